What follows belongs to an exercise in optimizing a design on an open flow for small area, a short achievable clock period and few clock cycles; a production flow would make more cautious choices.
At most, simulation tests tie the RTL to the original design; equivalence was not proved.
Runs are listed by start time; runs that overlapped did not see each other's results, and the first one shown may already differ from the original design.
The series may have gaps, and a smaller design here may also do less where the tests do not look.
Function not checked in runs 2 to 10, 13 to 20, 23 and 33: the RTL went through the layout flow alone.
Power figures rest on the tool's default switching activity, not on a simulated workload.

File: config.mk
export PLATFORM = sky130hd
export DESIGN_NAME = rle
export DESIGN_NICKNAME = rle
export VERILOG_FILES = /design/flow/design.v
export SDC_FILE = /design/flow/constraint.sdc
export NUM_CORES = 4
export LEC_CHECK = 0
export CAP_MARGIN = 20
export CORE_MARGIN = 2
export CORE_UTILIZATION = 40
export PLACE_DENSITY = 0.6
export SLEW_MARGIN = 20
File: constraint.sdc
create_clock -name core_clock -period 4.0 [get_ports {clk}]
set_input_delay 0.8000 -clock core_clock [delete_from_list [all_inputs] [get_ports {clk}]]
set_output_delay 0.8000 -clock core_clock [all_outputs]
set_load 0.01 [all_outputs]
File: design.v
module rle (
	clk, 		
	nreset, 	
	start,
	message_addr,	
	message_size, 	
	rle_addr, 	
	rle_size, 	
	done, 		
        port_A_data_in,
        port_A_data_out,
        port_A_addr,
        port_A_we
	);
input	clk;
input	nreset;
input	start;
input 	[31:0] message_addr;
input	[31:0] message_size;
input	[31:0] rle_addr;
input   [31:0] port_A_data_out;
output  [31:0] port_A_data_in;
output  [15:0] port_A_addr;
output  port_A_we;
output	[31:0] rle_size;
output	done;  
parameter IDLE = 2'b00, CALCULATE = 2'b01, PRECALC = 2'b10, FINISH = 2'b11;
reg [7:0] byte_read;		 
reg [7:0] similar_byte_count;  	 
reg [1:0] STATE;		 
reg [31:0] write_address_var;  	 
reg [31:0] read_address_var;	 
reg [31:0] write_buff, newData;  
reg [7:0] rle_counter;
reg [8:0] byte_written;
reg [1:0] byte_tracker;
reg lsb_half;			 
reg write, read;		 
reg doneFlag;
reg [2:0] shift_count;		 
wire [31:0] read_count;		 
wire [31:0] write_count;	 
wire [7:0] update_rle_counter;
wire [2:0] update_shift_count;
wire [7:0] update_similar_byte_count;
wire [8:0] update_byte_written;
wire [1:0] update_byte_tracker;
wire shift_count_compare;
wire similar_byte_compare;
wire byte_tracker_compare;
wire reach_msg_size;
assign read_count = read_address_var + 4;
assign write_count = write_address_var + 4;
assign update_rle_counter = rle_counter + 1;
assign update_shift_count = shift_count + 1;
assign update_similar_byte_count = similar_byte_count + 1;
assign update_byte_written = byte_written + 2;
assign update_byte_tracker = byte_tracker + 1;
assign shift_count_compare = (shift_count == 4);
assign similar_byte_compare = (similar_byte_count == 0);
assign byte_tracker_compare = (byte_tracker == 2);
assign reach_msg_size = (rle_counter == message_size);
assign port_A_addr = (write) ? write_address_var : read_address_var;
assign port_A_we = write;
assign port_A_data_in = write_buff;
assign rle_size = {23'b0, byte_written};
assign done = (doneFlag && STATE == IDLE);
always @ (posedge clk or negedge nreset)
begin
	if(!nreset)
	begin
		STATE <= IDLE;
		byte_read <= 8'b0;
		shift_count <= 3'b0;
		similar_byte_count <= 8'b0;
		write <= 1'b0;
		write_address_var <= 32'b0;
		read_address_var <= 32'b0;
		byte_written <= 9'b0;
		rle_counter <= 8'b0;
		write_buff <= 32'b0;
		lsb_half <= 1'b1;
		read <= 1'b0;
		doneFlag <= 1'b0;
		byte_tracker <= 2'b0;
	end
	else
		case(STATE)
			IDLE:
				if(start)
				begin
					write <= 1'b0;
					read_address_var <= message_addr;
					write_address_var <= rle_addr;
					shift_count <= 3'b0;
					byte_written <= 9'b0;
					rle_counter <= 8'b0;
					byte_read <= 8'b0;
					similar_byte_count <= 8'b0;
					write_buff <= 32'b0;
					lsb_half <= 1'b1;
					read <= 1'b0;
					doneFlag <= 1'b0;
					byte_tracker <= 2'b0;
					STATE <= PRECALC;
				end
			PRECALC: 	begin
				 	read_address_var <= read_count;
					read <= 1'b1;
					STATE <= CALCULATE;
					end
			CALCULATE:	begin
					if(read)
					begin
						read <= 1'b0;
						write <= 1'b0;
						newData <= port_A_data_out;
						STATE <= CALCULATE;
					end
					else 
					begin
						read <= 1'b0;
						STATE <= CALCULATE;
						if(shift_count_compare)
						begin
							shift_count <= 0;
							STATE <= PRECALC;
						end
						if(!write && shift_count != 4)
						begin
							if(!reach_msg_size && (similar_byte_compare || byte_read == newData[7:0]))
							begin
								byte_read <= newData[7:0]; 
								newData <= newData >> 8;
								rle_counter <= update_rle_counter;
								shift_count <= update_shift_count;
								similar_byte_count <= update_similar_byte_count;
							end
							else
							begin
								write <= 1'b1;
								read <= 1'b0;
							end	
						end  
						else if(write)
						begin
							if(byte_tracker_compare)
							begin
								write <= 1'b0;
								byte_tracker <= 0;
								lsb_half <= 1'b1;
								write_address_var <= write_count;
							end
							else
							begin
								byte_written <= update_byte_written;
								byte_tracker <= update_byte_tracker;
								similar_byte_count <= 8'b0;
								write <= 1'b0;
								if(lsb_half || (lsb_half && reach_msg_size))
								begin
									write_buff [31:0] <= {16'b0, byte_read, similar_byte_count};
									lsb_half <= 1'b0;
								end
								else
								begin
									write_buff [31:16] <= {byte_read, similar_byte_count};
									lsb_half <= 1'b1;
								end
								if(reach_msg_size)
								begin
									STATE <= FINISH;
									write <= 1'b1;
								end
							end
						end
					end  
					end
			FINISH: begin			
					write_address_var <= write_count;	
					doneFlag <= 1'b1;
					write <= 1'b0;
					STATE <= IDLE;
				end
		endcase
end
endmodule
File: run.sh
#!/bin/bash
# synth_recipe.tcl (not shown) runs the flow's synth.tcl, then flattens the netlist and writes it again
# the make line also repeats each setting of config.mk as NAME=value (left out here)
make -C /OpenROAD-flow-scripts/flow DESIGN_CONFIG=/design/flow/config.mk WORK_HOME=/design/flow/orfs CLKGATE_MAP_FILE= SYNTH_SCRIPT=/design/flow/synth_recipe.tcl finish
==> results of run 1 <==
-- worst paths after layout --
check,endpoint,slack (ns),cells past startpoint
setup reg to reg,write_address_var[12],1.18,5
min in group core_clock,write_buff[24],0.46,2
hold reg to reg,write_buff[24],0.46,2
max in group asynchronous,write_address_var[6],2.35,2
setup / recovery,port_A_addr[8],0.85,2
hold / removal,byte_read[5],0.36,1
-- Yosys cell counts (all sizes together), types with 2 or more instances --
cell type	count
and4	3
o22ai	13
a31oi	3
o21ai	40
a21oi	26
nor4	7
o31ai	6
ha	8
edfxtp	32
and3	22
xor2	4
nor3	11
a31o	11
xnor2	20
o211ai	2
a221o	5
a211oi	3
nand2b	11
nand4	15
nand2	110
mux2i	9
nor2	43
a22o	6
dfrtp	106
nor4b	2
a21o	3
a32o	2
mux2	43
o21a	2
nand3	36
and2	13
or3	4
inv	13
buf	32
clkbuf	28
-- through the flow --
step           power [uW]  area (sq um)  instances  setup slack [ns]
3_3_place_gp         4800          8840       1063             0.808
5_1_grt              6940          9470       1095             0.725
4_1_cts              6560          9470       1095             0.825
2_1_floorplan        3930          7240        730              1.21
3_5_place_dp         4870          8840       1063             0.780
6_report             6500          9470       1095             0.848
-- sequential cells by signal, indices dropped and copies added (netlist names) --
signal,flops
newData,32
write,1
write_address_var,16
lsb_half,1
byte_tracker,2
byte_written,8
read_address_var,16
rle_counter,8
byte_read,8
doneFlag,1
write_buff,32
STATE,2
shift_count,3
read,1
similar_byte_count,8
-- cell families (layout without fill, tap and decap cells) --
family	count (synthesis)	in the layout
compound gates	128	128
flops	139	139
simple gates	282	282
mux	52	52
fa+ha+maj	8	8
xor+xnor	24	24
other cells	1	24
buf+inv	73	213
-- worst max-delay path, stage by stage (launching register included) --
cell,delay (ns)
dfrtp_1,1.00
mux2_2,0.43
clkdlybuf4s50_1,0.49
-- metal layers --
layer  up-vias  routed length (um)  part of all wire, %
li1       2791                   -                    -
met1      2805                7780                   45
met2       175                8250                   48
met3        17                 959                  5.6
met4         0                 240                  1.4
met5         -                   0                    0
-- area by class of cell --
type / instances / area [sq um] / area share, %
inverter: 13 / 48.8 / 0.515
clock buffer: 21 / 472 / 4.98
multi-input combinational: 518 / 3220 / 34.0
sequential: 139 / 3640 / 38.4
tap: 225 / 282 / 2.97
clock inverter: 11 / 158 / 1.66
timing repair buffer: 168 / 1650 / 17.4
-- power by group --
part	internal, uW	switching, uW	total, uW
sequential	1900	474	2380
combinational	1150	1330	2470
clock	1040	610	1650
==> impl_metrics.toml, run 1 <==
[grt]
gr-total-overflow = 0
grt-busiest-layer = "met2"
antenna_found_initial = 0
met1_usage_pct = 25.4
met3_usage_pct = 4.56
grt_max_degree = 68
use_met2_pct = 30.1
track_usage_pct = 19.0
grt_pass1_vias = 5483
grt_first_pass_wirelength_mm = 27.8

[detailed_routing]
drt_iter0_drc = 254
antenna_left = 0
finalWirelength_mm = 17.2
drt-wirelength-per-cell_um = 15.7
drt_pass1_iterations = 5
drt-vias-per-instance = 5.29
route.detailed.drc = 0
vias = 5788

[die]
die_h_um = 138
rows = 48
die-area_sq_um = 19000
fp.dieW_um = 138
design.core.area_sq_um = 17400
io_pins = 213
start_util_pct = 41.1

[clock_tree]
cts_setup_buffers = 0
cts-root-buf = "clkbuf_16"
cts_hold_buf = 0
clock_path_buffers = 2
cts_buffers = 17
cts_sinks = 139
cts.repair.resized = 0
cts.reportedPaths.clkPinSlew_ns = 0.06
cts_htree_levels = 4
cts_tree = "built"
clock_latency_ns = 0.41

[logic_synthesis]
synth_top_cell_by_area = "dfrtp_1"
synthAdderAreaFrac_pct = 1.40
avgSynthCellArea_sq_um = 10.1
synth_ff_type = "dfrtp_1"
synth.distinct_cells = 60
synth_area_sq_um = 7150
seq_area_frac_synth_pct = 50.9
synthCells = 707
muxShareOfSynthArea_pct = 8.03
synth_edf_count = 32
yosys_warnings = 1
synth_top_area_share_pct = 37.1
synth-simple-area-share_pct = 19.7
synth_async_sr_flop_share_pct = 77.0
synth_top_family_by_area = "simple AND/OR/NAND/NOR gates"
synth_seq_cells = 139
synth_compound_area_share_pct = 11.6
synth_xor_area_share_pct = 2.94
synthTopCellsByArea = "dfrtp_1 (37%), edfxtp_1 (13%), mux2_2 (6.8%), nand2_1 (5.8%), o21ai_0 (2.7%)"

[final_layout]
final_cell_mix = "clkdlybuf4s50_1 (155), nand2_1 (110), dfrtp_1 (106)"
antenna_cells = 0
layout.cells.most_common = "clkdlybuf4s50_1"
fin_util_pct = 54.4
area_growth_pct = 32.4
layout-drive-gt1-share_pct = 12.1
fillerInstances = 1567
fin_nets = 996

[pwr]
power_density_nw_per_um2 = 687
p_leak_uw = 0.00397
peakVddDrop_mv = 0.362

[timing]
timing.setup.tns_ns = 0
fmax_mhz = 317
rsz0062_at_grt = "no"
slew_headroom_pct = 32.7
finalMaxSlewViolations = 0
fin_crit_sh_pct = 78.8
hold_viol_final = 0
min_period_ns = 3.15
whs_ns = 0.362
final-setup-viol-count = 0
finClkSkew_ns = 0.00765
worst_slew_pin_slew_ns = 1.01

[critical_path]
critPathArrivalTime_ns = 2.35
cp_max_fo = 27
crit_start = "write"
cp_data_required_time_ns = 3.20
start_kind = "flip-flop"
reg2reg_from = "write"
path_class = "reg -> out"
critPathCaptureType = "output pin"

[placement]
detailed_place_hpwl_mm = 12.3
place_congestion = 0.807
port_buffers = 156

[min_path]
min_path_type = "in -> async"

[flow_run]
maxCapViolCount = 0

[outcome]
status = "timing/DRC/antenna clean"
Testbench counts, summed over its fixed seeds: cycles 86,662.
==> run 2: changes to the inputs <==
==> design.v (replaced) <==
module rle (
	clk,
	nreset,
	start,
	message_addr,
	message_size,
	rle_addr,
	rle_size,
	done,
	port_A_data_in,
	port_A_data_out,
	port_A_addr,
	port_A_we
	);
input	clk;
input	nreset;
input	start;
input 	[31:0] message_addr;
input	[31:0] message_size;
input	[31:0] rle_addr;
input   [31:0] port_A_data_out;
output  [31:0] port_A_data_in;
output  [15:0] port_A_addr;
output  port_A_we;
output	[31:0] rle_size;
output	done;
localparam RUN = 2'd0, FIN = 2'd1, FIN2 = 2'd2;
reg        busy, done_r, we_r;
reg [1:0]  ph;
reg [13:0] A;             
reg [13:0] O;             
reg        rdv;           
reg        allin;         
reg        rlast;         
reg [5:0]  wleft;         
reg [31:0] W;
reg [3:0]  b;             
reg [3:1]  s;             
reg [3:1]  m;             
reg        Wv, last, first, half;
reg [1:0]  pos;
reg [7:0]  val, cnt, runs;
reg [15:0] lo;
wire [1:0] vb = message_size[1:0];      
wire go_start = start & ~busy;
assign port_A_we      = we_r;
assign port_A_addr    = {A, 2'b00};
assign port_A_data_in = {val, cnt, lo};
assign rle_size       = {23'b0, runs, 1'b0};
assign done           = done_r;
function [2:0] nxt;
	input [1:0] p;
	input [3:1] st;
	begin
		case (p)
			2'd0: nxt = st[1] ? 3'd1 : st[2] ? 3'd2 : st[3] ? 3'd3 : 3'd4;
			2'd1: nxt = st[2] ? 3'd2 : st[3] ? 3'd3 : 3'd4;
			2'd2: nxt = st[3] ? 3'd3 : 3'd4;
			default: nxt = 3'd4;
		endcase
	end
endfunction
wire [3:0] mm   = {m, 1'b0};
wire [2:0] q    = nxt(pos, s);
wire       cons = q[2] | mm[q[1:0]];
wire [2:0] q2   = nxt(q[1:0], s);
wire       cons2 = q2[2] | mm[q2[1:0]];    
wire [2:0] seglen = q - {1'b0, pos};
wire       bp   = b[pos];
wire       nr   = bp | first;
wire       emit = bp & ~first;
wire [7:0] byt  = W[{pos, 3'b000} +: 8];
wire run = busy & (ph == RUN);
wire go  = run & Wv;
wire [31:0] d = port_A_data_out;
wire [3:0] bl;
assign bl[0] = d[7:0]   != W[31:24];
assign bl[1] = d[15:8]  != d[7:0];
assign bl[2] = d[23:16] != d[15:8];
assign bl[3] = d[31:24] != d[23:16];
wire [3:1] ml;
assign ml[1] = rlast & (vb == 2'd1);
assign ml[2] = rlast & (vb == 2'd1 || vb == 2'd2);
assign ml[3] = rlast & (vb != 2'd0);
wire single_l = ~|bl[3:1];
wire land = busy & rdv;
wire free1 = land ? single_l : (go & ~cons) ? cons2 : 1'b1;
wire issue = run & ~we_r & ~allin & free1;
reg        Wv_n, first_n, half_n, busy_n, en_n;
reg [1:0]  ph_n;
always @(*) begin
	Wv_n = Wv; first_n = first; half_n = half;
	ph_n = ph; busy_n = busy; en_n = 1'b0;
	if (busy) begin
		case (ph)
			RUN: begin
				if (go) begin
					first_n = 1'b0;
					if (emit) half_n = ~half;
					if (cons) begin
						Wv_n = 1'b0;
						if (last) ph_n = FIN;
					end else
						en_n = 1'b1;
				end
				if (land) begin
					Wv_n = 1'b1;
					en_n = bl[0] & ~first_n;
				end
			end
			FIN: begin
				if (half) begin
					busy_n = 1'b0;
				end else begin
					half_n = 1'b1;
					ph_n = FIN2;
				end
			end
			default: busy_n = 1'b0;
		endcase
	end
	if (go_start) begin
		busy_n = 1'b1; ph_n = RUN; Wv_n = 1'b0; first_n = 1'b1; half_n = 1'b0;
	end
end
wire we_n = busy_n & ((ph_n == RUN) ? (en_n & half_n) :
                      (ph_n == FIN) ? half_n : 1'b1);
wire [13:0] inc = A + 14'd1;
wire [13:0] pr  = we_r ? O : (issue ? inc : A);
wire [13:0] pw  = we_r ? inc : O;
always @(posedge clk or negedge nreset) begin
	if (!nreset) begin
		busy <= 1'b0;
		done_r <= 1'b0;
		we_r <= 1'b0;
		ph <= RUN;
		rdv <= 1'b0;
		Wv <= 1'b0;
		first <= 1'b1;
		half <= 1'b0;
	end else begin
		busy <= busy_n;
		we_r <= we_n;
		ph <= ph_n;
		Wv <= Wv_n;
		first <= first_n;
		half <= half_n;
		rdv <= issue;
		if (go_start)
			done_r <= 1'b0;
		else if (busy & ~busy_n)
			done_r <= 1'b1;
	end
end
always @(posedge clk) begin
	if (go_start) begin
		A <= message_addr[15:2];
		O <= rle_addr[15:2];
		wleft <= message_size[7:2] - {5'd0, (vb == 2'd0)};
		allin <= 1'b0;
		runs <= 8'd0;
	end else begin
		A <= we_n ? pw : pr;
		O <= we_n ? pr : pw;
		if (issue) begin
			wleft <= wleft - 6'd1;
			rlast <= (wleft == 6'd0);
			if (wleft == 6'd0) allin <= 1'b1;
		end
		if (go) begin
			if (cons) last <= 1'b0;
			else pos <= q[1:0];
			if (nr) begin
				val <= byt;
				cnt <= {5'd0, seglen};
			end else
				cnt <= cnt + {5'd0, seglen};
			if (emit) begin
				runs <= runs + 8'd1;
				if (!half) lo <= {val, cnt};
			end
		end
		if (land) begin
			W <= d;
			b <= bl;
			s <= bl[3:1] | ml;
			m <= ml;
			last <= rlast;
			pos <= 2'd0;
		end
		if (busy && ph == FIN) begin
			runs <= runs + 8'd1;
			if (!half) begin
				lo <= {val, cnt};
				val <= 8'd0;
				cnt <= 8'd0;
			end
		end
	end
end
endmodule
==> impl_metrics.toml, run 2 <==
[placement]
pre_cts_ws_ns = 0.140
placed_cells = 1014
place_congestion = 0.823
detailed_place_hpwl_mm = 12.3
port_buffers = 126
placed_area_sq_um = 8660

[final_layout]
antenna_cells = 0
area_growth_pct = 28.2
layout-drive-gt1-share_pct = 10.6
final_cell_mix = "clkdlybuf4s50_1 (126), edfxtp_1 (84), nor2_1 (73)"
instances_no_fill = 1046
final_area_sq_um = 9310
fin_nets = 949
layout.cells.most_common = "clkdlybuf4s50_1"

[logic_synthesis]
synth.distinct_cells = 71
synth_top_family_by_area = "simple AND/OR/NAND/NOR gates"
synth_top_area_share_pct = 34.8
avgSynthCellArea_sq_um = 10.7
synth_ff_type = "edfxtp_1"
synth_seq_cells = 130
synth_async_sr_flop_share_pct = 6.92
synthTopCellsByArea = "edfxtp_1 (35%), dfxtp_1 (10%), xnor2_1 (4.7%), xor2_1 (4.7%), mux2i_1 (4.0%)"
synth_compound_area_share_pct = 12.2
synthCells = 678
yosys_warnings = 1
seq_area_frac_synth_pct = 48.1
synth_top_cell_by_area = "edfxtp_1"
synth_edf_count = 84
synth_xor_area_share_pct = 9.41
synthAdderAreaFrac_pct = 2.62
ys_top_cells_by_count = "edfxtp_1 (84), nor2_1 (74), nand2_1 (46)"
synth_area_sq_um = 7260
muxShareOfSynthArea_pct = 7.36
synth.most_common_cell = "edfxtp_1"
synth-simple-area-share_pct = 14.2

[clock_tree]
cts_htree_levels = 4
cts_buffers = 17
cts.reportedPaths.clkPinSlew_ns = 0.06
cts_setup_buffers = 0
clock_path_buffers = 2
cts.repair.resized = 0
cts-root-buf = "clkbuf_16"
cts_sinks = 130
cts_tree = "built"
cts_hold_buf = 0
clock_latency_ns = 0.42

[detailed_routing]
drt-met1-wl_mm = 7.86
topRoutingLayerUsed = "met4"
dr_wl_met3_um = 636
drt_iter0_drc = 449
finalWirelength_mm = 17.2
route.detailed.drc = 0
drt_pass1_iterations = 5
drt-wirelength-per-cell_um = 16.5
wl_met2_mm = 8.38
drt-vias-per-instance = 5.28
vias = 5519
antenna_left = 0

[timing]
finalMaxSlewViolations = 0
rsz0062_at_grt = "no"
final-setup-viol-count = 0
worst_slew_pin_slew_ns = 0.722
timing.setup.tns_ns = 0
setup_slack_ns = 0.543
hold_viol_final = 0
min_period_ns = 3.46
fin_crit_sh_pct = 86.4
finClkSkew_ns = 0.0109
fmax_mhz = 289
slew_headroom_pct = 51.6

[critical_path]
max_stage_delay_ns = 0.66
path_delay_family = "compound AO/OA/AOI/OAI gates"
crit_start = "pos[1]"
reg2regPathDepth = 7
cp_cell_sequence = "nand2b_4 > mux2_4 > a211o_1 > a32o_2 > o31ai_4 > nand2_1 > o31ai_1"
cp_data_required_time_ns = 4.31
critPathCaptureType = "flip-flop"
crit_slowest_cell = "o31ai_4"
critPathArrivalTime_ns = 3.76
rrSetupSlack_ns = 0.54
start_kind = "flip-flop"
worstReg2RegEnd = "A[10]"
cp_max_fo = 15
reg2reg_from = "pos[1]"
path_class = "reg -> reg"
critPathBufInv = 0

[grt]
gr-total-overflow = 0
grt_pass1_vias = 5436
grt_first_pass_wirelength_mm = 27.9
antenna_found_initial = 0
grt_max_degree = 47
track_usage_pct = 17.9

[min_path]
min_to = "allin"
holdCritStartpoint = "allin"
whs_path_depth = 1
min_path_type = "reg -> reg"

[die]
die-area_sq_um = 19200
fp.dieW_um = 139
rows = 49
design.core.area_sq_um = 17900
io_pins = 213
die_h_um = 139
start_util_pct = 40.5

[outcome]
status = "timing/DRC/antenna clean"

[pwr]
power_density_nw_per_um2 = 863
peakVddDrop_mv = 0.377
p_leak_uw = 0.00357

[flow_run]
maxCapViolCount = 0
## run 2: stage by stage
stage          util, %  power (uW)  hold WS [ns]
6_report          52.0        8030         0.479
5_1_grt           52.0        8570         0.511
4_1_cts           52.0        8090         0.480
3_5_place_dp      48.4        6340         0.467
3_3_place_gp      48.4        6170         0.459
2_1_floorplan        -        5070         0.443
## run 2: worst register-to-register path, stage by stage (launching register included)
cell,delay [ns]
edfxtp_1,0.57
nand2b_4,0.22
mux2_4,0.31
a211o_1,0.36
a32o_2,0.32
o31ai_4,0.66
nand2_1,0.52
o31ai_1,0.40
## run 2: power breakdown
part | leakage [uW] | switching [uW] | internal, uW
registers | 0.00121 | 454 | 2160
logic | 0.00204 | 2020 | 1690
clock network | 0.000314 | 639 | 1070
total | 0.00357 | 3120 | 4920
## run 2: area by class of cell
type                       instances  area, sq um
inverter                          24         92.6
tap                              229          287
sequential                       130         3490
clock inverter                    15          216
multi-input combinational        491         3430
fill                            1576         8600
clock buffer                      17          425
timing repair buffer             140         1370
## run 2: logic make-up after synthesis
kind of cell,count (synthesis)
buf+inv,82
fa+ha+maj,14
simple gates,206
xor+xnor,78
flops,130
mux,41
compound gates,126
other cells,1
## run 2: how the worst max path moves through the flow
stage / depth (start not counted) / to
floorplan: 15 / cnt[7]
global placement: 8 / A[8]
detailed placement: 8 / A[10]
CTS: 7 / A[10]
global route: 7 / A[10]
finish: 7 / A[10]
## run 2: routing by layer
metal	track usage, %	up-vias
met3	3.11	31
li1	-	2655
met5	0	-
met2	29.1	148
met1	24.0	2685
met4	6.59	0
==> run 3: changes to the inputs <==
--- a/config.mk
+++ b/config.mk
@@ -6,4 +6,5 @@
 export NUM_CORES = 4
 export LEC_CHECK = 0
+export ABC_AREA = 1
 export CAP_MARGIN = 20
 export CORE_MARGIN = 2
==> impl_metrics.toml, run 3 <==
[logic_synthesis]
synthCells = 937
synth_edf_count = 84
synth_top_area_share_pct = 33.0
synth.most_common_cell = "nand2_1"
ys_top_cells_by_count = "nand2_1 (259), inv_1 (107), edfxtp_1 (84)"
synth_ff_type = "edfxtp_1"
yosys_warnings = 1
seq_area_frac_synth_pct = 45.7
synth_seq_cells = 130
synthTopCellsByArea = "edfxtp_1 (33%), nand2_1 (13%), dfxtp_1 (9.7%), inv_1 (5.3%), nand3_1 (4.9%)"
synth_async_sr_flop_share_pct = 6.92
synth_top_cell_by_area = "edfxtp_1"
synth.distinct_cells = 55
avgSynthCellArea_sq_um = 8.16
synth_area_sq_um = 7640

[placement]
port_buffers = 126
place_congestion = 0.852
placed_cells = 1278
detailed_place_hpwl_mm = 13.0

[flow_run]
maxCapViolCount = 0

[grt]
grt_first_pass_wirelength_mm = 29.8
grt_pass1_vias = 6131
track_usage_pct = 18.5
antenna_found_initial = 0
grt_max_degree = 47
gr-total-overflow = 0

[timing]
hold_viol_final = 0
finalMaxSlewViolations = 0
final-setup-viol-count = 0
rsz0062_at_grt = "no"
worst_slew_pin_slew_ns = 0.754
fin_crit_sh_pct = 85.8
timing.setup.tns_ns = 0
min_period_ns = 3.43
slew_headroom_pct = 49.7
fmax_mhz = 291
finClkSkew_ns = 0.0132

[pwr]
p_leak_uw = 0.00411
power_density_nw_per_um2 = 875
peakVddDrop_mv = 0.469
total_power_uw = 8420

[critical_path]
reg2reg_from = "pos[1]"
critPathArrivalTime_ns = 3.60
critPathCaptureType = "flip-flop"
cp_max_fo = 10
worstReg2RegEnd = "cnt[6]"
cp_data_required_time_ns = 4.17
rrSetupSlack_ns = 0.57
reg2regPathDepth = 16
path_class = "reg -> reg"
start_kind = "flip-flop"

[die]
io_pins = 213
die_h_um = 142
die-area_sq_um = 20200
design.core.area_sq_um = 18700
rows = 50
fp.dieW_um = 142
start_util_pct = 40.9

[clock_tree]
cts-root-buf = "clkbuf_16"
cts_hold_buf = 0
cts.repair.resized = 0
cts_sinks = 130
clock_path_buffers = 2
cts_buffers = 17
clock_latency_ns = 0.43
cts_htree_levels = 4
cts.reportedPaths.clkPinSlew_ns = 0.06
cts_setup_buffers = 0
cts_tree = "built"

[final_layout]
antenna_cells = 0
area_growth_pct = 25.9
fin_nets = 1208
final_cell_mix = "nand2_1 (258), clkdlybuf4s50_1 (126), inv_1 (107)"
layout.cells.most_common = "nand2_1"
layout-drive-gt1-share_pct = 8.46
fillerInstances = 1771
instances_no_fill = 1310

[min_path]
whs_path_depth = 2
min_path_type = "reg -> reg"
min_to = "allin"
holdCritStartpoint = "allin"

[detailed_routing]
finalWirelength_mm = 18.0
drt-vias-per-instance = 4.85
vias = 6357
drt_pass1_iterations = 5
drt_iter0_drc = 270
drt-wirelength-per-cell_um = 13.8
antenna_left = 0
route.detailed.drc = 0

[outcome]
status = "timing/DRC/antenna clean"
-- run 3: cell count changes after synthesis, moves of 14 or more --
| cell | before | now |
|---|---|---|
| nor2_1 | 74 | 51 |
| nand4_1 | 8 | 22 |
| o21ai_0 | 24 | 41 |
| nand2_1 | 46 | 259 |
| a211oi_1 | 15 | 1 |
| nand3_1 | 14 | 75 |
| xnor2_1 | 39 | 25 |
| mux2i_1 | 29 | 1 |
| xor2_1 | 39 | 18 |
| inv_1 | 22 | 107 |
| a21oi_1 | 17 | 40 |
-- run 3: metal layers --
metal | vias up | routed length, um | global-route usage, %
li1 | 3309 | - | -
met1 | 2882 | 8540 | 24.4
met2 | 149 | 8550 | 30.3
met3 | 17 | 763 | 3.97
met4 | 0 | 197 | 5.89
met5 | - | 0 | 0
-- run 3: logic make-up (layout without fill, tap and decap cells) --
kind of cell	after synthesis	in the layout	share of synthesized area (%)
compound gates	126	126	9.86
xor+xnor	43	43	4.93
fa+ha+maj	14	14	2.49
buf+inv	171	285	10.4
flops	130	130	45.7
mux	1	1	0.131
other cells	1	26	0.0491
simple gates	451	451	26.5
-- run 3: cell type report --
type	count	area (sq um)	share of cell area (%)
clock buffer	17	425	4.42
timing repair buffer	138	1350	14.0
inverter	115	432	4.48
tap	234	293	3.04
clock inverter	15	183	1.90
sequential	130	3490	36.3
multi-input combinational	661	3450	35.9
-- run 3: worst max-delay path: stages, from the launching register on --
cell	delay, ns
edfxtp_1	0.46
inv_2	0.18
nor2_4	0.10
nand2_2	0.13
nand2_1	0.08
nor2_2	0.17
ha_1	0.16
inv_1	0.05
fa_1	0.51
inv_1	0.07
fa_1	0.42
o21bai_1	0.19
nand2_1	0.07
nor3_1	0.27
nand2_1	0.12
o21ai_0	0.17
a21oi_1	0.05
-- run 3: where the power goes --
part | leakage [uW] | switching (uW) | internal [uW]
logic | 0.00262 | 2570 | 1690
registers | 0.00121 | 411 | 2170
clock network | 0.000286 | 606 | 983
-- run 3: how the worst max path moves through the flow --
| stage | from | endpoint | slack (ns) | depth (start not counted) |
|---|---|---|---|---|
| finish | pos[1] | cnt[6] | 0.57 | 16 |
| global route | pos[1] | cnt[6] | 0.26 | 16 |
| CTS | pos[1] | cnt[6] | 0.57 | 16 |
| detailed placement | pos[1] | cnt[6] | 0.59 | 16 |
| global placement | pos[1] | cnt[6] | 0.64 | 16 |
| floorplan | pos[0] | cnt[6] | 0.85 | 17 |
-- run 3: through the flow --
step                worst slack [ns]  cell area [sq um]  hold WS, ns  util (%)
floorplan                      0.853               7740        0.451         -
global placement               0.636               9020        0.467      48.2
detailed placement             0.590               9020        0.468      48.2
CTS                            0.566               9630        0.480      51.5
global route                   0.264               9630        0.514      51.5
finish                         0.568               9630        0.477      51.5
==> run 4: changes to the inputs <==
--- a/config.mk
+++ b/config.mk
@@ -6,8 +6,8 @@
 export NUM_CORES = 4
 export LEC_CHECK = 0
-export ABC_AREA = 1
 export CAP_MARGIN = 20
 export CORE_MARGIN = 2
 export CORE_UTILIZATION = 40
 export PLACE_DENSITY = 0.6
+export SETUP_SLACK_MARGIN = 1.5
 export SLEW_MARGIN = 20
==> impl_metrics.toml, run 4 <==
[die]
io_pins = 213
rows = 49
die-area_sq_um = 19200
start_util_pct = 40.5
fp.dieW_um = 139
die_h_um = 139
design.core.area_sq_um = 17900

[timing]
finalMaxSlewViolations = 0
final-setup-viol-count = 0
timing.setup.tns_ns = 0
slew_headroom_pct = 49.7
fin_crit_sh_pct = 76.5
hold_viol_final = 0
rsz0062_at_grt = "yes"
worst_slew_pin_slew_ns = 0.750
finClkSkew_ns = 0.0112
min_period_ns = 3.06
fmax_mhz = 327

[logic_synthesis]
synthCells = 678
synth_edf_count = 84
synth_top_area_share_pct = 34.8
synthTopCellsByArea = "edfxtp_1 (35%), dfxtp_1 (10%), xnor2_1 (4.7%), xor2_1 (4.7%), mux2i_1 (4.0%)"
synth_seq_cells = 130
synth_area_sq_um = 7260
avgSynthCellArea_sq_um = 10.7
synth.distinct_cells = 71
synth_async_sr_flop_share_pct = 6.92
synth_top_cell_by_area = "edfxtp_1"
yosys_warnings = 1
seq_area_frac_synth_pct = 48.1
ys_top_cells_by_count = "edfxtp_1 (84), nor2_1 (74), nand2_1 (46)"
synth.most_common_cell = "edfxtp_1"
synth_ff_type = "edfxtp_1"

[critical_path]
crit_slowest_cell = "fa_2"
worstReg2RegEnd = "cnt[7]"
rrSetupSlack_ns = 0.94
reg2reg_from = "pos[1]"
reg2regPathDepth = 12
cp_max_fo = 4
max_stage_delay_ns = 0.52
path_delay_family = "adder cells"
cp_common_cell = "nor2_1"
start_kind = "flip-flop"
critPathCaptureType = "flip-flop"
critPathBufInv = 1
critical_path_cell_count = 12
crit_start = "pos[1]"
path_class = "reg -> reg"
critPathArrivalTime_ns = 3.24
cp_cell_sequence = "nand2b_4 > buf_4 > a211oi_4 > fa_2 > ha_1 > a21o_1 > a21oi_1 > nor2_1 > and3_1 > nand3_1 > xor2_1 > nor2_1"
crit_path_end = "cnt[7]"
cp_data_required_time_ns = 4.17

[final_layout]
multiInputGateArea_sq_um = 3780
seqCellArea_sq_um = 3490
final_cell_mix = "clkdlybuf4s50_1 (104), edfxtp_1 (84), nor2_1 (70)"
antenna_cells = 0
layout.cells.most_common = "clkdlybuf4s50_1"
layout-drive-gt1-share_pct = 21.0
area_growth_pct = 39.1
instances_no_fill = 1094
fin_nets = 997
fillerInstances = 1534

[placement]
placed_cells = 1015
detailed_place_hpwl_mm = 12.5
port_buffers = 126
place_congestion = 0.772

[pwr]
p_leak_uw = 0.00393
power_density_nw_per_um2 = 891
peakVddDrop_mv = 0.439

[detailed_routing]
drt-vias-per-instance = 5.27
route.detailed.drc = 0
antenna_left = 0
finalWirelength_mm = 18.8
drt-wirelength-per-cell_um = 17.2
drt_iter0_drc = 275
drt_pass1_iterations = 5
vias = 5763

[grt]
grt_max_degree = 47
track_usage_pct = 19.1
gr-total-overflow = 0
grt_first_pass_wirelength_mm = 29.6
grt_pass1_vias = 5788
antenna_found_initial = 0

[clock_tree]
cts_tree = "built"
cts_sinks = 130
cts_buffers = 17
clock_latency_ns = 0.42
cts_htree_levels = 4
clock_path_buffers = 2
cts-root-buf = "clkbuf_16"
cts.reportedPaths.clkPinSlew_ns = 0.06

[outcome]
status = "timing/DRC/antenna clean"

[min_path]
min_path_type = "reg -> reg"
whs_path_depth = 1

[flow_run]
maxCapViolCount = 0
[run 4: changes by cell type in the layout (fill, tap and decap cells not counted), sizes merged, moves of 28 or more]
cell   before  now
nand2     271   46
inv       113   26
nand3      86   14
buf        12   59
a21oi      46   18
mux2i       1   29
[run 4: worst reg2reg max path, delay by kind of cell, from the launching register on]
family | cells | cell delay, ns
and+or+nand+nor | 5 | 0.63
AOI/OAI and AO/OA | 3 | 0.55
DFF | 1 | 0.50
xor gates and xnor gates | 1 | 0.14
buffers and inverters | 1 | 0.15
adders and majority gates | 2 | 0.84
[run 4: metal layers]
| layer | track usage, % | share of wire, % |
|---|---|---|
| met5 | 0 | 0 |
| met1 | 25.3 | 45 |
| met2 | 31.7 | 50 |
| met4 | 5.85 | 1.2 |
| met3 | 3.80 | 4.1 |
[run 4: logic make-up (layout without fill, tap and decap cells)]
| group | Yosys count | count (layout) | share of synthesized area, % |
|---|---|---|---|
| adder cells (fa/ha/maj) | 14 | 14 | 2.62 |
| AND/OR/NAND/NOR | 206 | 206 | 14.2 |
| AO/OA/AOI/OAI | 126 | 126 | 12.2 |
| other | 1 | 26 | 0.0517 |
| XOR/XNOR | 78 | 78 | 9.41 |
| buffers and inverters | 82 | 244 | 6.09 |
| multiplexers | 41 | 41 | 7.36 |
| flip-flops | 130 | 130 | 48.1 |
[run 4: how the worst min path moves through the flow]
stage,start,end,slack [ns]
after global placement,allin,allin,0.46
after detailed placement,allin,allin,0.47
final,allin,allin,0.49
after CTS,allin,allin,0.49
after floorplan,allin,allin,0.44
after global routing,allin,allin,0.52
[run 4: metrics by stage]
stage | utilization [%] | instance area [sq um] | setup slack (ns) | total power, uW | hold WS [ns]
after floorplan | - | 7410 | 0.980 | 5130 | 0.443
after global placement | 48.6 | 8700 | 0.177 | 6230 | 0.459
after detailed placement | 48.6 | 8700 | 0.115 | 6420 | 0.471
after CTS | 54.5 | 9750 | 0.997 | 8480 | 0.486
after global routing | 56.4 | 10100 | 0.771 | 9550 | 0.515
final | 56.4 | 10100 | 0.938 | 8990 | 0.494
[run 4: timing repair]
action,4_1_cts,5_1_grt
pin swaps,15,35
gates cloned,1,2
buffers inserted,32,12
hold buffers,0,0
gates resized for setup,73,52
endpoints found under the setup margin,74,74
[run 4: report_power, final]
part | internal (uW) | total [uW] | switching (uW)
registers | 2160 | 2630 | 467
logic | 2400 | 4890 | 2490
clock network | 860 | 1470 | 612
[run 4: layout make-up]
cell class / instances / area share [%]
Multi-Input combinational cell: 491 / 37.5
Clock inverter: 14 / 1.28
Timing Repair inverter: 2 / 0.186
Timing Repair Buffer: 186 / 18.3
Tap cell: 229 / 2.84
Clock buffer: 18 / 4.25
Inverter: 24 / 1.09
Sequential cell: 130 / 34.6
==> run 5: changes to the inputs <==
--- a/config.mk
+++ b/config.mk
@@ -10,4 +10,4 @@
 export CORE_UTILIZATION = 40
 export PLACE_DENSITY = 0.6
-export SETUP_SLACK_MARGIN = 1.5
+export SETUP_SLACK_MARGIN = 2.0
 export SLEW_MARGIN = 20
==> impl_metrics.toml, run 5 <==
[pwr]
seqPwrFrac_pct = 28.6
clkPwrFrac_pct = 19.2
peakVddDrop_mv = 0.493
p_int_uw = 5530
combPwrFrac_pct = 52.2
p_sw_share_pct = 38.9
power_density_nw_per_um2 = 877
p_leak_uw = 0.00429
switchingPower_uw = 3520

[critical_path]
start_kind = "flip-flop"
critPathArrivalTime_ns = 3.29
reg2regPathDepth = 13
path_class = "reg -> reg"
cp_max_fo = 5
cp_data_required_time_ns = 4.17
critPathCaptureType = "flip-flop"

[timing]
slew_headroom_pct = 46.1
whs_ns = 0.481
fmax_mhz = 321
hold_viol_final = 0
timing.setup.tns_ns = 0
finClkSkew_ns = 0.0102
final-setup-viol-count = 0
finalMaxSlewViolations = 0
worst_slew_pin_slew_ns = 0.804
min_period_ns = 3.12
rsz0062_at_grt = "yes"
fin_crit_sh_pct = 78.0

[logic_synthesis]
synth_area_sq_um = 7260
synth_top_area_share_pct = 34.8
synth_seq_cells = 130
seq_area_frac_synth_pct = 48.1
ys_top_cells_by_count = "edfxtp_1 (84), nor2_1 (74), nand2_1 (46)"
avgSynthCellArea_sq_um = 10.7
synth_edf_count = 84
synth_async_sr_flop_share_pct = 6.92
synth_top_cell_by_area = "edfxtp_1"
synth.distinct_cells = 71
synthCells = 678
synth.most_common_cell = "edfxtp_1"
synth_ff_type = "edfxtp_1"
synthTopCellsByArea = "edfxtp_1 (35%), dfxtp_1 (10%), xnor2_1 (4.7%), xor2_1 (4.7%), mux2i_1 (4.0%)"
yosys_warnings = 1

[grt]
grt_pass1_vias = 5825
antenna_found_initial = 0
grt_max_degree = 47
track_usage_pct = 19.2
gr-total-overflow = 0
grt_first_pass_wirelength_mm = 29.8

[clock_tree]
cts-root-buf = "clkbuf_16"
cts_buffers = 17
cts.reportedPaths.clkPinSlew_ns = 0.06
cts_tree = "built"
clock_latency_ns = 0.42
cts_hold_buf = 0
clock_path_buffers = 2
cts_htree_levels = 4
cts_sinks = 130

[final_layout]
final_area_sq_um = 10300
layout-drive-gt1-share_pct = 24.7
layout.cells.most_common = "edfxtp_1"
fillerInstances = 1504
fin_nets = 1007
antenna_cells = 0
final_cell_mix = "edfxtp_1 (84), nor2_1 (67), dlygate4sd2_1 (58)"
area_growth_pct = 42.3

[flow_run]
maxCapViolCount = 0

[detailed_routing]
drt-wirelength-per-cell_um = 17.0
finalWirelength_mm = 18.7
drt_pass1_iterations = 6
vias = 5844
route.detailed.drc = 0
drt-vias-per-instance = 5.29
drt_iter0_drc = 439
antenna_left = 0

[die]
die_h_um = 139
fp.dieW_um = 139
die-area_sq_um = 19200
design.core.area_sq_um = 17900
start_util_pct = 40.5
io_pins = 213
rows = 49

[placement]
port_buffers = 126
detailed_place_hpwl_mm = 12.4
place_congestion = 0.836
placed_area_sq_um = 8740

[min_path]
min_path_type = "reg -> reg"
whs_path_depth = 1

[outcome]
status = "timing/DRC/antenna clean"
## run 5: final timing paths
check                      startpoint      to  slack, ns
max in group asynchronous      nreset    we_r       2.94
min in group asynchronous      nreset    half       0.71
max                            pos[0]  cnt[5]       0.88
min reg2reg                     allin   allin       0.48
max reg2reg                    pos[0]  cnt[5]       0.88
min                             allin   allin       0.48
## run 5: cell type report
cell class	count	area [sq um]	share of cell area [%]
clock buffer	18	429	4.15
clock inverter	14	225	2.18
inverter	24	105	1.02
multi-input combinational	491	3820	37.0
sequential	130	3510	33.9
tap	229	287	2.77
timing repair buffer	196	1940	18.8
timing repair inverter	2	15.0	0.145
## run 5: critical path: stages, from the launching register on
cell	delay, ns
edfxtp_1	0.55
nor3b_4	0.38
a31oi_4	0.08
ha_4	0.20
inv_2	0.05
fa_2	0.49
ha_4	0.26
a21o_1	0.18
a21oi_2	0.14
nor2_2	0.06
and3_4	0.19
buf_6	0.11
xnor2_2	0.11
nor2_1	0.05
## run 5: logic make-up (layout without fill, tap and decap cells)
group	after synthesis	in the layout	synth area share, %
xor+xnor	78	78	9.41
other cells	1	26	0.0517
mux	41	41	7.36
buf+inv	82	254	6.09
compound gates	126	126	12.2
fa+ha+maj	14	14	2.62
simple gates	206	206	14.2
flops	130	130	48.1
## run 5: through the flow
step | cells | utilization (%) | total power (uW) | setup slack (ns)
after detailed placement | 1012 | 48.8 | 6450 | 0.189
after CTS | 1090 | 55.7 | 8700 | 0.993
final | 1104 | 57.7 | 9050 | 0.882
after global routing | 1104 | 57.7 | 9600 | 0.791
after floorplan | 703 | - | 5200 | 0.980
after global placement | 1012 | 48.8 | 6280 | 0.243
## run 5: per-layer routing
metal,track usage (%),part of all wire (%),up-vias
met1,25.1,44,2876
li1,-,-,2769
met5,0,0,-
met2,31.9,50,178
met3,4.25,4.8,21
met4,6.01,1.6,0
## run 5: power groups by stage
stage	registers, uW	logic, uW	clock network (uW)
2_1_floorplan	2620	2580	0
3_3_place_gp	2610	3670	0
3_5_place_dp	2640	3810	0
4_1_cts	2590	4350	1750
5_1_grt	2680	5110	1820
6_report	2590	4730	1740
## run 5: repair_timing
item	4_1_cts	5_1_grt
setup buffers	42	14
cloned	4	0
pin swaps	31	34
endpoints found under the setup margin	160	112
gates resized for setup	140	58
==> run 6: changes to the inputs <==
==> design.v (replaced) <==
module rle (
	clk,
	nreset,
	start,
	message_addr,
	message_size,
	rle_addr,
	rle_size,
	done,
	port_A_data_in,
	port_A_data_out,
	port_A_addr,
	port_A_we
	);
input	clk;
input	nreset;
input	start;
input 	[31:0] message_addr;
input	[31:0] message_size;
input	[31:0] rle_addr;
input   [31:0] port_A_data_out;
output  [31:0] port_A_data_in;
output  [15:0] port_A_addr;
output  port_A_we;
output	[31:0] rle_size;
output	done;
reg        busy, done_r, we_r;
reg        fin, fin2;     
reg [13:0] A;             
reg [13:0] O;             
reg        rdv;           
reg        allin;         
reg        rlast;         
reg [5:0]  wleft;         
reg [31:0] W;
reg [3:1]  rb;            
reg [2:0]  qe;            
reg [1:0]  pos;           
reg [2:0]  sl;            
reg        cons;          
reg        eb;            
reg        Wv, last, first, half;
reg [7:0]  val, cnt, runs;
reg [15:0] lo;
wire [1:0] vb = message_size[1:0];      
wire go_start = start & ~busy;
assign port_A_we      = we_r;
assign port_A_addr    = {A, 2'b00};
assign port_A_data_in = {val, cnt, lo};
assign rle_size       = {23'b0, runs, 1'b0};
assign done           = done_r;
wire       run  = busy & ~fin & ~fin2;
wire       go   = run & Wv;
wire       nr   = eb | first;
wire       emit = eb & ~first;
wire [7:0] byt  = W[{pos, 3'b000} +: 8];
wire [2:0] q    = {1'b0, pos} + sl;                       
wire [2:0] nq   = rb[1] ? 3'd1 : rb[2] ? 3'd2 : rb[3] ? 3'd3 : qe;
wire [3:1] rbn  = rb[1] ? {rb[3:2], 1'b0} : rb[2] ? {rb[3], 2'b00} : 3'b000;
wire       consn = ~|rb;
wire [31:0] d = port_A_data_out;
wire [3:0] bl;
assign bl[0] = d[7:0]   != W[31:24];
assign bl[1] = d[15:8]  != d[7:0];
assign bl[2] = d[23:16] != d[15:8];
assign bl[3] = d[31:24] != d[23:16];
wire [3:1] ml;                                            
assign ml[1] = rlast & (vb == 2'd1);
assign ml[2] = rlast & (vb == 2'd1 || vb == 2'd2);
assign ml[3] = rlast & (vb != 2'd0);
wire [3:1] stl = bl[3:1] & ~ml;
wire [2:0] qel = rlast ? {vb == 2'd0, vb} : 3'd4;
wire [2:0] q0  = stl[1] ? 3'd1 : stl[2] ? 3'd2 : stl[3] ? 3'd3 : qel;
wire [3:1] rb0 = stl[1] ? {stl[3:2], 1'b0} : stl[2] ? {stl[3], 2'b00} : 3'b000;
wire land = busy & rdv;
wire free1 = land ? ~|bl[3:1] : (go & ~cons) ? consn : 1'b1;
wire issue = run & ~we_r & ~allin & free1;
wire first_n = first & ~go;
wire half_n  = half ^ (go & emit);
wire fin_n   = go & cons & last;
wire we_n    = (half_n & ((go & ~cons) | (land & bl[0] & ~first_n) | fin_n)) |
               (fin & ~half);
wire [13:0] inc = A + 14'd1;
wire [13:0] pr  = we_r ? O : (issue ? inc : A);
wire [13:0] pw  = we_r ? inc : O;
always @(posedge clk or negedge nreset) begin
	if (!nreset) begin
		busy <= 1'b0;
		done_r <= 1'b0;
		we_r <= 1'b0;
		fin <= 1'b0;
		fin2 <= 1'b0;
		rdv <= 1'b0;
		Wv <= 1'b0;
		first <= 1'b1;
		half <= 1'b0;
	end else if (go_start) begin
		busy <= 1'b1;
		done_r <= 1'b0;
		we_r <= 1'b0;
		fin <= 1'b0;
		fin2 <= 1'b0;
		rdv <= 1'b0;
		Wv <= 1'b0;
		first <= 1'b1;
		half <= 1'b0;
	end else begin
		we_r <= we_n;
		rdv <= issue;
		first <= first_n;
		half <= half_n | (fin & ~half);
		fin <= fin_n;
		fin2 <= fin & ~half;
		if (land) Wv <= 1'b1;
		else if (go & cons) Wv <= 1'b0;
		if ((fin & half) | fin2) begin
			busy <= 1'b0;
			done_r <= 1'b1;
		end
	end
end
always @(posedge clk) begin
	if (go_start) begin
		A <= message_addr[15:2];
		O <= rle_addr[15:2];
		wleft <= message_size[7:2] - {5'd0, (vb == 2'd0)};
		allin <= 1'b0;
		runs <= 8'd0;
	end else begin
		A <= we_n ? pw : pr;
		O <= we_n ? pr : pw;
		if (issue) begin
			wleft <= wleft - 6'd1;
			rlast <= (wleft == 6'd0);
			if (wleft == 6'd0) allin <= 1'b1;
		end
		if (go) begin
			rb <= rbn;
			pos <= q[1:0];
			sl <= nq - q;
			cons <= consn;
			eb <= 1'b1;
			if (nr) begin
				val <= byt;
				cnt <= {5'd0, sl};
			end else
				cnt <= cnt + {5'd0, sl};
			if (emit) begin
				runs <= runs + 8'd1;
				if (!half) lo <= {val, cnt};
			end
		end
		if (land) begin
			W <= d;
			rb <= rb0;
			qe <= qel;
			sl <= q0;
			cons <= ~|stl;
			eb <= bl[0];
			last <= rlast;
			pos <= 2'd0;
		end
		if (fin) begin
			runs <= runs + 8'd1;
			if (!half) begin
				lo <= {val, cnt};
				val <= 8'd0;
				cnt <= 8'd0;
			end
		end
	end
end
endmodule
--- a/config.mk
+++ b/config.mk
@@ -10,4 +10,4 @@
 export CORE_UTILIZATION = 40
 export PLACE_DENSITY = 0.6
-export SETUP_SLACK_MARGIN = 2.0
+export SETUP_SLACK_MARGIN = 1.5
 export SLEW_MARGIN = 20
==> impl_metrics.toml, run 6 <==
[timing]
final-setup-viol-count = 0
setup_slack_ns = 1.52
hold_viol_final = 0
finClkSkew_ns = 0.00828
slew_headroom_pct = 47.7
min_period_ns = 2.48
rsz0062_at_grt = "yes"
whs_ns = 0.499
fmax_mhz = 403
timing.setup.tns_ns = 0
finalMaxSlewViolations = 0
fin_crit_sh_pct = 62.0
worst_slew_pin_slew_ns = 0.783

[logic_synthesis]
synth_ff_type = "edfxtp_1"
synth_area_sq_um = 7470
seq_area_frac_synth_pct = 46.7
ys_top_cells_by_count = "edfxtp_1 (84), nand2_1 (76), nor2_1 (74)"
synth.distinct_cells = 75
synthTopCellsByArea = "edfxtp_1 (34%), dfxtp_1 (9.9%), xnor2_1 (6.0%), nand2_1 (3.8%), nor2_1 (3.7%)"
avgSynthCellArea_sq_um = 10.3
synth_seq_cells = 130
yosys_warnings = 1
synth_top_cell_by_area = "edfxtp_1"
synth.most_common_cell = "edfxtp_1"
synth_async_sr_flop_share_pct = 6.92
synthCells = 726
synth_edf_count = 84
synth_top_area_share_pct = 33.8

[grt]
track_usage_pct = 19.0
grt_pass1_vias = 5868
grt_max_degree = 49
grt_first_pass_wirelength_mm = 30.2
gr-total-overflow = 0
antenna_found_initial = 0

[detailed_routing]
finalWirelength_mm = 19.0
drt-wirelength-per-cell_um = 17.0
drt_pass1_iterations = 7
drt_iter0_drc = 521
route.detailed.drc = 0
drt-vias-per-instance = 5.38
vias = 6019
antenna_left = 0

[die]
io_pins = 213
design.core.area_sq_um = 18100
die_h_um = 141
start_util_pct = 41.1
fp.dieW_um = 141
die-area_sq_um = 19800
rows = 49

[min_path]
min_to = "runs[1]"
holdCritStartpoint = "runs[1]"
whs_path_depth = 2
min_path_type = "reg -> reg"

[flow_run]
maxCapViolCount = 0

[placement]
detailed_place_hpwl_mm = 13.0
port_buffers = 126
pre_cts_ws_ns = 0.319
place_congestion = 0.798

[critical_path]
critPathArrivalTime_ns = 2.77
reg2regPathDepth = 7
rrSetupSlack_ns = 1.63
critPathCaptureType = "flip-flop"
path_class = "in -> reg"
cp_data_required_time_ns = 4.29
start_kind = "primary input"
reg2reg_from = "fin"
worstReg2RegEnd = "O[9]"
cp_max_fo = 8

[final_layout]
antenna_cells = 0
final_cell_mix = "clkdlybuf4s50_1 (94), edfxtp_1 (84), nand2_1 (72)"
fin_util_pct = 54.2
layout-drive-gt1-share_pct = 18.4
area_growth_pct = 31.6
layout.cells.most_common = "clkdlybuf4s50_1"
fillerInstances = 1585
fin_nets = 1024

[clock_tree]
clock_latency_ns = 0.41
cts_tree = "built"
cts_buffers = 17
cts_sinks = 130
cts.reportedPaths.clkPinSlew_ns = 0.06
clock_path_buffers = 2
cts_htree_levels = 4
cts-root-buf = "clkbuf_16"

[pwr]
p_leak_uw = 0.00376
power_density_nw_per_um2 = 915
total_power_uw = 8990
peakVddDrop_mv = 0.424

[outcome]
status = "timing/DRC/antenna clean"
==> run 6: cell count changes after synthesis, moves of 7 or more <==
| cell | before | now |
|---|---|---|
| a22oi_2 | 7 | 0 |
| a22oi_1 | 20 | 13 |
| inv_1 | 22 | 13 |
| a21oi_1 | 17 | 32 |
| nand2_1 | 46 | 76 |
| o21ai_1 | 13 | 1 |
| xor2_1 | 39 | 16 |
| o21ai_0 | 24 | 34 |
| xnor2_1 | 39 | 51 |
==> run 6: kinds of logic after synthesis <==
kind of cell	share of synthesized area (%)
fa+ha+maj	2.98
other cells	0.0502
xor+xnor	7.86
buf+inv	6.10
flops	46.7
mux	6.33
simple gates	16.2
compound gates	13.8
==> run 6: report_power, final <==
part / total [uW] / internal, uW / switching [uW]
clock: 1490 / 908 / 586
sequential: 2800 / 2250 / 552
combinational: 4690 / 2220 / 2480
total: 8990 / 5380 / 3620
==> run 6: worst max-delay path by stage <==
stage	cells past startpoint	slack, ns	to	from
finish	8	1.52	O[5]	port_A_data_out[7]
detailed placement	9	0.32	A[5]	port_A_data_out[10]
floorplan	5	1.58	flip-flop	start
global placement	9	0.36	A[5]	port_A_data_out[10]
global route	8	1.47	O[5]	port_A_data_out[7]
CTS	9	1.51	A[1]	port_A_data_out[28]
==> run 6: area by class of cell <==
class / count / area, sq um / share of cell area (%)
tap: 229 / 287 / 2.92
sequential: 130 / 3490 / 35.5
clock inverter: 14 / 140 / 1.43
multi-input combinational: 544 / 3900 / 39.7
inverter: 15 / 60.1 / 0.611
clock buffer: 17 / 425 / 4.33
timing repair buffer: 169 / 1520 / 15.5
==> run 6: stage by stage <==
stage	std cells	area, sq um
finish	1118	9830
global route	1118	9830
CTS	1110	9710
detailed placement	1049	8800
global placement	1049	8800
floorplan	751	7570
==> run 6: what timing repair did <==
| action | 4_1_cts | 5_1_grt |
|---|---|---|
| cloned | 4 | 0 |
| hold buffers | 0 | 0 |
| pin swaps | 36 | 27 |
| setup buffers | 26 | 8 |
| gates resized for setup | 85 | 55 |
| setup endpoints to repair | 39 | 32 |
==> run 6: metal layers <==
layer | wire, um | up-vias | global-route usage (%)
li1 | - | 2913 | -
met1 | 8240 | 2866 | 25.3
met2 | 9520 | 216 | 31.8
met3 | 942 | 24 | 3.53
met4 | 270 | 0 | 5.74
met5 | 0 | - | 0
==> run 6: worst max-delay path, cell delays in order <==
cell and delay, ns:
dlygate4sd2_1 0.30, xnor2_2 0.19, nand4_1 0.27, or3_4 0.51, nand2_8 0.14, mux2_2 0.33
a21oi_1 0.15, a211oi_1 0.06
==> run 7: changes to the inputs <==
--- a/config.mk
+++ b/config.mk
@@ -10,4 +10,4 @@
 export CORE_UTILIZATION = 40
 export PLACE_DENSITY = 0.6
-export SETUP_SLACK_MARGIN = 1.5
+export SETUP_SLACK_MARGIN = 2.0
 export SLEW_MARGIN = 20
==> impl_metrics.toml, run 7 <==
[timing]
slew_headroom_pct = 36.4
worst_slew_pin_slew_ns = 0.953
final-setup-viol-count = 0
min_period_ns = 2.40
rsz0062_at_grt = "yes"
whs_ns = 0.489
finClkSkew_ns = 0.00704
finalMaxSlewViolations = 0
timing.setup.tns_ns = 0
fin_crit_sh_pct = 59.9
hold_viol_final = 0
fmax_mhz = 418

[logic_synthesis]
synth_ff_type = "edfxtp_1"
synth_top_area_share_pct = 33.8
synthCells = 726
synth.distinct_cells = 75
synth_area_sq_um = 7470
synth.most_common_cell = "edfxtp_1"
synth_seq_cells = 130
synthTopCellsByArea = "edfxtp_1 (34%), dfxtp_1 (9.9%), xnor2_1 (6.0%), nand2_1 (3.8%), nor2_1 (3.7%)"
synth_async_sr_flop_share_pct = 6.92
avgSynthCellArea_sq_um = 10.3
seq_area_frac_synth_pct = 46.7
synth_edf_count = 84
ys_top_cells_by_count = "edfxtp_1 (84), nand2_1 (76), nor2_1 (74)"
synth_top_cell_by_area = "edfxtp_1"
yosys_warnings = 1

[critical_path]
cp_common_cell = "buf_6"
cp_data_required_time_ns = 4.31
crit_slowest_cell = "nor4_2"
start_kind = "primary input"
max_stage_delay_ns = 0.37
cp_cell_sequence = "buf_12 > xnor2_4 > nand4_1 > nor4_2 > a41o_1 > buf_6 > buf_6 > buf_6 > a41o_1 > nor3_1 > a311oi_1"
path_class = "in -> reg"
critPathArrivalTime_ns = 2.70
critPathCaptureType = "flip-flop"
path_delay_family = "compound AO/OA/AOI/OAI gates"
critPathBufInv = 4
cp_max_fo = 4

[final_layout]
fillerInstances = 1517
fin_nets = 1048
area_growth_pct = 41.3
instances_no_fill = 1143
final_area_sq_um = 10500
fin_util_pct = 58.1
final_cell_mix = "edfxtp_1 (84), nand2_1 (71), nor2_1 (69)"
antenna_cells = 0
layout.cells.most_common = "edfxtp_1"
layout-drive-gt1-share_pct = 29.1

[detailed_routing]
route.detailed.drc = 0
finalWirelength_mm = 20.0
drt-vias-per-instance = 5.42
antenna_left = 0
drt_pass1_iterations = 6
drt-wirelength-per-cell_um = 17.5
drt_iter0_drc = 514
vias = 6199

[grt]
grt_max_degree = 57
gr-total-overflow = 0
grt_first_pass_wirelength_mm = 32.2
track_usage_pct = 20.3
antenna_found_initial = 0
grt_pass1_vias = 6286

[placement]
placed_cells = 1049
detailed_place_hpwl_mm = 13.2
place_congestion = 0.798
port_buffers = 126
placed_area_sq_um = 8900

[clock_tree]
clock_latency_ns = 0.42
cts_sinks = 130
cts.reportedPaths.clkPinSlew_ns = 0.06
cts_htree_levels = 4
cts_buffers = 17
cts_hold_buf = 0
clock_path_buffers = 2
cts-root-buf = "clkbuf_16"
cts_tree = "built"

[pwr]
p_leak_uw = 0.00420
peakVddDrop_mv = 0.448
power_density_nw_per_um2 = 923

[die]
die-area_sq_um = 19800
design.core.area_sq_um = 18100
io_pins = 213
start_util_pct = 41.1
rows = 49
die_h_um = 141
fp.dieW_um = 141

[flow_run]
maxCapViolCount = 0

[outcome]
status = "timing/DRC/antenna clean"

[min_path]
min_path_type = "reg -> reg"
run 7: cell counts after synthesis:
Identical to the previous run, type by type.
run 7: worst register-to-register path, delay by kind of cell, from the launching register on:
kind | cells | cell delay (ns)
adder cells (fa/ha/maj) | 3 | 1.06
AO/OA/AOI/OAI | 1 | 0.10
flip-flops | 1 | 0.41
XOR/XNOR | 3 | 0.49
run 7: kinds of logic after synthesis:
logic type	count (synthesis)	share of synthesized area [%]
compound gates	149	13.8
xor+xnor	67	7.86
mux	37	6.33
simple gates	245	16.2
fa+ha+maj	16	2.98
flops	130	46.7
buf+inv	81	6.10
other cells	1	0.0502
run 7: worst paths after layout:
path | endpoint | cells after the start | start | slack [ns]
worst min register to register | runs[1] | 2 | runs[1] | 0.49
min in group asynchronous | done_r | 1 | nreset | 0.70
worst max register to register | sl[2] | 7 | sl[0] | 1.67
worst max-delay path | A[6] | 11 | port_A_data_out[23] | 1.60
max in group asynchronous | first | 1 | nreset | 2.96
worst min-delay path | runs[1] | 2 | runs[1] | 0.49
run 7: power by group:
| group | internal (uW) | switching (uW) | total, uW |
|---|---|---|---|
| clock network | 987 | 624 | 1610 |
| logic | 2500 | 2810 | 5310 |
| registers | 2280 | 530 | 2810 |
run 7: cell type report:
| class | count | area, sq um | area share [%] |
|---|---|---|---|
| clock inverters | 15 | 180 | 1.71 |
| well taps | 229 | 287 | 2.72 |
| clock buffers | 17 | 425 | 4.03 |
| flip-flops and latches | 130 | 3520 | 33.4 |
| inverters | 15 | 72.6 | 0.688 |
| repair buffers | 192 | 1770 | 16.8 |
| multi-input cells | 545 | 4290 | 40.7 |
run 7: metal layers:
| metal | vias up | part of all wire [%] | track usage (%) |
|---|---|---|---|
| met4 | 0 | 1.8 | 6.53 |
| met5 | - | 0 | 0 |
| met3 | 47 | 5.4 | 4.55 |
| met2 | 212 | 51 | 35.2 |
| li1 | 2970 | - | - |
| met1 | 2970 | 42 | 25.4 |
run 7: what timing repair did:
action,4_1_cts,5_1_grt
resized for setup,297,75
setup buffers,45,12
endpoints found under the setup margin,121,52
cloned,4,1
pin swaps,64,57
run 7: through the flow:
step	setup WS, ns	total power (uW)
finish	1.60	9730
global route	1.55	10400
global placement	0.656	6840
detailed placement	0.553	7010
CTS	1.60	9350
floorplan	1.68	5740
==> run 8: changes to the inputs <==
--- a/design.v
+++ b/design.v
@@ -38,4 +38,5 @@
 reg [1:0]  pos;           
 reg [2:0]  sl;            
+reg [2:0]  q;             
 reg        cons;          
 reg        eb;            
@@ -55,8 +56,10 @@
 wire       emit = eb & ~first;
 wire [7:0] byt  = W[{pos, 3'b000} +: 8];
-wire [2:0] q    = {1'b0, pos} + sl;                       
 wire [2:0] nq   = rb[1] ? 3'd1 : rb[2] ? 3'd2 : rb[3] ? 3'd3 : qe;
 wire [3:1] rbn  = rb[1] ? {rb[3:2], 1'b0} : rb[2] ? {rb[3], 2'b00} : 3'b000;
 wire       consn = ~|rb;
+wire [3:0] clo  = {1'b0, cnt[2:0]} + {1'b0, sl};
+wire [4:0] chi1 = cnt[7:3] + 5'd1;
+wire [7:0] cadd = {clo[3] ? chi1 : cnt[7:3], clo[2:0]};
 wire [31:0] d = port_A_data_out;
 wire [3:0] bl;
@@ -82,6 +85,16 @@
                (fin & ~half);
 wire [13:0] inc = A + 14'd1;
-wire [13:0] pr  = we_r ? O : (issue ? inc : A);
-wire [13:0] pw  = we_r ? inc : O;
+wire [13:0] pr0 = we_r ? O : A;        
+wire [13:0] pr1 = we_r ? O : inc;      
+wire [13:0] pw  = we_r ? inc : O;      
+reg  [13:0] A_n, O_n;
+always @(*) begin
+	case ({we_n, issue})
+		2'b00: begin A_n = pr0; O_n = pw; end
+		2'b01: begin A_n = pr1; O_n = pw; end
+		2'b10: begin A_n = pw;  O_n = pr0; end
+		default: begin A_n = pw; O_n = pr1; end
+	endcase
+end
 always @(posedge clk or negedge nreset) begin
 	if (!nreset) begin
@@ -128,6 +141,6 @@
 		runs <= 8'd0;
 	end else begin
-		A <= we_n ? pw : pr;
-		O <= we_n ? pr : pw;
+		A <= A_n;
+		O <= O_n;
 		if (issue) begin
 			wleft <= wleft - 6'd1;
@@ -138,4 +151,5 @@
 			rb <= rbn;
 			pos <= q[1:0];
+			q <= nq;
 			sl <= nq - q;
 			cons <= consn;
@@ -145,5 +159,5 @@
 				cnt <= {5'd0, sl};
 			end else
-				cnt <= cnt + {5'd0, sl};
+				cnt <= cadd;
 			if (emit) begin
 				runs <= runs + 8'd1;
@@ -156,4 +170,5 @@
 			qe <= qel;
 			sl <= q0;
+			q <= q0;
 			cons <= ~|stl;
 			eb <= bl[0];
--- a/config.mk
+++ b/config.mk
@@ -10,4 +10,4 @@
 export CORE_UTILIZATION = 40
 export PLACE_DENSITY = 0.6
-export SETUP_SLACK_MARGIN = 2.0
+export SETUP_SLACK_MARGIN = 1.5
 export SLEW_MARGIN = 20
==> impl_metrics.toml, run 8 <==
[logic_synthesis]
yosys_warnings = 1
synth_edf_count = 87
synth.most_common_cell = "edfxtp_1"
synth_ff_type = "edfxtp_1"
synthTopCellsByArea = "edfxtp_1 (33%), dfxtp_1 (9.5%), xnor2_1 (5.2%), mux2i_1 (3.7%), nand2_1 (3.7%)"
synthAdderAreaFrac_pct = 2.59
synth.distinct_cells = 83
synth_seq_cells = 133
synthCells = 771
synth_top_area_share_pct = 33.4
synth_async_sr_flop_share_pct = 6.77
synth_top_family_by_area = "simple AND/OR/NAND/NOR gates"
synth-simple-area-share_pct = 15.6
ys_top_cells_by_count = "edfxtp_1 (87), nand2_1 (77), nor2_1 (75)"
avgSynthCellArea_sq_um = 10.1
synth_area_sq_um = 7810
muxShareOfSynthArea_pct = 6.74
synth_xor_area_share_pct = 7.06
synth_compound_area_share_pct = 15.4
seq_area_frac_synth_pct = 45.8
synth_top_cell_by_area = "edfxtp_1"

[min_path]
min_path_type = "reg -> reg"
holdCritStartpoint = "runs[1]"
whs_path_depth = 2
min_to = "runs[1]"

[critical_path]
cp_data_required_time_ns = 4.28
critPathArrivalTime_ns = 2.73
critPathCaptureType = "flip-flop"
cp_max_fo = 5
worstReg2RegEnd = "O[5]"
reg2reg_from = "fin"
start_kind = "primary input"
reg2regPathDepth = 9
path_class = "in -> reg"
rrSetupSlack_ns = 1.59

[detailed_routing]
antenna_left = 0
drt-vias-per-instance = 5.29
vias = 6319
finalWirelength_mm = 19.9
drt_iter0_drc = 416
route.detailed.drc = 0
drt_pass1_iterations = 5
drt-wirelength-per-cell_um = 16.7

[clock_tree]
cts_htree_levels = 4
cts_sinks = 133
cts_tree = "built"
cts-root-buf = "clkbuf_16"
clock_path_buffers = 2
clock_latency_ns = 0.42
cts_hold_buf = 0
cts.reportedPaths.clkPinSlew_ns = 0.06
cts_buffers = 17

[die]
die-area_sq_um = 20700
start_util_pct = 40.4
fp.dieW_um = 144
die_h_um = 144
io_pins = 213
rows = 51
design.core.area_sq_um = 19300

[grt]
grt_pass1_vias = 5887
met1_usage_pct = 26.1
grt_first_pass_wirelength_mm = 31.1
grt_max_degree = 51
gr-total-overflow = 0
track_usage_pct = 19.2
met3_usage_pct = 4.23
grt-busiest-layer = "met2"
use_met2_pct = 30.9
antenna_found_initial = 0

[timing]
slew_headroom_pct = 44.8
setup_slack_ns = 1.55
finClkSkew_ns = 0.00837
fin_crit_sh_pct = 61.2
worst_slew_pin_slew_ns = 0.828
hold_viol_final = 0
rsz0062_at_grt = "yes"
min_period_ns = 2.45
finalMaxSlewViolations = 0
timing.setup.tns_ns = 0
final-setup-viol-count = 0
fmax_mhz = 408

[final_layout]
seqCellArea_sq_um = 3580
final_area_sq_um = 10300
layout.cells.most_common = "clkdlybuf4s50_1"
antenna_cells = 0
layout-drive-gt1-share_pct = 17.7
multiInputGateArea_sq_um = 4040
fin_nets = 1062
fillerInstances = 1752
fin_util_pct = 53.2
final_cell_mix = "clkdlybuf4s50_1 (94), edfxtp_1 (87), nand2_1 (76)"
area_growth_pct = 31.7

[flow_run]
maxCapViolCount = 0

[placement]
port_buffers = 126
place_congestion = 0.840
placed_area_sq_um = 9190
pre_cts_ws_ns = 0.441
detailed_place_hpwl_mm = 13.2

[pwr]
peakVddDrop_mv = 0.413
power_density_nw_per_um2 = 922
p_leak_uw = 0.00396

[outcome]
status = "timing/DRC/antenna clean"
run 8: changes by cell type after synthesis, sizes merged, moves of 4 or more:
cell    change
a211oi     -11
nand3       +5
inv         +7
a21oi       +8
o22ai       +6
a22oi      -12
o31ai       +4
a31oi      +14
o211ai      +5
xnor2       -5
o41ai       +4
run 8: kinds of logic (layout without fill, tap and decap cells):
family                   Yosys count  count (layout)
other                              1              26
flip-flops                       133             133
AO/OA/AOI/OAI                    171             171
adder cells (fa/ha/maj)           15              15
AND/OR/NAND/NOR                  252             254
buffers and inverters             94             225
multiplexers                      42              42
XOR/XNOR                          63              63
run 8: power by group:
group,switching (uW),total (uW),leakage (uW),internal [uW]
clock,600,1640,0.000294,1040
combinational,2620,4970,0.00240,2350
sequential,567,2870,0.00127,2310
total,3790,9490,0.00396,5700
run 8: what timing repair did:
item                                    CTS  global route
setup buffers                            17            10
endpoints found under the setup margin   35            34
pin swaps                                29            29
gates cloned                              3             1
gates resized for setup                  75            94
endpoints found under the hold margin     0             0
run 8: worst max path at each step:
stage	startpoint	endpoint	slack, ns	depth (start not counted)
floorplan	port_A_data_out[11]	O[3]	1.56	8
global placement	port_A_data_out[18]	O[2]	0.47	9
detailed placement	port_A_data_out[1]	O[3]	0.44	8
CTS	port_A_data_out[19]	O[7]	1.50	9
global route	fin	O[3]	1.44	9
finish	port_A_data_out[5]	O[5]	1.55	9
run 8: per-stage QoR:
| stage | hold WS (ns) | power, uW | cells |
|---|---|---|---|
| 2_1_floorplan | 0.452 | 5960 | 796 |
| 3_3_place_gp | 0.484 | 7220 | 1131 |
| 3_5_place_dp | 0.499 | 7290 | 1131 |
| 4_1_cts | 0.508 | 9350 | 1183 |
| 5_1_grt | 0.528 | 10100 | 1194 |
| 6_report | 0.507 | 9490 | 1194 |
run 8: critical path, cell delays in order:
cell	delay, ns
dlygate4sd2_1	0.30
xnor2_1	0.20
nand4_1	0.17
or3_4	0.46
buf_4	0.19
a21o_1	0.17
o211a_1	0.12
a211oi_1	0.22
a211oi_1	0.09
run 8: final cells by class:
class	count	area share (%)
multi-input cells	571	39.2
flip-flops and latches	133	34.8
well taps	265	3.22
repair buffers	171	16.0
clock inverters	13	1.74
clock buffers	19	4.21
inverters	22	0.803
run 8: layer usage:
layer,up-vias,part of all wire [%]
met5,-,0
met4,0,1.3
met3,21,4.6
met2,189,48
met1,3037,46
li1,3072,-
==> run 9: changes to the inputs <==
--- a/config.mk
+++ b/config.mk
@@ -10,4 +10,4 @@
 export CORE_UTILIZATION = 40
 export PLACE_DENSITY = 0.6
-export SETUP_SLACK_MARGIN = 1.5
+export SETUP_SLACK_MARGIN = 2.0
 export SLEW_MARGIN = 20
==> impl_metrics.toml, run 9 <==
[clock_tree]
clock_path_buffers = 2
clock_latency_ns = 0.42
cts_buffers = 17
cts.reportedPaths.clkPinSlew_ns = 0.06
cts-root-buf = "clkbuf_16"
cts_tree = "built"
cts_sinks = 133
cts_htree_levels = 4

[critical_path]
critPathCaptureType = "flip-flop"
cp_max_fo = 6
path_class = "in -> reg"
critPathArrivalTime_ns = 2.74
start_kind = "primary input"
cp_data_required_time_ns = 4.29
rrSetupSlack_ns = 1.60

[logic_synthesis]
synth_ff_type = "edfxtp_1"
synth.most_common_cell = "edfxtp_1"
synth.distinct_cells = 83
avgSynthCellArea_sq_um = 10.1
ys_top_cells_by_count = "edfxtp_1 (87), nand2_1 (77), nor2_1 (75)"
synth_seq_cells = 133
synth_top_area_share_pct = 33.4
seq_area_frac_synth_pct = 45.8
synthTopCellsByArea = "edfxtp_1 (33%), dfxtp_1 (9.5%), xnor2_1 (5.2%), mux2i_1 (3.7%), nand2_1 (3.7%)"
synth_edf_count = 87
yosys_warnings = 1
synth_area_sq_um = 7810
synthCells = 771
synth_top_cell_by_area = "edfxtp_1"
synth_async_sr_flop_share_pct = 6.77

[final_layout]
layout.cells.most_common = "edfxtp_1"
final_cell_mix = "edfxtp_1 (87), nand2_1 (76), buf_4 (72)"
layout-drive-gt1-share_pct = 31.7
area_growth_pct = 46.5
fin_nets = 1132
antenna_cells = 0
instances_no_fill = 1262

[die]
fp.dieW_um = 144
rows = 51
io_pins = 213
die-area_sq_um = 20700
design.core.area_sq_um = 19300
die_h_um = 144
start_util_pct = 40.4

[timing]
slew_headroom_pct = 47.9
fin_crit_sh_pct = 61.1
timing.setup.tns_ns = 0
hold_viol_final = 0
finalMaxSlewViolations = 0
rsz0062_at_grt = "yes"
finClkSkew_ns = 0.00645
final-setup-viol-count = 0
fmax_mhz = 409
worst_slew_pin_slew_ns = 0.780
min_period_ns = 2.44
whs_ns = 0.493

[flow_run]
maxCapViolCount = 0

[detailed_routing]
drt_iter0_drc = 579
route.detailed.drc = 0
drt-vias-per-instance = 5.45
antenna_left = 0
vias = 6883
finalWirelength_mm = 22.8
drt-wirelength-per-cell_um = 18.0
drt_pass1_iterations = 6

[grt]
antenna_found_initial = 0
track_usage_pct = 22.3
grt_max_degree = 51
gr-total-overflow = 0
grt_pass1_vias = 6629
grt_first_pass_wirelength_mm = 35.5

[placement]
place_congestion = 0.834
port_buffers = 126
placed_cells = 1131
detailed_place_hpwl_mm = 13.3

[outcome]
status = "timing/DRC/antenna clean"

[pwr]
p_leak_uw = 0.00469
peakVddDrop_mv = 0.392
power_density_nw_per_um2 = 974

[min_path]
min_path_type = "reg -> reg"
-- run 9: metal layers --
layer	share of wire, %	track usage [%]	up-vias
met5	0	0	-
met4	2.9	9.80	0
met3	6.6	4.20	58
met2	48	35.0	295
met1	43	30.0	3310
li1	-	-	3220
-- run 9: power breakdown --
group	total, uW	internal, uW	switching (uW)	leakage [uW]
Sequential	2880	2330	549	0.00127
Clock	1660	1040	619	0.000287
Combinational	6620	3260	3360	0.00314
-- run 9: critical path: stages --
cell      delay [ns]
buf_4           0.14
xnor2_2         0.14
nand4_1         0.21
nor4_4          0.38
a31oi_4         0.18
buf_6           0.18
or4b_4          0.50
o211ai_1        0.12
o31ai_1         0.09
-- run 9: cell type report --
class / instances / area (sq um)
fill: 1605 / 7890
multi-input combinational: 576 / 4560
sequential: 133 / 3620
timing repair buffer: 236 / 2240
clock buffer: 18 / 429
tap: 265 / 332
clock inverter: 12 / 178
inverter: 22 / 90.1
-- run 9: per-stage QoR --
stage | area, sq um | util, % | power [uW] | setup WS (ns)
2_1_floorplan | 8110 | - | 6130 | 1.62
3_3_place_gp | 9320 | 48.2 | 7310 | 0.505
3_5_place_dp | 9320 | 48.2 | 7380 | 0.470
4_1_cts | 11100 | 57.2 | 10500 | 1.62
5_1_grt | 11400 | 59.2 | 11800 | 1.49
6_report | 11400 | 59.2 | 11200 | 1.56
-- run 9: logic make-up after synthesis --
| kind of cell | share of synthesized area (%) |
|---|---|
| other | 0.0480 |
| XOR/XNOR | 7.06 |
| buffers and inverters | 6.82 |
| AO/OA/AOI/OAI | 15.4 |
| flip-flops | 45.8 |
| multiplexers | 6.74 |
| adder cells (fa/ha/maj) | 2.59 |
| AND/OR/NAND/NOR | 15.6 |
-- run 9: worst paths after layout --
kind                            endpoint                start  depth (start not counted)
min in group asynchronous            fin               nreset                          1
worst min-delay path              done_r               done_r                          1
worst min register to register    done_r               done_r                          1
max in group asynchronous           busy               nreset                          1
worst max-delay path                O[7]  port_A_data_out[22]                          9
worst max register to register      O[7]                 fin2                          8
-- run 9: what timing repair did --
item	4_1_cts	5_1_grt
endpoints found under the setup margin	154	80
pin swaps	68	38
hold buffers	0	0
buffers inserted	64	26
hold endpoints to repair	0	0
cloned	11	0
resized for setup	332	45
==> run 10: changes to the inputs <==
==> flow/run.sh (new file) <==
#!/bin/bash
set -euo pipefail
bash standard.sh "BUFFER_PORTS_ARGS=-buffer_cell sky130_fd_sc_hd__buf_1" finish > standard_flow.log 2>&1
==> standard.sh (new file) <==
#!/bin/bash
# synth_recipe.tcl (not shown) runs the flow's synth.tcl, then flattens the netlist and writes it again
# the make line also repeats each setting of config.mk as NAME=value (left out here)
make -C /OpenROAD-flow-scripts/flow DESIGN_CONFIG=/design/flow/config.mk WORK_HOME=/design/flow/orfs CLKGATE_MAP_FILE= SYNTH_SCRIPT=/design/flow/synth_recipe.tcl "${@:-finish}"
--- a/config.mk
+++ b/config.mk
@@ -10,4 +10,4 @@
 export CORE_UTILIZATION = 40
 export PLACE_DENSITY = 0.6
-export SETUP_SLACK_MARGIN = 2.0
+export SETUP_SLACK_MARGIN = 1.5
 export SLEW_MARGIN = 20
removed: run.sh
==> impl_metrics.toml, run 10 <==
[logic_synthesis]
synth_xor_area_share_pct = 7.06
avgSynthCellArea_sq_um = 10.1
ys_top_cells_by_count = "edfxtp_1 (87), nand2_1 (77), nor2_1 (75)"
synthAdderAreaFrac_pct = 2.59
muxShareOfSynthArea_pct = 6.74
synth_edf_count = 87
synthTopCellsByArea = "edfxtp_1 (33%), dfxtp_1 (9.5%), xnor2_1 (5.2%), mux2i_1 (3.7%), nand2_1 (3.7%)"
synth_area_sq_um = 7810
synth_async_sr_flop_share_pct = 6.77
synth_top_family_by_area = "simple AND/OR/NAND/NOR gates"
synthCells = 771
synth_compound_area_share_pct = 15.4
synth.most_common_cell = "edfxtp_1"
synth_ff_type = "edfxtp_1"
yosys_warnings = 1
synth_top_area_share_pct = 33.4
synth.distinct_cells = 83
synth_seq_cells = 133
seq_area_frac_synth_pct = 45.8
synth_top_cell_by_area = "edfxtp_1"
synth-simple-area-share_pct = 15.6

[clock_tree]
cts_sinks = 133
cts_tree = "built"
cts_buffers = 17
cts_hold_buf = 0
cts_htree_levels = 4
cts-root-buf = "clkbuf_16"
clock_path_buffers = 2
cts.reportedPaths.clkPinSlew_ns = 0.06
clock_latency_ns = 0.42

[timing]
slew_headroom_pct = 44.5
final-setup-viol-count = 0
min_period_ns = 2.57
finClkSkew_ns = 0.00986
finalMaxSlewViolations = 0
whs_ns = 0.323
fin_crit_sh_pct = 64.3
fmax_mhz = 389
rsz0062_at_grt = "yes"
hold_viol_final = 0
worst_slew_pin_slew_ns = 0.831
timing.setup.tns_ns = 0

[die]
rows = 51
die-area_sq_um = 20700
design.core.area_sq_um = 19300
die_h_um = 144
io_pins = 213
start_util_pct = 40.4
fp.dieW_um = 144

[detailed_routing]
vias = 6273
drt_iter0_drc = 444
finalWirelength_mm = 19.5
drt-wirelength-per-cell_um = 16.5
antenna_left = 0
drt_pass1_iterations = 4
drt-vias-per-instance = 5.31
route.detailed.drc = 0

[final_layout]
final_cell_mix = "buf_1 (110), edfxtp_1 (87), nand2_1 (77)"
fin_nets = 1050
area_growth_pct = 21.2
layout-drive-gt1-share_pct = 15.2
fillerInstances = 1844
seqCellArea_sq_um = 3580
antenna_cells = 0
multiInputGateArea_sq_um = 4020
layout.cells.most_common = "buf_1"

[flow_run]
maxCapViolCount = 0

[pwr]
peakVddDrop_mv = 0.336
p_leak_uw = 0.00356
power_density_nw_per_um2 = 954

[placement]
detailed_place_hpwl_mm = 12.7
port_buffers = 126
place_congestion = 0.848

[critical_path]
rrSetupSlack_ns = 1.52
path_delay_family = "simple AND/OR/NAND/NOR gates"
cp_common_cell = "buf_4"
max_stage_delay_ns = 0.46
start_kind = "primary input"
cp_max_fo = 6
critPathArrivalTime_ns = 2.84
cp_cell_sequence = "buf_1 > xnor2_1 > nand4_1 > buf_4 > or3_4 > buf_4 > a21oi_1 > a21oi_4 > nor2_2 > a311oi_1"
reg2reg_from = "W[25]"
path_class = "in -> reg"
reg2regPathDepth = 9
critPathCaptureType = "flip-flop"
cp_data_required_time_ns = 4.27
critPathBufInv = 3
worstReg2RegEnd = "O[8]"
crit_slowest_cell = "or3_4"

[grt]
grt_pass1_vias = 5855
grt_first_pass_wirelength_mm = 30.1
gr-total-overflow = 0
track_usage_pct = 18.6
grt_max_degree = 51
antenna_found_initial = 0

[min_path]
min_path_type = "in -> async"

[outcome]
status = "timing/DRC/antenna clean"
==> run 10: cell counts after synthesis <==
No cell type changed its count.
==> run 10: final cells by class <==
type	count	share of cell area (%)
Multi-Input combinational cell	572	42.4
Sequential cell	133	37.8
Timing Repair Buffer	158	8.87
Clock buffer	19	4.57
Tap cell	265	3.50
Clock inverter	12	1.90
Inverter	22	0.899
==> run 10: worst max path at each step <==
stage                        start   end  slack, ns  cells after the start
6_report        port_A_data_out[1]  O[8]       1.43                     10
5_1_grt        port_A_data_out[11]  O[7]       1.38                      9
4_1_cts        port_A_data_out[22]  O[7]       1.48                      9
3_5_place_dp   port_A_data_out[10]  O[3]       0.73                      9
3_3_place_gp   port_A_data_out[19]  O[8]       0.73                      9
2_1_floorplan  port_A_data_out[11]  O[3]       1.56                      8
==> run 10: metal layers <==
metal  share of wire (%)  up-vias  GRT usage, %
met5                   0        -             0
met4                 1.4        0          5.88
met3                 5.9       20          4.43
met2                  47      191          29.8
met1                  45     3012          24.8
li1                    -     3050             -
==> run 10: timing repair <==
item	CTS	global route
gates resized for setup	12	67
endpoints found under the setup margin	28	27
hold endpoints to repair	0	0
pin swaps	4	19
setup buffers	8	11
gates cloned	2	3
==> run 10: through the flow <==
| stage | power [uW] | setup slack [ns] | cell area (sq um) | std cells | utilization [%] |
|---|---|---|---|---|---|
| after floorplan | 5960 | 1.56 | 7910 | 796 | - |
| after global placement | 6740 | 0.734 | 8360 | 1126 | 43.2 |
| after detailed placement | 6820 | 0.730 | 8360 | 1126 | 43.2 |
| after CTS | 8670 | 1.48 | 9120 | 1167 | 47.2 |
| after global routing | 9680 | 1.38 | 9470 | 1181 | 49.0 |
| final | 9030 | 1.43 | 9470 | 1181 | 49.0 |
==> run 10: report_power, final <==
group | total (uW) | switching [uW] | leakage (uW) | internal [uW]
clock | 1650 | 606 | 0.000295 | 1040
combinational | 4530 | 2620 | 0.00200 | 1900
sequential | 2860 | 553 | 0.00127 | 2300
total | 9030 | 3780 | 0.00356 | 5250
==> run 10: cell families after synthesis <==
family          count (synthesis)
compound gates                171
xor+xnor                       63
fa+ha+maj                      15
buf+inv                        94
flops                         133
mux                            42
other cells                     1
simple gates                  252
==> run 11: changes to the inputs <==
--- a/design.v
+++ b/design.v
@@ -27,6 +27,6 @@
 reg        busy, done_r, we_r;
 reg        fin, fin2;     
-reg [13:0] A;             
-reg [13:0] O;             
+reg [13:0] R;             
+reg [13:0] Wp;            
 reg        rdv;           
 reg        allin;         
@@ -47,5 +47,5 @@
 wire go_start = start & ~busy;
 assign port_A_we      = we_r;
-assign port_A_addr    = {A, 2'b00};
+assign port_A_addr    = {(we_r ? Wp : R), 2'b00};
 assign port_A_data_in = {val, cnt, lo};
 assign rle_size       = {23'b0, runs, 1'b0};
@@ -84,17 +84,4 @@
 wire we_n    = (half_n & ((go & ~cons) | (land & bl[0] & ~first_n) | fin_n)) |
                (fin & ~half);
-wire [13:0] inc = A + 14'd1;
-wire [13:0] pr0 = we_r ? O : A;        
-wire [13:0] pr1 = we_r ? O : inc;      
-wire [13:0] pw  = we_r ? inc : O;      
-reg  [13:0] A_n, O_n;
-always @(*) begin
-	case ({we_n, issue})
-		2'b00: begin A_n = pr0; O_n = pw; end
-		2'b01: begin A_n = pr1; O_n = pw; end
-		2'b10: begin A_n = pw;  O_n = pr0; end
-		default: begin A_n = pw; O_n = pr1; end
-	endcase
-end
 always @(posedge clk or negedge nreset) begin
 	if (!nreset) begin
@@ -135,12 +122,12 @@
 always @(posedge clk) begin
 	if (go_start) begin
-		A <= message_addr[15:2];
-		O <= rle_addr[15:2];
+		R <= message_addr[15:2];
+		Wp <= rle_addr[15:2];
 		wleft <= message_size[7:2] - {5'd0, (vb == 2'd0)};
 		allin <= 1'b0;
 		runs <= 8'd0;
 	end else begin
-		A <= A_n;
-		O <= O_n;
+		if (issue) R <= R + 14'd1;
+		if (we_r) Wp <= Wp + 14'd1;
 		if (issue) begin
 			wleft <= wleft - 6'd1;
--- a/config.mk
+++ b/config.mk
@@ -10,4 +10,4 @@
 export CORE_UTILIZATION = 40
 export PLACE_DENSITY = 0.6
-export SETUP_SLACK_MARGIN = 1.5
+export SETUP_SLACK_MARGIN = 1.8
 export SLEW_MARGIN = 20
==> impl_metrics.toml, run 11 <==
[flow_run]
maxCapViolCount = 0

[timing]
min_period_ns = 2.27
rsz0062_at_grt = "yes"
setup_slack_ns = 1.73
fin_crit_sh_pct = 56.8
worst_slew_pin_slew_ns = 0.997
slew_headroom_pct = 33.6
finalMaxSlewViolations = 0
finClkSkew_ns = 0.00970
fmax_mhz = 440
timing.setup.tns_ns = 0
hold_viol_final = 0
final-setup-viol-count = 0

[final_layout]
area_growth_pct = 19.3
final_area_sq_um = 8470
layout.cells.most_common = "edfxtp_1"
layout-drive-gt1-share_pct = 13.9
multiInputGateArea_sq_um = 3070
final_cell_mix = "edfxtp_1 (115), buf_1 (109), nand2_1 (79)"
fillerInstances = 1606
instances_no_fill = 993
fin_nets = 903
antenna_cells = 0
seqCellArea_sq_um = 3860

[critical_path]
path_class = "reg -> out"
max_stage_delay_ns = 0.49
critical_path_cell_count = 3
critPathBufInv = 2
reg2reg_from = "rb[2]"
start_kind = "flip-flop"
crit_slowest_cell = "dfrtp_4"
reg2regPathDepth = 6
cp_max_fo = 8
critPathCaptureType = "output pin"
critPathArrivalTime_ns = 1.47
cp_cell_sequence = "buf_12 > mux2_2 > clkbuf_2"
crit_start = "we_r"
path_delay_family = "flip-flops"
cp_data_required_time_ns = 3.20

[logic_synthesis]
synthCells = 621
seq_area_frac_synth_pct = 54.4
synthTopCellsByArea = "edfxtp_1 (49%), xnor2_1 (6.0%), nand2_1 (4.3%), xor2_1 (3.5%), dfrtp_1 (2.8%)"
muxShareOfSynthArea_pct = 7.30
synth.distinct_cells = 58
yosys_warnings = 1
synth-simple-area-share_pct = 14.0
synth_area_sq_um = 7100
synth_compound_area_share_pct = 6.45
synth_seq_cells = 133
synth_top_cell_by_area = "edfxtp_1"
synth_async_sr_flop_share_pct = 6.77
synth_xor_area_share_pct = 9.50
synth.most_common_cell = "edfxtp_1"
ys_top_cells_by_count = "edfxtp_1 (115), nand2_1 (81), nor2_1 (52)"
avgSynthCellArea_sq_um = 11.4
synth_ff_type = "edfxtp_1"
synth_top_area_share_pct = 48.6
synth_edf_count = 115
synth_top_family_by_area = "simple AND/OR/NAND/NOR gates"
synthAdderAreaFrac_pct = 3.03

[die]
start_util_pct = 41.1
fp.dieW_um = 137
die-area_sq_um = 18800
die_h_um = 137
rows = 48
io_pins = 213
design.core.area_sq_um = 17300

[placement]
place_congestion = 0.855
placed_cells = 953
port_buffers = 126
placed_area_sq_um = 7680
pre_cts_ws_ns = 1.04
detailed_place_hpwl_mm = 11.4

[clock_tree]
cts_sinks = 133
cts_htree_levels = 4
cts-root-buf = "clkbuf_16"
cts.reportedPaths.clkPinSlew_ns = 0.05
cts_hold_buf = 0
clock_path_buffers = 2
cts_tree = "built"
cts_buffers = 17
clock_latency_ns = 0.42

[detailed_routing]
finalWirelength_mm = 15.7
drt_pass1_iterations = 7
route.detailed.drc = 0
vias = 4959
drt-wirelength-per-cell_um = 15.8
drt_iter0_drc = 265
antenna_left = 0
drt-vias-per-instance = 4.99

[pwr]
p_leak_uw = 0.00305
peakVddDrop_mv = 0.455
power_density_nw_per_um2 = 854

[grt]
grt_pass1_vias = 4780
met1_usage_pct = 22.6
grt-busiest-layer = "met2"
track_usage_pct = 16.8
grt_max_degree = 67
grt_first_pass_wirelength_mm = 24.4
gr-total-overflow = 0
met3_usage_pct = 2.50
antenna_found_initial = 0
use_met2_pct = 27.4

[min_path]
min_path_type = "in -> async"

[outcome]
status = "timing/DRC/antenna clean"
run 11: cell types whose count changed after synthesis, sizes merged, moves of 7 or more:
cell | before | now
mux2i | 29 | 18
edfxtp | 87 | 115
a31oi | 14 | 0
nor3 | 19 | 8
buf | 51 | 36
nand3 | 24 | 17
a21oi | 41 | 19
o22ai | 7 | 0
dfxtp | 37 | 9
mux2 | 5 | 14
nor2 | 76 | 55
o21ai | 33 | 41
clkbuf | 21 | 12
xor2 | 17 | 28
run 11: path summary, 6_finish.rpt:
kind                                  end  slack [ns]
setup / recovery           port_A_addr[2]        1.73
hold / removal                       half        0.32
setup reg to reg                    sl[2]        1.89
hold reg to reg                     allin        0.48
max in group asynchronous            we_r        3.30
min in group core_clock             allin        0.48
run 11: layout make-up:
type,instances,area share (%)
inverters,19,0.886
flip-flops and latches,133,45.6
repair inverters,1,0.0591
repair buffers,135,6.97
clock inverters,13,1.88
clock buffers,18,5.06
well taps,225,3.32
multi-input cells,449,36.2
run 11: layer usage:
layer,vias to the layer above,part of all wire (%)
li1,2425,-
met4,0,1.6
met3,18,4.5
met5,-,0
met1,2370,45
met2,146,49
run 11: power breakdown:
group | total, uW | internal [uW] | switching [uW]
logic | 2690 | 1120 | 1570
registers | 3000 | 2430 | 566
clock network | 1550 | 973 | 576
run 11: kinds of logic after synthesis:
family                     after synthesis
AOI/OAI and AO/OA                       77
xor gates and xnor gates                77
adders and majority gates               16
buffers and inverters                   67
DFF                                    133
muxes                                   40
other                                    1
and+or+nand+nor                        210
run 11: stage by stage:
stage	util, %	hold slack [ns]	power [uW]
finish	49.0	0.321	7240
floorplan	-	0.427	4740
detailed placement	44.4	0.457	5520
CTS	48.4	0.328	7170
global placement	44.4	0.455	5410
global route	49.0	0.347	7740
run 11: what timing repair did:
item / 4_1_cts / 5_1_grt
gates resized for setup: 11 / 28
hold endpoints to repair: 0 / 0
pin swaps: 1 / 9
setup buffers: 3 / 2
cloned: 2 / 2
endpoints found under the setup margin: 39 / 36
Testbench counts for the RTL of run 11, summed over its fixed seeds: cycles 18,174.
==> run 12: changes to the inputs <==
--- a/config.mk
+++ b/config.mk
@@ -10,4 +10,4 @@
 export CORE_UTILIZATION = 40
 export PLACE_DENSITY = 0.6
-export SETUP_SLACK_MARGIN = 1.8
+export SETUP_SLACK_MARGIN = 1.5
 export SLEW_MARGIN = 20
==> impl_metrics.toml, run 12 <==
[final_layout]
final_cell_mix = "buf_1 (126), edfxtp_1 (115), nand2_1 (81)"
layout.cells.most_common = "buf_1"
instances_no_fill = 986
layout-drive-gt1-share_pct = 9.99
multiInputGateArea_sq_um = 2970
fin_nets = 895
fillerInstances = 1650
seqCellArea_sq_um = 3860
antenna_cells = 0
area_growth_pct = 16.3

[critical_path]
crit_slowest_cell = "nor4_1"
path_delay_family = "simple AND/OR/NAND/NOR gates"
cp_cell_sequence = "buf_1 > xnor2_1 > nand4_1 > nor4_1 > a41oi_1 > nand2_1 > buf_4"
crit_start = "port_A_data_out[12]"
critPathCaptureType = "flip-flop"
critPathArrivalTime_ns = 2.44
reg2regPathDepth = 6
worstReg2RegEnd = "R[0]"
max_stage_delay_ns = 0.47
path_class = "in -> reg"
cp_max_fo = 20
start_kind = "primary input"
critPathBufInv = 2
reg2reg_from = "busy"
cp_data_required_time_ns = 4.09
rrSetupSlack_ns = 1.76

[logic_synthesis]
avgSynthCellArea_sq_um = 11.4
synth_top_cell_by_area = "edfxtp_1"
synth_async_sr_flop_share_pct = 6.77
synth_ff_type = "edfxtp_1"
seq_area_frac_synth_pct = 54.4
synth_top_area_share_pct = 48.6
synthTopCellsByArea = "edfxtp_1 (49%), xnor2_1 (6.0%), nand2_1 (4.3%), xor2_1 (3.5%), dfrtp_1 (2.8%)"
ys_top_cells_by_count = "edfxtp_1 (115), nand2_1 (81), nor2_1 (52)"
yosys_warnings = 1
synth_area_sq_um = 7100
synth_edf_count = 115
synth.most_common_cell = "edfxtp_1"
synth_seq_cells = 133
synthCells = 621
synth.distinct_cells = 58

[detailed_routing]
finalWirelength_mm = 15.4
vias = 4891
drt-wirelength-per-cell_um = 15.6
drt_iter0_drc = 233
drt-vias-per-instance = 4.96
route.detailed.drc = 0
drt_pass1_iterations = 4
antenna_left = 0

[timing]
min_period_ns = 2.35
hold_viol_final = 0
finClkSkew_ns = 0.00591
finalMaxSlewViolations = 0
final-setup-viol-count = 0
fin_crit_sh_pct = 58.8
fmax_mhz = 426
worst_slew_pin_slew_ns = 0.999
slew_headroom_pct = 33.4
timing.setup.tns_ns = 0
rsz0062_at_grt = "no"

[die]
die-area_sq_um = 18800
design.core.area_sq_um = 17300
fp.dieW_um = 137
rows = 48
start_util_pct = 41.1
die_h_um = 137
io_pins = 213

[clock_tree]
cts_sinks = 133
cts_htree_levels = 4
cts.reportedPaths.clkPinSlew_ns = 0.06
clock_path_buffers = 2
cts_buffers = 17
cts_hold_buf = 0
cts_tree = "built"
clock_latency_ns = 0.42
cts-root-buf = "clkbuf_16"

[min_path]
min_path_type = "in -> async"

[grt]
track_usage_pct = 17.0
grt_pass1_vias = 4956
grt_max_degree = 67
gr-total-overflow = 0
grt_first_pass_wirelength_mm = 24.8
antenna_found_initial = 0

[placement]
placed_cells = 954
detailed_place_hpwl_mm = 11.4
place_congestion = 0.827
port_buffers = 126

[pwr]
p_leak_uw = 0.00293
power_density_nw_per_um2 = 843
peakVddDrop_mv = 0.385

[flow_run]
maxCapViolCount = 0

[outcome]
status = "timing/DRC/antenna clean"
==> run 12: cell counts after synthesis <==
Identical to the previous run, type by type.
==> run 12: worst max path at each step <==
stage	end	slack (ns)	cells past startpoint
after global placement	wleft[0]	1.20	7
after CTS	R[0]	1.55	6
after detailed placement	R[11]	1.19	7
after floorplan	flip-flop	1.60	4
after global routing	R[0]	1.51	7
final	R[0]	1.65	7
==> run 12: cell families after synthesis <==
| family | count (synthesis) | share of synthesized area (%) |
|---|---|---|
| AND/OR/NAND/NOR | 210 | 14.0 |
| flip-flops | 133 | 54.4 |
| AO/OA/AOI/OAI | 77 | 6.45 |
| XOR/XNOR | 77 | 9.50 |
| buffers and inverters | 67 | 5.34 |
| multiplexers | 40 | 7.30 |
| adder cells (fa/ha/maj) | 16 | 3.03 |
| other | 1 | 0.0528 |
==> run 12: timing repair <==
action / CTS / global route
gates resized for setup: 1 / 2
setup buffers: 0 / 0
setup endpoints to repair: 14 / 20
==> run 12: power breakdown <==
part	switching (uW)	internal, uW	leakage, uW
logic	1460	1020	0.00136
clock network	609	856	0.000264
registers	581	2430	0.00130
==> run 12: cell type report <==
class	count	share of cell area [%]
clock buffer	17	5.15
clock inverter	15	1.59
inverter	19	0.864
multi-input combinational	446	36.0
sequential	133	46.8
tap	225	3.41
timing repair buffer	131	6.26
==> run 12: routing by layer <==
metal	track usage [%]	part of all wire [%]	vias up
li1	-	-	2411
met1	22.4	45	2347
met2	27.4	49	112
met3	4.34	4.3	21
met4	5.78	1.6	0
met5	0	0	-
==> run 12: stage by stage <==
step / hold slack, ns / setup slack (ns) / cell area, sq um / power (uW) / utilization (%)
final: 0.320 / 1.65 / 8260 / 6960 / 47.7
after CTS: 0.333 / 1.55 / 8240 / 7020 / 47.7
after detailed placement: 0.482 / 1.19 / 7690 / 5530 / 44.4
after floorplan: 0.427 / 1.60 / 7200 / 4740 / -
after global placement: 0.457 / 1.20 / 7690 / 5410 / 44.4
after global routing: 0.353 / 1.51 / 8260 / 7460 / 47.7
==> run 13: changes to the inputs <==
--- a/design.v
+++ b/design.v
@@ -41,4 +41,7 @@
 reg        cons;          
 reg        eb;            
+reg        sv;            
+reg [7:0]  sb;            
+reg [2:0]  ssl;           
 reg        Wv, last, first, half;
 reg [7:0]  val, cnt, runs;
@@ -52,11 +55,12 @@
 assign done           = done_r;
 wire       run  = busy & ~fin & ~fin2;
-wire       go   = run & Wv;
+wire       go   = run & Wv & ~sv;
 wire       nr   = eb | first;
-wire       emit = eb & ~first;
+wire       emit = sv | (go & eb & ~first);
 wire [7:0] byt  = W[{pos, 3'b000} +: 8];
 wire [2:0] nq   = rb[1] ? 3'd1 : rb[2] ? 3'd2 : rb[3] ? 3'd3 : qe;
 wire [3:1] rbn  = rb[1] ? {rb[3:2], 1'b0} : rb[2] ? {rb[3], 2'b00} : 3'b000;
-wire       consn = ~|rb;
+wire       consn = ~|rb;                       
+wire       few  = ~((rb[1] & rb[2]) | (rb[1] & rb[3]) | (rb[2] & rb[3]));
 wire [3:0] clo  = {1'b0, cnt[2:0]} + {1'b0, sl};
 wire [4:0] chi1 = cnt[7:3] + 5'd1;
@@ -76,11 +80,18 @@
 wire [2:0] q0  = stl[1] ? 3'd1 : stl[2] ? 3'd2 : stl[3] ? 3'd3 : qel;
 wire [3:1] rb0 = stl[1] ? {stl[3:2], 1'b0} : stl[2] ? {stl[3], 2'b00} : 3'b000;
-wire land = busy & rdv;
-wire free1 = land ? ~|bl[3:1] : (go & ~cons) ? consn : 1'b1;
+wire land  = busy & rdv;
+wire early = land & go & ~cons;       
+wire nland = land & ~early;
+wire two_l = ~((bl[1] & bl[2]) | (bl[1] & bl[3]) | (bl[2] & bl[3]));
+wire free1 = sv    ? (cons | consn) :
+             early ? 1'b0 :
+             nland ? two_l :
+             (go & ~cons) ? few : 1'b1;
 wire issue = run & ~we_r & ~allin & free1;
 wire first_n = first & ~go;
-wire half_n  = half ^ (go & emit);
+wire half_n  = half ^ emit;
 wire fin_n   = go & cons & last;
-wire we_n    = (half_n & ((go & ~cons) | (land & bl[0] & ~first_n) | fin_n)) |
+wire we_n    = (half_n & ((go & ~cons) | (nland & bl[0] & ~first_n) |
+                          (sv & eb) | fin_n)) |
                (fin & ~half);
 always @(posedge clk or negedge nreset) begin
@@ -93,4 +104,5 @@
 		rdv <= 1'b0;
 		Wv <= 1'b0;
+		sv <= 1'b0;
 		first <= 1'b1;
 		half <= 1'b0;
@@ -103,4 +115,5 @@
 		rdv <= 1'b0;
 		Wv <= 1'b0;
+		sv <= 1'b0;
 		first <= 1'b1;
 		half <= 1'b0;
@@ -112,4 +125,5 @@
 		fin <= fin_n;
 		fin2 <= fin & ~half;
+		sv <= early;
 		if (land) Wv <= 1'b1;
 		else if (go & cons) Wv <= 1'b0;
@@ -135,4 +149,12 @@
 			if (wleft == 6'd0) allin <= 1'b1;
 		end
+		if (emit) begin
+			runs <= runs + 8'd1;
+			if (!half) lo <= {val, cnt};
+		end
+		if (sv) begin
+			val <= sb;
+			cnt <= {5'd0, ssl};
+		end
 		if (go) begin
 			rb <= rbn;
@@ -147,8 +169,8 @@
 			end else
 				cnt <= cadd;
-			if (emit) begin
-				runs <= runs + 8'd1;
-				if (!half) lo <= {val, cnt};
-			end
+		end
+		if (early) begin
+			sb <= W[31:24];
+			ssl <= 3'd4 - q;
 		end
 		if (land) begin
--- a/config.mk
+++ b/config.mk
@@ -10,4 +10,4 @@
 export CORE_UTILIZATION = 40
 export PLACE_DENSITY = 0.6
-export SETUP_SLACK_MARGIN = 1.5
+export SETUP_SLACK_MARGIN = 1.8
 export SLEW_MARGIN = 20
==> impl_metrics.toml, run 13 <==
[logic_synthesis]
synth_top_area_share_pct = 49.6
yosys_warnings = 1
seq_area_frac_synth_pct = 55.2
avgSynthCellArea_sq_um = 11.6
synth_area_sq_um = 7630
synth_ff_type = "edfxtp_1"
ys_top_cells_by_count = "edfxtp_1 (126), nand2_1 (70), nor2_1 (58)"
synth_seq_cells = 145
synthCells = 657
synth.distinct_cells = 57
synth_edf_count = 126
synthTopCellsByArea = "edfxtp_1 (50%), xnor2_1 (4.7%), xor2_1 (3.7%), nand2_1 (3.4%), mux2i_1 (3.3%)"
synth.most_common_cell = "edfxtp_1"
synth_top_cell_by_area = "edfxtp_1"
synth_async_sr_flop_share_pct = 6.90

[clock_tree]
cts_hold_buf = 0
cts_htree_levels = 4
cts_buffers = 17
cts.reportedPaths.clkPinSlew_ns = 0.06
clock_latency_ns = 0.42
clock_path_buffers = 2
cts_tree = "built"
cts_sinks = 145
cts-root-buf = "clkbuf_16"

[timing]
final-setup-viol-count = 0
timing.setup.tns_ns = 0
worst_slew_pin_slew_ns = 0.755
min_period_ns = 2.28
rsz0062_at_grt = "yes"
finalMaxSlewViolations = 0
hold_viol_final = 0
finClkSkew_ns = 0.0145
fin_crit_sh_pct = 57.1
slew_headroom_pct = 49.7
fmax_mhz = 438

[detailed_routing]
finalWirelength_mm = 16.5
vias = 5314
drt-vias-per-instance = 5.14
drt-wirelength-per-cell_um = 16.0
drt_iter0_drc = 423
drt_pass1_iterations = 5
route.detailed.drc = 0
antenna_left = 0

[flow_run]
maxCapViolCount = 0

[die]
die_h_um = 142
io_pins = 213
design.core.area_sq_um = 18700
fp.dieW_um = 142
die-area_sq_um = 20200
start_util_pct = 40.8
rows = 50

[critical_path]
critPathArrivalTime_ns = 1.48
max_stage_delay_ns = 0.49
cp_data_required_time_ns = 3.20
cp_cell_sequence = "buf_12 > mux2_2 > buf_6"
reg2reg_from = "rb[2]"
crit_start = "we_r"
critPathCaptureType = "output pin"
path_class = "reg -> out"
start_kind = "flip-flop"
cp_max_fo = 10
crit_slowest_cell = "dfrtp_4"

[pwr]
peakVddDrop_mv = 0.369
power_density_nw_per_um2 = 835
total_power_uw = 7520
p_leak_uw = 0.00320

[grt]
grt_pass1_vias = 5112
gr-total-overflow = 0
track_usage_pct = 16.6
antenna_found_initial = 0
grt_max_degree = 45
grt_first_pass_wirelength_mm = 26.3

[placement]
place_congestion = 0.808
port_buffers = 126
detailed_place_hpwl_mm = 12.1

[final_layout]
antenna_cells = 0
layout-drive-gt1-share_pct = 12.8
fin_nets = 934
final_cell_mix = "edfxtp_1 (126), buf_1 (113), nand2_1 (70)"
fillerInstances = 1685
area_growth_pct = 17.9
layout.cells.most_common = "edfxtp_1"

[outcome]
status = "timing/DRC/antenna clean"

[min_path]
min_path_type = "in -> async"
## run 13: critical path, delay by kind of cell, from the launching register on
| kind | cells | cell delay, ns |
|---|---|---|
| flops | 1 | 0.49 |
| mux | 1 | 0.29 |
| buf+inv | 2 | 0.29 |
## run 13: timing repair
item | CTS | global route
endpoints found under the setup margin | 99 | 42
resized for setup | 9 | 27
gates cloned | 0 | 1
buffers inserted | 3 | 1
pin swaps | 0 | 1
## run 13: worst paths after layout
check / cells past startpoint / to / slack, ns
hold reg to reg: 2 / runs[7] / 0.49
max in group asynchronous: 1 / sv / 3.23
min in group core_clock: 2 / runs[7] / 0.49
setup / recovery: 3 / port_A_addr[2] / 1.72
hold / removal: 1 / done_r / 0.35
setup reg to reg: 5 / sl[2] / 1.92
## run 13: layout make-up
type                            instances  area, sq um  share of cell area (%)
Inverter                               17         65.1                   0.723
Multi-Input combinational cell        470         3250                    36.1
Tap cell                              234          293                    3.25
Clock buffer                           17          425                    4.72
Clock inverter                         15          159                    1.76
Sequential cell                       145         4220                    46.9
Timing Repair Buffer                  135          591                    6.56
## run 13: per-layer routing
layer  vias up  wire (um)  track usage (%)
met5         -          0                0
met4         0        182             5.37
met3        16        857             4.34
met2       143       7930             26.7
met1      2556       7530             22.1
li1       2599          -                -
## run 13: kinds of logic (layout without fill, tap and decap cells)
family,after synthesis,after routing,synth area share (%)
other,1,26,0.0491
adders and majority gates,17,17,2.98
muxes,46,46,7.55
xor gates and xnor gates,73,73,8.37
AOI/OAI and AO/OA,94,94,7.80
and+or+nand+nor,213,214,13.1
DFF,145,145,55.2
buffers and inverters,68,184,4.88
## run 13: per-stage QoR
step	setup WS (ns)	util (%)	cells	area (sq um)	hold slack, ns
after floorplan	1.61	-	682	7800	0.457
after CTS	1.69	47.8	1031	8940	0.338
final	1.72	48.1	1033	9000	0.348
after global routing	1.68	48.1	1033	9000	0.363
after global placement	1.35	44.3	996	8290	0.472
after detailed placement	1.29	44.3	996	8290	0.477
## run 13: where the power goes
part | leakage [uW] | total [uW] | switching [uW] | internal, uW
sequential | 0.00140 | 3200 | 596 | 2610
combinational | 0.00152 | 2740 | 1580 | 1160
clock | 0.000280 | 1580 | 697 | 886
==> run 14: changes to the inputs <==
--- a/design.v
+++ b/design.v
@@ -26,4 +26,5 @@
 output	done;
 reg        busy, done_r, we_r;
+reg        rd_r;          
 reg        fin, fin2;     
 reg [13:0] R;             
@@ -41,7 +42,4 @@
 reg        cons;          
 reg        eb;            
-reg        sv;            
-reg [7:0]  sb;            
-reg [2:0]  ssl;           
 reg        Wv, last, first, half;
 reg [7:0]  val, cnt, runs;
@@ -50,17 +48,18 @@
 wire go_start = start & ~busy;
 assign port_A_we      = we_r;
-assign port_A_addr    = {(we_r ? Wp : R), 2'b00};
+wire [13:0] pa = ({14{we_r}} & Wp) | ({14{rd_r}} & R);
+wire [13:0] pa1 = pa + 14'd1;           
+assign port_A_addr    = {pa, 2'b00};
 assign port_A_data_in = {val, cnt, lo};
 assign rle_size       = {23'b0, runs, 1'b0};
 assign done           = done_r;
 wire       run  = busy & ~fin & ~fin2;
-wire       go   = run & Wv & ~sv;
+wire       go   = run & Wv;
 wire       nr   = eb | first;
-wire       emit = sv | (go & eb & ~first);
+wire       emit = eb & ~first;
 wire [7:0] byt  = W[{pos, 3'b000} +: 8];
 wire [2:0] nq   = rb[1] ? 3'd1 : rb[2] ? 3'd2 : rb[3] ? 3'd3 : qe;
 wire [3:1] rbn  = rb[1] ? {rb[3:2], 1'b0} : rb[2] ? {rb[3], 2'b00} : 3'b000;
-wire       consn = ~|rb;                       
-wire       few  = ~((rb[1] & rb[2]) | (rb[1] & rb[3]) | (rb[2] & rb[3]));
+wire       consn = ~|rb;
 wire [3:0] clo  = {1'b0, cnt[2:0]} + {1'b0, sl};
 wire [4:0] chi1 = cnt[7:3] + 5'd1;
@@ -80,18 +79,11 @@
 wire [2:0] q0  = stl[1] ? 3'd1 : stl[2] ? 3'd2 : stl[3] ? 3'd3 : qel;
 wire [3:1] rb0 = stl[1] ? {stl[3:2], 1'b0} : stl[2] ? {stl[3], 2'b00} : 3'b000;
-wire land  = busy & rdv;
-wire early = land & go & ~cons;       
-wire nland = land & ~early;
-wire two_l = ~((bl[1] & bl[2]) | (bl[1] & bl[3]) | (bl[2] & bl[3]));
-wire free1 = sv    ? (cons | consn) :
-             early ? 1'b0 :
-             nland ? two_l :
-             (go & ~cons) ? few : 1'b1;
+wire land = busy & rdv;
+wire free1 = land ? ~|bl[3:1] : (go & ~cons) ? consn : 1'b1;
 wire issue = run & ~we_r & ~allin & free1;
 wire first_n = first & ~go;
-wire half_n  = half ^ emit;
+wire half_n  = half ^ (go & emit);
 wire fin_n   = go & cons & last;
-wire we_n    = (half_n & ((go & ~cons) | (nland & bl[0] & ~first_n) |
-                          (sv & eb) | fin_n)) |
+wire we_n    = (half_n & ((go & ~cons) | (land & bl[0] & ~first_n) | fin_n)) |
                (fin & ~half);
 always @(posedge clk or negedge nreset) begin
@@ -100,9 +92,9 @@
 		done_r <= 1'b0;
 		we_r <= 1'b0;
+		rd_r <= 1'b1;
 		fin <= 1'b0;
 		fin2 <= 1'b0;
 		rdv <= 1'b0;
 		Wv <= 1'b0;
-		sv <= 1'b0;
 		first <= 1'b1;
 		half <= 1'b0;
@@ -111,13 +103,14 @@
 		done_r <= 1'b0;
 		we_r <= 1'b0;
+		rd_r <= 1'b1;
 		fin <= 1'b0;
 		fin2 <= 1'b0;
 		rdv <= 1'b0;
 		Wv <= 1'b0;
-		sv <= 1'b0;
 		first <= 1'b1;
 		half <= 1'b0;
 	end else begin
 		we_r <= we_n;
+		rd_r <= ~we_n;
 		rdv <= issue;
 		first <= first_n;
@@ -125,5 +118,4 @@
 		fin <= fin_n;
 		fin2 <= fin & ~half;
-		sv <= early;
 		if (land) Wv <= 1'b1;
 		else if (go & cons) Wv <= 1'b0;
@@ -142,18 +134,10 @@
 		runs <= 8'd0;
 	end else begin
-		if (issue) R <= R + 14'd1;
-		if (we_r) Wp <= Wp + 14'd1;
+		if (issue) R <= pa1;
+		if (we_r) Wp <= pa1;
 		if (issue) begin
 			wleft <= wleft - 6'd1;
 			rlast <= (wleft == 6'd0);
 			if (wleft == 6'd0) allin <= 1'b1;
-		end
-		if (emit) begin
-			runs <= runs + 8'd1;
-			if (!half) lo <= {val, cnt};
-		end
-		if (sv) begin
-			val <= sb;
-			cnt <= {5'd0, ssl};
 		end
 		if (go) begin
@@ -169,8 +153,8 @@
 			end else
 				cnt <= cadd;
-		end
-		if (early) begin
-			sb <= W[31:24];
-			ssl <= 3'd4 - q;
+			if (emit) begin
+				runs <= runs + 8'd1;
+				if (!half) lo <= {val, cnt};
+			end
 		end
 		if (land) begin
==> impl_metrics.toml, run 14 <==
[timing]
finalMaxSlewViolations = 0
slew_headroom_pct = 29.6
fin_crit_sh_pct = 59.2
min_period_ns = 2.37
hold_viol_final = 0
setup_slack_ns = 1.63
rsz0062_at_grt = "yes"
finClkSkew_ns = 0.00821
timing.setup.tns_ns = 0
worst_slew_pin_slew_ns = 1.06
final-setup-viol-count = 0
fmax_mhz = 423

[final_layout]
multiInputGateArea_sq_um = 3270
layout.cells.most_common = "edfxtp_1"
seqCellArea_sq_um = 3890
final_cell_mix = "edfxtp_1 (115), buf_1 (112), nand2_1 (72)"
antenna_cells = 0
layout-drive-gt1-share_pct = 20.3
area_growth_pct = 28.2
fillerInstances = 1497
fin_nets = 925

[grt]
grt_pass1_vias = 5119
grt_max_degree = 53
gr-total-overflow = 0
antenna_found_initial = 0
grt_first_pass_wirelength_mm = 25.7
track_usage_pct = 17.9

[min_path]
min_path_type = "in -> async"

[logic_synthesis]
synth_area_sq_um = 7080
synth_top_area_share_pct = 48.8
synth_ff_type = "edfxtp_1"
ys_top_cells_by_count = "edfxtp_1 (115), nand2_1 (73), nor2_1 (57)"
synth.most_common_cell = "edfxtp_1"
synth_edf_count = 115
yosys_warnings = 1
synth.distinct_cells = 66
synth_async_sr_flop_share_pct = 7.46
synthCells = 613
seq_area_frac_synth_pct = 54.9
avgSynthCellArea_sq_um = 11.5
synthTopCellsByArea = "edfxtp_1 (49%), xnor2_1 (4.6%), nand2_1 (3.9%), buf_4 (3.1%), nor2_1 (3.0%)"
synth_seq_cells = 134
synth_top_cell_by_area = "edfxtp_1"

[pwr]
p_leak_uw = 0.00344
p_sw_share_pct = 39.2
switchingPower_uw = 3220
combPwrFrac_pct = 45.3
p_int_uw = 5000
seqPwrFrac_pct = 36.5
clkPwrFrac_pct = 18.2
power_density_nw_per_um2 = 907
peakVddDrop_mv = 0.357

[die]
die-area_sq_um = 18800
rows = 48
die_h_um = 137
start_util_pct = 40.9
fp.dieW_um = 137
io_pins = 213
design.core.area_sq_um = 17300

[detailed_routing]
drt_iter0_drc = 338
drt_pass1_iterations = 5
vias = 5278
route.detailed.drc = 0
antenna_left = 0
drt-vias-per-instance = 5.19
drt-wirelength-per-cell_um = 16.6
finalWirelength_mm = 16.9

[critical_path]
cp_max_fo = 8
cp_data_required_time_ns = 3.20
critPathArrivalTime_ns = 1.57
start_kind = "flip-flop"
critPathCaptureType = "output pin"
path_class = "reg -> out"

[clock_tree]
cts.reportedPaths.clkPinSlew_ns = 0.06
cts_tree = "built"
cts_sinks = 134
clock_path_buffers = 2
clock_latency_ns = 0.43
cts_htree_levels = 4
cts-root-buf = "clkbuf_16"
cts_buffers = 17

[placement]
pre_cts_ws_ns = 1.00
place_congestion = 0.849
port_buffers = 126
detailed_place_hpwl_mm = 11.4

[outcome]
status = "timing/DRC/antenna clean"

[flow_run]
maxCapViolCount = 0
-- run 14: final timing paths --
kind                         from              end  slack, ns  depth (start not counted)
max in group asynchronous  nreset             we_r       3.29                          1
hold / removal             nreset               Wv       0.32                          1
min in group core_clock     allin            allin       0.48                          2
hold reg to reg             allin            allin       0.48                          2
setup / recovery             rd_r  port_A_addr[10]       1.63                          3
setup reg to reg             rd_r           Wp[13]       1.68                          7
-- run 14: cells by family (layout without fill, tap and decap cells) --
| logic type | count (synthesis) | in the layout | synth area share (%) |
|---|---|---|---|
| AND/OR/NAND/NOR | 212 | 212 | 14.3 |
| flip-flops | 134 | 134 | 54.9 |
| AO/OA/AOI/OAI | 96 | 97 | 9.81 |
| buffers and inverters | 69 | 222 | 5.39 |
| XOR/XNOR | 57 | 57 | 7.06 |
| multiplexers | 29 | 29 | 5.55 |
| adder cells (fa/ha/maj) | 15 | 15 | 2.86 |
| other | 1 | 26 | 0.0530 |
-- run 14: critical path, cell delays in order (launching register included) --
cell and delay [ns]:
dfstp_4 0.66, buf_12 0.14, a22o_1 0.19, buf_2 0.15
-- run 14: layout make-up --
type	count	area share (%)
clock buffers	17	4.69
inverters	20	0.841
well taps	225	3.10
multi-input cells	436	36.0
clock inverters	15	1.49
repair buffers	170	10.9
flip-flops and latches	134	42.9
-- run 14: through the flow --
| step | std cells | util [%] | total power, uW | hold slack, ns | instance area, sq um |
|---|---|---|---|---|---|
| after floorplan | 638 | - | 5010 | 0.426 | 7240 |
| final | 1017 | 52.4 | 8220 | 0.319 | 9070 |
| after detailed placement | 945 | 44.7 | 5880 | 0.447 | 7730 |
| after global routing | 1017 | 52.4 | 8760 | 0.377 | 9070 |
| after global placement | 945 | 44.7 | 5740 | 0.437 | 7730 |
| after CTS | 1003 | 50.6 | 7910 | 0.319 | 8750 |
-- run 14: power groups by stage --
stage | Clock, uW | Sequential, uW | Combinational [uW]
floorplan | 0 | 2870 | 2140
global placement | 0 | 3000 | 2740
detailed placement | 0 | 3040 | 2830
CTS | 1520 | 2990 | 3400
global route | 1580 | 3090 | 4090
finish | 1490 | 3000 | 3730
-- run 14: timing repair --
action	4_1_cts	5_1_grt
hold buffers	0	0
cloned	1	0
gates resized for setup	50	42
setup buffers	25	14
pin swaps	16	21
endpoints found under the setup margin	46	64
-- run 14: layer usage --
layer | up-vias | global-route usage, % | share of wire [%]
met5 | - | 0 | 0
met4 | 0 | 7.39 | 2.0
met2 | 151 | 29.0 | 50
met3 | 29 | 3.44 | 4.6
met1 | 2576 | 23.5 | 43
li1 | 2522 | - | -
==> run 15: changes to the inputs <==
--- a/design.v
+++ b/design.v
@@ -26,5 +26,4 @@
 output	done;
 reg        busy, done_r, we_r;
-reg        rd_r;          
 reg        fin, fin2;     
 reg [13:0] R;             
@@ -48,5 +47,5 @@
 wire go_start = start & ~busy;
 assign port_A_we      = we_r;
-wire [13:0] pa = ({14{we_r}} & Wp) | ({14{rd_r}} & R);
+wire [13:0] pa = we_r ? Wp : R;
 wire [13:0] pa1 = pa + 14'd1;           
 assign port_A_addr    = {pa, 2'b00};
@@ -92,5 +91,4 @@
 		done_r <= 1'b0;
 		we_r <= 1'b0;
-		rd_r <= 1'b1;
 		fin <= 1'b0;
 		fin2 <= 1'b0;
@@ -103,5 +101,4 @@
 		done_r <= 1'b0;
 		we_r <= 1'b0;
-		rd_r <= 1'b1;
 		fin <= 1'b0;
 		fin2 <= 1'b0;
@@ -112,5 +109,4 @@
 	end else begin
 		we_r <= we_n;
-		rd_r <= ~we_n;
 		rdv <= issue;
 		first <= first_n;
==> impl_metrics.toml, run 15 <==
[outcome]
status = "timing/DRC/antenna clean"

[placement]
placed_area_sq_um = 7600
detailed_place_hpwl_mm = 10.7
port_buffers = 126
place_congestion = 0.840
placed_cells = 923

[final_layout]
antenna_cells = 0
fillerInstances = 1552
final_cell_mix = "edfxtp_1 (115), buf_1 (112), nand2_1 (62)"
seqCellArea_sq_um = 3860
multiInputGateArea_sq_um = 3090
fin_nets = 889
instances_no_fill = 981
area_growth_pct = 24.3
layout-drive-gt1-share_pct = 18.7
final_area_sq_um = 8670
layout.cells.most_common = "edfxtp_1"

[clock_tree]
cts_hold_buf = 0
cts.reportedPaths.clkPinSlew_ns = 0.06
cts_sinks = 133
clock_path_buffers = 2
clock_latency_ns = 0.42
cts-root-buf = "clkbuf_16"
cts_tree = "built"
cts_buffers = 17
cts_htree_levels = 4

[critical_path]
cp_max_fo = 7
reg2reg_from = "we_r"
critPathArrivalTime_ns = 1.57
reg2regPathDepth = 7
path_class = "reg -> out"
critical_path_cell_count = 3
critPathCaptureType = "output pin"
path_delay_family = "flip-flops"
cp_cell_sequence = "buf_12 > mux2_4 > buf_6"
critPathBufInv = 2
worstReg2RegEnd = "Wp[11]"
start_kind = "flip-flop"
crit_slowest_cell = "dfrtp_4"
rrSetupSlack_ns = 1.67
max_stage_delay_ns = 0.53
cp_data_required_time_ns = 3.20

[logic_synthesis]
yosys_warnings = 1
ys_top_cells_by_count = "edfxtp_1 (115), nand2_1 (64), nor2_1 (56)"
synthCells = 590
synthTopCellsByArea = "edfxtp_1 (49%), xnor2_1 (5.5%), nand2_1 (3.4%), mux2_2 (3.2%), mux2i_1 (3.2%)"
synth_edf_count = 115
synth.distinct_cells = 55
seq_area_frac_synth_pct = 55.3
avgSynthCellArea_sq_um = 11.8
synth_async_sr_flop_share_pct = 6.77
synth_top_area_share_pct = 49.5
synth_seq_cells = 133
synth_top_cell_by_area = "edfxtp_1"
synth_area_sq_um = 6980
synth_ff_type = "edfxtp_1"
synth.most_common_cell = "edfxtp_1"

[timing]
final-setup-viol-count = 0
hold_viol_final = 0
min_period_ns = 2.37
whs_ns = 0.309
finalMaxSlewViolations = 0
worst_slew_pin_slew_ns = 1.04
slew_headroom_pct = 30.4
rsz0062_at_grt = "yes"
fmax_mhz = 422
finClkSkew_ns = 0.0132
fin_crit_sh_pct = 59.2
timing.setup.tns_ns = 0

[pwr]
switchingPower_uw = 2910
p_sw_share_pct = 38.1
power_density_nw_per_um2 = 881
p_leak_uw = 0.00329
seqPwrFrac_pct = 38.4
p_int_uw = 4730
combPwrFrac_pct = 43.1
peakVddDrop_mv = 0.346
clkPwrFrac_pct = 18.5

[grt]
grt_first_pass_wirelength_mm = 23.6
grt_max_degree = 47
gr-total-overflow = 0
antenna_found_initial = 0
met1_usage_pct = 21.6
met3_usage_pct = 3.28
grt-busiest-layer = "met2"
track_usage_pct = 16.7
use_met2_pct = 27.5
grt_pass1_vias = 4723

[detailed_routing]
vias = 4893
finalWirelength_mm = 15.6
route.detailed.drc = 0
drt-wirelength-per-cell_um = 15.9
drt-vias-per-instance = 4.99
drt_pass1_iterations = 4
antenna_left = 0
drt_iter0_drc = 296

[die]
design.core.area_sq_um = 17200
io_pins = 213
die-area_sq_um = 18500
start_util_pct = 40.6
die_h_um = 136
fp.dieW_um = 136
rows = 48

[min_path]
min_path_type = "in -> async"

[flow_run]
maxCapViolCount = 0
-- run 15: logic make-up after synthesis --
group	Yosys count	share of synthesized area, %
xor gates and xnor gates	61	7.66
buffers and inverters	69	5.52
muxes	51	9.16
AOI/OAI and AO/OA	69	6.56
adders and majority gates	15	2.91
and+or+nand+nor	191	12.8
DFF	133	55.3
other	1	0.0538
-- run 15: what timing repair did --
item	CTS	global route
hold endpoints to repair	0	0
setup endpoints to repair	62	61
cloned	0	2
buffers inserted	15	9
pin swaps	5	7
gates resized for setup	36	40
-- run 15: area by class of cell --
| cell class | count | share of cell area, % |
|---|---|---|
| tap | 225 | 3.25 |
| multi-input combinational | 415 | 35.7 |
| clock inverter | 14 | 1.20 |
| inverter | 22 | 0.953 |
| clock buffer | 18 | 4.95 |
| sequential | 133 | 44.6 |
| timing repair buffer | 154 | 9.40 |
-- run 15: how the worst max path moves through the flow --
| stage | from | to | slack, ns |
|---|---|---|---|
| floorplan | we_r | R[12] | 1.81 |
| global route | we_r | port_A_addr[2] | 1.59 |
| finish | we_r | port_A_addr[2] | 1.63 |
| global placement | we_r | R[12] | 1.15 |
| CTS | we_r | port_A_addr[2] | 1.63 |
| detailed placement | we_r | R[12] | 1.07 |
-- run 15: worst reg2reg max path: cells and delay by family (launching register included) --
family	cells	cell delay, ns
muxes	1	0.27
buffers and inverters	2	0.30
and+or+nand+nor	2	0.36
AOI/OAI and AO/OA	1	0.46
DFF	1	0.53
xor gates and xnor gates	1	0.17
-- run 15: power by group through the flow --
| stage | Sequential [uW] | Clock (uW) | Combinational [uW] |
|---|---|---|---|
| 2_1_floorplan | 2820 | 0 | 2050 |
| 3_3_place_gp | 2920 | 0 | 2630 |
| 3_5_place_dp | 2940 | 0 | 2710 |
| 4_1_cts | 2930 | 1430 | 3020 |
| 5_1_grt | 3020 | 1490 | 3620 |
| 6_report | 2930 | 1410 | 3290 |
-- run 15: metrics by stage --
step           total power [uW]  setup slack, ns  utilization, %
2_1_floorplan              4870             1.81               -
3_3_place_gp               5550             1.15            44.2
3_5_place_dp               5650             1.07            44.2
4_1_cts                    7380             1.63            49.0
5_1_grt                    8120             1.59            50.5
6_report                   7630             1.63            50.5
-- run 15: metal layers --
metal,vias to the layer above,wire (um)
met1,2356,6950
li1,2369,-
met3,20,726
met5,-,0
met4,0,244
met2,148,7670
==> run 16: changes to the inputs <==
--- a/design.v
+++ b/design.v
@@ -26,4 +26,5 @@
 output	done;
 reg        busy, done_r, we_r;
+reg        wd;            
 reg        fin, fin2;     
 reg [13:0] R;             
@@ -47,7 +48,5 @@
 wire go_start = start & ~busy;
 assign port_A_we      = we_r;
-wire [13:0] pa = we_r ? Wp : R;
-wire [13:0] pa1 = pa + 14'd1;           
-assign port_A_addr    = {pa, 2'b00};
+assign port_A_addr    = {(we_r ? Wp : R), 2'b00};
 assign port_A_data_in = {val, cnt, lo};
 assign rle_size       = {23'b0, runs, 1'b0};
@@ -123,4 +122,5 @@
 end
 always @(posedge clk) begin
+	wd <= we_r & ~go_start;
 	if (go_start) begin
 		R <= message_addr[15:2];
@@ -130,6 +130,6 @@
 		runs <= 8'd0;
 	end else begin
-		if (issue) R <= pa1;
-		if (we_r) Wp <= pa1;
+		if (issue) R <= R + 14'd1;
+		if (wd) Wp <= Wp + 14'd1;
 		if (issue) begin
 			wleft <= wleft - 6'd1;
--- a/config.mk
+++ b/config.mk
@@ -8,6 +8,6 @@
 export CAP_MARGIN = 20
 export CORE_MARGIN = 2
-export CORE_UTILIZATION = 40
-export PLACE_DENSITY = 0.6
+export CORE_UTILIZATION = 65
+export PLACE_DENSITY = 0.75
 export SETUP_SLACK_MARGIN = 1.8
 export SLEW_MARGIN = 20
==> impl_metrics.toml, run 16 <==
[outcome]
status = "timing/DRC/antenna clean"

[placement]
detailed_place_hpwl_mm = 10.4
port_buffers = 126
place_congestion = 0.870

[clock_tree]
cts_sinks = 134
cts_buffers = 17
cts.reportedPaths.clkPinSlew_ns = 0.06
cts_htree_levels = 4
clock_path_buffers = 2
clock_latency_ns = 0.52
cts_hold_buf = 0
cts_tree = "built"
cts-root-buf = "clkbuf_8"

[grt]
grt_max_degree = 67
grt-busiest-layer = "met2"
track_usage_pct = 26.2
use_met2_pct = 42.7
met3_usage_pct = 5.62
antenna_found_initial = 0
grt_first_pass_wirelength_mm = 23.5
grt_pass1_vias = 4736
gr-total-overflow = 0
met1_usage_pct = 34.9

[timing]
hold_viol_final = 0
finClkSkew_ns = 0.00645
fin_crit_sh_pct = 59.7
worst_slew_pin_slew_ns = 0.977
final-setup-viol-count = 0
fmax_mhz = 419
slew_headroom_pct = 34.9
min_period_ns = 2.39
timing.setup.tns_ns = 0
rsz0062_at_grt = "yes"
finalMaxSlewViolations = 0

[die]
die-area_sq_um = 11800
io_pins = 213
fp.dieW_um = 109
die_h_um = 109
rows = 38
design.core.area_sq_um = 10700
start_util_pct = 66.3

[pwr]
power_density_nw_per_um2 = 874
peakVddDrop_mv = 0.402
p_leak_uw = 0.00303

[critical_path]
cp_data_required_time_ns = 3.20
critPathCaptureType = "output pin"
max_stage_delay_ns = 0.50
path_delay_family = "flip-flops"
crit_slowest_cell = "dfrtp_4"
path_class = "reg -> out"
cp_cell_sequence = "buf_6 > mux2_2 > buf_6"
cp_max_fo = 4
start_kind = "flip-flop"
cp_common_cell = "buf_6"
critPathArrivalTime_ns = 1.59
critPathBufInv = 2

[logic_synthesis]
synth.most_common_cell = "edfxtp_1"
synthCells = 623
synthTopCellsByArea = "edfxtp_1 (48%), xnor2_1 (6.0%), nand2_1 (4.3%), xor2_1 (3.4%), dfrtp_1 (2.8%)"
synth_top_area_share_pct = 48.5
synth_async_sr_flop_share_pct = 6.72
synth_edf_count = 115
synth.distinct_cells = 58
yosys_warnings = 1
synth_top_cell_by_area = "edfxtp_1"
avgSynthCellArea_sq_um = 11.4
seq_area_frac_synth_pct = 54.4
synth_ff_type = "edfxtp_1"
synth_area_sq_um = 7130
synth_seq_cells = 134
ys_top_cells_by_count = "edfxtp_1 (115), nand2_1 (81), nor2_1 (52)"

[final_layout]
fillerInstances = 710
layout-drive-gt1-share_pct = 12.1
seqCellArea_sq_um = 3880
antenna_cells = 0
final_cell_mix = "buf_1 (117), edfxtp_1 (115), nand2_1 (79)"
layout.cells.most_common = "buf_1"
multiInputGateArea_sq_um = 3020
fin_nets = 902
area_growth_pct = 16.9
fin_util_pct = 77.6

[detailed_routing]
vias = 5053
drt-wirelength-per-cell_um = 16.7
drt_iter0_drc = 350
drt-vias-per-instance = 5.57
drt_pass1_iterations = 5
antenna_left = 0
finalWirelength_mm = 15.2
route.detailed.drc = 0

[min_path]
min_path_type = "in -> async"

[flow_run]
maxCapViolCount = 0
-- run 16: changes by cell type in the layout (fill, tap and decap cells not counted), moves of 5 or more --
cell / delta
a21o_1: -10
mux2_4: -7
buf_6: -7
buf_4: -18
xnor2_1: +9
buf_1: +5
o21ai_0: +17
inv_2: -6
nand2_1: +17
xor2_1: +11
bufinv_16: +5
-- run 16: final timing paths --
| kind | startpoint | endpoint | slack (ns) | cells after the start |
|---|---|---|---|---|
| min in group core_clock | allin | allin | 0.48 | 2 |
| max | we_r | port_A_addr[9] | 1.61 | 3 |
| min | nreset | fin2 | 0.21 | 1 |
| max reg2reg | fin2 | R[3] | 1.71 | 5 |
| max in group asynchronous | nreset | we_r | 3.42 | 1 |
| min reg2reg | allin | allin | 0.48 | 2 |
-- run 16: timing repair --
item	CTS	global route
gates resized for setup	7	15
endpoints found under the hold margin	0	0
pin swaps	0	1
gates cloned	1	2
endpoints found under the setup margin	40	34
setup buffers	3	0
-- run 16: layer usage --
| metal | wire length, um | part of all wire [%] |
|---|---|---|
| met1 | 6510 | 43 |
| met2 | 7580 | 50 |
| met4 | 297 | 2.0 |
| met3 | 796 | 5.2 |
| met5 | 0 | 0 |
-- run 16: area by class of cell --
type / instances / area share [%]
Sequential cell: 134 / 46.6
Clock inverter: 11 / 2.37
Clock buffer: 20 / 5.11
Tap cell: 140 / 2.10
Inverter: 19 / 0.901
Multi-Input combinational cell: 449 / 36.2
Timing Repair Buffer: 133 / 6.65
Timing Repair inverter: 1 / 0.0601
-- run 16: where the power goes --
group / switching (uW) / internal, uW
Combinational: 1550 / 1060
Clock: 582 / 1080
Sequential: 569 / 2450
Total: 2700 / 4580
-- run 16: per-stage QoR --
step	hold WS [ns]	power, uW	instance area, sq um	setup slack (ns)	std cells
2_1_floorplan	0.427	4750	7230	1.82	648
3_3_place_gp	0.459	5350	7600	1.14	870
3_5_place_dp	0.461	5490	7600	1.10	870
4_1_cts	0.217	7240	8280	1.61	905
5_1_grt	0.241	7720	8330	1.57	907
6_report	0.212	7280	8330	1.61	907
-- run 16: cell families after synthesis --
kind of cell,count (synthesis),share of synthesized area (%)
compound gates,77,6.43
xor+xnor,77,9.46
fa+ha+maj,16,3.02
buf+inv,67,5.32
flops,134,54.4
mux,40,7.27
other cells,1,0.0526
simple gates,211,14.0
-- run 16: worst register-to-register path, delay by kind of cell (launching register included) --
family,cells,cell delay (ns)
flops,1,0.40
compound gates,2,0.79
simple gates,3,0.77
==> run 17: changes to the inputs <==
--- a/config.mk
+++ b/config.mk
@@ -8,6 +8,6 @@
 export CAP_MARGIN = 20
 export CORE_MARGIN = 2
-export CORE_UTILIZATION = 65
-export PLACE_DENSITY = 0.75
+export CORE_UTILIZATION = 40
+export PLACE_DENSITY = 0.6
 export SETUP_SLACK_MARGIN = 1.8
 export SLEW_MARGIN = 20
==> impl_metrics.toml, run 17 <==
[detailed_routing]
antenna_left = 0
finalWirelength_mm = 15.8
vias = 4958
drt_iter0_drc = 357
drt-vias-per-instance = 4.97
drt-wirelength-per-cell_um = 15.8
route.detailed.drc = 0
drt_pass1_iterations = 4

[outcome]
status = "timing/DRC/antenna clean"

[critical_path]
critPathArrivalTime_ns = 1.47
reg2regPathDepth = 6
cp_data_required_time_ns = 3.20
start_kind = "flip-flop"
critPathCaptureType = "output pin"
cp_max_fo = 8
path_class = "reg -> out"

[grt]
gr-total-overflow = 0
grt_first_pass_wirelength_mm = 24.7
grt_max_degree = 67
antenna_found_initial = 0
grt_pass1_vias = 4797
track_usage_pct = 17.2

[pwr]
power_density_nw_per_um2 = 855
peakVddDrop_mv = 0.386
p_leak_uw = 0.00307
total_power_uw = 7280

[logic_synthesis]
synth.distinct_cells = 58
synth.most_common_cell = "edfxtp_1"
synthCells = 623
synth_ff_type = "edfxtp_1"
synth_compound_area_share_pct = 6.43
synth_area_sq_um = 7130
yosys_warnings = 1
synth-simple-area-share_pct = 14.0
synth_xor_area_share_pct = 9.46
seq_area_frac_synth_pct = 54.4
synth_top_area_share_pct = 48.5
synth_async_sr_flop_share_pct = 6.72
synthTopCellsByArea = "edfxtp_1 (48%), xnor2_1 (6.0%), nand2_1 (4.3%), xor2_1 (3.4%), dfrtp_1 (2.8%)"
synthAdderAreaFrac_pct = 3.02
avgSynthCellArea_sq_um = 11.4
synth_edf_count = 115
synth_top_cell_by_area = "edfxtp_1"
synth_top_family_by_area = "simple AND/OR/NAND/NOR gates"
muxShareOfSynthArea_pct = 7.27
ys_top_cells_by_count = "edfxtp_1 (115), nand2_1 (81), nor2_1 (52)"
synth_seq_cells = 134

[die]
die_h_um = 137
fp.dieW_um = 137
start_util_pct = 41.1
design.core.area_sq_um = 17400
die-area_sq_um = 18900
rows = 48
io_pins = 213

[placement]
place_congestion = 0.854
detailed_place_hpwl_mm = 11.4
port_buffers = 126

[clock_tree]
cts_hold_buf = 0
cts-root-buf = "clkbuf_16"
cts.reportedPaths.clkPinSlew_ns = 0.06
clock_latency_ns = 0.43
cts_sinks = 134
cts_buffers = 17
clock_path_buffers = 2
cts_tree = "built"
cts_htree_levels = 4

[timing]
min_period_ns = 2.27
hold_viol_final = 0
finClkSkew_ns = 0.00934
fmax_mhz = 441
finalMaxSlewViolations = 0
slew_headroom_pct = 32.3
final-setup-viol-count = 0
rsz0062_at_grt = "yes"
timing.setup.tns_ns = 0
worst_slew_pin_slew_ns = 1.02
fin_crit_sh_pct = 56.6

[final_layout]
layout-drive-gt1-share_pct = 14.5
fillerInstances = 1576
antenna_cells = 0
layout.cells.most_common = "edfxtp_1"
fin_nets = 906
area_growth_pct = 19.5
final_cell_mix = "edfxtp_1 (115), buf_1 (110), nand2_1 (79)"

[flow_run]
maxCapViolCount = 0

[min_path]
min_path_type = "in -> async"
run 17: cells by family after synthesis:
logic type      count (synthesis)
simple gates                  211
flops                         134
compound gates                 77
xor+xnor                       77
buf+inv                        67
mux                            40
fa+ha+maj                      16
other cells                     1
run 17: worst max-delay path, cell delays in order, from the launching register on:
cell,delay (ns)
dfrtp_4,0.49
buf_12,0.14
mux2_2,0.28
clkbuf_2,0.13
run 17: what timing repair did:
| action | 4_1_cts | 5_1_grt |
|---|---|---|
| pin swaps | 1 | 5 |
| buffers inserted | 3 | 3 |
| setup endpoints to repair | 39 | 44 |
| resized for setup | 17 | 22 |
| gates cloned | 3 | 1 |
run 17: power breakdown:
part / total (uW) / internal [uW] / switching, uW / leakage, uW
Combinational: 2740 / 1160 / 1580 / 0.00148
Clock: 1530 / 919 / 612 / 0.000288
Sequential: 3010 / 2440 / 565 / 0.00131
Total: 7280 / 4530 / 2750 / 0.00307
run 17: layer usage:
layer	up-vias	wire, um	global-route usage (%)
met5	-	0	0
met4	0	255	6.76
met3	19	686	3.31
met2	131	7810	28.1
met1	2369	7010	22.6
li1	2439	-	-
run 17: worst paths after layout:
path,startpoint,to,slack [ns]
setup / recovery,we_r,port_A_addr[2],1.73
hold / removal,nreset,fin,0.32
setup reg to reg,rb[2],sl[2],1.90
hold reg to reg,allin,allin,0.49
max in group asynchronous,nreset,we_r,3.31
min in group core_clock,allin,allin,0.49
run 17: area by class of cell:
class	count	area, sq um	share of cell area (%)
repair buffers	136	622	7.30
flip-flops and latches	134	3880	45.6
well taps	225	282	3.31
clock buffers	17	425	5.00
repair inverters	1	5.00	0.0588
clock inverters	15	154	1.81
multi-input cells	450	3060	36.0
inverters	19	78.8	0.926
run 17: per-stage QoR:
step	setup slack (ns)	cells	cell area, sq um	util, %	hold slack, ns
2_1_floorplan	1.82	648	7230	-	0.427
3_3_place_gp	1.06	955	7710	44.4	0.454
3_5_place_dp	1.01	955	7710	44.4	0.457
4_1_cts	1.72	993	8420	48.5	0.320
5_1_grt	1.70	997	8510	49.0	0.362
6_report	1.73	997	8510	49.0	0.316
==> run 18: changes to the inputs <==
--- a/design.v
+++ b/design.v
@@ -25,5 +25,6 @@
 output	[31:0] rle_size;
 output	done;
-reg        busy, done_r, we_r;
+reg        busy, done_r;
+reg        we_r;          
 reg        wd;            
 reg        fin, fin2;     
@@ -47,9 +48,71 @@
 wire [1:0] vb = message_size[1:0];      
 wire go_start = start & ~busy;
-assign port_A_we      = we_r;
+assign port_A_we      = we_r & busy;
 assign port_A_addr    = {(we_r ? Wp : R), 2'b00};
 assign port_A_data_in = {val, cnt, lo};
 assign rle_size       = {23'b0, runs, 1'b0};
 assign done           = done_r;
+function [13:0] inc14;
+	input [13:0] x;
+	integer i;
+	reg c;
+	begin
+		c = 1'b1;
+		for (i = 0; i < 14; i = i + 1) begin
+			inc14[i] = x[i] ^ c;
+			c = c & x[i];
+		end
+	end
+endfunction
+function [7:0] inc8;
+	input [7:0] x;
+	integer i;
+	reg c;
+	begin
+		c = 1'b1;
+		for (i = 0; i < 8; i = i + 1) begin
+			inc8[i] = x[i] ^ c;
+			c = c & x[i];
+		end
+	end
+endfunction
+function [5:0] dec6;
+	input [5:0] x;
+	integer i;
+	reg b;
+	begin
+		b = 1'b1;
+		for (i = 0; i < 6; i = i + 1) begin
+			dec6[i] = x[i] ^ b;
+			b = b & ~x[i];
+		end
+	end
+endfunction
+function [3:0] add3;
+	input [2:0] a;
+	input [2:0] b;
+	integer i;
+	reg c;
+	begin
+		c = 1'b0;
+		for (i = 0; i < 3; i = i + 1) begin
+			add3[i] = a[i] ^ b[i] ^ c;
+			c = (a[i] & b[i]) | (c & (a[i] ^ b[i]));
+		end
+		add3[3] = c;
+	end
+endfunction
+function [2:0] seg;
+	input [2:0] n;
+	input [2:0] p;
+	begin
+		case ({n, p})
+			{3'd2, 3'd1}, {3'd3, 3'd2}, {3'd4, 3'd3}: seg = 3'd1;
+			{3'd3, 3'd1}, {3'd4, 3'd2}:               seg = 3'd2;
+			{3'd4, 3'd1}:                             seg = 3'd3;
+			default:                                  seg = 3'd4;
+		endcase
+	end
+endfunction
 wire       run  = busy & ~fin & ~fin2;
 wire       go   = run & Wv;
@@ -60,6 +123,7 @@
 wire [3:1] rbn  = rb[1] ? {rb[3:2], 1'b0} : rb[2] ? {rb[3], 2'b00} : 3'b000;
 wire       consn = ~|rb;
-wire [3:0] clo  = {1'b0, cnt[2:0]} + {1'b0, sl};
-wire [4:0] chi1 = cnt[7:3] + 5'd1;
+wire [3:0] clo  = add3(cnt[2:0], sl);
+wire [7:0] chi8 = inc8({3'b000, cnt[7:3]});
+wire [4:0] chi1 = chi8[4:0];
 wire [7:0] cadd = {clo[3] ? chi1 : cnt[7:3], clo[2:0]};
 wire [31:0] d = port_A_data_out;
@@ -89,5 +153,4 @@
 		busy <= 1'b0;
 		done_r <= 1'b0;
-		we_r <= 1'b0;
 		fin <= 1'b0;
 		fin2 <= 1'b0;
@@ -99,5 +162,4 @@
 		busy <= 1'b1;
 		done_r <= 1'b0;
-		we_r <= 1'b0;
 		fin <= 1'b0;
 		fin2 <= 1'b0;
@@ -107,5 +169,4 @@
 		half <= 1'b0;
 	end else begin
-		we_r <= we_n;
 		rdv <= issue;
 		first <= first_n;
@@ -122,4 +183,5 @@
 end
 always @(posedge clk) begin
+	we_r <= we_n & ~go_start;
 	wd <= we_r & ~go_start;
 	if (go_start) begin
@@ -130,8 +192,8 @@
 		runs <= 8'd0;
 	end else begin
-		if (issue) R <= R + 14'd1;
-		if (wd) Wp <= Wp + 14'd1;
+		if (issue) R <= inc14(R);
+		if (wd) Wp <= inc14(Wp);
 		if (issue) begin
-			wleft <= wleft - 6'd1;
+			wleft <= dec6(wleft);
 			rlast <= (wleft == 6'd0);
 			if (wleft == 6'd0) allin <= 1'b1;
@@ -141,5 +203,5 @@
 			pos <= q[1:0];
 			q <= nq;
-			sl <= nq - q;
+			sl <= seg(nq, q);
 			cons <= consn;
 			eb <= 1'b1;
@@ -150,5 +212,5 @@
 				cnt <= cadd;
 			if (emit) begin
-				runs <= runs + 8'd1;
+				runs <= inc8(runs);
 				if (!half) lo <= {val, cnt};
 			end
@@ -166,5 +228,5 @@
 		end
 		if (fin) begin
-			runs <= runs + 8'd1;
+			runs <= inc8(runs);
 			if (!half) begin
 				lo <= {val, cnt};
--- a/config.mk
+++ b/config.mk
@@ -10,4 +10,4 @@
 export CORE_UTILIZATION = 40
 export PLACE_DENSITY = 0.6
-export SETUP_SLACK_MARGIN = 1.8
+export SETUP_SLACK_MARGIN = 2.0
 export SLEW_MARGIN = 20
==> impl_metrics.toml, run 18 <==
[die]
die-area_sq_um = 18800
fp.dieW_um = 137
die_h_um = 137
rows = 48
start_util_pct = 40.9
design.core.area_sq_um = 17300
io_pins = 213

[clock_tree]
cts_htree_levels = 4
cts.reportedPaths.clkPinSlew_ns = 0.06
cts_buffers = 17
cts_hold_buf = 0
cts_tree = "built"
cts-root-buf = "clkbuf_16"
clock_path_buffers = 2
clock_latency_ns = 0.42
cts_sinks = 134

[pwr]
peakVddDrop_mv = 0.397
p_leak_uw = 0.00372
power_density_nw_per_um2 = 855

[logic_synthesis]
yosys_warnings = 1
synthTopCellsByArea = "edfxtp_1 (49%), ha_1 (7.4%), nand2_1 (5.9%), xor2_1 (3.7%), mux2i_1 (3.3%)"
synth.most_common_cell = "edfxtp_1"
synth_ff_type = "edfxtp_1"
synthCells = 605
synth_seq_cells = 134
ys_top_cells_by_count = "edfxtp_1 (115), nand2_1 (111), nor2_1 (49)"
synth.distinct_cells = 51
synth_area_sq_um = 7080
synth_top_area_share_pct = 48.8
seq_area_frac_synth_pct = 54.7
avgSynthCellArea_sq_um = 11.7
synth_edf_count = 115
synth_async_sr_flop_share_pct = 5.97
synth_top_cell_by_area = "edfxtp_1"

[outcome]
status = "timing/DRC/antenna clean"

[critical_path]
crit_slowest_cell = "edfxtp_1"
critPathCaptureType = "flip-flop"
cp_max_fo = 2
path_delay_family = "adder cells"
cp_cell_sequence = "ha_2 > ha_4 > ha_4 > ha_4 > ha_4 > ha_4 > ha_4 > ha_4 > ha_4 > ha_4 > ha_4 > ha_4 > xnor2_2 > o21ai_1"
start_kind = "flip-flop"
cp_data_required_time_ns = 4.15
max_stage_delay_ns = 0.39
path_class = "reg -> reg"
critPathBufInv = 0
critPathArrivalTime_ns = 2.98
cp_common_cell = "ha_4"

[detailed_routing]
drt-vias-per-instance = 4.99
antenna_left = 0
drt_pass1_iterations = 5
route.detailed.drc = 0
drt_iter0_drc = 328
drt-wirelength-per-cell_um = 16.4
finalWirelength_mm = 16.3
vias = 4961

[final_layout]
fin_nets = 932
layout.cells.most_common = "edfxtp_1"
final_cell_mix = "edfxtp_1 (115), nand2_1 (98), buf_1 (92)"
antenna_cells = 0
layout-drive-gt1-share_pct = 26.4
area_growth_pct = 33.3
fillerInstances = 1489

[timing]
finClkSkew_ns = 0.00724
whs_ns = 0.304
finalMaxSlewViolations = 0
worst_slew_pin_slew_ns = 0.597
rsz0062_at_grt = "yes"
min_period_ns = 2.83
final-setup-viol-count = 0
fin_crit_sh_pct = 70.8
slew_headroom_pct = 60.2
fmax_mhz = 353
timing.setup.tns_ns = 0
hold_viol_final = 0

[grt]
met3_usage_pct = 4.78
use_met2_pct = 29.5
met1_usage_pct = 21.9
track_usage_pct = 17.6
grt_pass1_vias = 4952
antenna_found_initial = 0
grt_max_degree = 44
grt-busiest-layer = "met2"
gr-total-overflow = 0
grt_first_pass_wirelength_mm = 25.0

[placement]
port_buffers = 126
place_congestion = 0.837
detailed_place_hpwl_mm = 11.3

[flow_run]
maxCapViolCount = 0

[min_path]
min_path_type = "in -> async"
-- run 18: cell types whose count changed in the layout (fill, tap and decap cells not counted), sizes merged, moves of 9 or more --
cell / change
xnor2: -36
ha: +28
nand2: +27
o21ai: -27
buf: +22
nand3: -10
nand4: -9
-- run 18: cell type report --
| type | instances | area [sq um] | share of cell area [%] |
|---|---|---|---|
| sequential | 134 | 3880 | 41.1 |
| multi-input combinational | 432 | 3580 | 37.9 |
| timing repair buffer | 154 | 942 | 9.98 |
| clock buffer | 17 | 425 | 4.51 |
| tap | 225 | 282 | 2.98 |
| clock inverter | 15 | 253 | 2.68 |
| inverter | 18 | 73.8 | 0.782 |
-- run 18: path summary, 6_finish.rpt --
| check | startpoint | end | slack, ns | cells after the start |
|---|---|---|---|---|
| min | nreset | fin2 | 0.30 | 1 |
| min reg2reg | done_r | done_r | 0.52 | 1 |
| min in group core_clock | done_r | done_r | 0.52 | 1 |
| max reg2reg | Wp[0] | Wp[13] | 1.17 | 14 |
| max in group asynchronous | nreset | fin | 3.35 | 1 |
| max | Wp[0] | Wp[13] | 1.17 | 14 |
-- run 18: per-layer routing --
layer / part of all wire, % / vias to the layer above / wire [um]
li1: - / 2398 / -
met1: 42 / 2413 / 6900
met2: 51 / 126 / 8410
met3: 4.6 / 24 / 755
met4: 1.7 / 0 / 270
met5: 0 / - / 0
-- run 18: stage by stage --
step	cell area (sq um)	utilization [%]	worst slack [ns]	instances	total power, uW
after floorplan	7520	-	1.32	630	4820
after global placement	7990	46.2	1.01	935	5480
after detailed placement	7990	46.2	0.974	935	5610
after CTS	9200	53.2	1.21	987	7940
after global routing	9440	54.6	1.10	995	8600
final	9440	54.6	1.17	995	8070
-- run 18: kinds of logic after synthesis --
| family | share of synthesized area [%] |
|---|---|
| multiplexers | 8.02 |
| buffers and inverters | 5.28 |
| adder cells (fa/ha/maj) | 7.99 |
| AO/OA/AOI/OAI | 5.64 |
| flip-flops | 54.7 |
| XOR/XNOR | 5.32 |
| AND/OR/NAND/NOR | 13.0 |
| other | 0.0530 |
-- run 18: power breakdown --
part,switching (uW),internal (uW),total (uW)
Clock,611,1170,1780
Sequential,553,2450,3000
Combinational,1720,1560,3280
Total,2890,5180,8070
-- run 18: what timing repair did --
action | CTS | global route
resized for setup | 89 | 56
setup endpoints to repair | 112 | 87
setup buffers | 16 | 8
hold endpoints to repair | 0 | 0
pin swaps | 14 | 21
cloned | 4 | 0
==> run 19: changes to the inputs <==
--- a/config.mk
+++ b/config.mk
@@ -10,4 +10,4 @@
 export CORE_UTILIZATION = 40
 export PLACE_DENSITY = 0.6
-export SETUP_SLACK_MARGIN = 2.0
+export SETUP_SLACK_MARGIN = 1.8
 export SLEW_MARGIN = 20
==> impl_metrics.toml, run 19 <==
[grt]
antenna_found_initial = 0
gr-total-overflow = 0
grt_first_pass_wirelength_mm = 24.4
grt_pass1_vias = 4795
grt_max_degree = 46
track_usage_pct = 17.2

[timing]
worst_slew_pin_slew_ns = 1.03
rsz0062_at_grt = "yes"
finalMaxSlewViolations = 0
setup_slack_ns = 1.20
finClkSkew_ns = 0.00918
hold_viol_final = 0
fmax_mhz = 358
slew_headroom_pct = 31.5
timing.setup.tns_ns = 0
final-setup-viol-count = 0
min_period_ns = 2.80
fin_crit_sh_pct = 69.9

[logic_synthesis]
synth_top_cell_by_area = "edfxtp_1"
synth_edf_count = 115
synth_seq_cells = 134
synth_async_sr_flop_share_pct = 5.97
avgSynthCellArea_sq_um = 11.7
yosys_warnings = 1
synth.distinct_cells = 51
synth.most_common_cell = "edfxtp_1"
synth_area_sq_um = 7080
synth_top_area_share_pct = 48.8
synth_ff_type = "edfxtp_1"
seq_area_frac_synth_pct = 54.7
synthCells = 605
ys_top_cells_by_count = "edfxtp_1 (115), nand2_1 (111), nor2_1 (49)"
synthTopCellsByArea = "edfxtp_1 (49%), ha_1 (7.4%), nand2_1 (5.9%), xor2_1 (3.7%), mux2i_1 (3.3%)"

[detailed_routing]
drt-wirelength-per-cell_um = 16.4
route.detailed.drc = 0
vias = 4921
finalWirelength_mm = 16.1
drt_pass1_iterations = 5
drt-vias-per-instance = 5.00
antenna_left = 0
drt_iter0_drc = 320

[die]
design.core.area_sq_um = 17300
rows = 48
die_h_um = 137
io_pins = 213
fp.dieW_um = 137
die-area_sq_um = 18800
start_util_pct = 40.9

[critical_path]
path_class = "reg -> reg"
cp_max_fo = 2
cp_common_cell = "ha_4"
reg2regPathDepth = 14
crit_slowest_cell = "edfxtp_1"
critPathBufInv = 0
path_delay_family = "adder cells"
critical_path_cell_count = 14
start_kind = "flip-flop"
cp_data_required_time_ns = 4.16
max_stage_delay_ns = 0.41
critPathArrivalTime_ns = 2.96
cp_cell_sequence = "ha_2 > ha_4 > ha_4 > ha_4 > ha_4 > ha_4 > ha_4 > ha_4 > ha_4 > ha_4 > ha_4 > ha_4 > xnor2_2 > o21ai_1"
critPathCaptureType = "flip-flop"

[clock_tree]
cts_sinks = 134
cts_buffers = 17
clock_latency_ns = 0.42
cts-root-buf = "clkbuf_16"
cts_htree_levels = 4
clock_path_buffers = 2
cts_tree = "built"
cts.reportedPaths.clkPinSlew_ns = 0.06

[final_layout]
layout-drive-gt1-share_pct = 20.9
fin_nets = 922
final_cell_mix = "edfxtp_1 (115), buf_1 (102), nand2_1 (99)"
antenna_cells = 0
area_growth_pct = 28.7
layout.cells.most_common = "edfxtp_1"

[pwr]
peakVddDrop_mv = 0.487
power_density_nw_per_um2 = 847
p_leak_uw = 0.00358

[flow_run]
maxCapViolCount = 0

[placement]
pre_cts_ws_ns = 0.947
detailed_place_hpwl_mm = 11.3
place_congestion = 0.841
port_buffers = 126

[min_path]
min_path_type = "in -> async"

[outcome]
status = "timing/DRC/antenna clean"
-- run 19: changes by cell type in the layout (fill, tap and decap cells not counted), moves of 3 or more --
| cell | before | now |
|---|---|---|
| inv_6 | 1 | 4 |
| clkinv_4 | 6 | 2 |
| xor2_1 | 23 | 27 |
| xor2_2 | 6 | 3 |
| dfrtp_1 | 4 | 7 |
| buf_4 | 22 | 13 |
| clkbuf_2 | 8 | 3 |
| dfrtp_2 | 3 | 0 |
| buf_1 | 92 | 102 |
| buf_6 | 23 | 20 |
-- run 19: metrics by stage --
step                      cells  hold WS (ns)  cell area, sq um  power [uW]  utilization [%]
after global placement      936         0.484              7950        5460             45.9
after CTS                   980         0.312              8810        7480             50.9
after detailed placement    936         0.483              7950        5590             45.9
final                       985         0.305              9110        7720             52.7
after global routing        985         0.319              9110        8240             52.7
after floorplan             630         0.450              7470        4790                -
-- run 19: worst paths after layout --
kind / to / from / slack (ns)
setup / recovery: R[13] / R[0] / 1.20
hold / removal: busy / nreset / 0.31
setup reg to reg: R[13] / R[0] / 1.20
hold reg to reg: Wv / Wv / 0.51
max in group asynchronous: first / nreset / 3.35
min in group core_clock: Wv / Wv / 0.51
-- run 19: power breakdown --
part,switching (uW),internal [uW]
registers,545,2450
clock network,617,1050
logic,1650,1400
total,2820,4900
-- run 19: cells by family (layout without fill, tap and decap cells) --
logic type	count (synthesis)	after routing	share of synthesized area, %
buffers and inverters	67	194	5.28
other	1	26	0.0530
adder cells (fa/ha/maj)	44	44	7.99
flip-flops	134	134	54.7
AO/OA/AOI/OAI	60	60	5.64
AND/OR/NAND/NOR	211	214	13.0
multiplexers	45	45	8.02
XOR/XNOR	43	43	5.32
-- run 19: layer usage --
metal,vias up,global-route usage (%),share of wire [%]
met2,111,29.9,53
met3,16,4.30,4.1
met1,2406,21.0,42
li1,2388,-,-
met4,0,5.33,1.1
met5,-,0,0
-- run 19: area by class of cell --
class	count	area, sq um
Inverter	18	68.8
Fill cell	1509	8180
Timing Repair Buffer	144	811
Tap cell	225	282
Multi-Input combinational cell	432	3450
Clock buffer	17	425
Sequential cell	134	3880
Clock inverter	15	200
-- run 19: timing repair --
item	CTS	global route
hold endpoints to repair	0	0
setup endpoints to repair	65	70
buffers inserted	10	3
resized for setup	28	90
pin swaps	12	13
hold buffers	0	0
gates cloned	2	2
==> run 20: changes to the inputs <==
--- a/design.v
+++ b/design.v
@@ -53,54 +53,4 @@
 assign rle_size       = {23'b0, runs, 1'b0};
 assign done           = done_r;
-function [13:0] inc14;
-	input [13:0] x;
-	integer i;
-	reg c;
-	begin
-		c = 1'b1;
-		for (i = 0; i < 14; i = i + 1) begin
-			inc14[i] = x[i] ^ c;
-			c = c & x[i];
-		end
-	end
-endfunction
-function [7:0] inc8;
-	input [7:0] x;
-	integer i;
-	reg c;
-	begin
-		c = 1'b1;
-		for (i = 0; i < 8; i = i + 1) begin
-			inc8[i] = x[i] ^ c;
-			c = c & x[i];
-		end
-	end
-endfunction
-function [5:0] dec6;
-	input [5:0] x;
-	integer i;
-	reg b;
-	begin
-		b = 1'b1;
-		for (i = 0; i < 6; i = i + 1) begin
-			dec6[i] = x[i] ^ b;
-			b = b & ~x[i];
-		end
-	end
-endfunction
-function [3:0] add3;
-	input [2:0] a;
-	input [2:0] b;
-	integer i;
-	reg c;
-	begin
-		c = 1'b0;
-		for (i = 0; i < 3; i = i + 1) begin
-			add3[i] = a[i] ^ b[i] ^ c;
-			c = (a[i] & b[i]) | (c & (a[i] ^ b[i]));
-		end
-		add3[3] = c;
-	end
-endfunction
 function [2:0] seg;
 	input [2:0] n;
@@ -123,7 +73,6 @@
 wire [3:1] rbn  = rb[1] ? {rb[3:2], 1'b0} : rb[2] ? {rb[3], 2'b00} : 3'b000;
 wire       consn = ~|rb;
-wire [3:0] clo  = add3(cnt[2:0], sl);
-wire [7:0] chi8 = inc8({3'b000, cnt[7:3]});
-wire [4:0] chi1 = chi8[4:0];
+wire [3:0] clo  = {1'b0, cnt[2:0]} + {1'b0, sl};
+wire [4:0] chi1 = cnt[7:3] + 5'd1;
 wire [7:0] cadd = {clo[3] ? chi1 : cnt[7:3], clo[2:0]};
 wire [31:0] d = port_A_data_out;
@@ -192,8 +141,8 @@
 		runs <= 8'd0;
 	end else begin
-		if (issue) R <= inc14(R);
-		if (wd) Wp <= inc14(Wp);
+		if (issue) R <= R + 14'd1;
+		if (wd) Wp <= Wp + 14'd1;
 		if (issue) begin
-			wleft <= dec6(wleft);
+			wleft <= wleft - 6'd1;
 			rlast <= (wleft == 6'd0);
 			if (wleft == 6'd0) allin <= 1'b1;
@@ -212,5 +161,5 @@
 				cnt <= cadd;
 			if (emit) begin
-				runs <= inc8(runs);
+				runs <= runs + 8'd1;
 				if (!half) lo <= {val, cnt};
 			end
@@ -228,5 +177,5 @@
 		end
 		if (fin) begin
-			runs <= inc8(runs);
+			runs <= runs + 8'd1;
 			if (!half) begin
 				lo <= {val, cnt};
==> impl_metrics.toml, run 20 <==
[die]
io_pins = 213
die_h_um = 138
die-area_sq_um = 18900
fp.dieW_um = 138
design.core.area_sq_um = 17400
rows = 48
start_util_pct = 41.1

[final_layout]
final_cell_mix = "edfxtp_1 (115), buf_1 (103), nand2_1 (81)"
area_growth_pct = 20.7
antenna_cells = 0
fin_nets = 915
instances_no_fill = 1008
layout.cells.most_common = "edfxtp_1"
layout-drive-gt1-share_pct = 15.2

[logic_synthesis]
synth_async_sr_flop_share_pct = 5.97
synthTopCellsByArea = "edfxtp_1 (48%), xor2_1 (5.2%), nand2_1 (4.3%), xnor2_1 (4.2%), dfxtp_1 (3.1%)"
avgSynthCellArea_sq_um = 11.3
synth_top_area_share_pct = 48.4
synth_seq_cells = 134
synth_top_cell_by_area = "edfxtp_1"
ys_top_cells_by_count = "edfxtp_1 (115), nand2_1 (81), nor2_1 (56)"
seq_area_frac_synth_pct = 54.3
yosys_warnings = 1
synth.most_common_cell = "edfxtp_1"
synth_ff_type = "edfxtp_1"
synth_area_sq_um = 7140
synthCells = 631
synth.distinct_cells = 56
synth_edf_count = 115

[clock_tree]
cts.reportedPaths.clkPinSlew_ns = 0.06
cts_hold_buf = 0
cts-root-buf = "clkbuf_16"
cts_sinks = 134
clock_path_buffers = 2
cts_htree_levels = 4
clock_latency_ns = 0.42
cts_tree = "built"
cts_buffers = 17

[detailed_routing]
vias = 5059
route.detailed.drc = 0
drt_pass1_iterations = 5
antenna_left = 0
drt-wirelength-per-cell_um = 15.8
finalWirelength_mm = 15.9
drt_iter0_drc = 329
drt-vias-per-instance = 5.02

[timing]
fin_crit_sh_pct = 55.4
min_period_ns = 2.22
timing.setup.tns_ns = 0
finClkSkew_ns = 0.0126
setup_slack_ns = 1.78
final-setup-viol-count = 0
worst_slew_pin_slew_ns = 0.855
whs_ns = 0.305
fmax_mhz = 451
finalMaxSlewViolations = 0
rsz0062_at_grt = "yes"
hold_viol_final = 0
slew_headroom_pct = 42.9

[pwr]
p_sw_share_pct = 37.7
seqPwrFrac_pct = 40.4
p_int_uw = 4570
combPwrFrac_pct = 38.3
power_density_nw_per_um2 = 851
p_leak_uw = 0.00318
switchingPower_uw = 2760
peakVddDrop_mv = 0.449
clkPwrFrac_pct = 21.4

[grt]
gr-total-overflow = 0
grt_first_pass_wirelength_mm = 24.4
antenna_found_initial = 0
grt_pass1_vias = 4798
grt_max_degree = 49
track_usage_pct = 16.9

[critical_path]
critPathArrivalTime_ns = 2.35
path_class = "in -> reg"
cp_data_required_time_ns = 4.13
start_kind = "primary input"
cp_max_fo = 5
rrSetupSlack_ns = 1.93
critPathCaptureType = "flip-flop"

[min_path]
min_path_type = "in -> async"

[outcome]
status = "timing/DRC/antenna clean"

[placement]
port_buffers = 126
place_congestion = 0.837
pre_cts_ws_ns = 1.25
placed_cells = 966
detailed_place_hpwl_mm = 11.5

[flow_run]
maxCapViolCount = 0
run 20: changes by cell type in the layout (fill, tap and decap cells not counted), sizes merged, moves of 5 or more:
cell	previous run	this run
and3	2	8
buf	140	122
clkbuf	21	38
ha	42	13
mux2i	23	18
nand2	111	81
nand2b	11	6
nand3	7	16
nand4	3	9
nor2	50	57
nor3	5	12
o21ai	14	40
xnor2	13	34
xor2	30	42
run 20: power by group through the flow:
stage | Combinational [uW] | Clock [uW] | Sequential (uW)
4_1_cts | 2600 | 1600 | 2980
5_1_grt | 3130 | 1660 | 3060
2_1_floorplan | 1850 | 0 | 2880
3_3_place_gp | 2460 | 0 | 2970
6_report | 2810 | 1570 | 2960
3_5_place_dp | 2550 | 0 | 3000
run 20: logic make-up after synthesis:
| family | share of synthesized area, % |
|---|---|
| XOR/XNOR | 9.32 |
| other | 0.0525 |
| flip-flops | 54.3 |
| AO/OA/AOI/OAI | 6.46 |
| AND/OR/NAND/NOR | 15.0 |
| adder cells (fa/ha/maj) | 2.56 |
| multiplexers | 7.25 |
| buffers and inverters | 5.05 |
run 20: final cells by class:
cell class / count / area (sq um)
inverter: 17 / 63.8
clock inverter: 15 / 168
multi-input combinational: 457 / 3070
timing repair buffer: 143 / 726
tap: 225 / 282
clock buffer: 17 / 425
fill: 1584 / 8740
sequential: 134 / 3880
run 20: layer usage:
metal	routed length [um]	GRT usage (%)	vias to the layer above
met5	0	0	-
met4	233	5.27	0
met3	651	3.68	19
met2	7880	27.3	125
met1	7160	22.7	2437
li1	-	-	2478
run 20: final timing paths:
kind                       endpoint  cells after the start          startpoint
hold / removal                  rdv                      1              nreset
setup reg to reg               R[3]                      7                busy
setup / recovery              R[11]                      8  port_A_data_out[8]
max in group asynchronous      busy                      1              nreset
hold reg to reg                  Wv                      2                  Wv
min in group core_clock          Wv                      2                  Wv
run 20: timing repair:
item / CTS / global route
gates resized for setup: 6 / 46
gates cloned: 0 / 3
pin swaps: 0 / 6
endpoints found under the setup margin: 35 / 75
buffers inserted: 2 / 5
run 20: critical path: stages:
cell and delay [ns]:
buf_4 0.14, xnor2_2 0.14, nand4_1 0.18, nor4_1 0.33, nand3_1 0.22, a22oi_2 0.23
buf_6 0.16, clkbuf_16 0.15
run 20: stage by stage:
| step | cell area (sq um) | total power (uW) | util [%] |
|---|---|---|---|
| floorplan | 7270 | 4720 | - |
| global placement | 7780 | 5430 | 44.8 |
| detailed placement | 7780 | 5550 | 44.8 |
| CTS | 8410 | 7180 | 48.5 |
| global route | 8620 | 7840 | 49.7 |
| finish | 8620 | 7330 | 49.7 |
==> run 21: changes to the inputs <==
--- a/design.v
+++ b/design.v
@@ -43,4 +43,7 @@
 reg        cons;          
 reg        eb;            
+reg        sv;            
+reg [7:0]  sb;            
+reg [2:0]  ssl;           
 reg        Wv, last, first, half;
 reg [7:0]  val, cnt, runs;
@@ -66,11 +69,12 @@
 endfunction
 wire       run  = busy & ~fin & ~fin2;
-wire       go   = run & Wv;
+wire       go   = run & Wv & ~sv;
 wire       nr   = eb | first;
-wire       emit = eb & ~first;
+wire       emit = sv | (go & eb & ~first);
 wire [7:0] byt  = W[{pos, 3'b000} +: 8];
 wire [2:0] nq   = rb[1] ? 3'd1 : rb[2] ? 3'd2 : rb[3] ? 3'd3 : qe;
 wire [3:1] rbn  = rb[1] ? {rb[3:2], 1'b0} : rb[2] ? {rb[3], 2'b00} : 3'b000;
-wire       consn = ~|rb;
+wire       consn = ~|rb;                       
+wire       few  = ~((rb[1] & rb[2]) | (rb[1] & rb[3]) | (rb[2] & rb[3]));
 wire [3:0] clo  = {1'b0, cnt[2:0]} + {1'b0, sl};
 wire [4:0] chi1 = cnt[7:3] + 5'd1;
@@ -90,11 +94,18 @@
 wire [2:0] q0  = stl[1] ? 3'd1 : stl[2] ? 3'd2 : stl[3] ? 3'd3 : qel;
 wire [3:1] rb0 = stl[1] ? {stl[3:2], 1'b0} : stl[2] ? {stl[3], 2'b00} : 3'b000;
-wire land = busy & rdv;
-wire free1 = land ? ~|bl[3:1] : (go & ~cons) ? consn : 1'b1;
+wire land  = busy & rdv;
+wire early = land & go & ~cons;       
+wire nland = land & ~early;
+wire two_l = ~((bl[1] & bl[2]) | (bl[1] & bl[3]) | (bl[2] & bl[3]));
+wire free1 = sv    ? (cons | consn) :
+             early ? 1'b0 :
+             nland ? two_l :
+             (go & ~cons) ? few : 1'b1;
 wire issue = run & ~we_r & ~allin & free1;
 wire first_n = first & ~go;
-wire half_n  = half ^ (go & emit);
+wire half_n  = half ^ emit;
 wire fin_n   = go & cons & last;
-wire we_n    = (half_n & ((go & ~cons) | (land & bl[0] & ~first_n) | fin_n)) |
+wire we_n    = (half_n & ((go & ~cons) | (nland & bl[0] & ~first_n) |
+                          (sv & eb) | fin_n)) |
                (fin & ~half);
 always @(posedge clk or negedge nreset) begin
@@ -106,4 +117,5 @@
 		rdv <= 1'b0;
 		Wv <= 1'b0;
+		sv <= 1'b0;
 		first <= 1'b1;
 		half <= 1'b0;
@@ -115,4 +127,5 @@
 		rdv <= 1'b0;
 		Wv <= 1'b0;
+		sv <= 1'b0;
 		first <= 1'b1;
 		half <= 1'b0;
@@ -123,4 +136,5 @@
 		fin <= fin_n;
 		fin2 <= fin & ~half;
+		sv <= early;
 		if (land) Wv <= 1'b1;
 		else if (go & cons) Wv <= 1'b0;
@@ -148,4 +162,12 @@
 			if (wleft == 6'd0) allin <= 1'b1;
 		end
+		if (emit) begin
+			runs <= runs + 8'd1;
+			if (!half) lo <= {val, cnt};
+		end
+		if (sv) begin
+			val <= sb;
+			cnt <= {5'd0, ssl};
+		end
 		if (go) begin
 			rb <= rbn;
@@ -160,8 +182,8 @@
 			end else
 				cnt <= cadd;
-			if (emit) begin
-				runs <= runs + 8'd1;
-				if (!half) lo <= {val, cnt};
-			end
+		end
+		if (early) begin
+			sb <= W[31:24];
+			ssl <= seg(3'd4, q);
 		end
 		if (land) begin
--- a/config.mk
+++ b/config.mk
@@ -12,2 +12,3 @@
 export SETUP_SLACK_MARGIN = 1.8
 export SLEW_MARGIN = 20
+export TNS_END_PERCENT = 5
==> impl_metrics.toml, run 21 <==
[outcome]
status = "timing/DRC/antenna clean"

[final_layout]
antenna_cells = 0
fillerInstances = 1685
layout-drive-gt1-share_pct = 9.95
fin_nets = 926
area_growth_pct = 17.0
final_cell_mix = "edfxtp_1 (126), buf_1 (126), nand2_1 (69)"
seqCellArea_sq_um = 4240
multiInputGateArea_sq_um = 3170

[timing]
min_period_ns = 2.21
timing.setup.tns_ns = 0
setup_slack_ns = 1.79
fmax_mhz = 452
worst_slew_pin_slew_ns = 0.888
fin_crit_sh_pct = 55.3
finalMaxSlewViolations = 0
final-setup-viol-count = 0
whs_ns = 0.332
hold_viol_final = 0
finClkSkew_ns = 0.00860
rsz0062_at_grt = "yes"
slew_headroom_pct = 40.8

[clock_tree]
clock_path_buffers = 2
cts_sinks = 146
cts-root-buf = "clkbuf_16"
clock_latency_ns = 0.42
cts_buffers = 17
cts.reportedPaths.clkPinSlew_ns = 0.07
cts_tree = "built"
cts_htree_levels = 4

[logic_synthesis]
synth_seq_cells = 146
synth.distinct_cells = 60
ys_top_cells_by_count = "edfxtp_1 (126), nand2_1 (69), nor2_1 (55)"
synthTopCellsByArea = "edfxtp_1 (50%), xnor2_1 (4.0%), xor2_1 (3.9%), mux2i_1 (3.5%), nand2_1 (3.4%)"
synth_top_cell_by_area = "edfxtp_1"
synth.most_common_cell = "edfxtp_1"
synth_ff_type = "edfxtp_1"
synth_top_area_share_pct = 49.7
synth_async_sr_flop_share_pct = 6.16
synth_area_sq_um = 7610
seq_area_frac_synth_pct = 55.6
avgSynthCellArea_sq_um = 11.7
synthCells = 653
synth_edf_count = 126
yosys_warnings = 1

[detailed_routing]
route.detailed.drc = 0
drt_pass1_iterations = 5
drt_iter0_drc = 279
vias = 5302
drt-vias-per-instance = 5.16
antenna_left = 0
finalWirelength_mm = 16.8
drt-wirelength-per-cell_um = 16.4

[grt]
grt_pass1_vias = 5170
gr-total-overflow = 0
track_usage_pct = 16.7
grt_max_degree = 67
grt_first_pass_wirelength_mm = 26.1
antenna_found_initial = 0

[pwr]
p_leak_uw = 0.00318
power_density_nw_per_um2 = 863
peakVddDrop_mv = 0.389

[critical_path]
path_class = "reg -> reg"
reg2regPathDepth = 4
critPathCaptureType = "flip-flop"
cp_max_fo = 10
reg2reg_from = "busy"
cp_data_required_time_ns = 4.11
critPathBufInv = 0
crit_start = "busy"
crit_slowest_cell = "dfrtp_1"
path_delay_family = "simple AND/OR/NAND/NOR gates"
max_stage_delay_ns = 0.50
critical_path_cell_count = 4
cp_cell_sequence = "and2b_1 > nor4b_1 > o211ai_1 > nand3_4"
start_kind = "flip-flop"
critPathArrivalTime_ns = 2.32

[die]
design.core.area_sq_um = 18700
io_pins = 213
start_util_pct = 40.7
die_h_um = 142
fp.dieW_um = 142
die-area_sq_um = 20200
rows = 50

[placement]
detailed_place_hpwl_mm = 12.3
place_congestion = 0.827
pre_cts_ws_ns = 1.31
port_buffers = 126

[flow_run]
maxCapViolCount = 0

[min_path]
min_path_type = "in -> async"
==> run 21: cell count changes after synthesis, sizes merged, moves of 8 or more <==
| cell | previous run | this run |
|---|---|---|
| edfxtp | 115 | 126 |
| nand2 | 81 | 70 |
| mux2i | 18 | 27 |
| a211oi | 0 | 8 |
| xor2 | 42 | 34 |
==> run 21: path summary, 6_finish.rpt <==
check / endpoint / slack [ns]
worst max-delay path: R[13] / 1.79
worst min-delay path: busy / 0.33
worst max register to register: R[13] / 1.79
worst min register to register: allin / 0.48
max in group asynchronous: sv / 3.28
min in group core_clock: allin / 0.48
==> run 21: what timing repair did <==
| action | in CTS | in global routing |
|---|---|---|
| gates cloned | 0 | 1 |
| setup endpoints to repair | 65 | 42 |
| gates resized for setup | 3 | 5 |
| hold buffers | 0 | 0 |
| pin swaps | 1 | 0 |
| setup buffers | 1 | 0 |
==> run 21: metal layers <==
metal	vias up	global-route usage, %	wire, um
li1	2573	-	-
met1	2539	21.4	7320
met2	167	28.0	8350
met3	23	3.50	812
met4	0	6.42	332
met5	-	0	0
==> run 21: report_power, final <==
| group | leakage, uW | total [uW] | switching [uW] | internal [uW] |
|---|---|---|---|---|
| logic | 0.00147 | 2730 | 1610 | 1120 |
| clock network | 0.000297 | 1680 | 679 | 1000 |
| registers | 0.00142 | 3290 | 620 | 2670 |
==> run 21: cells by family after synthesis <==
logic type | synth area share [%]
AOI/OAI and AO/OA | 7.58
adders and majority gates | 2.53
and+or+nand+nor | 13.5
muxes | 7.99
buffers and inverters | 4.88
xor gates and xnor gates | 7.94
DFF | 55.6
other | 0.0493
==> run 21: metrics by stage <==
step                      cells  total power [uW]  util [%]  cell area, sq um
final                      1028              7690      47.6              8910
after global routing       1028              8190      47.6              8910
after CTS                  1027              7720      47.5              8880
after detailed placement    994              5990      44.0              8240
after global placement      994              5850      44.0              8240
after floorplan             678              5130         -              7730
==> run 21: final cells by class <==
| cell class | instances | area share, % |
|---|---|---|
| well taps | 234 | 3.29 |
| flip-flops and latches | 146 | 47.5 |
| clock inverters | 15 | 2.19 |
| clock buffers | 17 | 4.77 |
| inverters | 15 | 0.632 |
| repair buffers | 134 | 5.98 |
| multi-input cells | 467 | 35.6 |
Testbench counts for the RTL of run 21, summed over its fixed seeds: cycles 16,803.
==> run 22: changes to the inputs <==
--- a/config.mk
+++ b/config.mk
@@ -10,5 +10,5 @@
 export CORE_UTILIZATION = 40
 export PLACE_DENSITY = 0.6
-export SETUP_SLACK_MARGIN = 1.8
+export SETUP_SLACK_MARGIN = 2.0
 export SLEW_MARGIN = 20
 export TNS_END_PERCENT = 5
==> impl_metrics.toml, run 22 <==
[outcome]
status = "timing/DRC/antenna clean"

[timing]
timing.setup.tns_ns = 0
worst_slew_pin_slew_ns = 1.03
fin_crit_sh_pct = 53.9
setup_slack_ns = 1.84
min_period_ns = 2.16
slew_headroom_pct = 31.1
hold_viol_final = 0
rsz0062_at_grt = "yes"
finalMaxSlewViolations = 0
final-setup-viol-count = 0
finClkSkew_ns = 0.0122
fmax_mhz = 464

[grt]
grt_pass1_vias = 5344
gr-total-overflow = 0
antenna_found_initial = 0
track_usage_pct = 17.3
grt_first_pass_wirelength_mm = 27.2
grt_max_degree = 67

[die]
start_util_pct = 40.7
die-area_sq_um = 20200
die_h_um = 142
io_pins = 213
design.core.area_sq_um = 18700
rows = 50
fp.dieW_um = 142

[detailed_routing]
drt_iter0_drc = 305
topRoutingLayerUsed = "met4"
finalWirelength_mm = 17.8
drt_pass1_iterations = 5
antenna_left = 0
drt-vias-per-instance = 5.20
drt-met1-wl_mm = 7.96
route.detailed.drc = 0
dr_wl_met3_um = 769
vias = 5434
drt-wirelength-per-cell_um = 17.0
wl_met2_mm = 8.78

[placement]
place_congestion = 0.858
detailed_place_hpwl_mm = 12.3
pre_cts_ws_ns = 1.41
port_buffers = 126

[pwr]
p_int_uw = 4980
clkPwrFrac_pct = 19.8
switchingPower_uw = 3060
seqPwrFrac_pct = 41.3
p_leak_uw = 0.00346
combPwrFrac_pct = 38.9
power_density_nw_per_um2 = 866
p_sw_share_pct = 38.1
peakVddDrop_mv = 0.376

[final_layout]
layout-drive-gt1-share_pct = 17.0
fin_util_pct = 49.6
area_growth_pct = 21.8
antenna_cells = 0
final_cell_mix = "edfxtp_1 (126), buf_1 (96), nand2_1 (68)"
layout.cells.most_common = "edfxtp_1"
fin_nets = 944

[logic_synthesis]
yosys_warnings = 1
synth_ff_type = "edfxtp_1"
synth_async_sr_flop_share_pct = 6.16
synth_edf_count = 126
synth_seq_cells = 146
synthCells = 653
ys_top_cells_by_count = "edfxtp_1 (126), nand2_1 (69), nor2_1 (55)"
synth_top_area_share_pct = 49.7
synth.most_common_cell = "edfxtp_1"
synthTopCellsByArea = "edfxtp_1 (50%), xnor2_1 (4.0%), xor2_1 (3.9%), mux2i_1 (3.5%), nand2_1 (3.4%)"
seq_area_frac_synth_pct = 55.6
avgSynthCellArea_sq_um = 11.7
synth_area_sq_um = 7610
synth.distinct_cells = 60
synth_top_cell_by_area = "edfxtp_1"

[critical_path]
path_class = "reg -> out"
critPathCaptureType = "output pin"
cp_max_fo = 8
start_kind = "flip-flop"
critPathArrivalTime_ns = 1.36
cp_data_required_time_ns = 3.20

[flow_run]
maxCapViolCount = 0

[clock_tree]
cts.reportedPaths.clkPinSlew_ns = 0.06
cts_sinks = 146
clock_latency_ns = 0.42
cts_htree_levels = 4
cts_hold_buf = 0
clock_path_buffers = 2
cts-root-buf = "clkbuf_16"
cts_buffers = 17
cts_tree = "built"

[min_path]
min_path_type = "in -> async"
-- run 22: cell count changes in the layout (fill, tap and decap cells not counted), sizes merged --
cell	before	now
a311oi	2	3
buf	134	132
bufinv	3	1
clkbuf	17	35
clkinv	2	3
clkinvlp	3	0
inv	22	26
nand3	18	19
-- run 22: logic make-up after synthesis --
logic type                 Yosys count  share of synthesized area [%]
and+or+nand+nor                    213                           13.5
DFF                                146                           55.6
xor gates and xnor gates            69                           7.94
AOI/OAI and AO/OA                   94                           7.58
muxes                               49                           7.99
buffers and inverters               66                           4.88
other                                1                         0.0493
adders and majority gates           15                           2.53
-- run 22: metal layers --
layer	vias to the layer above	track usage, %
met1	2633	22.2
met2	166	29.0
met3	20	3.97
li1	2615	-
met4	0	5.53
met5	-	0
-- run 22: per-stage QoR --
stage	cell area, sq um	std cells	hold slack (ns)	total power, uW
final	9280	1046	0.335	8040
after global routing	9280	1046	0.368	8550
after CTS	8890	1028	0.337	7700
after detailed placement	8250	992	0.481	6000
after global placement	8250	992	0.476	5870
after floorplan	7740	678	0.438	5140
-- run 22: timing repair --
| item | in CTS | in global routing |
|---|---|---|
| pin swaps | 1 | 7 |
| buffers inserted | 3 | 16 |
| setup endpoints to repair | 107 | 111 |
| resized for setup | 3 | 89 |
| cloned | 1 | 2 |
-- run 22: final cells by class --
| type | count | area (sq um) |
|---|---|---|
| Timing Repair Buffer | 150 | 802 |
| Clock inverter | 15 | 161 |
| Sequential cell | 146 | 4240 |
| Multi-Input combinational cell | 469 | 3300 |
| Inverter | 15 | 56.3 |
| Clock buffer | 17 | 425 |
| Fill cell | 1680 | 9430 |
| Tap cell | 234 | 293 |
-- run 22: worst max-delay path, stage by stage (launching register included) --
cell,delay (ns)
dfxtp_4,0.37
buf_8,0.14
mux2_4,0.32
buf_6,0.12
-- run 22: power by group through the flow --
stage | clock (uW) | combinational [uW] | sequential, uW
2_1_floorplan | 0 | 2000 | 3140
3_3_place_gp | 0 | 2550 | 3320
3_5_place_dp | 0 | 2650 | 3350
4_1_cts | 1620 | 2740 | 3340
5_1_grt | 1680 | 3450 | 3420
6_report | 1590 | 3130 | 3320
-- run 22: worst paths after layout --
kind                         start               to  slack [ns]  depth (start not counted)
min                         nreset             busy        0.34                          1
min reg2reg                runs[6]          runs[6]        0.50                          2
max in group asynchronous   nreset               sv        3.27                          1
min in group core_clock    runs[6]          runs[6]        0.50                          2
max                           we_r  port_A_addr[11]        1.84                          3
max reg2reg                   busy          runs[7]        2.00                          6
==> run 23: changes to the inputs <==
--- a/design.v
+++ b/design.v
@@ -113,14 +113,14 @@
 		busy <= 1'b0;
 		done_r <= 1'b0;
-		fin <= 1'b0;
-		fin2 <= 1'b0;
-		rdv <= 1'b0;
-		Wv <= 1'b0;
-		sv <= 1'b0;
-		first <= 1'b1;
-		half <= 1'b0;
 	end else if (go_start) begin
 		busy <= 1'b1;
 		done_r <= 1'b0;
+	end else if (busy & ((fin & half) | fin2)) begin
+		busy <= 1'b0;
+		done_r <= 1'b1;
+	end
+end
+always @(posedge clk) begin
+	if (go_start) begin
 		fin <= 1'b0;
 		fin2 <= 1'b0;
@@ -139,8 +139,4 @@
 		if (land) Wv <= 1'b1;
 		else if (go & cons) Wv <= 1'b0;
-		if ((fin & half) | fin2) begin
-			busy <= 1'b0;
-			done_r <= 1'b1;
-		end
 	end
 end
--- a/config.mk
+++ b/config.mk
@@ -10,5 +10,4 @@
 export CORE_UTILIZATION = 40
 export PLACE_DENSITY = 0.6
-export SETUP_SLACK_MARGIN = 2.0
+export SETUP_SLACK_MARGIN = 1.8
 export SLEW_MARGIN = 20
-export TNS_END_PERCENT = 5
==> impl_metrics.toml, run 23 <==
[outcome]
status = "timing/DRC/antenna clean"

[logic_synthesis]
ys_top_cells_by_count = "edfxtp_1 (126), nor2_1 (65), nand2_1 (62)"
synthCells = 670
seq_area_frac_synth_pct = 54.4
synth_ff_type = "edfxtp_1"
synth.most_common_cell = "edfxtp_1"
synth_top_area_share_pct = 49.0
synthTopCellsByArea = "edfxtp_1 (49%), dfxtp_1 (4.7%), xnor2_1 (4.1%), xor2_1 (4.0%), mux2i_1 (3.5%)"
synth_async_sr_flop_share_pct = 1.37
synth_edf_count = 126
synth_top_cell_by_area = "edfxtp_1"
synth.distinct_cells = 62
synth_area_sq_um = 7710
synth_seq_cells = 146
yosys_warnings = 1
avgSynthCellArea_sq_um = 11.5

[die]
fp.dieW_um = 143
die-area_sq_um = 20400
design.core.area_sq_um = 18800
rows = 50
start_util_pct = 41.0
die_h_um = 143
io_pins = 213

[critical_path]
reg2reg_from = "rb[2]"
crit_slowest_cell = "dfxtp_4"
cp_cell_sequence = "buf_12 > mux2_2 > buf_1"
critPathArrivalTime_ns = 1.39
cp_data_required_time_ns = 3.20
path_delay_family = "flip-flops"
reg2regPathDepth = 6
start_kind = "flip-flop"
rrSetupSlack_ns = 1.94
critPathCaptureType = "output pin"
max_stage_delay_ns = 0.36
worstReg2RegEnd = "R[8]"
cp_max_fo = 9
path_class = "reg -> out"
critPathBufInv = 2

[timing]
rsz0062_at_grt = "yes"
timing.setup.tns_ns = 0
finalMaxSlewViolations = 0
fin_crit_sh_pct = 54.7
slew_headroom_pct = 50.3
worst_slew_pin_slew_ns = 0.745
final-setup-viol-count = 0
min_period_ns = 2.19
finClkSkew_ns = 0.0129
hold_viol_final = 0
fmax_mhz = 457
whs_ns = 0.166

[grt]
antenna_found_initial = 0
grt_pass1_vias = 5103
gr-total-overflow = 0
track_usage_pct = 17.0
grt_first_pass_wirelength_mm = 27.0
grt_max_degree = 55

[clock_tree]
clock_path_buffers = 2
cts_htree_levels = 4
cts_sinks = 146
cts_hold_buf = 0
cts-root-buf = "clkbuf_16"
cts_buffers = 17
clock_latency_ns = 0.42
cts_tree = "built"
cts.reportedPaths.clkPinSlew_ns = 0.07

[detailed_routing]
drt_iter0_drc = 346
drt-vias-per-instance = 4.98
antenna_left = 0
finalWirelength_mm = 17.0
drt-wirelength-per-cell_um = 15.8
route.detailed.drc = 0
drt_pass1_iterations = 4
vias = 5368

[final_layout]
layout-drive-gt1-share_pct = 11.6
final_area_sq_um = 9140
antenna_cells = 0
fin_util_pct = 48.6
fin_nets = 950
final_cell_mix = "edfxtp_1 (126), buf_1 (126), nor2_1 (61)"
area_growth_pct = 18.5

[placement]
port_buffers = 126
placed_area_sq_um = 8370
detailed_place_hpwl_mm = 12.3
place_congestion = 0.815

[pwr]
switchingPower_uw = 2990
seqPwrFrac_pct = 41.5
peakVddDrop_mv = 0.376
clkPwrFrac_pct = 20.7
power_density_nw_per_um2 = 849
p_leak_uw = 0.00323
combPwrFrac_pct = 37.8
p_sw_share_pct = 38.5
p_int_uw = 4770

[min_path]
min_path_type = "in -> async"

[flow_run]
maxCapViolCount = 0
## run 23: per-layer routing
metal / up-vias / global-route usage (%) / part of all wire [%]
met4: 0 / 4.59 / 0.79
met5: - / 0 / 0
met1: 2586 / 24.1 / 48
met2: 117 / 26.7 / 48
li1: 2657 / - / -
met3: 8 / 3.62 / 3.6
## run 23: what timing repair did
action	4_1_cts	5_1_grt
resized for setup	11	5
pin swaps	4	1
setup buffers	5	4
cloned	1	0
endpoints found under the hold margin	0	0
setup endpoints to repair	63	33
## run 23: layout make-up
cell class                      instances  area (sq um)
Clock inverter                         15           163
Clock buffer                           17           425
Fill cell                            1730          9690
Timing Repair Buffer                  141           627
Inverter                               20          78.8
Sequential cell                       146          4200
Multi-Input combinational cell        479          3320
Tap cell                              260           325
## run 23: through the flow
step                      total power (uW)  std cells  setup WS [ns]
after floorplan                       5130        695           1.65
after global placement                5930       1036          0.979
after detailed placement              5990       1036          0.944
after CTS                             7790       1074           1.74
after global routing                  8310       1078           1.77
final                                 7760       1078           1.81
## run 23: worst register-to-register path, cell delays in order, from the launching register on
cell and delay (ns):
edfxtp_1 0.46, nor2_1 0.14, o2111ai_1 0.30, nand2_2 0.13, o31ai_2 0.51, o21ai_4 0.12, buf_12 0.17
## run 23: power by group through the flow
stage / Combinational [uW] / Clock, uW / Sequential [uW]
3_3_place_gp: 2670 / 0 / 3260
3_5_place_dp: 2710 / 0 / 3280
6_report: 2930 / 1600 / 3220
4_1_cts: 2910 / 1630 / 3250
2_1_floorplan: 2040 / 0 / 3090
5_1_grt: 3290 / 1690 / 3330
## run 23: kinds of logic after synthesis
family / count (synthesis) / synth area share [%]
AOI/OAI and AO/OA: 107 / 8.69
DFF: 146 / 54.4
other: 1 / 0.0486
xor gates and xnor gates: 71 / 8.06
buffers and inverters: 71 / 5.14
adders and majority gates: 14 / 2.37
and+or+nand+nor: 213 / 13.7
muxes: 47 / 7.59
## run 23: how the worst max path moves through the flow
stage | start | end | cells past startpoint
floorplan | port_A_data_out[21] | R[0] | 5
global placement | port_A_data_out[21] | wleft[2] | 6
detailed placement | port_A_data_out[21] | wleft[4] | 6
CTS | we_r | port_A_addr[4] | 2
global route | we_r | port_A_addr[9] | 3
finish | we_r | port_A_addr[4] | 3
==> run 24: changes to the inputs <==
--- a/design.v
+++ b/design.v
@@ -113,14 +113,14 @@
 		busy <= 1'b0;
 		done_r <= 1'b0;
+		fin <= 1'b0;
+		fin2 <= 1'b0;
+		rdv <= 1'b0;
+		Wv <= 1'b0;
+		sv <= 1'b0;
+		first <= 1'b1;
+		half <= 1'b0;
 	end else if (go_start) begin
 		busy <= 1'b1;
 		done_r <= 1'b0;
-	end else if (busy & ((fin & half) | fin2)) begin
-		busy <= 1'b0;
-		done_r <= 1'b1;
-	end
-end
-always @(posedge clk) begin
-	if (go_start) begin
 		fin <= 1'b0;
 		fin2 <= 1'b0;
@@ -139,4 +139,8 @@
 		if (land) Wv <= 1'b1;
 		else if (go & cons) Wv <= 1'b0;
+		if ((fin & half) | fin2) begin
+			busy <= 1'b0;
+			done_r <= 1'b1;
+		end
 	end
 end
==> impl_metrics.toml, run 24 <==
[critical_path]
critPathArrivalTime_ns = 1.39
cp_cell_sequence = "buf_12 > mux2_2 > clkbuf_2"
cp_max_fo = 9
path_class = "reg -> out"
cp_data_required_time_ns = 3.20
crit_slowest_cell = "dfxtp_4"
reg2regPathDepth = 6
worstReg2RegEnd = "R[13]"
rrSetupSlack_ns = 1.95
start_kind = "flip-flop"
max_stage_delay_ns = 0.37
critPathBufInv = 2
path_delay_family = "flip-flops"
reg2reg_from = "fin"
critPathCaptureType = "output pin"

[logic_synthesis]
synth_top_area_share_pct = 49.7
seq_area_frac_synth_pct = 55.6
synth_compound_area_share_pct = 7.58
synth.distinct_cells = 60
yosys_warnings = 1
synth_edf_count = 126
synth_area_sq_um = 7610
ys_top_cells_by_count = "edfxtp_1 (126), nand2_1 (69), nor2_1 (55)"
synth_top_cell_by_area = "edfxtp_1"
synth_seq_cells = 146
synth.most_common_cell = "edfxtp_1"
synth_async_sr_flop_share_pct = 6.16
synthTopCellsByArea = "edfxtp_1 (50%), xnor2_1 (4.0%), xor2_1 (3.9%), mux2i_1 (3.5%), nand2_1 (3.4%)"
synth_top_family_by_area = "simple AND/OR/NAND/NOR gates"
synth_xor_area_share_pct = 7.94
synthCells = 653
muxShareOfSynthArea_pct = 7.99
synth_ff_type = "edfxtp_1"
avgSynthCellArea_sq_um = 11.7
synth-simple-area-share_pct = 13.5
synthAdderAreaFrac_pct = 2.53

[timing]
setup_slack_ns = 1.81
finClkSkew_ns = 0.0109
fin_crit_sh_pct = 54.7
rsz0062_at_grt = "yes"
fmax_mhz = 457
hold_viol_final = 0
finalMaxSlewViolations = 0
final-setup-viol-count = 0
min_period_ns = 2.19
timing.setup.tns_ns = 0
slew_headroom_pct = 55.4
worst_slew_pin_slew_ns = 0.669

[flow_run]
maxCapViolCount = 0

[pwr]
total_power_uw = 7660
power_density_nw_per_um2 = 855
p_leak_uw = 0.00323
peakVddDrop_mv = 0.307

[grt]
gr-total-overflow = 0
grt_max_degree = 67
track_usage_pct = 17.7
antenna_found_initial = 0
grt_pass1_vias = 5278
grt_first_pass_wirelength_mm = 27.6

[die]
design.core.area_sq_um = 18700
io_pins = 213
start_util_pct = 40.7
fp.dieW_um = 142
die-area_sq_um = 20200
die_h_um = 142
rows = 50

[final_layout]
area_growth_pct = 17.7
multiInputGateArea_sq_um = 3210
antenna_cells = 0
seqCellArea_sq_um = 4240
final_cell_mix = "edfxtp_1 (126), buf_1 (114), nand2_1 (69)"
final_area_sq_um = 8960
fin_util_pct = 47.9
layout.cells.most_common = "edfxtp_1"
layout-drive-gt1-share_pct = 12.3
fillerInstances = 1727
fin_nets = 931

[placement]
pre_cts_ws_ns = 1.34
placed_area_sq_um = 8250
detailed_place_hpwl_mm = 12.1
port_buffers = 126
place_congestion = 0.819

[clock_tree]
cts_htree_levels = 4
cts_buffers = 17
clock_latency_ns = 0.42
cts_sinks = 146
cts_hold_buf = 0
cts-root-buf = "clkbuf_16"
cts_tree = "built"
clock_path_buffers = 2
cts.reportedPaths.clkPinSlew_ns = 0.06

[detailed_routing]
antenna_left = 0
drt_pass1_iterations = 4
drt-wirelength-per-cell_um = 16.7
vias = 5329
drt_iter0_drc = 342
route.detailed.drc = 0
drt-vias-per-instance = 5.16
finalWirelength_mm = 17.2

[min_path]
min_path_type = "in -> async"

[outcome]
status = "timing/DRC/antenna clean"
## run 24: final cells by class
class	count	share of cell area, %
sequential	146	47.3
multi-input combinational	468	35.8
timing repair buffer	138	6.67
clock buffer	17	4.75
tap	234	3.27
inverter	15	0.628
clock inverter	15	1.59
## run 24: timing repair
action / 4_1_cts / 5_1_grt
pin swaps: 1 / 1
resized for setup: 6 / 19
setup buffers: 4 / 2
setup endpoints to repair: 64 / 48
cloned: 2 / 0
## run 24: worst max-delay path by stage
stage | slack (ns) | endpoint | cells past startpoint | start
global route | 1.77 | port_A_addr[3] | 3 | we_r
finish | 1.81 | port_A_addr[3] | 3 | we_r
global placement | 1.38 | R[9] | 7 | port_A_data_out[21]
CTS | 1.80 | port_A_addr[15] | 3 | we_r
floorplan | 1.85 | R[0] | 6 | port_A_data_out[31]
detailed placement | 1.34 | R[9] | 7 | port_A_data_out[15]
## run 24: power breakdown
group          internal (uW)  switching (uW)
Sequential              2670             622
Combinational           1190            1640
Clock                    871             667
Total                   4730            2930
## run 24: logic make-up after synthesis
logic type / Yosys count
other: 1
adder cells (fa/ha/maj): 15
multiplexers: 49
XOR/XNOR: 69
buffers and inverters: 66
AND/OR/NAND/NOR: 213
AO/OA/AOI/OAI: 94
flip-flops: 146
## run 24: metal layers
metal / wire length (um) / part of all wire [%] / track usage (%) / up-vias
met3: 683 / 4.0 / 4.17 / 14
li1: - / - / - / 2596
met4: 154 / 0.89 / 5.32 / 0
met2: 8560 / 50 / 29.4 / 131
met5: 0 / 0 / 0 / -
met1: 7810 / 45 / 23.1 / 2588
## run 24: metrics by stage
stage,instances,hold WS (ns)
floorplan,678,0.438
global placement,993,0.478
detailed placement,993,0.484
CTS,1031,0.329
global route,1033,0.355
finish,1033,0.338
Testbench counts for the RTL of run 24, summed over its fixed seeds: cycles 16,803.
==> run 25: changes to the inputs <==
--- a/config.mk
+++ b/config.mk
@@ -6,8 +6,8 @@
 export NUM_CORES = 4
 export LEC_CHECK = 0
-export CAP_MARGIN = 20
+export CAP_MARGIN = 0
 export CORE_MARGIN = 2
 export CORE_UTILIZATION = 40
 export PLACE_DENSITY = 0.6
 export SETUP_SLACK_MARGIN = 1.8
-export SLEW_MARGIN = 20
+export SLEW_MARGIN = 0
==> impl_metrics.toml, run 25 <==
[pwr]
seqPwrFrac_pct = 42.9
p_int_uw = 4730
combPwrFrac_pct = 37.0
p_sw_share_pct = 38.3
power_density_nw_per_um2 = 855
p_leak_uw = 0.00323
switchingPower_uw = 2930
clkPwrFrac_pct = 20.1
peakVddDrop_mv = 0.307

[grt]
track_usage_pct = 17.7
grt_pass1_vias = 5278
grt-busiest-layer = "met2"
antenna_found_initial = 0
gr-total-overflow = 0
grt_max_degree = 67
grt_first_pass_wirelength_mm = 27.6
met1_usage_pct = 23.1
use_met2_pct = 29.4
met3_usage_pct = 4.17

[final_layout]
instances_no_fill = 1033
layout.cells.most_common = "edfxtp_1"
fillerInstances = 1727
layout-drive-gt1-share_pct = 12.3
antenna_cells = 0
final_area_sq_um = 8960
fin_util_pct = 47.9
fin_nets = 931
final_cell_mix = "edfxtp_1 (126), buf_1 (114), nand2_1 (69)"
area_growth_pct = 17.7

[critical_path]
critPathCaptureType = "output pin"
rrSetupSlack_ns = 1.95
reg2regPathDepth = 6
worstReg2RegEnd = "R[13]"
critPathArrivalTime_ns = 1.39
path_class = "reg -> out"
cp_data_required_time_ns = 3.20
start_kind = "flip-flop"
cp_max_fo = 9
reg2reg_from = "fin"

[logic_synthesis]
synth_edf_count = 126
seq_area_frac_synth_pct = 55.6
synthTopCellsByArea = "edfxtp_1 (50%), xnor2_1 (4.0%), xor2_1 (3.9%), mux2i_1 (3.5%), nand2_1 (3.4%)"
yosys_warnings = 1
synth_ff_type = "edfxtp_1"
synth_top_area_share_pct = 49.7
synth.distinct_cells = 60
synth.most_common_cell = "edfxtp_1"
synth_async_sr_flop_share_pct = 6.16
synth_area_sq_um = 7610
synthCells = 653
synth_seq_cells = 146
avgSynthCellArea_sq_um = 11.7
ys_top_cells_by_count = "edfxtp_1 (126), nand2_1 (69), nor2_1 (55)"
synth_top_cell_by_area = "edfxtp_1"

[placement]
placed_cells = 993
place_congestion = 0.819
placed_area_sq_um = 8250
port_buffers = 126
detailed_place_hpwl_mm = 12.1

[die]
fp.dieW_um = 142
rows = 50
die_h_um = 142
io_pins = 213
die-area_sq_um = 20200
design.core.area_sq_um = 18700
start_util_pct = 40.7

[timing]
fmax_mhz = 457
finClkSkew_ns = 0.0109
final-setup-viol-count = 0
timing.setup.tns_ns = 0
hold_viol_final = 0
whs_ns = 0.338
rsz0062_at_grt = "yes"
finalMaxSlewViolations = 0
min_period_ns = 2.19
slew_headroom_pct = 55.4
fin_crit_sh_pct = 54.7
worst_slew_pin_slew_ns = 0.669

[detailed_routing]
drt_pass1_iterations = 4
drt-vias-per-instance = 5.16
finalWirelength_mm = 17.2
vias = 5329
route.detailed.drc = 0
drt-wirelength-per-cell_um = 16.7
antenna_left = 0
drt_iter0_drc = 342

[clock_tree]
cts_buffers = 17
cts-root-buf = "clkbuf_16"
cts_htree_levels = 4
cts_hold_buf = 0
clock_path_buffers = 2
cts_tree = "built"
clock_latency_ns = 0.42
cts.reportedPaths.clkPinSlew_ns = 0.06
cts_sinks = 146

[flow_run]
maxCapViolCount = 0

[min_path]
min_path_type = "in -> async"

[outcome]
status = "timing/DRC/antenna clean"
[run 25: per-layer routing]
| layer | wire length, um | part of all wire, % | vias up |
|---|---|---|---|
| met3 | 683 | 4.0 | 14 |
| met1 | 7810 | 45 | 2588 |
| met5 | 0 | 0 | - |
| li1 | - | - | 2596 |
| met2 | 8560 | 50 | 131 |
| met4 | 154 | 0.89 | 0 |
[run 25: what timing repair did]
| item | 4_1_cts | 5_1_grt |
|---|---|---|
| gates resized for setup | 6 | 19 |
| pin swaps | 1 | 1 |
| setup buffers | 4 | 2 |
| endpoints found under the setup margin | 64 | 48 |
| gates cloned | 2 | 0 |
[run 25: worst max path at each step]
stage | to | depth (start not counted) | startpoint | slack, ns
after CTS | port_A_addr[15] | 3 | we_r | 1.80
after detailed placement | R[9] | 7 | port_A_data_out[15] | 1.34
after floorplan | R[0] | 6 | port_A_data_out[31] | 1.85
after global placement | R[9] | 7 | port_A_data_out[21] | 1.38
after global routing | port_A_addr[3] | 3 | we_r | 1.77
final | port_A_addr[3] | 3 | we_r | 1.81
[run 25: critical path: stages, from the launching register on]
cell and delay, ns:
dfxtp_4 0.37, buf_12 0.13, mux2_2 0.35, clkbuf_2 0.13
[run 25: area by class of cell]
class | count | area [sq um] | area share, %
multi-input combinational | 468 | 3210 | 35.8
timing repair buffer | 138 | 598 | 6.67
clock buffer | 17 | 425 | 4.75
tap | 234 | 293 | 3.27
clock inverter | 15 | 143 | 1.59
sequential | 146 | 4240 | 47.3
inverter | 15 | 56.3 | 0.628
[run 25: power groups by stage]
stage	logic (uW)	clock network (uW)	registers (uW)
after floorplan	2000	0	3140
after global placement	2590	0	3280
after detailed placement	2670	0	3320
after CTS	2810	1570	3290
after global routing	3160	1640	3400
final	2840	1540	3290
[run 25: cells by family (layout without fill, tap and decap cells)]
group                    Yosys count  count (layout)  share of synthesized area (%)
flip-flops                       146             146                           55.6
multiplexers                      49              49                           7.99
AO/OA/AOI/OAI                     94              95                           7.58
other                              1              26                         0.0493
buffers and inverters             66             185                           4.88
adder cells (fa/ha/maj)           15              15                           2.53
XOR/XNOR                          69              69                           7.94
AND/OR/NAND/NOR                  213             214                           13.5
[run 25: through the flow]
stage	total power, uW	setup WS, ns
2_1_floorplan	5130	1.85
3_3_place_gp	5870	1.38
3_5_place_dp	5980	1.34
4_1_cts	7670	1.80
5_1_grt	8200	1.77
6_report	7660	1.81
==> run 26: changes to the inputs <==
--- a/config.mk
+++ b/config.mk
@@ -6,8 +6,9 @@
 export NUM_CORES = 4
 export LEC_CHECK = 0
-export CAP_MARGIN = 0
+export CAP_MARGIN = 20
 export CORE_MARGIN = 2
 export CORE_UTILIZATION = 40
+export CTS_BUF_LIST = sky130_fd_sc_hd__clkbuf_8
 export PLACE_DENSITY = 0.6
 export SETUP_SLACK_MARGIN = 1.8
-export SLEW_MARGIN = 0
+export SLEW_MARGIN = 20
==> impl_metrics.toml, run 26 <==
[placement]
detailed_place_hpwl_mm = 12.1
place_congestion = 0.819
port_buffers = 126

[critical_path]
rrSetupSlack_ns = 1.95
critPathCaptureType = "output pin"
cp_data_required_time_ns = 3.20
path_class = "reg -> out"
worstReg2RegEnd = "wleft[5]"
critPathArrivalTime_ns = 1.43
crit_start = "we_r"
reg2reg_from = "sv"
cp_max_fo = 4
reg2regPathDepth = 6
start_kind = "flip-flop"

[logic_synthesis]
synthTopCellsByArea = "edfxtp_1 (50%), xnor2_1 (4.0%), xor2_1 (3.9%), mux2i_1 (3.5%), nand2_1 (3.4%)"
synth_seq_cells = 146
yosys_warnings = 1
synth.distinct_cells = 60
synth.most_common_cell = "edfxtp_1"
synth_area_sq_um = 7610
synth_async_sr_flop_share_pct = 6.16
synth_edf_count = 126
synthCells = 653
synth_top_cell_by_area = "edfxtp_1"
synth_top_area_share_pct = 49.7
ys_top_cells_by_count = "edfxtp_1 (126), nand2_1 (69), nor2_1 (55)"
avgSynthCellArea_sq_um = 11.7
seq_area_frac_synth_pct = 55.6
synth_ff_type = "edfxtp_1"

[final_layout]
final_cell_mix = "edfxtp_1 (126), buf_1 (118), nand2_1 (69)"
fin_util_pct = 46.9
layout-drive-gt1-share_pct = 11.9
fillerInstances = 1731
area_growth_pct = 15.2
fin_nets = 933
layout.cells.most_common = "edfxtp_1"
antenna_cells = 0

[pwr]
combPwrFrac_pct = 39.3
p_sw_share_pct = 39.9
switchingPower_uw = 2900
clkPwrFrac_pct = 15.6
p_int_uw = 4370
power_density_nw_per_um2 = 829
p_leak_uw = 0.00314
seqPwrFrac_pct = 45.2
peakVddDrop_mv = 0.285

[die]
start_util_pct = 40.7
fp.dieW_um = 142
design.core.area_sq_um = 18700
die-area_sq_um = 20200
die_h_um = 142
io_pins = 213
rows = 50

[timing]
rsz0062_at_grt = "yes"
fin_crit_sh_pct = 55.7
hold_viol_final = 0
worst_slew_pin_slew_ns = 0.669
final-setup-viol-count = 0
timing.setup.tns_ns = 0
finClkSkew_ns = 0.0150
slew_headroom_pct = 55.4
fmax_mhz = 448
finalMaxSlewViolations = 0
min_period_ns = 2.23

[clock_tree]
cts.reportedPaths.clkPinSlew_ns = 0.08
cts-root-buf = "clkbuf_8"
cts_tree = "built"
cts_htree_levels = 4
cts_hold_buf = 0
cts_sinks = 146
clock_path_buffers = 2
clock_latency_ns = 0.46
cts_buffers = 17

[grt]
grt_max_degree = 67
grt_first_pass_wirelength_mm = 27.3
grt_pass1_vias = 5247
antenna_found_initial = 0
gr-total-overflow = 0
track_usage_pct = 17.5

[outcome]
status = "timing/DRC/antenna clean"

[detailed_routing]
antenna_left = 0
drt_pass1_iterations = 4
drt-wirelength-per-cell_um = 16.6
finalWirelength_mm = 17.2
route.detailed.drc = 0
vias = 5341
drt_iter0_drc = 249
drt-vias-per-instance = 5.16

[flow_run]
maxCapViolCount = 0

[min_path]
min_path_type = "in -> async"
==> run 26: cell counts after synthesis <==
Identical to the previous run, type by type.
==> run 26: worst max path at each step <==
stage / to / cells past startpoint
5_1_grt: port_A_addr[3] / 3
3_3_place_gp: R[9] / 7
2_1_floorplan: R[0] / 6
6_report: port_A_addr[15] / 3
3_5_place_dp: R[9] / 7
4_1_cts: port_A_addr[15] / 3
==> run 26: final cells by class <==
| type | instances | area, sq um | share of cell area (%) |
|---|---|---|---|
| Sequential cell | 146 | 4240 | 48.3 |
| Multi-Input combinational cell | 468 | 3210 | 36.6 |
| Timing Repair Buffer | 140 | 598 | 6.82 |
| Tap cell | 234 | 293 | 3.34 |
| Clock buffer | 17 | 234 | 2.67 |
| Clock inverter | 15 | 143 | 1.63 |
| Inverter | 15 | 56.3 | 0.642 |
==> run 26: metrics by stage <==
step | hold slack (ns) | cells | total power, uW | worst slack [ns] | cell area (sq um)
3_5_place_dp | 0.484 | 993 | 5980 | 1.34 | 8250
5_1_grt | 0.303 | 1035 | 7790 | 1.71 | 8770
4_1_cts | 0.283 | 1034 | 7270 | 1.74 | 8730
3_3_place_gp | 0.478 | 993 | 5870 | 1.38 | 8250
6_report | 0.282 | 1035 | 7270 | 1.77 | 8770
2_1_floorplan | 0.438 | 678 | 5130 | 1.85 | 7730
==> run 26: power groups by stage <==
stage / Sequential (uW) / Combinational (uW) / Clock, uW
after floorplan: 3140 / 2000 / 0
after global placement: 3280 / 2590 / 0
after detailed placement: 3320 / 2670 / 0
after CTS: 3280 / 2840 / 1150
after global routing: 3390 / 3170 / 1220
final: 3280 / 2850 / 1130
==> run 26: layer usage <==
layer  GRT usage, %  part of all wire [%]
met5              0                     0
met2           29.5                    49
met1           22.6                    45
met4           5.47                   1.4
met3           3.87                   3.9
==> run 26: logic make-up after synthesis <==
group / count (synthesis) / synth area share [%]
other: 1 / 0.0493
muxes: 49 / 7.99
DFF: 146 / 55.6
AOI/OAI and AO/OA: 94 / 7.58
adders and majority gates: 15 / 2.53
buffers and inverters: 66 / 4.88
and+or+nand+nor: 213 / 13.5
xor gates and xnor gates: 69 / 7.94
==> run 26: what timing repair did <==
action / in CTS / in global routing
buffers inserted: 7 / 1
gates resized for setup: 9 / 13
gates cloned: 2 / 0
pin swaps: 1 / 1
endpoints found under the setup margin: 59 / 40
==> run 26: worst max-delay path, cell delays in order, from the launching register on <==
cell and delay [ns]:
dfxtp_4 0.36, buf_4 0.14, mux2_2 0.35, clkbuf_2 0.13
==> run 27: changes to the inputs <==
--- a/config.mk
+++ b/config.mk
@@ -11,4 +11,4 @@
 export CTS_BUF_LIST = sky130_fd_sc_hd__clkbuf_8
 export PLACE_DENSITY = 0.6
-export SETUP_SLACK_MARGIN = 1.8
+export SETUP_SLACK_MARGIN = 2.0
 export SLEW_MARGIN = 20
==> impl_metrics.toml, run 27 <==
[outcome]
status = "timing/DRC/antenna clean"

[final_layout]
seqCellArea_sq_um = 4240
layout.cells.most_common = "edfxtp_1"
area_growth_pct = 20.0
final_cell_mix = "edfxtp_1 (126), buf_1 (101), nand2_1 (68)"
fillerInstances = 1745
final_area_sq_um = 9140
fin_nets = 955
instances_no_fill = 1057
antenna_cells = 0
multiInputGateArea_sq_um = 3340
layout-drive-gt1-share_pct = 18.8

[die]
start_util_pct = 40.7
die-area_sq_um = 20200
design.core.area_sq_um = 18700
io_pins = 213
rows = 50
fp.dieW_um = 142
die_h_um = 142

[placement]
pre_cts_ws_ns = 1.38
place_congestion = 0.826
detailed_place_hpwl_mm = 12.5
port_buffers = 126
placed_cells = 993
placed_area_sq_um = 8260

[critical_path]
critPathArrivalTime_ns = 1.45
critPathCaptureType = "output pin"
cp_max_fo = 9
path_class = "reg -> out"
cp_data_required_time_ns = 3.20
start_kind = "flip-flop"

[logic_synthesis]
synth_top_cell_by_area = "edfxtp_1"
synth_xor_area_share_pct = 7.94
synth_compound_area_share_pct = 7.58
synthTopCellsByArea = "edfxtp_1 (50%), xnor2_1 (4.0%), xor2_1 (3.9%), mux2i_1 (3.5%), nand2_1 (3.4%)"
synthAdderAreaFrac_pct = 2.53
synth.distinct_cells = 60
synth_edf_count = 126
synthCells = 653
synth_top_family_by_area = "simple AND/OR/NAND/NOR gates"
synth_seq_cells = 146
synth_top_area_share_pct = 49.7
synth_area_sq_um = 7610
avgSynthCellArea_sq_um = 11.7
synth_ff_type = "edfxtp_1"
synth_async_sr_flop_share_pct = 6.16
ys_top_cells_by_count = "edfxtp_1 (126), nand2_1 (69), nor2_1 (55)"
yosys_warnings = 1
synth-simple-area-share_pct = 13.5
synth.most_common_cell = "edfxtp_1"
seq_area_frac_synth_pct = 55.6
muxShareOfSynthArea_pct = 7.99

[clock_tree]
cts_sinks = 146
cts_buffers = 17
clock_latency_ns = 0.46
cts-root-buf = "clkbuf_8"
clock_path_buffers = 2
cts.reportedPaths.clkPinSlew_ns = 0.10
cts_htree_levels = 4
cts_tree = "built"

[detailed_routing]
drt-vias-per-instance = 5.16
antenna_left = 0
drt-wirelength-per-cell_um = 17.0
finalWirelength_mm = 18.0
drt_iter0_drc = 256
vias = 5449
drt_pass1_iterations = 5
route.detailed.drc = 0

[grt]
grt_max_degree = 67
antenna_found_initial = 0
gr-total-overflow = 0
grt_first_pass_wirelength_mm = 27.7
grt_pass1_vias = 5300
track_usage_pct = 17.8

[timing]
final-setup-viol-count = 0
fin_crit_sh_pct = 56.2
setup_slack_ns = 1.75
min_period_ns = 2.25
finClkSkew_ns = 0.0144
timing.setup.tns_ns = 0
slew_headroom_pct = 56.4
fmax_mhz = 444
worst_slew_pin_slew_ns = 0.654
hold_viol_final = 0
finalMaxSlewViolations = 0
rsz0062_at_grt = "yes"

[pwr]
power_density_nw_per_um2 = 837
total_power_uw = 7650
p_leak_uw = 0.00336
peakVddDrop_mv = 0.367

[flow_run]
maxCapViolCount = 0

[min_path]
min_path_type = "in -> async"
==> run 27: cell counts after synthesis <==
Identical to the previous run, type by type.
==> run 27: logic make-up (layout without fill, tap and decap cells) <==
| family | after synthesis | count (layout) |
|---|---|---|
| mux | 49 | 49 |
| simple gates | 213 | 216 |
| compound gates | 94 | 95 |
| flops | 146 | 146 |
| buf+inv | 66 | 207 |
| fa+ha+maj | 15 | 15 |
| other cells | 1 | 26 |
| xor+xnor | 69 | 69 |
==> run 27: through the flow <==
step                      hold slack, ns  utilization, %
final                              0.279            48.9
after global routing               0.292            48.9
after CTS                          0.273            47.7
after detailed placement           0.491            44.2
after global placement             0.474            44.2
after floorplan                    0.438               -
==> run 27: final cells by class <==
type	instances	area share, %
sequential	146	46.4
multi-input combinational	470	36.6
clock buffer	17	2.56
tap	234	3.20
timing repair buffer	159	8.56
inverter	15	0.657
timing repair inverter	1	0.0548
clock inverter	15	2.01
==> run 27: final timing paths <==
kind / to / start / depth (start not counted) / slack (ns)
min: fin2 / nreset / 1 / 0.28
max: port_A_addr[15] / we_r / 3 / 1.75
max in group asynchronous: sv / nreset / 1 / 3.33
min in group core_clock: runs[6] / runs[6] / 2 / 0.51
max reg2reg: rlast / fin2 / 7 / 2.08
min reg2reg: runs[6] / runs[6] / 2 / 0.51
==> run 27: critical path, stage by stage (launching register included) <==
cell and delay, ns:
dfxtp_4 0.38, buf_12 0.13, mux2_2 0.35, clkbuf_2 0.13
==> run 27: report_power, final <==
part           internal, uW  switching (uW)  leakage, uW
clock                   535             670     0.000209
sequential             2660             585      0.00141
combinational          1370            1820      0.00174
==> run 27: timing repair <==
action,in CTS,in global routing
setup endpoints to repair,111,54
setup buffers,12,15
gates resized for setup,27,38
pin swaps,4,13
cloned,5,0
hold buffers,0,0
==> run 27: layer usage <==
layer / global-route usage, % / vias to the layer above / part of all wire, %
li1: - / 2643 / -
met1: 22.8 / 2621 / 44
met2: 30.1 / 158 / 50
met3: 4.24 / 27 / 4.7
met4: 5.68 / 0 / 1.7
met5: 0 / - / 0
==> run 28: changes to the inputs <==
--- a/config.mk
+++ b/config.mk
@@ -8,7 +8,7 @@
 export CAP_MARGIN = 20
 export CORE_MARGIN = 2
-export CORE_UTILIZATION = 40
+export CORE_UTILIZATION = 50
 export CTS_BUF_LIST = sky130_fd_sc_hd__clkbuf_8
-export PLACE_DENSITY = 0.6
-export SETUP_SLACK_MARGIN = 2.0
+export PLACE_DENSITY = 0.7
+export SETUP_SLACK_MARGIN = 1.8
 export SLEW_MARGIN = 20
==> impl_metrics.toml, run 28 <==
[outcome]
status = "timing/DRC/antenna clean"

[placement]
place_congestion = 0.841
port_buffers = 126
pre_cts_ws_ns = 1.33
detailed_place_hpwl_mm = 11.7

[logic_synthesis]
yosys_warnings = 1
muxShareOfSynthArea_pct = 7.99
synth.most_common_cell = "edfxtp_1"
synth_top_area_share_pct = 49.7
ys_top_cells_by_count = "edfxtp_1 (126), nand2_1 (69), nor2_1 (55)"
synth_top_family_by_area = "simple AND/OR/NAND/NOR gates"
synth_seq_cells = 146
synthAdderAreaFrac_pct = 2.53
synthCells = 653
seq_area_frac_synth_pct = 55.6
synth_top_cell_by_area = "edfxtp_1"
synth_ff_type = "edfxtp_1"
synth_area_sq_um = 7610
synth.distinct_cells = 60
synth_async_sr_flop_share_pct = 6.16
synth_edf_count = 126
synth-simple-area-share_pct = 13.5
synthTopCellsByArea = "edfxtp_1 (50%), xnor2_1 (4.0%), xor2_1 (3.9%), mux2i_1 (3.5%), nand2_1 (3.4%)"
avgSynthCellArea_sq_um = 11.7
synth_compound_area_share_pct = 7.58
synth_xor_area_share_pct = 7.94

[detailed_routing]
route.detailed.drc = 0
drt_iter0_drc = 323
drt_pass1_iterations = 5
drt-wirelength-per-cell_um = 17.0
vias = 5421
finalWirelength_mm = 16.8
antenna_left = 0
drt-vias-per-instance = 5.49

[critical_path]
cp_data_required_time_ns = 3.20
cp_max_fo = 8
rrSetupSlack_ns = 1.87
critPathArrivalTime_ns = 1.41
path_class = "reg -> out"
start_kind = "flip-flop"
critPathCaptureType = "output pin"

[pwr]
clkPwrFrac_pct = 15.8
p_leak_uw = 0.00325
peakVddDrop_mv = 0.314
power_density_nw_per_um2 = 849
p_sw_share_pct = 39.0
combPwrFrac_pct = 40.0
switchingPower_uw = 2940
seqPwrFrac_pct = 44.2
p_int_uw = 4610

[final_layout]
final_cell_mix = "edfxtp_1 (126), buf_1 (112), nand2_1 (69)"
multiInputGateArea_sq_um = 3250
layout.cells.most_common = "edfxtp_1"
fin_nets = 932
seqCellArea_sq_um = 4240
fillerInstances = 1254
area_growth_pct = 16.8
layout-drive-gt1-share_pct = 12.6
antenna_cells = 0

[die]
start_util_pct = 50.6
design.core.area_sq_um = 15000
fp.dieW_um = 127
die_h_um = 127
rows = 45
io_pins = 213
die-area_sq_um = 16200

[grt]
grt_pass1_vias = 5280
antenna_found_initial = 0
gr-total-overflow = 0
grt_first_pass_wirelength_mm = 26.5
track_usage_pct = 20.9
grt_max_degree = 67

[timing]
rsz0062_at_grt = "yes"
slew_headroom_pct = 29.3
finClkSkew_ns = 0.0135
min_period_ns = 2.21
finalMaxSlewViolations = 0
hold_viol_final = 0
final-setup-viol-count = 0
worst_slew_pin_slew_ns = 1.06
fin_crit_sh_pct = 55.1
timing.setup.tns_ns = 0
setup_slack_ns = 1.79
fmax_mhz = 454

[clock_tree]
cts_tree = "built"
cts_buffers = 17
clock_path_buffers = 2
cts-root-buf = "clkbuf_8"
cts_sinks = 146
cts.reportedPaths.clkPinSlew_ns = 0.08
cts_htree_levels = 4
clock_latency_ns = 0.46

[min_path]
min_path_type = "in -> async"

[flow_run]
maxCapViolCount = 0
==> run 28: repair_timing <==
item | in CTS | in global routing
endpoints found under the setup margin | 72 | 59
buffers inserted | 8 | 0
resized for setup | 50 | 5
cloned | 1 | 1
pin swaps | 1 | 0
hold buffers | 0 | 0
hold endpoints to repair | 0 | 0
==> run 28: layer usage <==
layer  track usage [%]  up-vias  part of all wire [%]
li1                  -     2593                     -
met1              27.0     2613                    44
met2              34.0      180                    49
met3              4.73       35                   4.5
met4              8.60        0                   2.3
met5                 0        -                     0
==> run 28: path summary, 6_finish.rpt <==
check,start,depth (start not counted),endpoint
worst max-delay path,we_r,3,port_A_addr[9]
worst min-delay path,nreset,1,fin2
max in group asynchronous,nreset,1,sv
min in group core_clock,W[28],0,sb[4]
worst min register to register,W[28],0,sb[4]
worst max register to register,fin,6,wleft[0]
==> run 28: cell type report <==
type / count / share of cell area (%)
timing repair buffer: 139 / 7.91
tap: 188 / 2.65
clock buffer: 17 / 2.63
sequential: 146 / 47.6
clock inverter: 15 / 1.91
inverter: 15 / 0.676
multi-input combinational: 468 / 36.6
==> run 28: cells by family (layout without fill, tap and decap cells) <==
logic type,count (synthesis),after routing
AOI/OAI and AO/OA,94,95
xor gates and xnor gates,69,69
adders and majority gates,15,15
buffers and inverters,66,186
DFF,146,146
muxes,49,49
other,1,26
and+or+nand+nor,213,214
==> run 28: through the flow <==
stage | area [sq um] | hold WS [ns] | power, uW | util (%) | instances
2_1_floorplan | 7730 | 0.438 | 5130 | - | 678
3_3_place_gp | 8180 | 0.474 | 5820 | 54.4 | 946
3_5_place_dp | 8180 | 0.484 | 5970 | 54.4 | 946
4_1_cts | 8850 | 0.255 | 7540 | 58.9 | 987
5_1_grt | 8890 | 0.288 | 8020 | 59.1 | 988
6_report | 8890 | 0.271 | 7550 | 59.1 | 988
==> run 28: power by group through the flow <==
stage | combinational, uW | clock, uW | sequential [uW]
after global routing | 3320 | 1280 | 3420
after CTS | 2990 | 1220 | 3330
after detailed placement | 2610 | 0 | 3360
after global placement | 2510 | 0 | 3310
after floorplan | 2000 | 0 | 3140
final | 3020 | 1190 | 3330
==> run 28: worst max-delay path, cell delays in order (launching register included) <==
cell and delay, ns:
dfxtp_4 0.38, buf_8 0.14, mux2_4 0.31, buf_6 0.12
==> run 29: changes to the inputs <==
--- a/config.mk
+++ b/config.mk
@@ -8,7 +8,7 @@
 export CAP_MARGIN = 20
 export CORE_MARGIN = 2
-export CORE_UTILIZATION = 50
+export CORE_UTILIZATION = 40
 export CTS_BUF_LIST = sky130_fd_sc_hd__clkbuf_8
-export PLACE_DENSITY = 0.7
-export SETUP_SLACK_MARGIN = 1.8
+export PLACE_DENSITY = 0.6
+export SETUP_SLACK_MARGIN = 1.6
 export SLEW_MARGIN = 20
==> impl_metrics.toml, run 29 <==
[outcome]
status = "timing/DRC/antenna clean"

[critical_path]
critPathCaptureType = "output pin"
cp_max_fo = 18
reg2regPathDepth = 6
path_class = "reg -> out"
reg2reg_from = "busy"
start_kind = "flip-flop"
critPathArrivalTime_ns = 1.46
rrSetupSlack_ns = 1.81
cp_data_required_time_ns = 3.20
worstReg2RegEnd = "sl[2]"

[final_layout]
seqCellArea_sq_um = 4240
final_cell_mix = "edfxtp_1 (126), buf_1 (126), nand2_1 (69)"
layout-drive-gt1-share_pct = 9.47
multiInputGateArea_sq_um = 3130
fillerInstances = 1785
antenna_cells = 0
fin_util_pct = 46.3
instances_no_fill = 1026
area_growth_pct = 13.8
fin_nets = 924

[detailed_routing]
finalWirelength_mm = 16.1
route.detailed.drc = 0
drt_pass1_iterations = 5
vias = 5157
antenna_left = 0
drt-wirelength-per-cell_um = 15.7
drt_iter0_drc = 363
drt-vias-per-instance = 5.03

[timing]
finalMaxSlewViolations = 0
slew_headroom_pct = 42.6
timing.setup.tns_ns = 0
rsz0062_at_grt = "no"
worst_slew_pin_slew_ns = 0.860
whs_ns = 0.273
finClkSkew_ns = 0.0113
min_period_ns = 2.26
hold_viol_final = 0
fin_crit_sh_pct = 56.4
fmax_mhz = 443
final-setup-viol-count = 0

[logic_synthesis]
synth.distinct_cells = 60
synth_area_sq_um = 7610
synth_seq_cells = 146
synthCells = 653
synth_top_area_share_pct = 49.7
synth_ff_type = "edfxtp_1"
ys_top_cells_by_count = "edfxtp_1 (126), nand2_1 (69), nor2_1 (55)"
synth_top_cell_by_area = "edfxtp_1"
seq_area_frac_synth_pct = 55.6
avgSynthCellArea_sq_um = 11.7
synth_async_sr_flop_share_pct = 6.16
synth_edf_count = 126
yosys_warnings = 1
synth.most_common_cell = "edfxtp_1"
synthTopCellsByArea = "edfxtp_1 (50%), xnor2_1 (4.0%), xor2_1 (3.9%), mux2i_1 (3.5%), nand2_1 (3.4%)"

[clock_tree]
cts.reportedPaths.clkPinSlew_ns = 0.09
cts_htree_levels = 4
cts_setup_buffers = 0
cts_sinks = 146
cts_buffers = 17
clock_path_buffers = 2
cts_tree = "built"
cts_hold_buf = 0
clock_latency_ns = 0.47
cts-root-buf = "clkbuf_8"

[die]
io_pins = 213
fp.dieW_um = 142
design.core.area_sq_um = 18700
rows = 50
die-area_sq_um = 20200
start_util_pct = 40.7
die_h_um = 142

[pwr]
p_sw_share_pct = 39.3
seqPwrFrac_pct = 46.0
p_leak_uw = 0.00309
switchingPower_uw = 2810
clkPwrFrac_pct = 17.5
total_power_uw = 7130
p_int_uw = 4330
power_density_nw_per_um2 = 823
combPwrFrac_pct = 36.6
peakVddDrop_mv = 0.282

[grt]
track_usage_pct = 16.8
gr-total-overflow = 0
grt_first_pass_wirelength_mm = 26.3
grt_max_degree = 67
antenna_found_initial = 0
grt_pass1_vias = 5070

[flow_run]
maxCapViolCount = 0

[min_path]
min_path_type = "in -> async"

[placement]
place_congestion = 0.779
detailed_place_hpwl_mm = 11.8
placed_cells = 994
port_buffers = 126
run 29: cell counts after synthesis:
Identical to the previous run, type by type.
run 29: per-stage QoR:
stage               worst slack, ns  instance area (sq um)
finish                         1.74                   8670
global route                   1.66                   8670
detailed placement             1.06                   8230
CTS                            1.63                   8660
global placement               1.10                   8230
floorplan                      1.68                   7720
run 29: kinds of logic after synthesis:
family          Yosys count  synth area share, %
fa+ha+maj                15                 2.53
mux                      49                 7.99
simple gates            213                 13.5
other cells               1               0.0493
xor+xnor                 69                 7.94
compound gates           94                 7.58
flops                   146                 55.6
buf+inv                  66                 4.88
run 29: repair_timing:
item / 4_1_cts / 5_1_grt
setup endpoints to repair: 35 / 24
gates resized for setup: 3 / 2
pin swaps: 0 / 0
run 29: worst max-delay path, stage by stage, from the launching register on:
cell,delay [ns]
dfxtp_4,0.48
mux2_2,0.38
buf_1,0.13
run 29: per-layer routing:
layer / up-vias / global-route usage (%) / share of wire [%]
li1: 2567 / - / -
met5: - / 0 / 0
met3: 21 / 3.67 / 3.9
met1: 2453 / 22.9 / 47
met2: 116 / 26.8 / 48
met4: 0 / 5.89 / 1.4
run 29: worst max-delay path by stage:
stage                                   start        endpoint  slack (ns)  cells after the start
after floorplan           port_A_data_out[31]            R[0]        1.68                      6
after global placement    port_A_data_out[21]            R[8]        1.10                      7
after detailed placement  port_A_data_out[14]            R[9]        1.06                      7
after CTS                                  sv           R[13]        1.63                      6
after global routing                     busy           sl[2]        1.66                      6
final                                    we_r  port_A_addr[2]        1.74                      2
run 29: cell type report:
type	count	share of cell area [%]
timing repair buffer	133	6.11
tap	234	3.38
clock buffer	17	2.70
multi-input combinational	466	36.1
inverter	15	0.650
sequential	146	48.9
clock inverter	15	2.19
run 29: power groups by stage:
| stage | Sequential, uW | Clock (uW) | Combinational (uW) |
|---|---|---|---|
| floorplan | 3140 | 0 | 1970 |
| detailed placement | 3310 | 0 | 2640 |
| finish | 3280 | 1250 | 2610 |
| global placement | 3300 | 0 | 2600 |
| CTS | 3290 | 1280 | 2660 |
| global route | 3380 | 1340 | 2950 |
==> run 30: changes to the inputs <==
--- a/config.mk
+++ b/config.mk
@@ -11,4 +11,4 @@
 export CTS_BUF_LIST = sky130_fd_sc_hd__clkbuf_8
 export PLACE_DENSITY = 0.6
-export SETUP_SLACK_MARGIN = 1.6
+export SETUP_SLACK_MARGIN = 1.9
 export SLEW_MARGIN = 20
==> impl_metrics.toml, run 30 <==
[placement]
place_congestion = 0.858
port_buffers = 126
placed_cells = 992
pre_cts_ws_ns = 1.41
detailed_place_hpwl_mm = 12.3

[pwr]
seqPwrFrac_pct = 42.8
clkPwrFrac_pct = 15.2
p_int_uw = 4690
p_sw_share_pct = 39.2
power_density_nw_per_um2 = 845
p_leak_uw = 0.00337
switchingPower_uw = 3020
peakVddDrop_mv = 0.295
combPwrFrac_pct = 42.0

[detailed_routing]
antenna_left = 0
vias = 5431
drt-vias-per-instance = 5.16
finalWirelength_mm = 17.6
drt_iter0_drc = 306
drt-wirelength-per-cell_um = 16.7
drt_pass1_iterations = 5
route.detailed.drc = 0

[critical_path]
cp_data_required_time_ns = 3.20
critPathCaptureType = "output pin"
path_class = "reg -> out"
cp_max_fo = 8
start_kind = "flip-flop"
critPathArrivalTime_ns = 1.39

[logic_synthesis]
synthCells = 653
synth_seq_cells = 146
avgSynthCellArea_sq_um = 11.7
synth_edf_count = 126
ys_top_cells_by_count = "edfxtp_1 (126), nand2_1 (69), nor2_1 (55)"
synth_top_cell_by_area = "edfxtp_1"
synth_ff_type = "edfxtp_1"
synthTopCellsByArea = "edfxtp_1 (50%), xnor2_1 (4.0%), xor2_1 (3.9%), mux2i_1 (3.5%), nand2_1 (3.4%)"
synth_area_sq_um = 7610
synth.distinct_cells = 60
synth.most_common_cell = "edfxtp_1"
yosys_warnings = 1
synth_top_area_share_pct = 49.7
synth_async_sr_flop_share_pct = 6.16
seq_area_frac_synth_pct = 55.6

[final_layout]
area_growth_pct = 19.9
fin_nets = 951
multiInputGateArea_sq_um = 3300
instances_no_fill = 1053
layout-drive-gt1-share_pct = 15.8
seqCellArea_sq_um = 4240
layout.cells.most_common = "edfxtp_1"
final_cell_mix = "edfxtp_1 (126), buf_1 (109), nand2_1 (68)"
antenna_cells = 0
fin_util_pct = 48.8
fillerInstances = 1710

[clock_tree]
cts_htree_levels = 4
clock_latency_ns = 0.45
cts_tree = "built"
cts_hold_buf = 0
cts.reportedPaths.clkPinSlew_ns = 0.09
cts_sinks = 146
clock_path_buffers = 2
cts-root-buf = "clkbuf_8"
cts_buffers = 17

[flow_run]
maxCapViolCount = 0

[timing]
final-setup-viol-count = 0
timing.setup.tns_ns = 0
rsz0062_at_grt = "yes"
fin_crit_sh_pct = 54.7
finClkSkew_ns = 0.0163
worst_slew_pin_slew_ns = 0.999
min_period_ns = 2.19
finalMaxSlewViolations = 0
hold_viol_final = 0
fmax_mhz = 457
setup_slack_ns = 1.81
slew_headroom_pct = 33.4
whs_ns = 0.283

[die]
design.core.area_sq_um = 18700
rows = 50
die-area_sq_um = 20200
io_pins = 213
fp.dieW_um = 142
start_util_pct = 40.7
die_h_um = 142

[min_path]
min_path_type = "in -> async"

[grt]
grt_max_degree = 67
antenna_found_initial = 0
grt_pass1_vias = 5335
track_usage_pct = 17.3
gr-total-overflow = 0
grt_first_pass_wirelength_mm = 27.2

[outcome]
status = "timing/DRC/antenna clean"
==> run 30: cell types whose count changed in the layout (fill, tap and decap cells not counted), sizes merged <==
| cell | change |
|---|---|
| buf | +21 |
| nand3 | +3 |
| clkinv | -1 |
| clkbuf | +2 |
| bufinv | -1 |
| inv | +2 |
| a311oi | +1 |
==> run 30: cell type report <==
| class | count | share of cell area [%] |
|---|---|---|
| flip-flops and latches | 146 | 46.5 |
| multi-input cells | 470 | 36.1 |
| repair buffers | 156 | 9.24 |
| well taps | 234 | 3.21 |
| clock buffers | 17 | 2.56 |
| clock inverters | 15 | 1.77 |
| inverters | 15 | 0.617 |
==> run 30: critical path: stages, from the launching register on <==
cell and delay, ns:
dfxtp_4 0.37, buf_12 0.13, mux2_4 0.32, buf_6 0.12
==> run 30: worst paths after layout <==
check / slack [ns] / to / depth (start not counted) / start
max in group asynchronous: 3.35 / sv / 1 / nreset
worst max register to register: 1.97 / R[12] / 7 / Wv
worst min register to register: 0.50 / runs[6] / 2 / runs[6]
worst max-delay path: 1.81 / port_A_addr[11] / 3 / we_r
min in group core_clock: 0.50 / runs[6] / 2 / runs[6]
worst min-delay path: 0.28 / sv / 1 / nreset
==> run 30: logic make-up (layout without fill, tap and decap cells) <==
group                      Yosys count  in the layout  share of synthesized area (%)
muxes                               49             49                           7.99
and+or+nand+nor                    213            216                           13.5
buffers and inverters               66            203                           4.88
adders and majority gates           15             15                           2.53
xor gates and xnor gates            69             69                           7.94
DFF                                146            146                           55.6
other                                1             26                         0.0493
AOI/OAI and AO/OA                   94             95                           7.58
==> run 30: metal layers <==
layer  track usage [%]  part of all wire, %
met1              22.4                   45
met2              28.9                   49
met3              3.67                  4.5
met4              5.89                  1.5
met5                 0                    0
==> run 30: power groups by stage <==
stage | Combinational [uW] | Sequential, uW | Clock [uW]
detailed placement | 2650 | 3350 | 0
floorplan | 2000 | 3140 | 0
global route | 3570 | 3400 | 1260
CTS | 2840 | 3330 | 1200
global placement | 2550 | 3320 | 0
finish | 3240 | 3300 | 1170
==> run 30: timing repair <==
action / 4_1_cts / 5_1_grt
setup buffers: 5 / 20
cloned: 2 / 2
endpoints found under the hold margin: 0 / 0
pin swaps: 1 / 7
gates resized for setup: 12 / 65
setup endpoints to repair: 80 / 43
==> run 30: through the flow <==
stage	cell area (sq um)	power, uW
floorplan	7740	5140
global placement	8250	5870
CTS	8770	7360
finish	9130	7720
detailed placement	8250	6000
global route	9130	8230
==> run 31: changes to the inputs <==
--- a/config.mk
+++ b/config.mk
@@ -11,4 +11,4 @@
 export CTS_BUF_LIST = sky130_fd_sc_hd__clkbuf_8
 export PLACE_DENSITY = 0.6
-export SETUP_SLACK_MARGIN = 1.9
+export SETUP_SLACK_MARGIN = 1.7
 export SLEW_MARGIN = 20
==> impl_metrics.toml, run 31 <==
[final_layout]
area_growth_pct = 14.1
fin_nets = 926
final_cell_mix = "edfxtp_1 (126), buf_1 (126), nand2_1 (69)"
antenna_cells = 0
layout-drive-gt1-share_pct = 10.1

[placement]
detailed_place_hpwl_mm = 12.3
place_congestion = 0.855
pre_cts_ws_ns = 1.28
port_buffers = 126

[timing]
min_period_ns = 2.25
fin_crit_sh_pct = 56.1
slew_headroom_pct = 39.9
finClkSkew_ns = 0.0155
rsz0062_at_grt = "yes"
whs_ns = 0.284
fmax_mhz = 445
final-setup-viol-count = 0
timing.setup.tns_ns = 0
worst_slew_pin_slew_ns = 0.900
setup_slack_ns = 1.75
hold_viol_final = 0
finalMaxSlewViolations = 0

[detailed_routing]
finalWirelength_mm = 17.0
antenna_left = 0
route.detailed.drc = 0
vias = 5252
drt_pass1_iterations = 4
drt_iter0_drc = 273
drt-vias-per-instance = 5.11
drt-wirelength-per-cell_um = 16.5

[pwr]
switchingPower_uw = 2930
p_int_uw = 4250
seqPwrFrac_pct = 45.8
combPwrFrac_pct = 37.6
clkPwrFrac_pct = 16.6
power_density_nw_per_um2 = 826
p_sw_share_pct = 40.8
peakVddDrop_mv = 0.247
p_leak_uw = 0.00310

[critical_path]
path_class = "reg -> out"
critPathCaptureType = "output pin"
crit_start = "we_r"
cp_max_fo = 17
start_kind = "flip-flop"
cp_data_required_time_ns = 3.20
critPathArrivalTime_ns = 1.45
reg2reg_from = "busy"

[clock_tree]
clock_latency_ns = 0.46
cts_sinks = 146
cts_hold_buf = 0
cts-root-buf = "clkbuf_8"
cts_htree_levels = 4
cts_buffers = 17
clock_path_buffers = 2
cts.reportedPaths.clkPinSlew_ns = 0.09
cts_tree = "built"

[logic_synthesis]
ys_top_cells_by_count = "edfxtp_1 (126), nand2_1 (69), nor2_1 (55)"
synth_top_cell_by_area = "edfxtp_1"
seq_area_frac_synth_pct = 55.6
synthCells = 653
synth_ff_type = "edfxtp_1"
synthTopCellsByArea = "edfxtp_1 (50%), xnor2_1 (4.0%), xor2_1 (3.9%), mux2i_1 (3.5%), nand2_1 (3.4%)"
avgSynthCellArea_sq_um = 11.7
synth_top_area_share_pct = 49.7
yosys_warnings = 1
synth.most_common_cell = "edfxtp_1"
synth.distinct_cells = 60
synth_seq_cells = 146
synth_area_sq_um = 7610
synth_async_sr_flop_share_pct = 6.16
synth_edf_count = 126

[min_path]
min_path_type = "in -> async"

[die]
rows = 50
design.core.area_sq_um = 18700
start_util_pct = 40.7
io_pins = 213
fp.dieW_um = 142
die_h_um = 142
die-area_sq_um = 20200

[grt]
grt_pass1_vias = 5207
track_usage_pct = 17.1
grt_first_pass_wirelength_mm = 26.9
gr-total-overflow = 0
grt_max_degree = 65
antenna_found_initial = 0

[flow_run]
maxCapViolCount = 0

[outcome]
status = "timing/DRC/antenna clean"
run 31: cell counts after synthesis:
No cell type changed its count.
run 31: kinds of logic (layout without fill, tap and decap cells):
logic type,Yosys count,after routing,share of synthesized area [%]
and+or+nand+nor,213,214,13.5
DFF,146,146,55.6
AOI/OAI and AO/OA,94,94,7.58
xor gates and xnor gates,69,69,7.94
buffers and inverters,66,181,4.88
muxes,49,49,7.99
adders and majority gates,15,15,2.53
other,1,26,0.0493
run 31: per-layer routing:
metal / GRT usage (%) / wire length [um] / part of all wire (%)
met4: 4.37 / 181 / 1.1
met5: 0 / 0 / 0
met1: 22.2 / 7730 / 46
met3: 4.27 / 713 / 4.2
met2: 28.9 / 8360 / 49
run 31: worst max-delay path, stage by stage, from the launching register on:
cell and delay [ns]:
dfxtp_4 0.48, mux2_2 0.38, buf_1 0.14
run 31: through the flow:
step | total power, uW | cell area, sq um | utilization, % | std cells
floorplan | 5120 | 7720 | - | 678
global placement | 5850 | 8230 | 44.0 | 994
detailed placement | 5990 | 8230 | 44.0 | 994
CTS | 7190 | 8650 | 46.3 | 1026
global route | 7680 | 8690 | 46.5 | 1028
finish | 7180 | 8690 | 46.5 | 1028
run 31: final timing paths:
check                                   to  slack [ns]  cells after the start
max in group asynchronous               sv        3.34                      1
min in group core_clock            runs[6]        0.51                      2
setup reg to reg                 flip-flop        1.87                      4
hold reg to reg                    runs[6]        0.51                      2
hold / removal                          Wv        0.28                      1
setup / recovery           port_A_addr[14]        1.75                      2
run 31: power by group through the flow:
stage / clock network (uW) / registers (uW) / logic [uW]
finish: 1190 / 3290 / 2700
global route: 1290 / 3390 / 3000
CTS: 1220 / 3290 / 2680
detailed placement: 0 / 3320 / 2670
global placement: 0 / 3280 / 2580
floorplan: 0 / 3140 / 1980
run 31: layout make-up:
cell class	count	area, sq um
Multi-Input combinational cell	467	3160
Inverter	15	56.3
Timing Repair Buffer	134	533
Tap cell	234	293
Clock inverter	15	181
Sequential cell	146	4240
Fill cell	1732	10000
Clock buffer	17	234
run 31: repair_timing:
| action | CTS | global route |
|---|---|---|
| setup buffers | 0 | 1 |
| gates cloned | 0 | 1 |
| gates resized for setup | 3 | 4 |
| endpoints found under the setup margin | 42 | 33 |
| pin swaps | 0 | 1 |
==> run 32: changes to the inputs <==
--- a/design.v
+++ b/design.v
@@ -27,4 +27,5 @@
 reg        busy, done_r;
 reg        we_r;          
+reg        psel;          
 reg        wd;            
 reg        fin, fin2;     
@@ -52,5 +53,5 @@
 wire go_start = start & ~busy;
 assign port_A_we      = we_r & busy;
-assign port_A_addr    = {(we_r ? Wp : R), 2'b00};
+assign port_A_addr    = {(psel ? Wp : R), 2'b00};
 assign port_A_data_in = {val, cnt, lo};
 assign rle_size       = {23'b0, runs, 1'b0};
@@ -147,4 +148,5 @@
 always @(posedge clk) begin
 	we_r <= we_n & ~go_start;
+	psel <= we_n;
 	wd <= we_r & ~go_start;
 	if (go_start) begin
==> impl_metrics.toml, run 32 <==
[critical_path]
path_class = "reg -> out"
critPathArrivalTime_ns = 1.40
cp_data_required_time_ns = 3.20
cp_max_fo = 16
critPathCaptureType = "output pin"
start_kind = "flip-flop"

[logic_synthesis]
synth_top_area_share_pct = 49.6
synth.distinct_cells = 56
avgSynthCellArea_sq_um = 11.5
synth_edf_count = 126
synth_top_family_by_area = "simple AND/OR/NAND/NOR gates"
synth_compound_area_share_pct = 7.97
yosys_warnings = 1
muxShareOfSynthArea_pct = 7.84
synthCells = 664
synth-simple-area-share_pct = 13.0
synthAdderAreaFrac_pct = 2.53
ys_top_cells_by_count = "edfxtp_1 (126), nand2_1 (69), nor2_1 (62)"
seq_area_frac_synth_pct = 55.7
synth.most_common_cell = "edfxtp_1"
synth_xor_area_share_pct = 8.04
synthTopCellsByArea = "edfxtp_1 (50%), xnor2_1 (4.9%), mux2i_1 (3.4%), nand2_1 (3.4%), dfxtp_1 (3.2%)"
synth_top_cell_by_area = "edfxtp_1"
synth_area_sq_um = 7630
synth_async_sr_flop_share_pct = 6.12
synth_seq_cells = 147
synth_ff_type = "edfxtp_1"

[clock_tree]
cts_setup_buffers = 0
cts_buffers = 17
cts-root-buf = "clkbuf_8"
cts.reportedPaths.clkPinSlew_ns = 0.08
clock_latency_ns = 0.44
cts_tree = "built"
cts_htree_levels = 4
clock_path_buffers = 2
cts_sinks = 147

[detailed_routing]
drt-vias-per-instance = 4.99
drt_iter0_drc = 317
drt-wirelength-per-cell_um = 15.5
vias = 5188
route.detailed.drc = 0
drt_pass1_iterations = 5
finalWirelength_mm = 16.1
antenna_left = 0

[pwr]
power_density_nw_per_um2 = 824
peakVddDrop_mv = 0.363
p_leak_uw = 0.00306

[die]
start_util_pct = 40.8
die-area_sq_um = 20200
die_h_um = 142
rows = 50
io_pins = 213
design.core.area_sq_um = 18700
fp.dieW_um = 142

[placement]
port_buffers = 126
place_congestion = 0.804
detailed_place_hpwl_mm = 11.6

[final_layout]
fin_nets = 937
multiInputGateArea_sq_um = 3160
area_growth_pct = 14.1
layout-drive-gt1-share_pct = 10.4
fin_util_pct = 46.5
antenna_cells = 0
final_cell_mix = "edfxtp_1 (126), buf_1 (126), nand2_1 (68)"
fillerInstances = 1779
seqCellArea_sq_um = 4260

[timing]
whs_ns = 0.300
finalMaxSlewViolations = 0
fmax_mhz = 454
finClkSkew_ns = 0.0149
slew_headroom_pct = 32.4
worst_slew_pin_slew_ns = 1.01
timing.setup.tns_ns = 0
rsz0062_at_grt = "no"
fin_crit_sh_pct = 55.1
min_period_ns = 2.20
hold_viol_final = 0
final-setup-viol-count = 0

[flow_run]
maxCapViolCount = 0

[grt]
grt_first_pass_wirelength_mm = 25.7
grt_pass1_vias = 4893
track_usage_pct = 16.4
gr-total-overflow = 0
grt_max_degree = 66
antenna_found_initial = 0

[outcome]
status = "timing/DRC/antenna clean"

[min_path]
min_path_type = "in -> async"
-- run 32: changes by cell type in the layout (fill, tap and decap cells not counted), sizes merged, moves of 3 or more --
cell,previous run,this run
xnor2,35,43
nor2,55,62
xor2,34,27
nor3,11,17
clkinv,6,1
a31oi,0,4
inv,24,28
and3,9,6
clkinvlp,0,3
nand3,18,15
nand4,13,10
o21ai,42,45
-- run 32: final timing paths --
check | start | slack (ns) | cells after the start | end
hold reg to reg | allin | 0.47 | 2 | allin
setup reg to reg | busy | 1.89 | 7 | we_r
setup / recovery | psel | 1.80 | 2 | port_A_addr[15]
max in group asynchronous | nreset | 3.33 | 1 | busy
hold / removal | nreset | 0.30 | 1 | sv
min in group core_clock | allin | 0.47 | 2 | allin
-- run 32: layout make-up --
cell class              count  share of cell area [%]
flip-flops and latches    147                    48.9
multi-input cells         473                    36.3
repair buffers            135                    6.30
well taps                 234                    3.36
clock buffers              17                    2.69
clock inverters            15                    1.67
inverters                  18                   0.776
-- run 32: where the power goes --
part / leakage, uW / internal [uW] / total (uW) / switching (uW)
Combinational: 0.00145 / 1150 / 2730 / 1580
Clock: 0.000190 / 510 / 1130 / 625
Sequential: 0.00142 / 2680 / 3310 / 631
Total: 0.00306 / 4340 / 7170 / 2840
-- run 32: what timing repair did --
item                       4_1_cts  5_1_grt
setup endpoints to repair       36       43
hold buffers                     0        0
gates resized for setup          4        7
-- run 32: critical path, stage by stage (launching register included) --
cell,delay [ns]
dfxtp_4,0.47
mux2_2,0.37
buf_1,0.13
-- run 32: kinds of logic after synthesis --
group                      Yosys count
AOI/OAI and AO/OA                  101
adders and majority gates           15
xor gates and xnor gates            70
other                                1
DFF                                147
buffers and inverters               69
and+or+nand+nor                    213
muxes                               48
-- run 32: routing by layer --
| layer | share of wire (%) | vias to the layer above | routed length (um) | GRT usage (%) |
|---|---|---|---|---|
| li1 | - | 2600 | - | - |
| met1 | 48 | 2452 | 7780 | 22.5 |
| met2 | 46 | 117 | 7350 | 25.6 |
| met3 | 4.3 | 19 | 694 | 3.87 |
| met4 | 1.7 | 0 | 268 | 5.47 |
| met5 | 0 | - | 0 | 0 |
-- run 32: metrics by stage --
step	setup WS [ns]	std cells	instance area, sq um	total power (uW)
after floorplan	1.14	689	7750	5170
after global placement	1.32	1007	8290	6020
after detailed placement	1.30	1007	8290	6070
after CTS	1.76	1039	8680	7220
after global routing	1.72	1039	8700	7730
final	1.80	1039	8700	7170
Testbench counts for the RTL of run 32, summed over its fixed seeds: cycles 16,803.
==> run 33: changes to the inputs <==
--- a/design.v
+++ b/design.v
@@ -34,5 +34,4 @@
 reg        rdv;           
 reg        allin;         
-reg        rlast;         
 reg [5:0]  wleft;         
 reg [31:0] W;
@@ -88,4 +87,5 @@
 assign bl[3] = d[31:24] != d[23:16];
 wire [3:1] ml;                                            
+wire rlast = (wleft == 6'd0);                             
 assign ml[1] = rlast & (vb == 2'd1);
 assign ml[2] = rlast & (vb == 2'd1 || vb == 2'd2);
@@ -103,5 +103,5 @@
              nland ? two_l :
              (go & ~cons) ? few : 1'b1;
-wire issue = run & ~we_r & ~allin & free1;
+wire issue = run & ~we_r & ~allin & ~(rdv & rlast) & free1;
 wire first_n = first & ~go;
 wire half_n  = half ^ emit;
@@ -159,9 +159,4 @@
 		if (issue) R <= R + 14'd1;
 		if (wd) Wp <= Wp + 14'd1;
-		if (issue) begin
-			wleft <= wleft - 6'd1;
-			rlast <= (wleft == 6'd0);
-			if (wleft == 6'd0) allin <= 1'b1;
-		end
 		if (emit) begin
 			runs <= runs + 8'd1;
@@ -198,4 +193,6 @@
 			eb <= bl[0];
 			last <= rlast;
+			wleft <= wleft - 6'd1;
+			if (rlast) allin <= 1'b1;
 			pos <= 2'd0;
 		end
==> impl_metrics.toml, run 33 <==
[critical_path]
reg2reg_from = "wleft[1]"
critPathArrivalTime_ns = 1.43
reg2regPathDepth = 9
rrSetupSlack_ns = 1.79
start_kind = "flip-flop"
critPathCaptureType = "output pin"
worstReg2RegEnd = "R[2]"
cp_data_required_time_ns = 3.20
cp_max_fo = 14
path_class = "reg -> out"

[die]
start_util_pct = 41.1
die-area_sq_um = 20500
die_h_um = 143
design.core.area_sq_um = 18800
io_pins = 213
rows = 50
fp.dieW_um = 143

[logic_synthesis]
synth_top_cell_by_area = "edfxtp_1"
synth_seq_cells = 146
yosys_warnings = 1
synth_ff_type = "edfxtp_1"
synth_async_sr_flop_share_pct = 6.16
synth_edf_count = 125
synth_area_sq_um = 7730
synth.distinct_cells = 69
synth.most_common_cell = "edfxtp_1"
synthCells = 668
synth_top_area_share_pct = 48.5
synthTopCellsByArea = "edfxtp_1 (49%), xnor2_1 (4.6%), mux2i_1 (3.5%), nor2_1 (3.3%), xor2_1 (3.3%)"
ys_top_cells_by_count = "edfxtp_1 (125), nor2_1 (68), nand2_1 (60)"
seq_area_frac_synth_pct = 54.6
avgSynthCellArea_sq_um = 11.6

[pwr]
seqPwrFrac_pct = 44.6
peakVddDrop_mv = 0.327
combPwrFrac_pct = 39.2
total_power_uw = 7340
p_leak_uw = 0.00316
p_int_uw = 4350
p_sw_share_pct = 40.8
clkPwrFrac_pct = 16.3
power_density_nw_per_um2 = 813
switchingPower_uw = 2990

[final_layout]
antenna_cells = 0
instances_no_fill = 1079
fin_nets = 951
final_area_sq_um = 9030
area_growth_pct = 16.7
layout-drive-gt1-share_pct = 13.4
final_cell_mix = "buf_1 (126), edfxtp_1 (125), nor2_1 (63)"
layout.cells.most_common = "buf_1"

[detailed_routing]
drt_iter0_drc = 315
drt-wirelength-per-cell_um = 15.8
route.detailed.drc = 0
finalWirelength_mm = 17.1
vias = 5378
antenna_left = 0
drt-vias-per-instance = 4.98
drt_pass1_iterations = 4

[min_path]
min_path_type = "in -> async"

[timing]
setup_slack_ns = 1.77
worst_slew_pin_slew_ns = 0.996
fin_crit_sh_pct = 55.7
slew_headroom_pct = 33.4
finClkSkew_ns = 0.0239
final-setup-viol-count = 0
fmax_mhz = 449
rsz0062_at_grt = "yes"
timing.setup.tns_ns = 0
finalMaxSlewViolations = 0
min_period_ns = 2.23
hold_viol_final = 0

[outcome]
status = "timing/DRC/antenna clean"

[clock_tree]
cts_sinks = 146
clock_latency_ns = 0.47
cts-root-buf = "clkbuf_8"
clock_path_buffers = 2
cts_tree = "built"
cts_htree_levels = 4
cts.reportedPaths.clkPinSlew_ns = 0.10
cts_buffers = 17

[placement]
detailed_place_hpwl_mm = 12.2
placed_area_sq_um = 8470
pre_cts_ws_ns = 1.40
place_congestion = 0.787
port_buffers = 126
placed_cells = 1038

[flow_run]
maxCapViolCount = 0

[grt]
gr-total-overflow = 0
antenna_found_initial = 0
grt_pass1_vias = 4982
grt_max_degree = 54
track_usage_pct = 16.8
grt_first_pass_wirelength_mm = 26.3
==> run 33: cell families (layout without fill, tap and decap cells) <==
logic type      count (synthesis)  count (layout)  synth area share [%]
fa+ha+maj                      15              15                  2.49
mux                            49              49                  7.86
compound gates                109             109                  9.25
simple gates                  211             211                  13.2
buf+inv                        67             193                  4.69
other cells                     1              26                0.0485
xor+xnor                       70              70                  7.93
flops                         146             146                  54.6
==> run 33: worst max-delay path by stage <==
stage,slack [ns],startpoint,cells after the start,to
final,1.77,psel,2,port_A_addr[7]
after floorplan,1.51,port_A_data_out[19],5,R[0]
after global routing,1.70,wleft[1],9,R[2]
after CTS,1.70,sv,6,R[2]
after detailed placement,1.40,sv,6,R[13]
after global placement,1.41,sv,6,R[13]
==> run 33: stage by stage <==
step | util (%) | hold slack, ns
CTS | 47.2 | 0.276
finish | 47.9 | 0.283
floorplan | - | 0.438
global placement | 45.0 | 0.455
global route | 47.9 | 0.312
detailed placement | 45.0 | 0.463
==> run 33: cell type report <==
cell class | instances | area, sq um
inverter | 17 | 63.8
clock inverter | 15 | 185
multi-input combinational | 480 | 3370
fill | 1780 | 9800
clock buffer | 17 | 234
timing repair buffer | 144 | 619
sequential | 146 | 4230
tap | 260 | 325
==> run 33: timing repair <==
action / 4_1_cts / 5_1_grt
resized for setup: 4 / 18
gates cloned: 0 / 1
pin swaps: 0 / 5
buffers inserted: 0 / 8
endpoints found under the setup margin: 47 / 25
hold buffers: 0 / 0
==> run 33: critical path, stage by stage, from the launching register on <==
cell	delay, ns
dfxtp_4	0.46
mux2_2	0.37
buf_1	0.14
==> run 33: power groups by stage <==
| stage | Sequential, uW | Combinational (uW) | Clock, uW |
|---|---|---|---|
| global route | 3370 | 3200 | 1280 |
| finish | 3270 | 2870 | 1190 |
| floorplan | 3130 | 2020 | 0 |
| global placement | 3280 | 2710 | 0 |
| detailed placement | 3290 | 2760 | 0 |
| CTS | 3260 | 2770 | 1220 |
==> run 33: metal layers <==
metal / wire, um / global-route usage [%]
met5: 0 / 0
met4: 274 / 6.36
met3: 640 / 2.98
met2: 7910 / 26.1
met1: 8230 / 23.5

static timing again, ports no longer ideal:
No port has a modelled driver above. Below, the same layouts with a new extraction and two added sets of constraints. Step 1, drivers: a clkbuf_16 drives clk and a buf_2 each remaining input, both assumed. Step 2, shift: input delay + t, output delay - t, t = (earliest + latest rising clock arrival at the registers) / 2. This alone moves slack from input paths to output paths. Slacks: ideal ports / drivers / drivers and shift; pairs: ideal ports / drivers.
| run | t (ns) | setup slack, ns | worst register clock-pin slew, ns | cell pins on the clock port's net |
|---|---|---|---|---|
| run 1 | 0.453 | 0.848 / 0.806 / 0.804 | 0.06 / 0.06 | 1 |
| run 2 | 0.455 | 0.543 / 0.543 / 0.123 | 0.07 / 0.07 | 1 |
| run 3 | 0.461 | 0.568 / 0.568 / 0.568 | 0.06 / 0.06 | 1 |
| run 4 | 0.458 | 0.938 / 0.938 / 0.810 | 0.06 / 0.06 | 1 |
| run 5 | 0.460 | 0.882 / 0.882 / 0.862 | 0.06 / 0.06 | 1 |
| run 6 | 0.456 | 1.520 / 1.540 / 1.089 | 0.06 / 0.06 | 1 |
| run 7 | 0.460 | 1.605 / 1.601 / 1.141 | 0.06 / 0.06 | 1 |
| run 8 | 0.464 | 1.551 / 1.529 / 1.094 | 0.06 / 0.06 | 1 |
| run 9 | 0.467 | 1.557 / 1.569 / 1.103 | 0.06 / 0.06 | 1 |
| run 10 | 0.458 | 1.426 / 1.447 / 0.989 | 0.06 / 0.06 | 1 |
| run 11 | 0.447 | 1.727 / 1.690 / 1.413 | 0.06 / 0.06 | 1 |
| run 12 | 0.456 | 1.650 / 1.627 / 1.212 | 0.06 / 0.06 | 1 |
| run 13 | 0.463 | 1.716 / 1.670 / 1.449 | 0.07 / 0.07 | 1 |
| run 14 | 0.464 | 1.633 / 1.593 / 1.403 | 0.07 / 0.07 | 1 |
| run 15 | 0.455 | 1.632 / 1.596 / 1.453 | 0.06 / 0.06 | 1 |
| run 16 | 0.553 | 1.614 / 1.576 / 1.195 | 0.06 / 0.06 | 1 |
| run 17 | 0.462 | 1.735 / 1.693 / 1.425 | 0.06 / 0.06 | 1 |
| run 18 | 0.455 | 1.169 / 1.169 / 1.169 | 0.06 / 0.06 | 1 |
| run 19 | 0.462 | 1.204 / 1.204 / 1.204 | 0.06 / 0.06 | 1 |
| run 20 | 0.458 | 1.784 / 1.785 / 1.348 | 0.07 / 0.07 | 1 |
| run 21 | 0.463 | 1.787 / 1.749 / 1.396 | 0.07 / 0.07 | 1 |
| run 22 | 0.456 | 1.844 / 1.801 / 1.510 | 0.07 / 0.07 | 1 |
| run 23 | 0.453 | 1.814 / 1.775 / 1.405 | 0.07 / 0.07 | 1 |
| run 24 | 0.459 | 1.812 / 1.767 / 1.445 | 0.07 / 0.07 | 1 |
| run 25 | 0.459 | 1.812 / 1.767 / 1.445 | 0.07 / 0.07 | 1 |
| run 26 | 0.488 | 1.770 / 1.732 / 1.441 | 0.09 / 0.09 | 1 |
| run 27 | 0.490 | 1.750 / 1.710 / 1.515 | 0.10 / 0.10 | 1 |
| run 28 | 0.491 | 1.795 / 1.758 / 1.343 | 0.09 / 0.09 | 1 |
| run 29 | 0.499 | 1.745 / 1.705 / 1.303 | 0.10 / 0.10 | 1 |
| run 30 | 0.483 | 1.813 / 1.775 / 1.485 | 0.10 / 0.10 | 1 |
| run 31 | 0.496 | 1.755 / 1.714 / 1.366 | 0.11 / 0.11 | 1 |
| run 32 | 0.478 | 1.797 / 1.755 / 1.391 | 0.09 / 0.09 | 1 |
| run 33 | 0.497 | 1.774 / 1.736 / 1.435 | 0.11 / 0.11 | 1 |
After both steps every run listed still meets setup and hold. The setup slack of run 7, which loses most, moves by -0.004 ns with the drivers and by -0.464 ns with both steps.
